This design comes from an exercise in tuning for small area and a short achievable clock period on the open sky130 flow, not from production work.
Where RTL was checked, it was by simulation tests only, not by an equivalence proof against the original.
The runs stand in the order in which they began. Some may have run side by side, so a run need not build on the results above it, and the first need not be the original design.
The series may have gaps, and a smaller design here may also do less where the tests do not look.
No functional check of the RTL was part of runs 3 to 12, 18 and 20.
The clock cells of runs 10 and 12 to 24 come from the design's own scripts or RTL, not from TritonCTS.
The clock port is modelled as an ideal driver, which makes a skipped or thinned clock tree look cheaper than it is; a real chip needs a root buffer or a tree.

==> flow/design.v <==
module fifo #(
  parameter DATA_WIDTH = 32,
  parameter DEPTH      = 16
) (
  input  logic                  clk,
  input  logic                  rst_n,
  input  logic                  wr_en,
  input  logic [DATA_WIDTH-1:0] wr_data,
  input  logic                  rd_en,
  output logic [DATA_WIDTH-1:0] rd_data,
  output logic                  full,
  output logic                  empty
);
  localparam AW = $clog2(DEPTH);
  logic [DATA_WIDTH-1:0] mem [DEPTH];
  logic [AW:0] wr_ptr;
  logic [AW:0] rd_ptr;
  logic [AW:0] used;
  always_ff @(posedge clk or negedge rst_n) begin
    if (!rst_n) begin
      wr_ptr <= '0;
      rd_ptr <= '0;
    end else begin
      if (wr_en && !full) begin
        mem[wr_ptr[AW-1:0]] <= wr_data;
        wr_ptr      <= wr_ptr + 1;
      end
      if (rd_en && !empty) begin
        rd_ptr <= rd_ptr + 1;
      end
    end
  end
  assign used    = wr_ptr - rd_ptr;
  assign rd_data = mem[rd_ptr[AW-1:0]];
  assign full    = used == DEPTH;
  assign empty   = wr_ptr == rd_ptr;
endmodule
==> flow/run.sh <==
#!/bin/bash
# synth_recipe.tcl (not shown) runs the flow's synth.tcl, then flattens the netlist and writes it again
# the make line also repeats each setting of config.mk as NAME=value (left out here)
make -C /OpenROAD-flow-scripts/flow DESIGN_CONFIG=/design/flow/config.mk WORK_HOME=/design/flow/orfs CLKGATE_MAP_FILE= SYNTH_SCRIPT=/design/flow/synth_recipe.tcl finish
==> flow/config.mk <==
export PLATFORM = sky130hd
export DESIGN_NAME = fifo
export DESIGN_NICKNAME = fifo
export VERILOG_FILES = /design/flow/design.v
export SDC_FILE = /design/flow/constraint.sdc
export NUM_CORES = 4
export LEC_CHECK = 0
export CAP_MARGIN = 20
export CORE_MARGIN = 2
export CORE_UTILIZATION = 40
export PLACE_DENSITY = 0.6
export SLEW_MARGIN = 20
==> flow/constraint.sdc <==
create_clock -name core_clock -period 4.2 [get_ports {clk}]
set_input_delay 0.8400 -clock core_clock [delete_from_list [all_inputs] [get_ports {clk}]]
set_output_delay 0.8400 -clock core_clock [all_outputs]
set_load 0.01 [all_outputs]
==> reports/metrics.csv, run 1 <==
metric;value;unit
die-area;52300;um2
grt_pass1_wl;82.2;mm
numCtsBuffers;52;
final_cell_mix;512 x edfxtp_1, 68 x clkdlybuf4s50_1, 61 x buf_4;
cts.clk_slew.worst_paths;0.06;ns
async_flop_share;1.92;%
yosys_warnings;2;
vias;12181;
fp.dieW;229;um
critical_path_class;reg -> out;
setup_viol;0;
core_area;50000;um2
io_pins;70;
overflow;0;
arrival;3.24;ns
root_buffer;clkbuf_16;
holdCritPathClass;in -> async;
cap_violations;0;
critical_path_required;3.36;ns
clk_latency;0.61;ns
synth_cell_types;60;
synth_seq_cells;522;
fin_nets;1363;
synth_top_flop_cell;edfxtp_1;
syn_inst;1193;
max_slew_margin;53.3;%
place.gp.congestion;0.769;
ff2ff_path_depth;9;
cp-start-kind;register;
hold_viol_final;0;
endpoint_kind;output pin;
htree_levels;2;
synth_edf_count;512;
fp-row-count;82;
r2r_slack;0.82;ns
drc;0;
skew;0.0217;ns
finalWirelength;56.5;mm
grt_pass1_vias;12214;
min_period_over_period;97.2;%
min_period;4.08;ns
cts_sinks;522;
antenna_found_initial;1;
final_area;24100;um2
seq_area_frac_synth;77.3;%
initial_utilization;40.4;%
drive_above_1_share;16.3;%
first_iter_violations;1466;
hold_buffers;0;
run_status;complete, no violations;
drt-wirelength-per-cell;27.9;um
fp.dieH;229;um
syn_nets;1241;
cts_tree;yes;
max_freq;245;MHz
drt-vias-per-instance;6.01;
critPathMaxFanout;15;
n_antenna_cell;0;
area_growth;19.1;%
place_area;22200;um2
layout_commonest_cell;edfxtp_1;
gr-usage-all-layers;21.3;%
syn_area;20200;um2
hpwl;30.4;mm
firstDrtPassIters;5;
detail-route-antenna-nets;0;
synth_area_per_cell;16.9;um2
io_buffer_count;69;
grt_max_degree;50;
worstMarginPinSlew;0.701;ns
report.final.slew_viol_count;0;
nFillCells;4272;
cts_buffer_depth;3;
-- area by class of cell --
class	instances	area, um2	share of cell area [%]
clock buffer	70	1390	5.78
tap	672	841	3.49
multi-input combinational	574	4350	18.1
sequential	522	15600	65.0
clock inverter	23	218	0.905
timing repair buffer	155	1600	6.63
inverter	10	38.8	0.161
-- critical path, cell delays in order, from the launching register on --
cell and delay (ns):
dfrtp_4 0.59, buf_4 0.24, nor2_1 0.25, buf_4 0.26, nand2_1 0.07, o21ai_0 0.14
a22oi_1 0.15, a31oi_1 0.34, clkdlybuf4s50_1 0.61
-- sequential cells by signal, summed over array words and instances (netlist names) --
register,flops
wr_ptr,5
mem,512
rd_ptr,5
-- synthesized netlist by cell type (7+ instances only) --
library cell	n	area share, %
a21oi_1	48	1.2
edfxtp_1	512	76
buf_1	8	0.15
a221oi_1	55	2.4
nand2_1	54	1.0
buf_2	40	0.99
a31oi_1	17	0.53
a22oi_1	57	2.1
nor3_1	23	0.57
o21ai_0	38	0.94
ha_1	12	0.74
buf_4	8	0.30
inv_1	9	0.17
nor2_1	39	0.72
a222oi_1	34	1.7
nand3_1	25	0.62
a32oi_1	10	0.43
xnor2_1	7	0.30
nor2b_1	12	0.37
mux2i_1	20	0.99
mux2_2	18	1.0
dfrtp_1	10	1.2
clkbuf_1	30	0.56
a22o_1	29	1.3
-- worst paths after layout --
path,end,from
min in group core_clock,rd_ptr[4]$_DFFE_PN0P_,rd_ptr[4]$_DFFE_PN0P_
hold / removal,rd_ptr[0]$_DFFE_PN0P_,rst_n
setup / recovery,rd_data[0],rd_ptr[2]$_DFFE_PN0P_
max in group asynchronous,rd_ptr[3]$_DFFE_PN0P_,rst_n
hold reg to reg,rd_ptr[4]$_DFFE_PN0P_,rd_ptr[4]$_DFFE_PN0P_
setup reg to reg,mem[1][6]$_DFFE_PP_,rd_ptr[2]$_DFFE_PN0P_
-- per-stage QoR --
stage | TNS (ns) | cells | setup slack (ns) | utilization (%) | hold slack [ns]
2_1_floorplan | -278.96 | 1193 | -0.712 | - | 0.502
3_3_place_gp | 0 | 1918 | 0.413 | 44.5 | 0.528
3_5_place_dp | 0 | 1918 | 0.370 | 44.5 | 0.528
4_1_cts | 0 | 2015 | 0.00518 | 47.9 | 0.506
5_1_grt | -0.00469 | 2026 | -0.00444 | 48.2 | 0.521
6_report | 0 | 2026 | 0.117 | 48.2 | 0.518
-- cells by family (layout without fill, tap and decap cells) --
family          count (synthesis)  after routing  synth area share, %
xor+xnor                       10             10                0.564
simple gates                  174            174                 3.95
buf+inv                        97            258                 2.24
compound gates                336            336                 12.7
mux                            42             42                 2.44
flops                         522            522                 77.3
fa+ha+maj                      12             12                0.743
-- routing by layer --
layer / global-route usage [%] / routed length (um) / up-vias
met5: 0 / 13 / -
met4: 7.41 / 1870 / 2
met3: 3.42 / 4240 / 126
met2: 34.4 / 26900 / 581
met1: 29.5 / 23500 / 6282
li1: - / - / 5190
-- repair_timing --
item	in CTS	in global routing
pin swaps	1	3
hold endpoints to repair	0	0
gates cloned	0	0
endpoints found under the setup margin	30	22
setup buffers	4	11
gates resized for setup	16	9
Power of run 1 is not shown: the default activity estimate is doubtful for this run.
==> run 2, diff against run 1 <==
==> flow/design.v (replaced) <==
module fifo #(
  parameter DATA_WIDTH = 32,
  parameter DEPTH      = 16
) (
  input  logic                  clk,
  input  logic                  rst_n,
  input  logic                  wr_en,
  input  logic [DATA_WIDTH-1:0] wr_data,
  input  logic                  rd_en,
  output logic [DATA_WIDTH-1:0] rd_data,
  output logic                  full,
  output logic                  empty
);
  localparam RD  = DEPTH - 1;           
  localparam RAW = $clog2(RD);
  localparam CW  = $clog2(DEPTH) + 1;
  logic [DATA_WIDTH-1:0] head;
  logic [DATA_WIDTH-1:0] mem [RD];
  logic [RAW-1:0]        wptr;
  logic [RD-1:0]         rsel;           
  logic [CW-1:0]         cnt;
  logic                  full_r, empty_r, ram_empty;
  logic push, pop, winc, rinc;
  logic [DATA_WIDTH-1:0] ram_q;
  assign push = wr_en && !full_r;
  assign pop  = rd_en && !empty_r;
  assign winc = push && !(empty_r || (ram_empty && pop));
  assign rinc = pop && !ram_empty;
  always_ff @(posedge clk) begin
    for (int i = 0; i < RD; i++)
      if (push && wptr == i) mem[i] <= wr_data;
  end
  always_comb begin
    ram_q = '0;
    for (int i = 0; i < RD; i++)
      ram_q = ram_q | (mem[i] & {DATA_WIDTH{rsel[i]}});
  end
  always_ff @(posedge clk) begin
    if (rd_en || empty_r)
      head <= ram_empty ? wr_data : ram_q;
  end
  always_ff @(posedge clk or negedge rst_n) begin
    if (!rst_n) begin
      wptr    <= '0;
      rsel    <= {{(RD-1){1'b0}}, 1'b1};
      cnt     <= '0;
      full_r  <= 1'b0;
      empty_r <= 1'b1;
      ram_empty <= 1'b1;
    end else begin
      if (winc)
        wptr <= (wptr == RD-1) ? '0 : wptr + 1'b1;
      if (rinc)
        rsel <= {rsel[RD-2:0], rsel[RD-1]};
      if (push && !pop) begin
        cnt       <= cnt + 1'b1;
        full_r    <= cnt == DEPTH-1;
        empty_r   <= 1'b0;
        ram_empty <= cnt == 0;
      end else if (pop && !push) begin
        cnt       <= cnt - 1'b1;
        full_r    <= 1'b0;
        empty_r   <= cnt == 1;
        ram_empty <= cnt <= 2;
      end
    end
  end
  assign rd_data = head;
  assign full    = full_r;
  assign empty   = empty_r;
endmodule
==> reports/metrics.csv, run 2 <==
metric;value;unit
ctsResizeCount;0;
worstMarginPinSlew;0.956;ns
yosys_warnings;2;
cts_buffer_depth;3;
initial_utilization;40.5;%
n_antenna_cell;0;
syn_area;19800;um2
fp.dieW;226;um
finalWirelength;49.7;mm
place.gp.congestion;0.798;
min_period_over_period;65.2;%
grt_pass1_vias;10688;
io_pins;70;
reg2reg_from;full_r$_DFFE_PN0P_;
layout_commonest_cell;edfxtp_1;
run_status;complete, no violations;
cp-start-kind;input port;
numCtsBuffers;55;
seqCellArea;16100;um2
max_freq;365;MHz
drc;0;
grt_setup_unrepaired;no;
synth_area_leaders;edfxtp_1 78%, a22oi_1 3.6%, dfrtp_1 3.0%, a221oi_1 2.8%, a22o_1 2.8%;
syn_nets;1103;
multi_input_area;3330;um2
synth_top_area_share;77.7;%
cap_violations;0;
setup_tns;0;ns
synth_edf_count;512;
min_period;2.74;ns
fp-row-count;81;
synth_cell_types;41;
cts_tree;yes;
grt_max_degree;35;
critical_path_required;4.47;ns
gr-usage-all-layers;19.6;%
detail-route-antenna-nets;0;
endpoint_kind;register;
drive_above_1_share;13.6;%
first_iter_violations;1046;
firstDrtPassIters;5;
cts_setup_buffers;0;
vias;10687;
io_buffer_count;69;
htree_levels;2;
skew;0.0182;ns
hold_viol_final;0;
die-area;51300;um2
synth_area_per_cell;18.7;um2
critPathMaxFanout;17;
seq_area_frac_synth;81.2;%
yosys-top-cells-count;512 x edfxtp_1, 96 x a22oi_1, 64 x a221oi_1, 64 x a22o_1, 55 x buf_2;
setup_viol;0;
synth_seq_cells;539;
arrival;3.01;ns
max_slew_margin;36.2;%
hold_buffers;0;
synth_most_common_cell;edfxtp_1;
fp.dieH;226;um
root_buffer;clkbuf_16;
report.final.slew_viol_count;0;
core_area;48800;um2
syn_inst;1060;
largest_register_ffs;480;
final_cell_mix;512 x edfxtp_1, 96 x a22oi_1, 68 x clkdlybuf4s50_1;
critical_path_class;in -> reg;
async_flop_share;5.01;%
grt_pass1_wl;72.5;mm
drt-vias-per-instance;5.74;
nFillCells;4115;
clk_latency;0.60;ns
overflow;0;
cts.clk_slew.worst_paths;0.07;ns
cts_sinks;539;
hpwl;29.4;mm
synth_area_leader_cell;edfxtp_1;
synth_top_flop_cell;edfxtp_1;
area_growth;17.5;%
holdCritPathClass;in -> async;
drt-wirelength-per-cell;26.7;um
antenna_found_initial;1;
fin_nets;1199;
critPathLaunch;wr_en;
-- run 2: layout make-up --
| type | instances | area share [%] |
|---|---|---|
| clock buffer | 68 | 6.13 |
| tap | 664 | 3.58 |
| inverter | 38 | 0.614 |
| sequential | 539 | 69.1 |
| clock inverter | 32 | 1.62 |
| timing repair buffer | 113 | 4.64 |
| multi-input combinational | 409 | 14.3 |
-- run 2: worst paths after layout --
check	depth (start not counted)	end	slack (ns)
max	5	mem[7][4]$_DFFE_PP_	1.46
min	1	cnt[1]$_DFFE_PN0P_	0.22
max reg2reg	4	mem[7][4]$_DFFE_PP_	1.72
min reg2reg	2	full_r$_DFFE_PN0P_	0.50
max in group asynchronous	2	wptr[3]$_DFFE_PN0P_	3.49
min in group core_clock	2	full_r$_DFFE_PN0P_	0.50
-- run 2: cells by family (layout without fill, tap and decap cells) --
group / after synthesis / after routing / share of synthesized area, %
buf+inv: 112 / 251 / 2.56
simple gates: 75 / 75 / 2.54
mux: 17 / 17 / 0.961
xor+xnor: 4 / 4 / 0.177
flops: 539 / 539 / 81.2
fa+ha+maj: 7 / 7 / 0.443
compound gates: 306 / 306 / 12.2
-- run 2: critical path, cell delays in order --
cell	delay [ns]
clkdlybuf4s50_1	0.48
nand2b_1	0.20
or3_1	0.52
nor2_4	0.53
buf_4	0.41
-- run 2: metrics by stage --
step	cell area (um2)	worst slack (ns)	utilization, %	cells	hold slack [ns]
finish	23200	1.46	47.6	1863	0.216
global route	23200	1.39	47.6	1863	0.239
CTS	23200	1.47	47.6	1863	0.510
detailed placement	21400	0.835	43.9	1763	0.495
global placement	21400	0.856	43.9	1763	0.490
floorplan	19800	0.201	-	1060	0.469
-- run 2: layer usage --
layer,wire [um],track usage [%],vias to the layer above,part of all wire (%)
met3,3060,3.93,76,6.2
met5,13,0,-,0.026
met1,21900,27.4,5597,44
met4,1060,5.24,2,2.1
met2,23700,31.6,388,48
li1,-,-,4624,-
Power of run 2 is not shown: the default activity estimate is doubtful for this run.
==> run 3, diff against run 2 <==
==> flow/design.v (replaced) <==
module fifo #(
  parameter DATA_WIDTH = 32,
  parameter DEPTH      = 16
) (
  input  logic                  clk,
  input  logic                  rst_n,
  input  logic                  wr_en,
  input  logic [DATA_WIDTH-1:0] wr_data,
  input  logic                  rd_en,
  output logic [DATA_WIDTH-1:0] rd_data,
  output logic                  full,
  output logic                  empty
);
  localparam RD = DEPTH - 1;             
  localparam CW = $clog2(DEPTH) + 1;
  logic [DATA_WIDTH-1:0] head;
  logic [DATA_WIDTH-1:0] mem [RD];
  logic [RD-1:0]         wsel, src;
  logic                  src_w;          
  logic [CW-1:0]         cnt;
  logic                  full_r, empty_r;
  logic push, pop, winc, rinc;
  logic [RD-1:0] woh, rsel, woh_n, rsel_n;
  logic [CW-1:0] cnt_n;
  logic full_n, empty_n, ram_empty_n;
  logic [DATA_WIDTH-1:0] head_d;
  assign push = wr_en && !full_r;
  assign pop  = rd_en && !empty_r;
  assign winc = push && !(empty_r || (src_w && pop));
  assign rinc = pop && !src_w;
  assign woh  = full_r ? src  : wsel;
  assign rsel = src_w  ? wsel : src;
  always_ff @(posedge clk) begin
    for (int i = 0; i < RD; i++)
      if (wr_en && wsel[i]) mem[i] <= wr_data;
  end
  always_comb begin
    head_d = wr_data & {DATA_WIDTH{src_w}};
    for (int i = 0; i < RD; i++)
      head_d = head_d | (mem[i] & {DATA_WIDTH{src[i]}});
  end
  always_ff @(posedge clk) begin
    if (rd_en || empty_r)
      head <= head_d;
  end
  always_comb begin
    woh_n       = winc ? {woh[RD-2:0], woh[RD-1]}   : woh;
    rsel_n      = rinc ? {rsel[RD-2:0], rsel[RD-1]} : rsel;
    cnt_n       = cnt;
    full_n      = full_r;
    empty_n     = empty_r;
    ram_empty_n = src_w;
    if (push && !pop) begin
      cnt_n       = cnt + 1'b1;
      full_n      = cnt == DEPTH-1;
      empty_n     = 1'b0;
      ram_empty_n = cnt == 0;
    end else if (pop && !push) begin
      cnt_n       = cnt - 1'b1;
      full_n      = 1'b0;
      empty_n     = cnt == 1;
      ram_empty_n = cnt <= 2;
    end
  end
  always_ff @(posedge clk or negedge rst_n) begin
    if (!rst_n) begin
      wsel    <= {{(RD-1){1'b0}}, 1'b1};
      src     <= '0;
      src_w   <= 1'b1;
      cnt     <= '0;
      full_r  <= 1'b0;
      empty_r <= 1'b1;
    end else begin
      wsel    <= full_n ? '0 : woh_n;
      src     <= ram_empty_n ? '0 : rsel_n;
      src_w   <= ram_empty_n;
      cnt     <= cnt_n;
      full_r  <= full_n;
      empty_r <= empty_n;
    end
  end
  assign rd_data = head;
  assign full    = full_r;
  assign empty   = empty_r;
endmodule
--- a/flow/config.mk
+++ b/flow/config.mk
@@ -8,5 +8,8 @@
 export CAP_MARGIN = 20
 export CORE_MARGIN = 2
-export CORE_UTILIZATION = 40
-export PLACE_DENSITY = 0.6
+export CORE_UTILIZATION = 65
+export CTS_CLUSTER_DIAMETER = 80
+export CTS_CLUSTER_SIZE = 30
+export PLACE_DENSITY = 0.75
+export SETUP_SLACK_MARGIN = 2.6
 export SLEW_MARGIN = 20
==> reports/metrics.csv, run 3 <==
metric;value;unit
run_status;complete, no violations;
overflow;0;
drive_above_1_share;33.9;%
critPathMaxFanout;2;
largest_register_ffs;480;
crit_chain;buf_6;
detail-route-antenna-nets;0;
syn_nets;1129;
layout_commonest_cell;edfxtp_1;
max_freq;486;MHz
yosys-top-cells-count;512 x edfxtp_1, 128 x a22o_1, 127 x a221oi_1;
worstMarginPinSlew;0.914;ns
async_flop_share;6.91;%
synth_area_leaders;edfxtp_1 76%, a22o_1 5.5%, a221oi_1 5.5%, dfrtp_1 4.3%, nand4_1 1.0%;
grt_pass1_wl;84.7;mm
drt-wirelength-per-cell;39.0;um
fp.dieW;181;um
path_depth;1;
synth_seq_cells;550;
initial_utilization;66.2;%
hold_buffers;0;
max_slew_margin;39.0;%
critPathTopFamily;flip-flops;
cts.clk_slew.worst_paths;0.12;ns
first_iter_violations;2333;
report.final.slew_viol_count;0;
area_growth;21.5;%
hold_viol_final;0;
grt_max_degree;39;
cts_sinks;550;
grt_setup_unrepaired;yes;
synth_top_flop_cell;edfxtp_1;
vias;12806;
gr-usage-all-layers;36.9;%
synth_area_per_cell;18.7;um2
hpwl;22.0;mm
die-area;32700;um2
synth_cell_types;43;
arrival;1.22;ns
synth_edf_count;512;
multi_input_area;4700;um2
syn_area;20300;um2
yosys_warnings;2;
seq_area_frac_synth;80.4;%
endpoint;empty;
io_buffer_count;69;
synth_most_common_cell;edfxtp_1;
skew;0.0144;ns
seqCellArea;16400;um2
io_pins;70;
place.gp.congestion;0.766;
ff2ff_path_depth;5;
cap_violations;0;
syn_inst;1085;
grt_pass1_vias;11951;
antenna_found_initial;4;
r2r_slack;2.25;ns
finalWirelength;64.5;mm
path_buf_inv;1;
critical_path_class;reg -> out;
r2r-end;head[6]$_DFFE_PP_;
setup_viol;0;
min_period_over_period;49.0;%
fp.dieH;181;um
root_buffer;clkbuf_16;
numCtsBuffers;22;
core_area;30700;um2
fin_nets;1291;
synth_area_leader_cell;edfxtp_1;
final_cell_mix;512 x edfxtp_1, 128 x a22o_1, 107 x a221oi_2;
firstDrtPassIters;6;
holdCritPathClass;in -> async;
cts_buffer_depth;3;
htree_levels;1;
setup_tns;0;ns
clk_latency;0.57;ns
cp-start-kind;register;
nFillCells;1451;
drt-vias-per-instance;7.74;
fp-row-count;64;
critPathLaunch;empty_r$_DFFE_PN1P_;
critical-path-slowest-cell;dfstp_2;
cts_tree;yes;
synth_top_area_share;75.7;%
drc;0;
reg2reg_from;src[0]$_DFF_PN0_;
cpPeakStageDelay;0.56;ns
min_period;2.06;ns
endpoint_kind;output pin;
critical_path_required;3.36;ns
## run 3: cell types whose count changed after synthesis, moves of 26 or more
cell,previous run,this run
clkbuf_1,14,41
a22o_1,64,128
and4_1,32,0
a22oi_1,96,0
a32oi_1,32,0
inv_1,38,5
buf_2,55,29
nand4_1,1,33
a221oi_1,64,127
## run 3: stage by stage
step	utilization (%)	setup slack (ns)	std cells	hold slack, ns	area, um2
6_report	80.4	2.14	1654	0.396	24700
5_1_grt	80.4	2.12	1653	0.470	24700
4_1_cts	78.1	2.14	1620	0.404	24000
3_5_place_dp	69.9	1.06	1483	0.496	21500
3_3_place_gp	69.9	1.10	1483	0.485	21500
2_1_floorplan	-	2.04	1085	0.461	20600
## run 3: logic make-up after synthesis
kind of cell | after synthesis | share of synthesized area (%)
xor gates and xnor gates | 4 | 0.172
buffers and inverters | 84 | 1.97
AOI/OAI and AO/OA | 310 | 12.5
and+or+nand+nor | 98 | 2.69
muxes | 31 | 1.74
adders and majority gates | 8 | 0.493
DFF | 550 | 80.4
## run 3: per-layer routing
| layer | GRT usage [%] | up-vias | part of all wire [%] |
|---|---|---|---|
| li1 | - | 4900 | - |
| met1 | 50.5 | 6333 | 32 |
| met2 | 56.0 | 1262 | 45 |
| met3 | 9.82 | 305 | 16 |
| met4 | 18.1 | 6 | 6.9 |
| met5 | 0 | - | 0.068 |
## run 3: timing repair
action,4_1_cts,5_1_grt
hold endpoints to repair,0,0
buffers inserted,77,26
pin swaps,51,45
setup endpoints to repair,616,234
gates resized for setup,345,97
cloned,26,7
## run 3: cell type report
type	count	area share [%]
clock buffer	29	2.42
multi-input combinational	467	19.0
tap	396	2.01
timing repair buffer	199	9.74
clock inverter	5	0.218
sequential	550	66.4
antenna	1	0.0101
inverter	7	0.188
## run 3: worst register-to-register path, stage by stage, from the launching register on
cell	delay (ns)
dfrtp_4	0.58
buf_12	0.18
buf_12	0.14
a22o_1	0.22
a221oi_2	0.24
nand4_1	0.27
## run 3: how the worst min path moves through the flow
| stage | end | cells past startpoint | start | slack, ns |
|---|---|---|---|---|
| 3_5_place_dp | wsel[0]$_DFF_PN1_ | 2 | wsel[0]$_DFF_PN1_ | 0.50 |
| 2_1_floorplan | wsel[0]$_DFF_PN1_ | 2 | wsel[0]$_DFF_PN1_ | 0.46 |
| 3_3_place_gp | wsel[0]$_DFF_PN1_ | 2 | wsel[0]$_DFF_PN1_ | 0.48 |
| 6_report | src[3]$_DFF_PN0_ | 1 | rst_n | 0.40 |
| 5_1_grt | cnt[0]$_DFFE_PN0P_ | 1 | rst_n | 0.47 |
| 4_1_cts | cnt[2]$_DFFE_PN0P_ | 1 | rst_n | 0.40 |
Power of run 3 is not shown: the default activity estimate is doubtful for this run.
==> run 4, diff against run 3 <==
==> flow/config.mk (replaced) <==
export PLATFORM = sky130hd
export DESIGN_NAME = fifo
export DESIGN_NICKNAME = fifo
export VERILOG_FILES = /design/flow/design.v
export SDC_FILE = /design/flow/constraint.sdc
export NUM_CORES = 4
export LEC_CHECK = 0
export CAP_MARGIN = 20
export CORE_MARGIN = 2
export CORE_UTILIZATION = 40
export PLACE_DENSITY = 0.6
export SLEW_MARGIN = 20
==> reports/metrics.csv, run 4 <==
metric;value;unit
synth_cell_types;43;
cp-start-kind;register;
final_cell_mix;512 x edfxtp_1, 128 x a22o_1, 127 x a221oi_1;
finalWirelength;51.2;mm
nFillCells;4132;
synth_top_area_share;75.7;%
path_buf_inv;1;
synth_top_flop_cell;edfxtp_1;
first_iter_violations;963;
cap_violations;0;
layout_commonest_cell;edfxtp_1;
hold_viol_final;0;
syn_area;20300;um2
io_pins;70;
min_period;2.86;ns
synth_seq_cells;550;
cts_buffer_depth;3;
drt-vias-per-instance;5.87;
report.final.slew_viol_count;0;
synth_most_common_cell;edfxtp_1;
detail-route-antenna-nets;0;
critPathMaxFanout;18;
skew;0.0231;ns
n_antenna_cell;0;
worstMarginPinSlew;1.14;ns
place.gp.congestion;0.771;
fp.dieW;229;um
firstDrtPassIters;5;
antenna_found_initial;1;
cpPeakStageDelay;0.74;ns
grt_pass1_wl;75.1;mm
area_growth;15.5;%
synth_edf_count;512;
drc;0;
clk_latency;0.60;ns
io_buffer_count;69;
setup_tns;0;ns
numCtsBuffers;53;
synth_area_leaders;edfxtp_1 76%, a22o_1 5.5%, a221oi_1 5.5%, dfrtp_1 4.3%, nand4_1 1.0%;
setup_viol;0;
fp.dieH;229;um
hpwl;27.0;mm
grt_setup_unrepaired;no;
endpoint_kind;output pin;
cts_setup_buffers;0;
holdCritPathClass;in -> async;
grt_pass1_vias;10993;
max_freq;350;MHz
max_slew_margin;24.2;%
hold_slack;0.348;ns
async_flop_share;6.91;%
synth_area_per_cell;18.7;um2
run_status;complete, no violations;
critPathTopFamily;flip-flops;
fp-row-count;82;
gr-usage-all-layers;19.4;%
yosys-top-cells-count;512 x edfxtp_1, 128 x a22o_1, 127 x a221oi_1;
cts.clk_slew.worst_paths;0.07;ns
fin_nets;1203;
syn_nets;1129;
critical_path_required;3.36;ns
min_period_over_period;68.1;%
drive_above_1_share;13.6;%
synth_area_leader_cell;edfxtp_1;
critical-path-slowest-cell;dfrtp_1;
initial_utilization;40.5;%
seq_area_frac_synth;80.4;%
cts_tree;yes;
critical_path_class;reg -> out;
vias;11001;
drt-wirelength-per-cell;27.3;um
crit_chain;clkdlybuf4s50_1;
largest_register_ffs;480;
arrival;2.02;ns
syn_inst;1085;
cts_sinks;550;
hold_buffers;0;
die-area;52600;um2
core_area;50200;um2
ctsResizeCount;0;
grt_max_degree;39;
root_buffer;clkbuf_16;
overflow;0;
htree_levels;2;
yosys_warnings;2;
## run 4: path summary, 6_finish.rpt
| kind | start | end | slack, ns | cells past startpoint |
|---|---|---|---|---|
| min reg2reg | wsel[0]$_DFF_PN1_ | wsel[0]$_DFF_PN1_ | 0.51 | 2 |
| max in group asynchronous | rst_n | src[13]$_DFF_PN0_ | 3.23 | 1 |
| max reg2reg | full_r$_DFF_PN0_ | wsel[10]$_DFF_PN0_ | 1.64 | 8 |
| min in group core_clock | wsel[0]$_DFF_PN1_ | wsel[0]$_DFF_PN1_ | 0.51 | 2 |
| max | full_r$_DFF_PN0_ | full | 1.34 | 1 |
| min | rst_n | cnt[2]$_DFFE_PN0P_ | 0.35 | 1 |
## run 4: final cells by class
cell class | count | area, um2 | share of cell area [%]
multi-input combinational | 451 | 3610 | 15.4
clock buffer | 70 | 1480 | 6.32
clock inverter | 27 | 219 | 0.933
timing repair buffer | 96 | 938 | 4.00
sequential | 550 | 16300 | 69.7
inverter | 7 | 26.3 | 0.112
tap | 672 | 841 | 3.58
## run 4: metrics by stage
| step | std cells | util, % | cell area [um2] | setup slack [ns] |
|---|---|---|---|---|
| floorplan | 1085 | - | 20300 | 1.81 |
| global placement | 1776 | 43.4 | 21800 | 0.867 |
| detailed placement | 1776 | 43.4 | 21800 | 0.818 |
| CTS | 1873 | 46.8 | 23500 | 1.32 |
| global route | 1873 | 46.8 | 23500 | 1.19 |
| finish | 1873 | 46.8 | 23500 | 1.34 |
## run 4: layer usage
metal	routed length [um]	track usage [%]
met5	11	0
met4	801	4.97
met3	3310	3.56
met2	24500	31.3
met1	22500	27.3
## run 4: cells by family after synthesis
family	after synthesis	synth area share (%)
multiplexers	31	1.74
adder cells (fa/ha/maj)	8	0.493
AO/OA/AOI/OAI	310	12.5
buffers and inverters	84	1.97
XOR/XNOR	4	0.172
AND/OR/NAND/NOR	98	2.69
flip-flops	550	80.4
Power of run 4 is not shown: the default activity estimate is doubtful for this run.
==> run 5, diff against run 4 <==
--- a/flow/design.v
+++ b/flow/design.v
@@ -17,7 +17,8 @@
   logic [DATA_WIDTH-1:0] mem [RD];
   logic [RD-1:0]         wsel, src;
-  logic                  src_w;          
+  logic                  ram_ne;         
+  logic                  src_w;
   logic [CW-1:0]         cnt;
-  logic                  full_r, empty_r;
+  logic                  full_r, nempty_r, empty_r;
   logic push, pop, winc, rinc;
   logic [RD-1:0] woh, rsel, woh_n, rsel_n;
@@ -25,4 +26,6 @@
   logic full_n, empty_n, ram_empty_n;
   logic [DATA_WIDTH-1:0] head_d;
+  assign src_w   = !ram_ne;
+  assign empty_r = !nempty_r;
   assign push = wr_en && !full_r;
   assign pop  = rd_en && !empty_r;
@@ -67,15 +70,15 @@
       wsel    <= {{(RD-1){1'b0}}, 1'b1};
       src     <= '0;
-      src_w   <= 1'b1;
+      ram_ne  <= 1'b0;
       cnt     <= '0;
       full_r  <= 1'b0;
-      empty_r <= 1'b1;
+      nempty_r <= 1'b0;
     end else begin
       wsel    <= full_n ? '0 : woh_n;
       src     <= ram_empty_n ? '0 : rsel_n;
-      src_w   <= ram_empty_n;
+      ram_ne  <= !ram_empty_n;
       cnt     <= cnt_n;
       full_r  <= full_n;
-      empty_r <= empty_n;
+      nempty_r <= !empty_n;
     end
   end
--- a/flow/config.mk
+++ b/flow/config.mk
@@ -8,5 +8,6 @@
 export CAP_MARGIN = 20
 export CORE_MARGIN = 2
-export CORE_UTILIZATION = 40
-export PLACE_DENSITY = 0.6
+export CORE_UTILIZATION = 65
+export PLACE_DENSITY = 0.75
+export SETUP_SLACK_MARGIN = 2.4
 export SLEW_MARGIN = 20
==> reports/metrics.csv, run 5 <==
metric;value;unit
arrival;1.23;ns
area_growth;16.3;%
cp-start-kind;register;
grt_max_degree;39;
grt_pass1_vias;12021;
max_slew_margin;38.7;%
run_status;complete, no violations;
root_buffer;clkbuf_16;
critical_path_required;3.36;ns
drt-vias-per-instance;7.26;
worstMarginPinSlew;0.920;ns
min_period;2.07;ns
overflow;0;
final_cell_mix;512 x edfxtp_1, 128 x a22o_1, 119 x a221oi_1;
n_antenna_cell;0;
clk_latency;0.58;ns
syn_area;20700;um2
fin_nets;1266;
grt_pass1_wl;74.7;mm
holdCritPathClass;in -> async;
drc;0;
cts.clk_slew.worst_paths;0.06;ns
endpoint_kind;output pin;
setup_tns;0;ns
numCtsBuffers;51;
async_flop_share;6.91;%
cts_buffer_depth;3;
synth_edf_count;512;
cts_tree;yes;
synth_most_common_cell;edfxtp_1;
place_area;21700;um2
fin_util;76.5;%
skew;0.0170;ns
critPathMaxFanout;2;
synth_seq_cells;550;
synth_cell_types;45;
setup_viol;0;
die-area;33300;um2
final_area;24100;um2
hpwl;23.6;mm
min_period_over_period;49.4;%
grt_setup_unrepaired;yes;
place.gp.congestion;0.779;
antenna_found_initial;1;
yosys-top-cells-count;512 x edfxtp_1, 141 x a221oi_1, 128 x a22o_1;
critical_path_class;reg -> out;
synth_top_area_share;74.2;%
detail-route-antenna-nets;0;
firstDrtPassIters;5;
cap_violations;0;
fp-row-count;65;
nFillCells;1622;
htree_levels;2;
io_pins;70;
layout_commonest_cell;edfxtp_1;
initial_utilization;65.8;%
synth_area_leader_cell;edfxtp_1;
synth_area_per_cell;18.3;um2
drive_above_1_share;21.4;%
io_buffer_count;69;
gr-usage-all-layers;31.1;%
vias;12069;
report.final.slew_viol_count;0;
drt-wirelength-per-cell;31.9;um
cts_sinks;550;
first_iter_violations;1725;
hold_buffers;0;
finalWirelength;53.1;mm
core_area;31500;um2
fp.dieH;182;um
synth_area_leaders;edfxtp_1 74%, a221oi_1 6.0%, a22o_1 5.4%, dfrtp_1 4.5%, buf_2 1.1%;
syn_nets;1177;
seq_area_frac_synth;78.8;%
yosys_warnings;2;
synth_top_flop_cell;edfxtp_1;
fp.dieW;182;um
largest_register_ffs;480;
syn_inst;1133;
max_freq;482;MHz
hold_viol_final;0;
## run 5: changes by cell type after synthesis, sizes merged, moves of 15 or more
cell,previous run,this run
a21bo,0,15
o21ai,19,4
a21oi,33,3
mux2i,17,2
buf,36,59
nand2,19,2
a31o,0,16
## run 5: logic make-up after synthesis
family	Yosys count	share of synthesized area (%)
adder cells (fa/ha/maj)	8	0.483
AO/OA/AOI/OAI	352	14.9
buffers and inverters	116	2.68
AND/OR/NAND/NOR	100	2.73
XOR/XNOR	4	0.169
multiplexers	3	0.151
flip-flops	550	78.8
## run 5: timing repair
item,4_1_cts,5_1_grt
setup buffers,24,9
endpoints found under the setup margin,607,130
cloned,6,2
pin swaps,19,7
gates resized for setup,226,56
## run 5: layout make-up
type / count / area [um2] / share of cell area [%]
Sequential cell: 550 / 16400 / 68.0
Multi-Input combinational cell: 470 / 4210 / 17.5
Clock buffer: 63 / 1360 / 5.66
Timing Repair Buffer: 126 / 1330 / 5.51
Tap cell: 402 / 503 / 2.09
Clock inverter: 28 / 190 / 0.790
Inverter: 22 / 103 / 0.426
Timing Repair inverter: 1 / 16.3 / 0.0675
## run 5: critical path, cell delays in order, from the launching register on
cell and delay [ns]:
dfrtp_1 0.39, clkinvlp_4 0.14, buf_6 0.14
## run 5: final timing paths
path	startpoint	endpoint	slack [ns]	depth (start not counted)
min in group core_clock	wsel[0]$_DFF_PN1_	wsel[0]$_DFF_PN1_	0.52	2
max in group asynchronous	rst_n	src[10]$_DFF_PN0_	3.12	1
min	rst_n	cnt[3]$_DFFE_PN0P_	0.41	1
max reg2reg	nempty_r$_DFF_PN0_	src[14]$_DFF_PN0_	2.21	9
max	nempty_r$_DFF_PN0_	empty	2.13	2
min reg2reg	wsel[0]$_DFF_PN1_	wsel[0]$_DFF_PN1_	0.52	2
## run 5: layer usage
layer	routed length, um	track usage, %	vias up
li1	-	-	5003
met4	1580	11.6	2
met1	19600	42.4	6111
met5	13	0	-
met3	5580	5.51	131
met2	26300	51.1	822
## run 5: through the flow
| stage | setup WS (ns) | cells | hold WS (ns) |
|---|---|---|---|
| floorplan | 1.89 | 1133 | 0.487 |
| global placement | 1.07 | 1530 | 0.507 |
| detailed placement | 0.970 | 1530 | 0.511 |
| global route | 2.09 | 1662 | 0.471 |
| CTS | 2.13 | 1651 | 0.424 |
| finish | 2.13 | 1662 | 0.405 |
Power of run 5 is not shown: the default activity estimate is doubtful for this run.
==> run 6, diff against run 5 <==
==> flow/design.v (replaced) <==
module fifo #(
  parameter DATA_WIDTH = 32,
  parameter DEPTH      = 16
) (
  input  logic                  clk,
  input  logic                  rst_n,
  input  logic                  wr_en,
  input  logic [DATA_WIDTH-1:0] wr_data,
  input  logic                  rd_en,
  output logic [DATA_WIDTH-1:0] rd_data,
  output logic                  full,
  output logic                  empty
);
  localparam RD = DEPTH - 1;             
  logic [DATA_WIDTH-1:0] head;
  logic [DATA_WIDTH-1:0] mem [RD];
  logic [RD-1:0]         wsel, src;
  logic [DEPTH-1:0]      lvl;
  logic nempty, ram_ne, is_full;
  logic push, pop, up, down;
  logic [DATA_WIDTH-1:0] head_d;
  logic [DEPTH-1:0]      lvl_n;
  logic [RD-1:0]         wsel_n, src_n;
  assign nempty  = lvl[0];
  assign ram_ne  = lvl[1];
  assign is_full = lvl[DEPTH-1];
  assign push = wr_en && !is_full;
  assign pop  = rd_en && nempty;
  assign up   = push && !pop;
  assign down = pop && !push;
  always_ff @(posedge clk) begin
    for (int i = 0; i < RD; i++)
      if (wr_en && wsel[i]) mem[i] <= wr_data;
  end
  always_comb begin
    head_d = wr_data & {DATA_WIDTH{!ram_ne}};
    for (int i = 0; i < RD; i++)
      head_d = head_d | (mem[i] & {DATA_WIDTH{src[i]}});
  end
  always_ff @(posedge clk) begin
    if (rd_en || !nempty)
      head <= head_d;
  end
  always_comb begin
    for (int k = 0; k < DEPTH; k++) begin
      if (up)
        lvl_n[k] = (k == 0) ? 1'b1 : lvl[k-1];
      else if (down)
        lvl_n[k] = (k == DEPTH-1) ? 1'b0 : lvl[k+1];
      else
        lvl_n[k] = lvl[k];
    end
    if (is_full)
      wsel_n = rd_en ? src : '0;
    else if (push && nempty && !(pop && !ram_ne))
      wsel_n = (up && lvl[DEPTH-2]) ? '0 : {wsel[RD-2:0], wsel[RD-1]};
    else
      wsel_n = wsel;
    if (ram_ne) begin
      if (down && !lvl[2])
        src_n = '0;                          
      else if (rd_en)
        src_n = {src[RD-2:0], src[RD-1]};
      else
        src_n = src;
    end else begin
      src_n = (up && nempty) ? wsel : '0;
    end
  end
  always_ff @(posedge clk or negedge rst_n) begin
    if (!rst_n) begin
      wsel <= {{(RD-1){1'b0}}, 1'b1};
      src  <= '0;
      lvl  <= '0;
    end else begin
      wsel <= wsel_n;
      src  <= src_n;
      lvl  <= lvl_n;
    end
  end
  assign rd_data = head;
  assign full    = is_full;
  assign empty   = !nempty;
endmodule
--- a/flow/config.mk
+++ b/flow/config.mk
@@ -6,4 +6,5 @@
 export NUM_CORES = 4
 export LEC_CHECK = 0
+export ABC_AREA = 1
 export CAP_MARGIN = 20
 export CORE_MARGIN = 2
==> reports/metrics.csv, run 6 <==
metric;value;unit
drc;0;
multi_input_area;4700;um2
grt_pass1_wl;78.7;mm
cts.clk_slew.worst_paths;0.07;ns
fin_nets;2087;
cts_buffer_depth;3;
root_buffer;clkbuf_16;
vias;14144;
n_antenna_cell;0;
drt-vias-per-instance;5.57;
final_cell_mix;870 x nand2_1, 512 x edfxtp_1, 158 x inv_1;
cp-start-kind;register;
synth_seq_cells;558;
synth_area_leaders;edfxtp_1 69%, nand2_1 15%, dfrtp_1 5.1%, inv_1 3.0%, nand3_1 2.6%;
arrival;1.20;ns
drt-wirelength-per-cell;20.5;um
clk_latency;0.58;ns
syn_nets;1993;
finalWirelength;52.0;mm
seqCellArea;16600;um2
antenna_found_initial;0;
synth_area_per_cell;11.4;um2
synth_most_common_cell;nand2_1;
report.final.slew_viol_count;0;
max_slew_margin;30.7;%
run_status;complete, no violations;
hold_viol_final;0;
crit_chain;buf_6;
first_iter_violations;1465;
synth_top_area_share;69.3;%
critPathTopFamily;flip-flops;
drive_above_1_share;10.7;%
synth_top_flop_cell;edfxtp_1;
syn_inst;1955;
fp-row-count;67;
nFillCells;2069;
syn_area;22200;um2
min_period;2.04;ns
fp.dieW;189;um
place.gp.congestion;0.786;
hpwl;25.0;mm
cts_sinks;558;
synth_area_leader_cell;edfxtp_1;
cpPeakStageDelay;0.49;ns
path_buf_inv;1;
largest_register_ffs;480;
setup_tns;0;ns
core_area;33600;um2
r2r_slack;2.46;ns
critical-path-slowest-cell;dfrtp_4;
numCtsBuffers;54;
setup_viol;0;
fp.dieH;189;um
critical_path_required;3.36;ns
yosys-top-cells-count;884 x nand2_1, 512 x edfxtp_1, 177 x inv_1;
initial_utilization;66.0;%
holdCritPathClass;in -> async;
layout_commonest_cell;nand2_1;
synth_edf_count;512;
endpoint_kind;output pin;
seq_area_frac_synth;74.5;%
io_buffer_count;69;
min_period_over_period;48.6;%
grt_pass1_vias;13729;
yosys_warnings;2;
gr-usage-all-layers;29.9;%
cap_violations;0;
grt_setup_unrepaired;yes;
r2r-end;head[10]$_DFFE_PP_;
grt_max_degree;51;
cts_tree;yes;
worstMarginPinSlew;1.04;ns
critPathMaxFanout;2;
overflow;0;
skew;0.0197;ns
detail-route-antenna-nets;0;
async_flop_share;8.24;%
hold_slack;0.268;ns
io_pins;70;
ff2ff_path_depth;4;
max_freq;490;MHz
critical_path_class;reg -> out;
htree_levels;2;
firstDrtPassIters;6;
area_growth;14.1;%
die-area;35600;um2
reg2reg_from;src[9]$_DFFE_PN0P_;
synth_cell_types;21;
## run 6: cell types whose count changed in the layout (fill, tap and decap cells not counted), sizes merged, moves of 16 or more
| cell | before | now |
|---|---|---|
| nand2 | 2 | 885 |
| inv | 20 | 166 |
| a221oi | 142 | 0 |
| a22o | 128 | 0 |
| nand3 | 15 | 116 |
| nor2 | 19 | 73 |
| clkinvlp | 2 | 33 |
| clkdlybuf4s50 | 0 | 23 |
| a31o | 17 | 0 |
| and2 | 17 | 0 |
| buf | 88 | 72 |
## run 6: logic make-up after synthesis
family / Yosys count / synth area share (%)
AND/OR/NAND/NOR: 1098 / 19.6
flip-flops: 558 / 74.5
buffers and inverters: 265 / 5.00
AO/OA/AOI/OAI: 32 / 0.874
adder cells (fa/ha/maj): 2 / 0.113
## run 6: final cells by class
| cell class | count | share of cell area [%] |
|---|---|---|
| flip-flops and latches | 558 | 65.3 |
| multi-input cells | 1132 | 18.6 |
| clock buffers | 62 | 5.45 |
| repair buffers | 106 | 3.88 |
| inverters | 180 | 2.98 |
| well taps | 448 | 2.21 |
| clock inverters | 38 | 1.08 |
| repair inverters | 17 | 0.509 |
## run 6: worst max-delay path by stage
stage / from / depth (start not counted) / to
5_1_grt: lvl[15]$_DFFE_PN0P_ / 1 / full
6_report: lvl[15]$_DFFE_PN0P_ / 1 / full
3_5_place_dp: wr_en / 4 / mem[12][31]$_DFFE_PP_
2_1_floorplan: wr_en / 4 / mem[13][0]$_DFFE_PP_
3_3_place_gp: wr_en / 4 / mem[12][31]$_DFFE_PP_
4_1_cts: lvl[15]$_DFFE_PN0P_ / 1 / full
## run 6: per-stage QoR
stage / std cells / setup WS, ns / instance area (um2) / util, %
finish: 2541 / 2.16 / 25300 / 75.4
global route: 2541 / 2.15 / 25300 / 75.4
CTS: 2537 / 2.16 / 25200 / 75.0
detailed placement: 2395 / 0.655 / 23300 / 69.2
global placement: 2395 / 0.705 / 23300 / 69.2
floorplan: 1955 / 2.19 / 22500 / -
## run 6: metal layers
| layer | part of all wire (%) | vias to the layer above | track usage (%) |
|---|---|---|---|
| li1 | - | 6600 | - |
| met4 | 4.2 | 0 | 12.4 |
| met1 | 38 | 6666 | 40.2 |
| met3 | 9.4 | 163 | 4.86 |
| met5 | 0 | - | 0 |
| met2 | 48 | 715 | 49.4 |
## run 6: timing repair
action | 4_1_cts | 5_1_grt
buffers inserted | 26 | 3
gates cloned | 16 | 1
endpoints found under the setup margin | 602 | 178
hold buffers | 0 | 0
gates resized for setup | 173 | 24
pin swaps | 0 | 1
Power of run 6 is not shown: the default activity estimate is doubtful for this run.
==> run 7, diff against run 6 <==
--- a/flow/config.mk
+++ b/flow/config.mk
@@ -6,5 +6,4 @@
 export NUM_CORES = 4
 export LEC_CHECK = 0
-export ABC_AREA = 1
 export CAP_MARGIN = 20
 export CORE_MARGIN = 2
==> reports/metrics.csv, run 7 <==
metric;value;unit
run_status;complete, no violations;
clk_latency;0.57;ns
synth-compound-area-share;13.3;%
first_iter_violations;1340;
critPathMaxFanout;2;
synth-simple-area-share;2.12;%
synthMuxAreaShare;1.70;%
htree_levels;2;
layout_commonest_cell;edfxtp_1;
drive_above_1_share;20.1;%
antenna_found_initial;0;
place_area;21400;um2
synth_top_area_share;75.3;%
r2r_slack;2.36;ns
synth_xor_xnor_area_share;0;%
min_period;1.96;ns
worstMarginPinSlew;0.717;ns
hold_slack;0.274;ns
reg2reg_from;lvl[15]$_DFFE_PN0P_;
synth_edf_count;512;
syn_inst;1066;
fp.dieH;181;um
setup_viol;0;
seqCellArea;16600;um2
synth_seq_cells;558;
cp-start-kind;register;
max_freq;510;MHz
async_flop_share;8.24;%
final_cell_mix;512 x edfxtp_1, 157 x a22o_1, 121 x a221oi_1;
synth_area_per_cell;19.1;um2
max_slew_margin;52.2;%
grt_max_degree;47;
skew;0.0149;ns
cts_buffer_depth;3;
fp.dieW;181;um
critical_path_required;3.36;ns
setup_tns;0;ns
endpoint_kind;output pin;
multi_input_area;3680;um2
largest_register_ffs;480;
place_worst_setup_slack;1.31;ns
initial_utilization;66.4;%
synth_area_leaders;edfxtp_1 75%, a22o_1 6.7%, dfrtp_1 5.5%, a221oi_1 5.5%, clkbuf_1 1.2%;
ff2ff_path_depth;8;
n_antenna_cell;0;
endpoint;empty;
grt_pass1_wl;73.4;mm
place.gp.congestion;0.750;
synth_area_leader_cell;edfxtp_1;
numCtsBuffers;53;
cts_tree;yes;
root_buffer;clkbuf_16;
area_growth;17.0;%
synth_most_common_cell;edfxtp_1;
syn_nets;1104;
firstDrtPassIters;7;
holdCritPathClass;in -> async;
final_area;23900;um2
core_area;30700;um2
setup_slack;2.24;ns
drt-vias-per-instance;7.15;
critPathLaunch;lvl[0]$_DFFE_PN0P_;
hold_buffers;0;
detail-route-antenna-nets;0;
synth_cell_types;31;
seq_area_frac_synth;81.0;%
io_buffer_count;69;
report.final.slew_viol_count;0;
grt_pass1_vias;11451;
yosys-top-cells-count;512 x edfxtp_1, 157 x a22o_1, 128 x a221oi_1;
cap_violations;0;
synth_top_flop_cell;edfxtp_1;
nFillCells;1601;
hold_viol_final;0;
drt-wirelength-per-cell;31.6;um
hpwl;22.9;mm
cts.clk_slew.worst_paths;0.07;ns
fp-row-count;64;
synthAdderAreaFrac;0.123;%
gr-usage-all-layers;30.7;%
yosys_warnings;2;
drc;0;
vias;11516;
r2r-end;src[12]$_DFFE_PN0P_;
die-area;32800;um2
finalWirelength;50.9;mm
io_pins;70;
critical_path_class;reg -> out;
min_period_over_period;46.7;%
fin_nets;1210;
arrival;1.12;ns
syn_area;20400;um2
synth_top_family_by_area;compound AO/OA/AOI/OAI gates;
overflow;0;
grt_setup_unrepaired;yes;
cts_sinks;558;
-- run 7: changes by cell type in the layout (fill, tap and decap cells not counted), moves of 18 or more --
cell and delta:
nand2_1 -853, nor2_1 -72, a22o_1 +157, clkdlybuf4s50_1 -21, clkinvlp_4 -29, nand3_1 -115, inv_1 -157, dlygate4sd2_1 +18
a221oi_1 +121
-- run 7: cells by family after synthesis --
logic type | Yosys count
flops | 558
compound gates | 319
buf+inv | 83
simple gates | 75
mux | 29
fa+ha+maj | 2
-- run 7: what timing repair did --
action / CTS / global route
resized for setup: 196 / 29
hold endpoints to repair: 0 / 0
buffers inserted: 22 / 24
gates cloned: 4 / 1
pin swaps: 2 / 7
endpoints found under the setup margin: 622 / 79
-- run 7: critical path, cell delays in order (launching register included) --
cell and delay [ns]:
dfrtp_2 0.41, inv_2 0.06, buf_6 0.09
-- run 7: worst min-delay path by stage --
stage / from / end / cells after the start
global route: rst_n / src[14]$_DFFE_PN0P_ / 1
CTS: rst_n / wsel[2]$_DFFE_PN0P_ / 1
global placement: lvl[11]$_DFFE_PN0P_ / lvl[11]$_DFFE_PN0P_ / 2
detailed placement: lvl[6]$_DFFE_PN0P_ / lvl[6]$_DFFE_PN0P_ / 2
finish: rst_n / src[10]$_DFFE_PN0P_ / 1
floorplan: lvl[10]$_DFFE_PN0P_ / lvl[10]$_DFFE_PN0P_ / 2
-- run 7: routing by layer --
metal  GRT usage (%)  vias to the layer above  routed length, um
met2            48.5                      735              24500
met3            6.35                      112               5150
met1            43.5                     5918              19700
met4            10.5                        0               1640
li1                -                     4751                  -
met5               0                        -                  0
-- run 7: area by class of cell --
cell class / count / share of cell area [%]
clock buffer: 68 / 6.01
clock inverter: 29 / 1.45
inverter: 4 / 0.0786
multi-input combinational: 427 / 15.4
sequential: 558 / 69.5
tap: 396 / 2.08
timing repair buffer: 127 / 5.47
timing repair inverter: 1 / 0.0314
-- run 7: metrics by stage --
step / cells / util (%)
6_report: 1610 / 77.6
5_1_grt: 1610 / 77.6
4_1_cts: 1585 / 76.2
3_5_place_dp: 1462 / 69.6
3_3_place_gp: 1462 / 69.6
2_1_floorplan: 1066 / -
Power of run 7 is not shown: the default activity estimate is doubtful for this run.
==> run 8, diff against run 7 <==
--- a/flow/config.mk
+++ b/flow/config.mk
@@ -8,6 +8,8 @@
 export CAP_MARGIN = 20
 export CORE_MARGIN = 2
-export CORE_UTILIZATION = 65
-export PLACE_DENSITY = 0.75
-export SETUP_SLACK_MARGIN = 2.4
+export CORE_UTILIZATION = 70
+export CTS_CLUSTER_DIAMETER = 80
+export CTS_CLUSTER_SIZE = 30
+export PLACE_DENSITY = 0.8
+export SETUP_SLACK_MARGIN = 2.6
 export SLEW_MARGIN = 20
==> reports/metrics.csv, run 8 <==
metric;value;unit
cap_violations;0;
fp-row-count;62;
r2r_slack;2.37;ns
synth_top_flop_cell;edfxtp_1;
grt_setup_unrepaired;yes;
drc;0;
nFillCells;1279;
synth_edf_count;512;
fp.dieH;175;um
cts_buffer_depth;3;
finalWirelength;54.4;mm
area_growth;15.2;%
cp-start-kind;register;
layout_commonest_cell;edfxtp_1;
drt-vias-per-instance;7.56;
yosys-top-cells-count;512 x edfxtp_1, 157 x a22o_1, 128 x a221oi_1;
antenna_found_initial;3;
core_area;28700;um2
synth_area_per_cell;19.1;um2
path_buf_inv;1;
yosys_warnings;2;
initial_utilization;71.1;%
synth_most_common_cell;edfxtp_1;
synth_cell_types;31;
synth_top_area_share;75.3;%
critical_path_required;3.36;ns
critPathTopFamily;flip-flops;
grt_pass1_vias;11432;
io_buffer_count;69;
drt-wirelength-per-cell;34.9;um
setup_viol;0;
firstDrtPassIters;8;
fin_nets;1192;
grt_pass1_wl;73.0;mm
synth_seq_cells;558;
reg2reg_from;src[8]$_DFFE_PN0P_;
fp.dieW;175;um
hpwl;22.6;mm
endpoint_kind;output pin;
setup_tns;0;ns
htree_levels;1;
holdCritPathClass;in -> async;
gr-usage-all-layers;33.1;%
root_buffer;clkbuf_16;
hold_viol_final;0;
cts_tree;yes;
cts_sinks;558;
critical-path-slowest-cell;edfxtp_1;
numCtsBuffers;23;
critPathMaxFanout;1;
syn_area;20400;um2
io_pins;70;
overflow;0;
cts.clk_slew.worst_paths;0.12;ns
drive_above_1_share;24.1;%
crit_chain;buf_2;
max_freq;487;MHz
report.final.slew_viol_count;0;
detail-route-antenna-nets;0;
async_flop_share;8.24;%
r2r-end;head[16]$_DFFE_PP_;
clk_latency;0.58;ns
hold_buffers;0;
syn_inst;1066;
place.gp.congestion;0.748;
die-area;30500;um2
cpPeakStageDelay;0.45;ns
min_period_over_period;48.9;%
ff2ff_path_depth;4;
synth_area_leader_cell;edfxtp_1;
max_slew_margin;51.8;%
syn_nets;1104;
grt_max_degree;47;
run_status;complete, no violations;
skew;0.0263;ns
largest_register_ffs;480;
worstMarginPinSlew;0.722;ns
critical_path_class;reg -> out;
arrival;1.21;ns
seq_area_frac_synth;81.0;%
min_period;2.05;ns
vias;11785;
first_iter_violations;1872;
synth_area_leaders;edfxtp_1 75%, a22o_1 6.7%, dfrtp_1 5.5%, a221oi_1 5.5%, clkbuf_1 1.2%;
final_cell_mix;512 x edfxtp_1, 156 x a22o_1, 80 x a221oi_2;
## run 8: cell counts after synthesis
Identical to the previous run, type by type.
## run 8: final cells by class
type / count / area [um2] / share of cell area, %
repair inverters: 1 / 7.51 / 0.0319
well taps: 384 / 480 / 2.04
repair buffers: 134 / 1410 / 6.01
flip-flops and latches: 558 / 16500 / 70.4
clock inverters: 4 / 62.6 / 0.266
diodes: 3 / 7.51 / 0.0319
clock buffers: 38 / 642 / 2.73
multi-input cells: 432 / 4340 / 18.4
inverters: 4 / 18.8 / 0.0798
## run 8: cells by family after synthesis
logic type | Yosys count | synth area share [%]
buffers and inverters | 83 | 1.74
DFF | 558 | 81.0
AOI/OAI and AO/OA | 319 | 13.3
and+or+nand+nor | 75 | 2.12
muxes | 29 | 1.70
adders and majority gates | 2 | 0.123
## run 8: per-layer routing
layer  GRT usage, %  vias up  share of wire, %
met1           46.8     5910                35
met4           13.4        2               5.0
met5              0        -             0.017
met3           6.09      187                13
li1               -     4697                 -
met2           52.5      989                48
## run 8: through the flow
stage	instances	setup WS (ns)	hold WS [ns]	utilization [%]	area (um2)
after floorplan	1066	2.17	0.470	-	20500
after detailed placement	1458	1.22	0.504	74.7	21400
after global placement	1458	1.30	0.488	74.7	21400
final	1558	2.15	0.268	81.9	23500
after CTS	1542	2.20	0.469	79.9	22900
after global routing	1556	2.14	0.303	81.9	23500
## run 8: what timing repair did
action | 4_1_cts | 5_1_grt
endpoints found under the hold margin | 0 | 0
endpoints found under the setup margin | 624 | 182
gates cloned | 7 | 9
resized for setup | 285 | 92
pin swaps | 28 | 38
buffers inserted | 35 | 4
## run 8: worst max path at each step
stage	slack, ns	cells after the start	from	endpoint
3_3_place_gp	1.30	6	rd_en	wsel[6]$_DFFE_PN0P_
4_1_cts	2.20	2	lvl[0]$_DFFE_PN0P_	empty
2_1_floorplan	2.17	9	wr_en	src[10]$_DFFE_PN0P_
3_5_place_dp	1.22	6	rd_en	wsel[12]$_DFFE_PN0P_
6_report	2.15	1	head[18]$_DFFE_PP_	rd_data[18]
5_1_grt	2.14	1	head[18]$_DFFE_PP_	rd_data[18]
Power of run 8 is not shown: the default activity estimate is doubtful for this run.
==> run 9, diff against run 8 <==
==> flow/config.mk (replaced) <==
export PLATFORM = sky130hd
export DESIGN_NAME = fifo
export DESIGN_NICKNAME = fifo
export VERILOG_FILES = /design/flow/design.v
export SDC_FILE = /design/flow/constraint.sdc
export NUM_CORES = 4
export LEC_CHECK = 0
export CAP_MARGIN = 20
export CORE_MARGIN = 2
export CORE_UTILIZATION = 65
export CTS_CLUSTER_DIAMETER = 70
export CTS_CLUSTER_SIZE = 25
export PLACE_DENSITY = 0.75
export SETUP_SLACK_MARGIN = 2.4
export SLEW_MARGIN = 20
==> reports/metrics.csv, run 9 <==
metric;value;unit
run_status;complete, no violations;
firstDrtPassIters;5;
numCtsBuffers;28;
max_slew_margin;52.5;%
hpwl;22.9;mm
layout_commonest_cell;edfxtp_1;
critical_path_class;reg -> out;
syn_area;20400;um2
critPathLaunch;lvl[0]$_DFFE_PN0P_;
synth_seq_cells;558;
yosys_warnings;2;
synth_most_common_cell;edfxtp_1;
fp.dieW;181;um
cts_buffer_depth;3;
final_area;23000;um2
setup_viol;0;
synth_area_per_cell;19.1;um2
area_growth;12.8;%
first_iter_violations;1468;
critPathTopFamily;flip-flops;
worstMarginPinSlew;0.713;ns
cap_violations;0;
hold_viol_final;0;
die-area;32800;um2
clk_latency;0.61;ns
synth_area_leader_cell;edfxtp_1;
final_cell_mix;512 x edfxtp_1, 157 x a22o_1, 115 x a221oi_1;
hold_buffers;0;
min_period_over_period;48.0;%
vias;11407;
place_area;21400;um2
cts.clk_slew.worst_paths;0.10;ns
syn_inst;1066;
drt-wirelength-per-cell;32.6;um
cts_tree;yes;
syn_nets;1104;
cpPeakStageDelay;0.42;ns
skew;0.0336;ns
yosys-top-cells-count;512 x edfxtp_1, 157 x a22o_1, 128 x a221oi_1;
fin_nets;1191;
cts_sinks;558;
report.final.slew_viol_count;0;
drive_above_1_share;18.3;%
core_area;30700;um2
synth_cell_types;31;
place.gp.congestion;0.750;
grt_pass1_wl;72.3;mm
drt-vias-per-instance;7.30;
crit_chain;inv_2 > buf_6;
grt_max_degree;47;
critical_path_required;3.36;ns
synth_area_leaders;edfxtp_1 75%, a22o_1 6.7%, dfrtp_1 5.5%, a221oi_1 5.5%, clkbuf_1 1.2%;
synth_top_flop_cell;edfxtp_1;
overflow;0;
io_pins;70;
htree_levels;1;
max_freq;496;MHz
min_period;2.02;ns
antenna_found_initial;0;
gr-usage-all-layers;30.3;%
detail-route-antenna-nets;0;
drc;0;
async_flop_share;8.24;%
synth_edf_count;512;
grt_setup_unrepaired;yes;
cp-start-kind;register;
setup_tns;0;ns
fp.dieH;181;um
seq_area_frac_synth;81.0;%
critPathMaxFanout;2;
arrival;1.18;ns
n_antenna_cell;0;
reg2reg_from;src[11]$_DFFE_PN0P_;
largest_register_ffs;480;
finalWirelength;51.0;mm
hold_slack;0.225;ns
nFillCells;1743;
grt_pass1_vias;11066;
initial_utilization;66.4;%
critical-path-slowest-cell;dfrtp_2;
path_buf_inv;2;
holdCritPathClass;in -> async;
io_buffer_count;69;
fp-row-count;64;
endpoint_kind;output pin;
root_buffer;clkbuf_16;
synth_top_area_share;75.3;%
## run 9: cell counts after synthesis
No cell type changed its count.
## run 9: path summary, 6_finish.rpt
check	slack [ns]	depth (start not counted)	end
worst max-delay path	2.18	2	empty
worst min-delay path	0.22	1	lvl[2]$_DFFE_PN0P_
worst max register to register	2.36	4	head[30]$_DFFE_PP_
worst min register to register	0.52	2	lvl[6]$_DFFE_PN0P_
max in group asynchronous	3.47	1	src[12]$_DFFE_PN0P_
min in group core_clock	0.52	2	lvl[6]$_DFFE_PN0P_
## run 9: per-layer routing
| layer | GRT usage, % | routed length (um) |
|---|---|---|
| met5 | 0 | 0 |
| met1 | 44.5 | 19500 |
| met4 | 10.4 | 1680 |
| met3 | 4.84 | 5530 |
| met2 | 47.3 | 24300 |
## run 9: metrics by stage
step           worst slack (ns)  util (%)  std cells
3_3_place_gp               1.34      69.6       1462
4_1_cts                    2.18      73.6       1545
6_report                   2.18      74.8       1563
2_1_floorplan              2.17         -       1066
3_5_place_dp               1.31      69.6       1462
5_1_grt                    2.16      74.8       1563
## run 9: timing repair
action	CTS	global route
pin swaps	1	4
gates resized for setup	186	38
buffers inserted	35	18
setup endpoints to repair	617	100
gates cloned	4	0
## run 9: layout make-up
| cell class | instances | area, um2 | area share (%) |
|---|---|---|---|
| Multi-Input combinational cell | 427 | 3720 | 16.1 |
| Timing Repair inverter | 1 | 7.51 | 0.0326 |
| Clock buffer | 34 | 723 | 3.14 |
| Inverter | 4 | 18.8 | 0.0815 |
| Clock inverter | 10 | 97.6 | 0.424 |
| Tap cell | 396 | 495 | 2.15 |
| Sequential cell | 558 | 16600 | 72.1 |
| Timing Repair Buffer | 133 | 1370 | 5.95 |
## run 9: cells by family after synthesis
kind of cell    after synthesis  synth area share [%]
flops                       558                  81.0
compound gates              319                  13.3
buf+inv                      83                  1.74
simple gates                 75                  2.12
mux                          29                  1.70
fa+ha+maj                     2                 0.123
Power of run 9 is not shown: the default activity estimate is doubtful for this run.
==> run 10, diff against run 9 <==
==> flow/flow/run.sh (new file) <==
#!/bin/bash
# Standard layout, except that the clock tree CTS builds is replaced (in the
# POST_CTS hook) by a balanced two-level tree: four root buffers fed by the
# clock port, each feeding leaf buffers that drive ~28 registers each.
set -euo pipefail
export POST_CTS_TCL="$PWD/flow/mycts.tcl"
export MYCTS_CLK=clk
bash standard.sh > standard_flow.log 2>&1 || { tail -50 standard_flow.log; exit 1; }
tail -5 standard_flow.log
==> flow/flow/mycts.tcl (new file) <==
# Replace the clock tree that CTS built (run from the POST_CTS hook) with a
# balanced two-level tree: a few root buffers on the clock port, each feeding
# leaf buffers that each drive a cluster of nearby registers.
proc mycts_kmeans {pts k iters} {
  set n [llength $pts]
  set cents {}
  set sorted [lsort -real -index 0 $pts]
  for {set i 0} {$i < $k} {incr i} {
    lappend cents [lindex $sorted [expr {int(($i + 0.5) * $n / $k)}]]
  }
  set cap [expr {int(ceil($n / double($k)))}]
  for {set iter 0} {$iter < $iters} {incr iter} {
    set pairs {}
    for {set s 0} {$s < $n} {incr s} {
      lassign [lindex $pts $s] x y
      for {set c 0} {$c < $k} {incr c} {
        lassign [lindex $cents $c] cx cy
        lappend pairs [list [expr {abs($x-$cx)+abs($y-$cy)}] $s $c]
      }
    }
    set pairs [lsort -real -index 0 $pairs]
    set asg [lrepeat $n -1]
    set cnt [lrepeat $k 0]
    foreach pr $pairs {
      lassign $pr d s c
      if {[lindex $asg $s] >= 0 || [lindex $cnt $c] >= $cap} continue
      lset asg $s $c; lset cnt $c [expr {[lindex $cnt $c]+1}]
    }
    set sx [lrepeat $k 0.0]; set sy [lrepeat $k 0.0]
    for {set s 0} {$s < $n} {incr s} {
      set c [lindex $asg $s]; lassign [lindex $pts $s] x y
      lset sx $c [expr {[lindex $sx $c]+$x}]; lset sy $c [expr {[lindex $sy $c]+$y}]
    }
    set nc {}
    for {set c 0} {$c < $k} {incr c} {
      set m [lindex $cnt $c]
      if {$m == 0} { lappend nc [lindex $cents $c] } else { lappend nc [list [expr {[lindex $sx $c]/$m}] [expr {[lindex $sy $c]/$m}]] }
    }
    set cents $nc
  }
  return [list $asg $cents]
}

proc mycts_run {} {
  set block [ord::get_db_block]
  set clk [$block findNet $::env(MYCTS_CLK)]
  set bufm [[ord::get_db] findMaster sky130_fd_sc_hd__clkbuf_16]
  set per [expr {[info exists ::env(MYCTS_PER)] ? $::env(MYCTS_PER) : 28}]

  # walk the existing tree: collect buffers and sinks
  set sinks {}
  set tree {}
  set todo [list [list $clk 0]]
  while {[llength $todo]} {
    lassign [lindex $todo 0] net par; set todo [lrange $todo 1 end]
    foreach it [$net getITerms] {
      if {![$it isInputSignal] && [$it getIoType] ne "INPUT"} continue
      set inst [$it getInst]
      set mname [[$inst getMaster] getName]
      set inv [expr {[string match "sky130_fd_sc_hd__clkinv*" $mname] || [string match "sky130_fd_sc_hd__inv_*" $mname]}]
      if {[string match "clkload*" [$inst getName]]} { lappend tree $inst; continue }
      if {$inv || [string match "sky130_fd_sc_hd__clkbuf*" $mname] || [string match "sky130_fd_sc_hd__buf_*" $mname]} {
        lappend tree $inst
        foreach o [$inst getITerms] {
          if {[$o isOutputSignal]} { set on [$o getNet]; if {$on ne "NULL"} { lappend todo [list $on [expr {$par ^ $inv}]] } }
        }
      } else {
        if {$par} { error "mycts: sink [[$it getInst] getName] sees an inverted clock" }
        lappend sinks $it
      }
    }
  }
  foreach it $sinks { set mn [[[$it getInst] getMaster] getName]; if {![string match "*df*" $mn]} { puts "mycts: odd sink [[$it getInst] getName] $mn [[$it getMTerm] getName]" } }
  puts "mycts: [llength $sinks] sinks, removing [llength $tree] tree buffers"
  # disconnect sinks, remove tree
  foreach it $sinks { $it disconnect }
  foreach inst $tree {
    foreach o [$inst getITerms] {
      set n [$o getNet]
      if {$n ne "NULL" && [$o isOutputSignal]} { $o disconnect; if {[llength [$n getITerms]] == 0 && [llength [$n getBTerms]] == 0} { odb::dbNet_destroy $n } }
    }
    odb::dbInst_destroy $inst
  }
  # sink locations
  set pts {}
  foreach it $sinks {
    set b [[$it getInst] getBBox]
    lappend pts [list [expr {([$b xMin]+[$b xMax])/2.0}] [expr {([$b yMin]+[$b yMax])/2.0}]]
  }
  set n [llength $sinks]
  set k [expr {int(ceil($n / double($per)))}]
  lassign [mycts_kmeans $pts $k 30] asg cents
  set nroot [expr {[info exists ::env(MYCTS_ROOTS)] ? $::env(MYCTS_ROOTS) : 4}]
  lassign [mycts_kmeans $cents $nroot 30] rasg rcents
  set rnets {}
  for {set r 0} {$r < $nroot} {incr r} {
    lassign [lindex $rcents $r] rx ry
    set root [odb::dbInst_create $block $bufm "mycts_root_$r"]
    $root setLocation [expr {int($rx)}] [expr {int($ry)}]; $root setPlacementStatus PLACED
    [$root findITerm A] connect $clk
    set rnet [odb::dbNet_create $block "mycts_root_net_$r"]
    $rnet setSigType CLOCK
    [$root findITerm X] connect $rnet
    lappend rnets $rnet
  }
  for {set c 0} {$c < $k} {incr c} {
    set leaf [odb::dbInst_create $block $bufm "mycts_leaf_$c"]
    lassign [lindex $cents $c] cx cy
    $leaf setLocation [expr {int($cx)}] [expr {int($cy)}]; $leaf setPlacementStatus PLACED
    [$leaf findITerm A] connect [lindex $rnets [lindex $rasg $c]]
    set ln [odb::dbNet_create $block "mycts_leaf_net_$c"]
    $ln setSigType CLOCK
    [$leaf findITerm X] connect $ln
    for {set s 0} {$s < $n} {incr s} {
      if {[lindex $asg $s] == $c} { [lindex $sinks $s] connect $ln }
    }
  }
  puts "mycts: built $nroot roots + $k leaves"
}
mycts_run
global_connect
detailed_placement
estimate_parasitics -placement
==> flow/standard.sh (new file) <==
#!/bin/bash
# synth_recipe.tcl (not shown) runs the flow's synth.tcl, then flattens the netlist and writes it again
# the make line also repeats each setting of config.mk as NAME=value (left out here)
make -C /OpenROAD-flow-scripts/flow DESIGN_CONFIG=/design/flow/config.mk WORK_HOME=/design/flow/orfs CLKGATE_MAP_FILE= SYNTH_SCRIPT=/design/flow/synth_recipe.tcl "${@:-finish}"
--- a/flow/config.mk
+++ b/flow/config.mk
@@ -9,6 +9,4 @@
 export CORE_MARGIN = 2
 export CORE_UTILIZATION = 65
-export CTS_CLUSTER_DIAMETER = 70
-export CTS_CLUSTER_SIZE = 25
 export PLACE_DENSITY = 0.75
 export SETUP_SLACK_MARGIN = 2.4
removed: flow/run.sh
==> reports/metrics.csv, run 10 <==
metric;value;unit
run_status;complete, no violations;
max_slew_margin;52.2;%
initial_utilization;66.4;%
setup_viol;0;
synth_seq_cells;558;
synth_cell_types;31;
fp.dieW;181;um
place_worst_setup_slack;1.31;ns
die-area;32800;um2
fin_nets;1237;
synth_edf_count;512;
grt_pass1_wl;72.4;mm
synth_most_common_cell;edfxtp_1;
drt-wirelength-per-cell;32.9;um
vias;11371;
hold_viol_final;0;
largest_register_ffs;480;
io_pins;70;
critPathMaxFanout;8;
cts.clk_slew.worst_paths;0.11;ns
syn_nets;1104;
cpPeakStageDelay;0.31;ns
yosys-top-cells-count;512 x edfxtp_1, 157 x a22o_1, 128 x a221oi_1;
n_antenna_cell;0;
final_cell_mix;512 x edfxtp_1, 157 x a22o_1, 105 x a221oi_1;
drt-vias-per-instance;7.35;
endpoint_kind;register;
multi_input_area;3780;um2
clk_latency;0.37;ns
min_period_over_period;44.5;%
drive_above_1_share;19.3;%
synth_area_leaders;edfxtp_1 75%, a22o_1 6.7%, dfrtp_1 5.5%, a221oi_1 5.5%, clkbuf_1 1.2%;
place.gp.congestion;0.750;
io_buffer_count;69;
max_freq;535;MHz
cap_violations;0;
synth_top_area_share;75.3;%
area_growth;11.9;%
seqCellArea;16600;um2
synth_area_leader_cell;edfxtp_1;
grt_max_degree;47;
firstDrtPassIters;5;
grt_pass1_vias;11133;
fp-row-count;64;
fp.dieH;181;um
place_area;21400;um2
crit_chain;buf_8 > buf_8 > nand2b_4 > inv_2 > ha_4 > and3b_2 > a22o_1 > a21o_1;
arrival;2.13;ns
drc;0;
setup_slack;2.33;ns
syn_area;20400;um2
core_area;30700;um2
path_common_cell;buf_8;
report.final.slew_viol_count;0;
layout_commonest_cell;edfxtp_1;
hpwl;22.9;mm
finalWirelength;50.9;mm
detail-route-antenna-nets;0;
async_flop_share;8.24;%
skew;0.0316;ns
seq_area_frac_synth;81.0;%
cp-start-kind;input port;
syn_inst;1066;
synth_area_per_cell;19.1;um2
critical_path_class;in -> reg;
final_area;22800;um2
cts_sinks;558;
synth_top_flop_cell;edfxtp_1;
antenna_found_initial;0;
yosys_warnings;2;
gr-usage-all-layers;30.4;%
first_iter_violations;1311;
overflow;0;
worstMarginPinSlew;0.716;ns
critical_path_required;4.46;ns
min_period;1.87;ns
grt_setup_unrepaired;yes;
holdCritPathClass;in -> async;
setup_tns;0;ns
nFillCells;1742;
critical-path-slowest-cell;and3b_2;
[run 10: cell counts after synthesis]
Identical to the previous run, type by type.
[run 10: cell type report]
class	count	share of cell area [%]
Timing Repair inverter	1	0.0329
Inverter	4	0.0822
Buffer	24	2.63
Multi-Input combinational cell	427	16.6
Sequential cell	558	72.7
Tap cell	396	2.17
Timing Repair Buffer	137	5.88
[run 10: worst max-delay path, delay by kind of cell]
family | cells | cell delay (ns)
AND/OR/NAND/NOR | 2 | 0.38
adder cells (fa/ha/maj) | 1 | 0.20
AO/OA/AOI/OAI | 2 | 0.42
buffers and inverters | 3 | 0.27
[run 10: kinds of logic after synthesis]
family                     synth area share, %
DFF                                       81.0
AOI/OAI and AO/OA                         13.3
muxes                                     1.70
buffers and inverters                     1.74
adders and majority gates                0.123
and+or+nand+nor                           2.12
[run 10: final timing paths]
path,cells past startpoint,to,from,slack [ns]
min reg2reg,2,lvl[6]$_DFFE_PN0P_,lvl[6]$_DFFE_PN0P_,0.52
max reg2reg,8,src[12]$_DFFE_PN0P_,lvl[15]$_DFFE_PN0P_,2.39
max,8,src[12]$_DFFE_PN0P_,wr_en,2.33
max in group asynchronous,2,wsel[0]$_DFFE_PN1P_,rst_n,3.27
min,1,lvl[3]$_DFFE_PN0P_,rst_n,0.36
min in group core_clock,2,lvl[6]$_DFFE_PN0P_,lvl[6]$_DFFE_PN0P_,0.52
[run 10: metal layers]
metal  part of all wire, %  GRT usage (%)  vias to the layer above
met5                     0              0                        -
met4                   2.9           8.59                        0
met3                    11           5.93                      109
met2                    48           48.5                      723
met1                    38           43.6                     5871
li1                      -              -                     4668
[run 10: stage by stage]
step	instances	utilization, %	hold slack [ns]
floorplan	1066	-	0.470
global placement	1462	69.6	0.494
detailed placement	1462	69.6	0.501
global route	1547	74.2	0.369
finish	1547	74.2	0.364
Power of run 10 is not shown: the default activity estimate is doubtful for this run.
==> run 11, diff against run 10 <==
--- a/flow/design.v
+++ b/flow/design.v
@@ -18,5 +18,4 @@
   logic [DEPTH-1:0]      lvl;
   logic nempty, ram_ne, is_full;
-  logic push, pop, up, down;
   logic [DATA_WIDTH-1:0] head_d;
   logic [DEPTH-1:0]      lvl_n;
@@ -25,8 +24,4 @@
   assign ram_ne  = lvl[1];
   assign is_full = lvl[DEPTH-1];
-  assign push = wr_en && !is_full;
-  assign pop  = rd_en && nempty;
-  assign up   = push && !pop;
-  assign down = pop && !push;
   always_ff @(posedge clk) begin
     for (int i = 0; i < RD; i++)
@@ -42,29 +37,33 @@
       head <= head_d;
   end
+  logic [DEPTH-1:0] lvl_up, lvl_dn;
+  logic [RD-1:0]    wsel_adv, src_rot;
+  assign lvl_up   = {lvl[DEPTH-2:0], 1'b1};
+  assign lvl_dn   = {1'b0, lvl[DEPTH-1:1]};
+  assign wsel_adv = {wsel[RD-2:0], wsel[RD-1]};
+  assign src_rot  = {src[RD-2:0], src[RD-1]};
   always_comb begin
-    for (int k = 0; k < DEPTH; k++) begin
-      if (up)
-        lvl_n[k] = (k == 0) ? 1'b1 : lvl[k-1];
-      else if (down)
-        lvl_n[k] = (k == DEPTH-1) ? 1'b0 : lvl[k+1];
-      else
-        lvl_n[k] = lvl[k];
-    end
-    if (is_full)
-      wsel_n = rd_en ? src : '0;
-    else if (push && nempty && !(pop && !ram_ne))
-      wsel_n = (up && lvl[DEPTH-2]) ? '0 : {wsel[RD-2:0], wsel[RD-1]};
-    else
-      wsel_n = wsel;
-    if (ram_ne) begin
-      if (down && !lvl[2])
-        src_n = '0;                          
-      else if (rd_en)
-        src_n = {src[RD-2:0], src[RD-1]};
-      else
-        src_n = src;
-    end else begin
-      src_n = (up && nempty) ? wsel : '0;
-    end
+    case ({wr_en, rd_en})
+      2'b10: begin    
+        lvl_n  = is_full ? lvl : lvl_up;
+        wsel_n = (!is_full && nempty) ? (lvl[DEPTH-2] ? '0 : wsel_adv) : wsel;
+        src_n  = ram_ne ? src : (nempty ? wsel : '0);
+      end
+      2'b01: begin    
+        lvl_n  = nempty ? lvl_dn : lvl;
+        wsel_n = is_full ? src : wsel;
+        src_n  = (ram_ne && lvl[2]) ? src_rot : '0;
+      end
+      2'b11: begin    
+        lvl_n  = !nempty ? lvl_up : (is_full ? lvl_dn : lvl);
+        wsel_n = is_full ? src : (ram_ne ? wsel_adv : wsel);
+        src_n  = ram_ne ? src_rot : '0;
+      end
+      default: begin  
+        lvl_n  = lvl;
+        wsel_n = wsel;
+        src_n  = src;
+      end
+    endcase
   end
   always_ff @(posedge clk or negedge rst_n) begin
==> flow/run.sh (new file) <==
#!/bin/bash
# synth_recipe.tcl (not shown) runs the flow's synth.tcl, then flattens the netlist and writes it again
# the make line also repeats each setting of config.mk as NAME=value (left out here)
make -C /OpenROAD-flow-scripts/flow DESIGN_CONFIG=/design/flow/config.mk WORK_HOME=/design/flow/orfs CLKGATE_MAP_FILE= SYNTH_SCRIPT=/design/flow/synth_recipe.tcl finish
--- a/flow/config.mk
+++ b/flow/config.mk
@@ -9,4 +9,6 @@
 export CORE_MARGIN = 2
 export CORE_UTILIZATION = 65
+export CTS_CLUSTER_DIAMETER = 70
+export CTS_CLUSTER_SIZE = 25
 export PLACE_DENSITY = 0.75
 export SETUP_SLACK_MARGIN = 2.4
removed: flow/flow/run.sh
removed: flow/flow/mycts.tcl
removed: flow/standard.sh
==> reports/metrics.csv, run 11 <==
metric;value;unit
endpoint_kind;output pin;
grt_use_met1;46.0;%
numCtsBuffers;28;
setup_viol;0;
path_depth;1;
grt_util_met3;5.72;%
dp_cells;1539;
antenna_found_initial;4;
drive_above_1_share;16.1;%
cap_violations;0;
cp-start-kind;register;
finalWirelength;54.9;mm
crit_chain;buf_2;
htree_levels;1;
place.gp.congestion;0.779;
setup_tns;0;ns
syn_nets;1175;
critPathMaxFanout;1;
fp-row-count;65;
synth_edf_count;512;
syn_area;20800;um2
overflow;0;
run_status;complete, no violations;
synth_most_common_cell;edfxtp_1;
fp.dieW;183;um
report.final.slew_viol_count;0;
cpPeakStageDelay;0.46;ns
critPathTopFamily;flip-flops;
met2_usage;49.2;%
nFillCells;1867;
first_iter_violations;1978;
seq_area_frac_synth;79.5;%
path_buf_inv;1;
arrival;1.24;ns
cts_buffer_depth;3;
root_buffer;clkbuf_16;
critical-path-slowest-cell;edfxtp_1;
yosys_warnings;2;
clk_latency;0.60;ns
grt_pass1_vias;11484;
hold_slack;0.260;ns
drt-vias-per-instance;7.54;
synth_cell_types;39;
max_freq;481;MHz
synth_seq_cells;558;
synth_top_area_share;74.0;%
hpwl;24.0;mm
critical_path_required;3.36;ns
grt_pass1_wl;75.6;mm
stdcell_count;1624;
core_area;31600;um2
layout_commonest_cell;edfxtp_1;
synth_top_flop_cell;edfxtp_1;
critical_path_class;reg -> out;
drt-wirelength-per-cell;33.8;um
initial_utilization;65.9;%
min_period;2.08;ns
skew;0.0235;ns
cts.clk_slew.worst_paths;0.10;ns
largest_register_ffs;480;
io_buffer_count;69;
cts_tree;yes;
max_slew_margin;50.1;%
vias;12253;
async_flop_share;8.24;%
area_growth;11.2;%
holdCritPathClass;in -> async;
hold_viol_final;0;
synth_area_leaders;edfxtp_1 74%, a22o_1 5.5%, dfrtp_1 5.4%, a221oi_1 5.4%, a41oi_2 1.2%;
grt_setup_unrepaired;yes;
cts_sinks;558;
worstMarginPinSlew;0.748;ns
synth_area_per_cell;18.3;um2
fp.dieH;183;um
firstDrtPassIters;7;
top_usage_layer;met2;
drc;0;
final_cell_mix;512 x edfxtp_1, 130 x a22o_1, 124 x a221oi_1;
grt_max_degree;47;
min_period_over_period;49.5;%
yosys-top-cells-count;512 x edfxtp_1, 130 x a22o_1, 128 x a221oi_1;
gr-usage-all-layers;31.3;%
synth_area_leader_cell;edfxtp_1;
syn_inst;1139;
die-area;33400;um2
ff2ff_path_depth;4;
io_pins;70;
fin_nets;1242;
detail-route-antenna-nets;0;
-- run 11: changes by cell type after synthesis, moves of 17 or more --
cell	previous run	this run
nor2_1	0	17
clkbuf_1	65	36
a22o_1	157	130
nand3_1	0	17
nand2_1	18	45
buf_2	8	41
-- run 11: timing repair --
action	CTS	global route
pin swaps	3	2
hold endpoints to repair	0	0
gates resized for setup	177	39
cloned	1	4
hold buffers	0	0
buffers inserted	13	21
setup endpoints to repair	623	196
-- run 11: cell families after synthesis --
group                  after synthesis  synth area share [%]
AOI/OAI and AO/OA                  338                  14.6
DFF                                558                  79.5
and+or+nand+nor                    138                  3.51
buffers and inverters              105                  2.43
-- run 11: area by class of cell --
cell class / instances / area [um2] / area share, %
Inverter: 18 / 101 / 0.439
Tap cell: 402 / 503 / 2.18
Clock inverter: 10 / 125 / 0.541
Clock buffer: 34 / 723 / 3.13
Timing Repair inverter: 1 / 8.76 / 0.0379
Antenna cell: 2 / 5.00 / 0.0217
Multi-Input combinational cell: 480 / 3870 / 16.8
Timing Repair Buffer: 119 / 1190 / 5.17
Sequential cell: 558 / 16600 / 71.7
-- run 11: path summary, 6_finish.rpt --
path                               startpoint                  end  slack [ns]
max                        head[15]$_DFFE_PP_          rd_data[15]        2.12
min                                     rst_n   lvl[4]$_DFFE_PN0P_        0.26
max reg2reg                src[6]$_DFFE_PN0P_    head[7]$_DFFE_PP_        2.37
min reg2reg                lvl[3]$_DFFE_PN0P_   lvl[3]$_DFFE_PN0P_        0.55
max in group asynchronous               rst_n  src[14]$_DFFE_PN0P_        3.46
min in group core_clock    lvl[3]$_DFFE_PN0P_   lvl[3]$_DFFE_PN0P_        0.55
-- run 11: per-stage QoR --
step	util [%]	worst slack, ns	cell area, um2
4_1_cts	71.9	2.13	22700
5_1_grt	73.2	2.09	23100
2_1_floorplan	-	2.27	20900
3_5_place_dp	68.9	0.861	21700
3_3_place_gp	68.9	0.959	21700
6_report	73.2	2.12	23100
-- run 11: per-layer routing --
metal	part of all wire [%]	routed length (um)
met1	37	20100
met2	47	25800
met3	13	7060
met4	3.5	1940
met5	0.044	24
Power of run 11 is not shown: the default activity estimate is doubtful for this run.
==> run 12, diff against run 11 <==
==> flow/flow/run.sh (new file) <==
#!/bin/bash
# Standard layout, except that the clock tree CTS builds is replaced (in the
# POST_CTS hook) by a balanced two-level tree: four root buffers fed by the
# clock port, each feeding leaf buffers that drive ~28 registers each.
set -euo pipefail
export POST_CTS_TCL="$PWD/flow/mycts.tcl"
export MYCTS_CLK=clk
bash standard.sh > standard_flow.log 2>&1 || { tail -50 standard_flow.log; exit 1; }
tail -5 standard_flow.log
==> flow/flow/mycts.tcl: back to that of run 10 <==
==> flow/standard.sh (new file) <==
#!/bin/bash
# synth_recipe.tcl (not shown) runs the flow's synth.tcl, then flattens the netlist and writes it again
# the make line also repeats each setting of config.mk as NAME=value (left out here)
make -C /OpenROAD-flow-scripts/flow DESIGN_CONFIG=/design/flow/config.mk WORK_HOME=/design/flow/orfs CLKGATE_MAP_FILE= SYNTH_SCRIPT=/design/flow/synth_recipe.tcl "${@:-finish}"
--- a/flow/config.mk
+++ b/flow/config.mk
@@ -9,6 +9,4 @@
 export CORE_MARGIN = 2
 export CORE_UTILIZATION = 65
-export CTS_CLUSTER_DIAMETER = 70
-export CTS_CLUSTER_SIZE = 25
 export PLACE_DENSITY = 0.75
 export SETUP_SLACK_MARGIN = 2.4
removed: flow/run.sh
==> reports/metrics.csv, run 12 <==
metric;value;unit
io_buffer_count;69;
die-area;33400;um2
drt-wirelength-per-cell;34.6;um
critPathTopFamily;compound AO/OA/AOI/OAI gates;
min_period_over_period;43.9;%
finalWirelength;55.9;mm
path_depth;4;
synth_area_leaders;edfxtp_1 74%, a22o_1 5.5%, dfrtp_1 5.4%, a221oi_1 5.4%, a41oi_2 1.2%;
setup_viol;0;
core_area;31600;um2
cpPeakStageDelay;0.50;ns
place.gp.congestion;0.779;
overflow;0;
skew;0.0247;ns
yosys_warnings;2;
largest_register_ffs;480;
synth_cell_types;39;
r2r_slack;2.36;ns
cp-start-kind;register;
endpoint_kind;register;
endpoint;head[18]$_DFFE_PP_;
crit_chain;buf_6 > a22o_1 > a221oi_1 > nand4_1;
wl_met1;19.7;mm
synth_edf_count;512;
holdCritPathClass;in -> async;
critPathMaxFanout;20;
r2r-end;head[18]$_DFFE_PP_;
yosys-top-cells-count;512 x edfxtp_1, 130 x a22o_1, 128 x a221oi_1;
synth_area_per_cell;18.3;um2
grt_setup_unrepaired;yes;
synth_most_common_cell;edfxtp_1;
cts_sinks;558;
wl_met2;26.0;mm
synth_area_leader_cell;edfxtp_1;
fp-row-count;65;
critPathLaunch;src[8]$_DFFE_PN0P_;
drc;0;
report.final.slew_viol_count;0;
arrival;1.88;ns
clk_latency;0.36;ns
cap_violations;0;
grt_pass1_wl;76.2;mm
max_slew_margin;51.7;%
syn_nets;1175;
critical_path_class;reg -> reg;
top_layer;met5;
synth_top_area_share;74.0;%
min_period;1.84;ns
fp.dieH;183;um
grt_max_degree;47;
hold_viol_final;0;
syn_area;20800;um2
drive_above_1_share;16.9;%
critical_path_required;4.24;ns
layout_commonest_cell;edfxtp_1;
synth_top_flop_cell;edfxtp_1;
run_status;complete, no violations;
cts.clk_slew.worst_paths;0.11;ns
nFillCells;1862;
critical-path-slowest-cell;dfrtp_4;
area_growth;11.1;%
async_flop_share;8.24;%
initial_utilization;65.9;%
hpwl;24.0;mm
first_iter_violations;2328;
reg2reg_from;src[8]$_DFFE_PN0P_;
ff2ff_path_depth;4;
firstDrtPassIters;13;
detail-route-antenna-nets;0;
synth_seq_cells;558;
fin_nets;1300;
io_pins;70;
grt_pass1_vias;11662;
gr-usage-all-layers;31.6;%
worstMarginPinSlew;0.724;ns
drt-vias-per-instance;7.65;
final_cell_mix;512 x edfxtp_1, 130 x a22o_1, 120 x a221oi_1;
vias;12367;
seq_area_frac_synth;79.5;%
dr_wl_met3;7.85;mm
path_buf_inv;1;
antenna_found_initial;2;
syn_inst;1139;
n_antenna_cell;0;
max_freq;542;MHz
fp.dieW;183;um
setup_tns;0;ns
run 12: cell count changes in the layout (fill, tap and decap cells not counted), moves of 3 or more:
cell / change
clkbuf_1: -6
buf_6: +5
dlygate4sd2_1: +3
dlymetal6s2s_1: +3
a221oi_1: -4
buf_4: +6
clkdlybuf4s50_1: -8
a221oi_2: +4
run 12: final cells by class:
type,instances,area [um2],share of cell area [%]
repair inverters,1,8.76,0.0379
plain buffers,24,601,2.60
inverters,18,104,0.450
flip-flops and latches,558,16600,71.8
well taps,402,503,2.18
repair buffers,132,1370,5.91
multi-input cells,482,3930,17.0
run 12: how the worst min path moves through the flow:
stage          slack, ns  depth (start not counted)                  end
6_report            0.48                          1   lvl[5]$_DFFE_PN0P_
3_3_place_gp        0.52                          2   lvl[3]$_DFFE_PN0P_
3_5_place_dp        0.53                          2   lvl[3]$_DFFE_PN0P_
2_1_floorplan       0.49                          2  lvl[13]$_DFFE_PN0P_
5_1_grt             0.52                          1   lvl[5]$_DFFE_PN0P_
run 12: layer usage:
metal / GRT usage [%] / vias to the layer above
li1: - / 4938
met1: 45.8 / 6242
met2: 49.3 / 1009
met3: 6.27 / 174
met4: 11.0 / 4
met5: 0 / -
run 12: kinds of logic after synthesis:
| logic type | synth area share [%] |
|---|---|
| DFF | 79.5 |
| AOI/OAI and AO/OA | 14.6 |
| and+or+nand+nor | 3.51 |
| buffers and inverters | 2.43 |
run 12: per-stage QoR:
| stage | util [%] | worst slack, ns | cells | instance area, um2 | hold slack [ns] |
|---|---|---|---|---|---|
| 6_report | 73.2 | 2.36 | 1617 | 23100 | 0.476 |
| 5_1_grt | 73.2 | 2.36 | 1617 | 23100 | 0.522 |
| 3_5_place_dp | 68.9 | 0.861 | 1539 | 21700 | 0.526 |
| 3_3_place_gp | 68.9 | 0.959 | 1539 | 21700 | 0.525 |
| 2_1_floorplan | - | 2.27 | 1139 | 20900 | 0.493 |
Power of run 12 is not shown: the default activity estimate is doubtful for this run.
==> run 13, diff against run 12 <==
--- a/flow/design.v
+++ b/flow/design.v
@@ -33,8 +33,8 @@
       head_d = head_d | (mem[i] & {DATA_WIDTH{src[i]}});
   end
-  always_ff @(posedge clk) begin
-    if (rd_en || !nempty)
-      head <= head_d;
-  end
+  logic hold;
+  assign hold = nempty && !rd_en;
+  always_ff @(posedge clk)
+    head <= (head & {DATA_WIDTH{hold}}) | (head_d & {DATA_WIDTH{!hold}});
   logic [DEPTH-1:0] lvl_up, lvl_dn;
   logic [RD-1:0]    wsel_adv, src_rot;
==> reports/metrics.csv, run 13 <==
metric;value;unit
arrival;1.89;ns
synth_cell_types;43;
worstMarginPinSlew;0.740;ns
place.gp.congestion;0.747;
grt_max_degree;47;
dp_cells;1531;
grt_pass1_wl;73.7;mm
hpwl;22.0;mm
synth_area_leaders;edfxtp_1 75%, a22o_1 5.5%, dfrtp_1 5.5%, a221oi_1 5.4%, a22oi_1 0.98%;
synth_top_area_share;74.6;%
drt-wirelength-per-cell;33.1;um
area_growth;11.0;%
nFillCells;1811;
first_iter_violations;1655;
holdCritPathClass;in -> async;
max_slew_margin;50.7;%
critical_path_class;reg -> reg;
drc;0;
firstDrtPassIters;6;
synth_most_common_cell;edfxtp_1;
io_buffer_count;69;
r2r_slack;2.40;ns
layout_commonest_cell;edfxtp_1;
setup_viol;0;
synth_edf_count;512;
synth_top_flop_cell;edfxtp_1;
seq_area_frac_synth;80.2;%
synth_area_leader_cell;edfxtp_1;
gr-usage-all-layers;31.0;%
fp-row-count;65;
min_period;1.80;ns
drive_above_1_share;14.3;%
core_area;31400;um2
drt-vias-per-instance;7.41;
critPathMaxFanout;19;
cts_sinks;558;
hold_viol_final;0;
io_pins;70;
clk_latency;0.36;ns
cap_violations;0;
grt_pass1_vias;11288;
endpoint_kind;register;
ff2ff_path_depth;3;
fp.dieH;182;um
skew;0.0212;ns
async_flop_share;8.24;%
largest_register_ffs;480;
syn_area;20600;um2
critical_path_required;4.29;ns
reg2reg_from;src[10]$_DFFE_PN0P_;
die-area;33100;um2
stdcell_count;1602;
cp-start-kind;register;
overflow;0;
grt_setup_unrepaired;yes;
setup_tns;0;ns
synth_seq_cells;558;
detail-route-antenna-nets;0;
initial_utilization;65.6;%
cts.clk_slew.worst_paths;0.12;ns
yosys_warnings;2;
syn_nets;1176;
yosys-top-cells-count;512 x edfxtp_1, 129 x a22o_1, 128 x a221oi_1;
syn_inst;1140;
finalWirelength;53.0;mm
fp.dieW;182;um
critPathLaunch;src[10]$_DFFE_PN0P_;
max_freq;555;MHz
run_status;complete, no violations;
report.final.slew_viol_count;0;
min_period_over_period;42.9;%
synth_area_per_cell;18.1;um2
antenna_found_initial;2;
fin_nets;1282;
final_cell_mix;512 x edfxtp_1, 129 x a22o_1, 122 x a221oi_1;
vias;11875;
==> run 13: changes by cell type after synthesis, sizes merged, moves of 2 or more <==
| cell | previous run | this run |
|---|---|---|
| o21ai | 16 | 32 |
| a41oi | 15 | 0 |
| a22oi | 14 | 27 |
| a32o | 12 | 0 |
| nor2 | 20 | 8 |
| a31oi | 0 | 11 |
| a21o | 0 | 10 |
| inv | 18 | 8 |
| a222oi | 13 | 4 |
| buf | 51 | 45 |
| clkbuf | 36 | 42 |
| nor2b | 1 | 4 |
| and2 | 15 | 17 |
| o211ai | 2 | 0 |
==> run 13: worst max-delay path: stages, from the launching register on <==
cell	delay, ns
dfrtp_4	0.68
buf_12	0.24
a221oi_1	0.43
nand4_1	0.15
==> run 13: logic make-up (layout without fill, tap and decap cells) <==
| group | Yosys count | count (layout) | synth area share [%] |
|---|---|---|---|
| AOI/OAI and AO/OA | 354 | 354 | 14.1 |
| DFF | 558 | 558 | 80.2 |
| buffers and inverters | 95 | 153 | 2.20 |
| muxes | 1 | 1 | 0.109 |
| other | 0 | 1 | 0 |
| and+or+nand+nor | 132 | 133 | 3.38 |
==> run 13: through the flow <==
stage                     util (%)  area [um2]  hold slack, ns  worst slack (ns)
after floorplan                  -       20700           0.460              2.15
after global placement        68.4       21500           0.483             0.994
after detailed placement      68.4       21500           0.505             0.925
after global routing          72.8       22900           0.517              2.38
final                         72.8       22900           0.482              2.40
==> run 13: worst max path at each step <==
stage | end | slack [ns] | cells past startpoint
after floorplan | register | 2.15 | 4
after global placement | src[14]$_DFFE_PN0P_ | 0.99 | 6
after detailed placement | wsel[13]$_DFFE_PN0P_ | 0.93 | 6
after global routing | empty | 2.38 | 2
final | register | 2.40 | 3
==> run 13: per-layer routing <==
metal / vias up / share of wire, % / global-route usage, %
met5: - / 0.028 / 0
met4: 2 / 3.9 / 11.8
met3: 152 / 12 / 5.07
met2: 808 / 47 / 48.2
met1: 6040 / 38 / 45.3
li1: 4873 / - / -
==> run 13: area by class of cell <==
cell class | count | area (um2) | share of cell area, %
diodes | 1 | 2.50 | 0.0109
plain buffers | 24 | 601 | 2.63
inverters | 8 | 41.3 | 0.181
multi-input cells | 488 | 3760 | 16.4
flip-flops and latches | 558 | 16600 | 72.5
well taps | 402 | 503 | 2.20
repair buffers | 121 | 1370 | 6.00
Power of run 13 is not shown: the default activity estimate is doubtful for this run.
==> run 14, diff against run 13 <==
--- a/flow/flow/run.sh
+++ b/flow/flow/run.sh
@@ -6,4 +6,5 @@
 export POST_CTS_TCL="$PWD/flow/mycts.tcl"
 export MYCTS_CLK=clk
+export MYCTS_PER=22
 bash standard.sh > standard_flow.log 2>&1 || { tail -50 standard_flow.log; exit 1; }
 tail -5 standard_flow.log
==> reports/metrics.csv, run 14 <==
metric;value;unit
initial_utilization;65.6;%
worstMarginPinSlew;0.741;ns
setup_tns;0;ns
drc;0;
grt_util_met3;5.60;%
grt_use_met1;45.8;%
cp-start-kind;register;
stdcell_count;1608;
synth_top_area_share;74.6;%
grt_setup_unrepaired;yes;
hpwl;22.0;mm
synth_area_leader_cell;edfxtp_1;
final_cell_mix;512 x edfxtp_1, 129 x a22o_1, 124 x a221oi_1;
synth_top_flop_cell;edfxtp_1;
critPathMaxFanout;1;
fp-row-count;65;
nFillCells;1796;
core_area;31400;um2
min_period_over_period;43.2;%
synth_most_common_cell;edfxtp_1;
io_pins;70;
synth_seq_cells;558;
vias;12010;
dp_cells;1531;
yosys_warnings;2;
critPathTopFamily;flip-flops;
drt-wirelength-per-cell;33.2;um
setup_viol;0;
drt-vias-per-instance;7.47;
firstDrtPassIters;7;
detail-route-antenna-nets;0;
cpPeakStageDelay;0.43;ns
die-area;33100;um2
largest_register_ffs;480;
run_status;complete, no violations;
gr-usage-all-layers;31.3;%
crit_chain;buf_2;
met2_usage;48.5;%
layout_commonest_cell;edfxtp_1;
critical_path_required;3.36;ns
async_flop_share;8.24;%
skew;0.0647;ns
hold_slack;0.484;ns
cap_violations;0;
report.final.slew_viol_count;0;
syn_nets;1176;
synth_area_leaders;edfxtp_1 75%, a22o_1 5.5%, dfrtp_1 5.5%, a221oi_1 5.4%, a22oi_1 0.98%;
critical_path_class;reg -> out;
fin_nets;1288;
holdCritPathClass;in -> async;
drive_above_1_share;14.9;%
place.gp.congestion;0.747;
io_buffer_count;69;
min_period;1.81;ns
top_usage_layer;met2;
critical-path-slowest-cell;edfxtp_1;
max_freq;552;MHz
synth_cell_types;43;
area_growth;11.6;%
synth_area_per_cell;18.1;um2
antenna_found_initial;2;
fp.dieW;182;um
cts_sinks;558;
path_buf_inv;1;
syn_area;20600;um2
arrival;0.97;ns
cts.clk_slew.worst_paths;0.09;ns
finalWirelength;53.5;mm
synth_edf_count;512;
yosys-top-cells-count;512 x edfxtp_1, 129 x a22o_1, 128 x a221oi_1;
overflow;0;
max_slew_margin;50.6;%
fp.dieH;182;um
grt_pass1_wl;74.3;mm
clk_latency;0.39;ns
hold_viol_final;0;
first_iter_violations;1711;
endpoint_kind;output pin;
grt_pass1_vias;11352;
syn_inst;1140;
seq_area_frac_synth;80.2;%
grt_max_degree;47;
run 14: kinds of logic after synthesis:
family | Yosys count | synth area share [%]
flops | 558 | 80.2
compound gates | 354 | 14.1
simple gates | 132 | 3.38
buf+inv | 95 | 2.20
mux | 1 | 0.109
run 14: worst reg2reg max path, stage by stage, from the launching register on:
cell      delay (ns)
dfrtp_4         0.75
a22o_1          0.34
a221oi_1        0.25
nand4_1         0.21
run 14: per-layer routing:
layer  share of wire, %  wire (um)
met1                 38      20300
met2                 47      25000
met3                 12       6270
met4                3.5       1860
met5              0.030         16
run 14: area by class of cell:
cell class	count	area [um2]	area share, %
Multi-Input combinational cell	490	3810	16.6
Sequential cell	558	16600	72.1
Tap cell	402	503	2.19
Antenna cell	1	2.50	0.0109
Timing Repair Buffer	119	1280	5.58
Inverter	8	60.1	0.261
Buffer	30	751	3.26
run 14: final timing paths:
kind                                          start             endpoint  slack (ns)  cells after the start
min in group core_clock         lvl[10]$_DFFE_PN0P_  lvl[10]$_DFFE_PN0P_        0.54                      1
max in group asynchronous                     rst_n  src[13]$_DFFE_PN0P_        3.22                      1
worst min register to register  lvl[10]$_DFFE_PN0P_  lvl[10]$_DFFE_PN0P_        0.54                      1
worst max-delay path                       register          rd_data[23]        2.39                      1
worst min-delay path                          rst_n   src[4]$_DFFE_PN0P_        0.48                      1
worst max register to register   src[8]$_DFFE_PN0P_             register        2.39                      3
run 14: through the flow:
stage               worst slack (ns)  cell area, um2  util (%)
global placement               0.994           21500      68.4
floorplan                       2.15           20700         -
finish                          2.39           23000      73.3
global route                    2.36           23000      73.3
detailed placement             0.925           21500      68.4
Power of run 14 is not shown: the default activity estimate is doubtful for this run.
==> run 15, diff against run 14 <==
--- a/flow/config.mk
+++ b/flow/config.mk
@@ -10,4 +10,5 @@
 export CORE_UTILIZATION = 65
 export PLACE_DENSITY = 0.75
-export SETUP_SLACK_MARGIN = 2.4
+export SETUP_SLACK_MARGIN = 2.55
 export SLEW_MARGIN = 20
+export TNS_END_PERCENT = 10
==> reports/metrics.csv, run 15 <==
metric;value;unit
clk_latency;0.37;ns
fp-row-count;65;
run_status;complete, no violations;
setup_viol;0;
yosys_warnings;2;
synth_area_leaders;edfxtp_1 75%, a22o_1 5.5%, dfrtp_1 5.5%, a221oi_1 5.4%, a22oi_1 0.98%;
largest_register_ffs;480;
detail-route-antenna-nets;0;
cp-start-kind;register;
area_growth;23.8;%
cts_sinks;558;
syn_inst;1140;
cts.clk_slew.worst_paths;0.09;ns
grt_max_degree;47;
critical-path-slowest-cell;dfrtp_4;
hold_slack;0.490;ns
min_period;1.88;ns
place.gp.congestion;0.741;
cpPeakStageDelay;0.65;ns
grt_pass1_wl;77.0;mm
final_cell_mix;512 x edfxtp_1, 129 x a22o_1, 88 x buf_12;
ff2ff_path_depth;3;
arrival;1.91;ns
drt-wirelength-per-cell;38.4;um
critical_path_required;4.24;ns
synth_top_flop_cell;edfxtp_1;
final_area;25500;um2
endpoint_kind;register;
hpwl;21.9;mm
fp.dieH;182;um
layout_commonest_cell;edfxtp_1;
firstDrtPassIters;6;
synth_seq_cells;558;
synth_area_per_cell;18.1;um2
hold_viol_final;0;
min_period_over_period;44.7;%
worstMarginPinSlew;0.675;ns
synth_area_leader_cell;edfxtp_1;
grt_setup_unrepaired;yes;
drt-vias-per-instance;7.77;
syn_area;20600;um2
die-area;33100;um2
overflow;0;
seq_area_frac_synth;80.2;%
setup_tns;0;ns
max_freq;533;MHz
fin_nets;1446;
gr-usage-all-layers;32.8;%
async_flop_share;8.24;%
critPathMaxFanout;18;
critical_path_class;reg -> reg;
max_slew_margin;54.9;%
nFillCells;1423;
io_buffer_count;69;
drive_above_1_share;27.5;%
first_iter_violations;2247;
vias;13698;
synth_most_common_cell;edfxtp_1;
place_area;21500;um2
r2r_slack;2.32;ns
cap_violations;0;
synth_edf_count;512;
drc;0;
initial_utilization;65.6;%
fp.dieW;182;um
syn_nets;1176;
report.final.slew_viol_count;0;
reg2reg_from;src[5]$_DFFE_PN0P_;
grt_pass1_vias;11571;
synth_top_area_share;74.6;%
antenna_found_initial;1;
yosys-top-cells-count;512 x edfxtp_1, 129 x a22o_1, 128 x a221oi_1;
skew;0.0300;ns
crit_chain;buf_16 > a221oi_1 > nand4_1;
finalWirelength;67.7;mm
io_pins;70;
holdCritPathClass;in -> async;
core_area;31400;um2
synth_cell_types;43;
==> run 15: through the flow <==
step	instances	util, %	worst slack [ns]
2_1_floorplan	1140	-	2.15
3_3_place_gp	1535	68.5	1.23
3_5_place_dp	1535	68.5	1.14
5_1_grt	1761	81.2	2.23
6_report	1764	81.3	2.32
==> run 15: how the worst max path moves through the flow <==
stage	from	to	depth (start not counted)
5_1_grt	lvl[1]$_DFFE_PN0P_	register	5
2_1_floorplan	rd_en	register	4
3_3_place_gp	rd_en	register	5
3_5_place_dp	rd_en	register	5
6_report	src[5]$_DFFE_PN0P_	register	3
==> run 15: final cells by class <==
class                           instances  area, um2  area share (%)
Multi-Input combinational cell        502       4170            16.3
Buffer                                 30        751            2.94
Timing Repair Buffer                  261       3460            13.6
Inverter                                8       36.3           0.142
Antenna cell                            3       7.51          0.0294
Tap cell                              402        503            1.97
Sequential cell                       558      16600            65.0
==> run 15: routing by layer <==
layer | GRT usage, % | routed length [um] | up-vias | share of wire [%]
met4 | 12.3 | 4210 | 0 | 6.2
met3 | 7.60 | 10500 | 320 | 15
li1 | - | - | 5216 | -
met1 | 45.0 | 21900 | 6801 | 32
met2 | 52.4 | 31200 | 1361 | 46
met5 | 0 | 0 | - | 0
==> run 15: cells by family (layout without fill, tap and decap cells) <==
family / Yosys count / after routing / synth area share [%]
AOI/OAI and AO/OA: 354 / 354 / 14.1
buffers and inverters: 95 / 299 / 2.20
DFF: 558 / 558 / 80.2
muxes: 1 / 1 / 0.109
other: 0 / 3 / 0
and+or+nand+nor: 132 / 147 / 3.38
==> run 15: worst max-delay path: cells and delay by family, from the launching register on <==
family                 cells  cell delay (ns)
AO/OA/AOI/OAI              1             0.37
buffers and inverters      1             0.24
flip-flops                 1             0.65
AND/OR/NAND/NOR            1             0.28
Power of run 15 is not shown: the default activity estimate is doubtful for this run.
==> run 16, diff against run 15 <==
--- a/flow/config.mk
+++ b/flow/config.mk
@@ -10,5 +10,4 @@
 export CORE_UTILIZATION = 65
 export PLACE_DENSITY = 0.75
-export SETUP_SLACK_MARGIN = 2.55
+export SETUP_SLACK_MARGIN = 2.0
 export SLEW_MARGIN = 20
-export TNS_END_PERCENT = 10
==> reports/metrics.csv, run 16 <==
metric;value;unit
fp.dieW;182;um
min_period_over_period;51.3;%
n_antenna_cell;0;
syn_inst;1140;
endpoint_kind;register;
clk_latency;0.36;ns
area_growth;9.39;%
dp_cells;1561;
grt_max_degree;47;
synth_cell_types;43;
skew;0.0337;ns
critical_path_class;reg -> reg;
synth_xor_xnor_area_share;0;%
seqCellArea;16600;um2
fin_util;71.8;%
synth-simple-area-share;3.38;%
final_cell_mix;512 x edfxtp_1, 129 x a22o_1, 128 x a221oi_1;
min_period;2.15;ns
syn_area;20600;um2
grt_pass1_vias;11409;
yosys-top-cells-count;512 x edfxtp_1, 129 x a22o_1, 128 x a221oi_1;
fp.dieH;182;um
layout_commonest_cell;edfxtp_1;
largest_register_ffs;480;
arrival;2.20;ns
io_pins;70;
first_iter_violations;1593;
grt_setup_unrepaired;no;
firstDrtPassIters;7;
place_worst_setup_slack;0.993;ns
grt_pass1_wl;73.4;mm
yosys_warnings;2;
drive_above_1_share;9.97;%
worstMarginPinSlew;1.14;ns
vias;11730;
synth_seq_cells;558;
stdcell_count;1595;
seq_area_frac_synth;80.2;%
synthMuxAreaShare;0.109;%
holdCritPathClass;in -> async;
critical_path_required;4.24;ns
synthAdderAreaFrac;0;%
finalWirelength;49.7;mm
critPathTopFamily;compound AO/OA/AOI/OAI gates;
synth_area_leader_cell;edfxtp_1;
io_buffer_count;69;
synth_most_common_cell;edfxtp_1;
setup_viol;0;
cap_violations;0;
drc;0;
die-area;33100;um2
hold_viol_final;0;
cpPeakStageDelay;0.59;ns
synth_edf_count;512;
hpwl;26.1;mm
setup_tns;0;ns
synth_area_leaders;edfxtp_1 75%, a22o_1 5.5%, dfrtp_1 5.5%, a221oi_1 5.4%, a22oi_1 0.98%;
synth_top_area_share;74.6;%
synth_top_flop_cell;edfxtp_1;
path_buf_inv;1;
place.gp.congestion;0.805;
multi_input_area;3660;um2
syn_nets;1176;
max_slew_margin;23.7;%
report.final.slew_viol_count;0;
drt-wirelength-per-cell;31.1;um
critPathMaxFanout;14;
crit_chain;buf_4 > a22o_1 > a221oi_1 > nand4_1;
gr-usage-all-layers;30.4;%
run_status;complete, no violations;
cts_sinks;558;
detail-route-antenna-nets;0;
synth_top_family_by_area;compound AO/OA/AOI/OAI gates;
nFillCells;1831;
setup_slack;2.05;ns
fin_nets;1277;
core_area;31400;um2
async_flop_share;8.24;%
cts.clk_slew.worst_paths;0.09;ns
synth-compound-area-share;14.1;%
antenna_found_initial;1;
cp-start-kind;register;
synth_area_per_cell;18.1;um2
max_freq;464;MHz
overflow;0;
fp-row-count;65;
critical-path-slowest-cell;dfrtp_2;
drt-vias-per-instance;7.35;
initial_utilization;65.6;%
run 16: cell counts after synthesis:
No cell type changed its count.
run 16: layout make-up:
type | count | area share (%)
plain buffers | 30 | 3.33
inverters | 8 | 0.150
multi-input cells | 487 | 16.3
flip-flops and latches | 558 | 73.4
well taps | 402 | 2.23
repair buffers | 110 | 4.58
run 16: worst paths after layout:
kind | from | end | slack, ns | cells after the start
worst max register to register | src[3]$_DFFE_PN0P_ | register | 2.05 | 4
max in group asynchronous | rst_n | src[9]$_DFFE_PN0P_ | 3.27 | 1
min in group core_clock | wsel[0]$_DFFE_PN1P_ | wsel[0]$_DFFE_PN1P_ | 0.49 | 2
worst min register to register | wsel[0]$_DFFE_PN1P_ | wsel[0]$_DFFE_PN1P_ | 0.49 | 2
worst min-delay path | rst_n | src[0]$_DFFE_PN0P_ | 0.48 | 1
worst max-delay path | src[3]$_DFFE_PN0P_ | register | 2.05 | 4
run 16: metrics by stage:
stage | hold slack (ns) | cell area (um2)
after floorplan | 0.457 | 20600
after global placement | 0.471 | 21700
after detailed placement | 0.480 | 21700
after global routing | 0.504 | 22500
final | 0.478 | 22500
run 16: per-layer routing:
metal	track usage (%)	share of wire, %	vias to the layer above
met5	0	0	-
met4	9.48	2.7	0
met3	6.04	11	100
met2	47.4	48	782
met1	44.3	39	5997
li1	-	-	4851
run 16: cell families after synthesis:
| logic type | Yosys count |
|---|---|
| buf+inv | 95 |
| simple gates | 132 |
| compound gates | 354 |
| mux | 1 |
| flops | 558 |
Power of run 16 is not shown: the default activity estimate is doubtful for this run.
==> run 17, diff against run 16 <==
--- a/flow/config.mk
+++ b/flow/config.mk
@@ -10,4 +10,4 @@
 export CORE_UTILIZATION = 65
 export PLACE_DENSITY = 0.75
-export SETUP_SLACK_MARGIN = 2.0
+export SETUP_SLACK_MARGIN = 2.3
 export SLEW_MARGIN = 20
==> reports/metrics.csv, run 17 <==
metric;value;unit
ff2ff_path_depth;3;
critical_path_required;4.28;ns
cts_sinks;558;
max_slew_margin;53.6;%
antenna_found_initial;2;
synth-compound-area-share;14.1;%
firstDrtPassIters;6;
grt_pass1_wl;76.1;mm
cts.clk_slew.worst_paths;0.09;ns
cp-start-kind;register;
layout_commonest_cell;edfxtp_1;
overflow;0;
cap_violations;0;
syn_area;20600;um2
synth_edf_count;512;
detail-route-antenna-nets;0;
critPathLaunch;src[10]$_DFFE_PN0P_;
min_period;1.89;ns
synth_area_leader_cell;edfxtp_1;
syn_nets;1176;
synth_area_per_cell;18.1;um2
drt-wirelength-per-cell;34.5;um
synth_cell_types;43;
synth_top_flop_cell;edfxtp_1;
grt_pass1_vias;11321;
skew;0.0366;ns
fin_util;72.8;%
drive_above_1_share;13.5;%
clk_latency;0.38;ns
grt_setup_unrepaired;yes;
syn_inst;1140;
vias;12114;
hold_viol_final;0;
setup_tns;0;ns
drc;0;
place_worst_setup_slack;1.10;ns
reg2reg_from;src[10]$_DFFE_PN0P_;
fin_nets;1281;
holdCritPathClass;in -> async;
report.final.slew_viol_count;0;
seq_area_frac_synth;80.2;%
synth-simple-area-share;3.38;%
synthAdderAreaFrac;0;%
largest_register_ffs;480;
critPathMaxFanout;19;
synth_xor_xnor_area_share;0;%
initial_utilization;65.6;%
gr-usage-all-layers;32.4;%
synthMuxAreaShare;0.109;%
run_status;complete, no violations;
r2r_slack;2.31;ns
synth_most_common_cell;edfxtp_1;
grt_max_degree;47;
place.gp.congestion;0.764;
synth_top_family_by_area;compound AO/OA/AOI/OAI gates;
hold_slack;0.480;ns
hpwl;21.6;mm
synth_area_leaders;edfxtp_1 75%, a22o_1 5.5%, dfrtp_1 5.5%, a221oi_1 5.4%, a22oi_1 0.98%;
async_flop_share;8.24;%
endpoint_kind;register;
arrival;1.97;ns
area_growth;10.9;%
critical_path_class;reg -> reg;
first_iter_violations;1754;
core_area;31400;um2
max_freq;529;MHz
worstMarginPinSlew;0.696;ns
fp-row-count;65;
die-area;33100;um2
final_cell_mix;512 x edfxtp_1, 129 x a22o_1, 128 x a221oi_1;
io_pins;70;
yosys-top-cells-count;512 x edfxtp_1, 129 x a22o_1, 128 x a221oi_1;
setup_slack;2.31;ns
synth_seq_cells;558;
yosys_warnings;2;
finalWirelength;55.3;mm
io_buffer_count;69;
fp.dieW;182;um
min_period_over_period;45.0;%
fp.dieH;182;um
drt-vias-per-instance;7.56;
setup_viol;0;
synth_top_area_share;74.6;%
[run 17: cell counts after synthesis]
No cell type changed its count.
[run 17: how the worst max path moves through the flow]
stage / to / cells past startpoint
finish: register / 3
global route: register / 3
detailed placement: register / 5
global placement: register / 5
floorplan: register / 4
[run 17: cell type report]
type	count	area (um2)
flip-flops and latches	558	16600
fillers	1847	8550
multi-input cells	504	3880
repair buffers	99	1090
plain buffers	30	751
well taps	402	503
inverters	8	33.8
diodes	1	2.50
[run 17: critical path, cell delays in order (launching register included)]
cell      delay [ns]
dfrtp_4         0.68
a22o_1          0.31
a221oi_1        0.41
nand4_1         0.21
[run 17: cells by family (layout without fill, tap and decap cells)]
| family | count (synthesis) | count (layout) |
|---|---|---|
| flops | 558 | 558 |
| other cells | 0 | 1 |
| simple gates | 132 | 148 |
| mux | 1 | 1 |
| buf+inv | 95 | 137 |
| compound gates | 354 | 355 |
[run 17: metal layers]
layer	up-vias	track usage (%)	routed length [um]
met2	966	49.6	25500
met5	-	0	12
met3	152	5.68	7840
li1	4899	-	-
met1	6095	47.5	19900
met4	2	12.6	2150
[run 17: metrics by stage]
step	cells	area [um2]
finish	1602	22800
detailed placement	1534	21500
floorplan	1140	20700
global placement	1534	21500
global route	1602	22800
Power of run 17 is not shown: the default activity estimate is doubtful for this run.
==> run 18, diff against run 17 <==
--- a/flow/design.v
+++ b/flow/design.v
@@ -12,7 +12,9 @@
   output logic                  empty
 );
-  localparam RD = DEPTH - 1;             
+  localparam RD  = DEPTH - 1;            
+  localparam RAW = $clog2(RD);
   logic [DATA_WIDTH-1:0] head;
   logic [DATA_WIDTH-1:0] mem [RD];
+  logic [RAW-1:0]        wptr;
   logic [RD-1:0]         wsel, src;
   logic [DEPTH-1:0]      lvl;
@@ -20,8 +22,12 @@
   logic [DATA_WIDTH-1:0] head_d;
   logic [DEPTH-1:0]      lvl_n;
-  logic [RD-1:0]         wsel_n, src_n;
+  logic [RAW-1:0]        wptr_n;
+  logic [RD-1:0]         src_n;
   assign nempty  = lvl[0];
   assign ram_ne  = lvl[1];
   assign is_full = lvl[DEPTH-1];
+  always_comb
+    for (int i = 0; i < RD; i++)
+      wsel[i] = !is_full && wptr == i;
   always_ff @(posedge clk) begin
     for (int i = 0; i < RD; i++)
@@ -38,8 +44,9 @@
     head <= (head & {DATA_WIDTH{hold}}) | (head_d & {DATA_WIDTH{!hold}});
   logic [DEPTH-1:0] lvl_up, lvl_dn;
-  logic [RD-1:0]    wsel_adv, src_rot;
+  logic [RAW-1:0]   wptr_adv;
+  logic [RD-1:0]    src_rot;
   assign lvl_up   = {lvl[DEPTH-2:0], 1'b1};
   assign lvl_dn   = {1'b0, lvl[DEPTH-1:1]};
-  assign wsel_adv = {wsel[RD-2:0], wsel[RD-1]};
+  assign wptr_adv = (wptr == RD-1) ? '0 : wptr + 1'b1;
   assign src_rot  = {src[RD-2:0], src[RD-1]};
   always_comb begin
@@ -47,20 +54,20 @@
       2'b10: begin    
         lvl_n  = is_full ? lvl : lvl_up;
-        wsel_n = (!is_full && nempty) ? (lvl[DEPTH-2] ? '0 : wsel_adv) : wsel;
+        wptr_n = (!is_full && nempty) ? wptr_adv : wptr;
         src_n  = ram_ne ? src : (nempty ? wsel : '0);
       end
       2'b01: begin    
         lvl_n  = nempty ? lvl_dn : lvl;
-        wsel_n = is_full ? src : wsel;
+        wptr_n = wptr;
         src_n  = (ram_ne && lvl[2]) ? src_rot : '0;
       end
       2'b11: begin    
         lvl_n  = !nempty ? lvl_up : (is_full ? lvl_dn : lvl);
-        wsel_n = is_full ? src : (ram_ne ? wsel_adv : wsel);
+        wptr_n = (!is_full && ram_ne) ? wptr_adv : wptr;
         src_n  = ram_ne ? src_rot : '0;
       end
       default: begin  
         lvl_n  = lvl;
-        wsel_n = wsel;
+        wptr_n = wptr;
         src_n  = src;
       end
@@ -69,9 +76,9 @@
   always_ff @(posedge clk or negedge rst_n) begin
     if (!rst_n) begin
-      wsel <= {{(RD-1){1'b0}}, 1'b1};
+      wptr <= '0;
       src  <= '0;
       lvl  <= '0;
     end else begin
-      wsel <= wsel_n;
+      wptr <= wptr_n;
       src  <= src_n;
       lvl  <= lvl_n;
--- a/flow/config.mk
+++ b/flow/config.mk
@@ -10,4 +10,4 @@
 export CORE_UTILIZATION = 65
 export PLACE_DENSITY = 0.75
-export SETUP_SLACK_MARGIN = 2.3
+export SETUP_SLACK_MARGIN = 2.4
 export SLEW_MARGIN = 20
==> reports/metrics.csv, run 18 <==
metric;value;unit
run_status;complete, no violations;
syn_inst;1167;
critical_path_required;4.27;ns
clk_latency;0.39;ns
r2r_slack;2.13;ns
arrival;2.19;ns
synth_area_leaders;edfxtp_1 76%, a221oi_1 5.6%, dfrtp_1 4.3%, a22o_1 4.2%, clkbuf_1 1.3%;
holdCritPathClass;reg -> reg;
skew;0.0545;ns
finalWirelength;64.4;mm
min_period;2.12;ns
setup_tns;0;ns
hpwl;24.8;mm
setup_viol;0;
worstMarginPinSlew;0.675;ns
fp.dieW;180;um
detail-route-antenna-nets;0;
yosys_warnings;2;
nFillCells;1294;
final_cell_mix;512 x edfxtp_1, 98 x a22o_1, 98 x a221oi_1;
grt_pass1_vias;12058;
die-area;32500;um2
endpoint_kind;register;
synth_most_common_cell;edfxtp_1;
critical_path_class;in -> reg;
drc;0;
largest_register_ffs;480;
core_area;30600;um2
gr-usage-all-layers;34.1;%
area_growth;24.6;%
drive_above_1_share;27.5;%
synth_seq_cells;547;
io_pins;70;
cts.clk_slew.worst_paths;0.09;ns
report.final.slew_viol_count;0;
fp-row-count;64;
cts_sinks;547;
fp.dieH;180;um
synth_edf_count;512;
fin_nets;1442;
drt-vias-per-instance;7.67;
grt_setup_unrepaired;yes;
max_slew_margin;55.0;%
syn_nets;1203;
synth_top_flop_cell;edfxtp_1;
firstDrtPassIters;8;
first_iter_violations;2573;
io_buffer_count;69;
hold_viol_final;0;
cp-start-kind;input port;
vias;13498;
max_freq;472;MHz
seq_area_frac_synth;80.5;%
min_period_over_period;50.5;%
critPathMaxFanout;6;
place.gp.congestion;0.786;
antenna_found_initial;0;
grt_max_degree;36;
synth_top_area_share;76.1;%
synth_cell_types;40;
synth_area_per_cell;17.3;um2
synth_area_leader_cell;edfxtp_1;
cap_violations;0;
async_flop_share;6.40;%
yosys-top-cells-count;512 x edfxtp_1, 128 x a221oi_1, 98 x a22o_1;
grt_pass1_wl;80.6;mm
syn_area;20200;um2
overflow;0;
layout_commonest_cell;edfxtp_1;
initial_utilization;66.0;%
drt-wirelength-per-cell;36.6;um
-- run 18: cell count changes after synthesis, moves of 10 or more --
| cell | change |
|---|---|
| o21ai_0 | +35 |
| o21ai_1 | -26 |
| a21oi_1 | +13 |
| dfrtp_1 | -10 |
| nor2_1 | +24 |
| a22o_1 | -31 |
| inv_1 | +30 |
| and2_1 | -16 |
| clkbuf_1 | +26 |
| buf_2 | -22 |
| a22oi_1 | -18 |
-- run 18: layout make-up --
cell class | instances | area [um2] | area share (%)
Multi-Input combinational cell | 503 | 4090 | 16.3
Sequential cell | 547 | 16300 | 64.7
Antenna cell | 1 | 2.50 | 0.00994
Tap cell | 396 | 495 | 1.97
Inverter | 36 | 135 | 0.537
Buffer | 29 | 726 | 2.88
Timing Repair Buffer | 248 | 3430 | 13.6
-- run 18: worst paths after layout --
kind | cells past startpoint | from | end
max in group asynchronous | 2 | rst_n | lvl[1]$_DFFE_PN0P_
setup / recovery | 8 | wr_en | mem[3][22]$_DFFE_PP_
hold / removal | 1 | lvl[9]$_DFFE_PN0P_ | lvl[9]$_DFFE_PN0P_
setup reg to reg | 7 | lvl[15]$_DFFE_PN0P_ | mem[3][22]$_DFFE_PP_
hold reg to reg | 1 | lvl[9]$_DFFE_PN0P_ | lvl[9]$_DFFE_PN0P_
min in group asynchronous | 2 | rst_n | lvl[14]$_DFFE_PN0P_
-- run 18: cell families (layout without fill, tap and decap cells) --
family / Yosys count / in the layout / share of synthesized area, %
multiplexers: 1 / 1 / 0.0557
AO/OA/AOI/OAI: 330 / 332 / 13.0
XOR/XNOR: 1 / 1 / 0.0434
other: 0 / 1 / 0
AND/OR/NAND/NOR: 168 / 169 / 4.14
buffers and inverters: 120 / 313 / 2.33
flip-flops: 547 / 547 / 80.5
-- run 18: per-stage QoR --
stage / hold slack [ns] / std cells / util [%] / worst slack, ns / cell area (um2)
global route: 0.577 / 1759 / 82.3 / 2.07 / 25200
global placement: 0.511 / 1587 / 70.7 / 1.10 / 21600
detailed placement: 0.522 / 1587 / 70.7 / 1.03 / 21600
finish: 0.564 / 1760 / 82.3 / 2.08 / 25200
floorplan: 0.487 / 1167 / - / 1.54 / 20400
-- run 18: worst max-delay path, cell delays in order --
cell	delay, ns
buf_8	0.08
buf_6	0.10
nand2b_4	0.06
or3_4	0.44
nor2_4	0.25
buf_12	0.17
buf_12	0.10
buf_16	0.12
-- run 18: routing by layer --
layer | track usage, % | share of wire (%)
met1 | 47.8 | 33
met2 | 53.8 | 47
met3 | 7.60 | 15
met4 | 12.3 | 5.3
met5 | 0 | 0
Power of run 18 is not shown: the default activity estimate is doubtful for this run.
==> run 19, diff against run 18 <==
--- a/flow/design.v
+++ b/flow/design.v
@@ -12,9 +12,7 @@
   output logic                  empty
 );
-  localparam RD  = DEPTH - 1;            
-  localparam RAW = $clog2(RD);
+  localparam RD = DEPTH - 1;             
   logic [DATA_WIDTH-1:0] head;
   logic [DATA_WIDTH-1:0] mem [RD];
-  logic [RAW-1:0]        wptr;
   logic [RD-1:0]         wsel, src;
   logic [DEPTH-1:0]      lvl;
@@ -22,12 +20,8 @@
   logic [DATA_WIDTH-1:0] head_d;
   logic [DEPTH-1:0]      lvl_n;
-  logic [RAW-1:0]        wptr_n;
-  logic [RD-1:0]         src_n;
+  logic [RD-1:0]         wsel_n, src_n;
   assign nempty  = lvl[0];
   assign ram_ne  = lvl[1];
   assign is_full = lvl[DEPTH-1];
-  always_comb
-    for (int i = 0; i < RD; i++)
-      wsel[i] = !is_full && wptr == i;
   always_ff @(posedge clk) begin
     for (int i = 0; i < RD; i++)
@@ -44,9 +38,8 @@
     head <= (head & {DATA_WIDTH{hold}}) | (head_d & {DATA_WIDTH{!hold}});
   logic [DEPTH-1:0] lvl_up, lvl_dn;
-  logic [RAW-1:0]   wptr_adv;
-  logic [RD-1:0]    src_rot;
+  logic [RD-1:0]    wsel_adv, src_rot;
   assign lvl_up   = {lvl[DEPTH-2:0], 1'b1};
   assign lvl_dn   = {1'b0, lvl[DEPTH-1:1]};
-  assign wptr_adv = (wptr == RD-1) ? '0 : wptr + 1'b1;
+  assign wsel_adv = {wsel[RD-2:0], wsel[RD-1]};
   assign src_rot  = {src[RD-2:0], src[RD-1]};
   always_comb begin
@@ -54,20 +47,20 @@
       2'b10: begin    
         lvl_n  = is_full ? lvl : lvl_up;
-        wptr_n = (!is_full && nempty) ? wptr_adv : wptr;
+        wsel_n = (!is_full && nempty) ? (lvl[DEPTH-2] ? '0 : wsel_adv) : wsel;
         src_n  = ram_ne ? src : (nempty ? wsel : '0);
       end
       2'b01: begin    
         lvl_n  = nempty ? lvl_dn : lvl;
-        wptr_n = wptr;
+        wsel_n = is_full ? src : wsel;
         src_n  = (ram_ne && lvl[2]) ? src_rot : '0;
       end
       2'b11: begin    
         lvl_n  = !nempty ? lvl_up : (is_full ? lvl_dn : lvl);
-        wptr_n = (!is_full && ram_ne) ? wptr_adv : wptr;
+        wsel_n = is_full ? src : (ram_ne ? wsel_adv : wsel);
         src_n  = ram_ne ? src_rot : '0;
       end
       default: begin  
         lvl_n  = lvl;
-        wptr_n = wptr;
+        wsel_n = wsel;
         src_n  = src;
       end
@@ -76,9 +69,9 @@
   always_ff @(posedge clk or negedge rst_n) begin
     if (!rst_n) begin
-      wptr <= '0;
+      wsel <= {{(RD-1){1'b0}}, 1'b1};
       src  <= '0;
       lvl  <= '0;
     end else begin
-      wptr <= wptr_n;
+      wsel <= wsel_n;
       src  <= src_n;
       lvl  <= lvl_n;
--- a/flow/config.mk
+++ b/flow/config.mk
@@ -8,6 +8,6 @@
 export CAP_MARGIN = 20
 export CORE_MARGIN = 2
-export CORE_UTILIZATION = 65
-export PLACE_DENSITY = 0.75
+export CORE_UTILIZATION = 75
+export PLACE_DENSITY = 0.85
 export SETUP_SLACK_MARGIN = 2.4
 export SLEW_MARGIN = 20
==> reports/metrics.csv, run 19 <==
metric;value;unit
cts_sinks;558;
critical_path_class;reg -> reg;
firstDrtPassIters;9;
drt-wirelength-per-cell;37.1;um
finalWirelength;57.8;mm
place.gp.congestion;0.783;
syn_inst;1140;
endpoint_kind;register;
grt_max_degree;47;
setup_tns;0;ns
multi_input_area;3960;um2
layout_commonest_cell;edfxtp_1;
synth_area_leaders;edfxtp_1 75%, a22o_1 5.5%, dfrtp_1 5.5%, a221oi_1 5.4%, a22oi_1 0.98%;
gr-usage-all-layers;39.8;%
clk_latency;0.38;ns
vias;12817;
async_flop_share;8.24;%
final_cell_mix;512 x edfxtp_1, 128 x a22o_1, 92 x a221oi_1;
fin_nets;1293;
fp.dieW;170;um
largest_register_ffs;480;
run_status;complete, no violations;
grt_pass1_wl;81.0;mm
grt_setup_unrepaired;yes;
critical_path_required;4.23;ns
grt_util_met3;10.4;%
io_buffer_count;69;
area_growth;11.2;%
nFillCells;1044;
top_usage_layer;met2;
detail-route-antenna-nets;0;
grt_pass1_vias;12618;
cap_violations;0;
io_pins;70;
fp-row-count;60;
yosys_warnings;2;
syn_area;20600;um2
skew;0.0479;ns
hpwl;24.9;mm
drc;0;
yosys-top-cells-count;512 x edfxtp_1, 129 x a22o_1, 128 x a221oi_1;
min_period;1.92;ns
max_freq;520;MHz
max_slew_margin;51.6;%
synth_area_leader_cell;edfxtp_1;
drt-vias-per-instance;8.24;
antenna_found_initial;3;
worstMarginPinSlew;0.725;ns
cp-start-kind;register;
core_area;27000;um2
fp.dieH;170;um
min_period_over_period;45.8;%
arrival;1.95;ns
cts.clk_slew.worst_paths;0.09;ns
hold_viol_final;0;
syn_nets;1176;
synth_top_flop_cell;edfxtp_1;
met2_usage;61.7;%
drive_above_1_share;18.0;%
synth_top_area_share;74.6;%
synth_area_per_cell;18.1;um2
synth_most_common_cell;edfxtp_1;
holdCritPathClass;in -> async;
place_area;21500;um2
initial_utilization;76.4;%
die-area;28800;um2
report.final.slew_viol_count;0;
hold_slack;0.466;ns
grt_use_met1;53.0;%
seq_area_frac_synth;80.2;%
setup_viol;0;
first_iter_violations;2527;
seqCellArea;16600;um2
synth_seq_cells;558;
critPathMaxFanout;18;
synth_edf_count;512;
synth_cell_types;43;
overflow;0;
final_area;22900;um2
[run 19: changes by cell type after synthesis, sizes merged, moves of 9 or more]
cell	before	now
buf	16	45
a22o	98	129
dfrtp	35	45
o21ai	41	32
clkbuf	68	42
inv	36	8
and2	1	17
nor2	32	8
a21oi	18	4
a22oi	9	27
[run 19: layout make-up]
class	instances	area share [%]
diodes	3	0.0328
plain buffers	30	3.28
inverters	8	0.191
multi-input cells	489	17.3
flip-flops and latches	558	72.3
well taps	341	1.86
repair buffers	126	5.04
repair inverters	1	0.0328
[run 19: metal layers]
layer / vias to the layer above / part of all wire (%)
met4: 2 / 5.9
li1: 4897 / -
met2: 1345 / 47
met3: 290 / 15
met5: - / 0.026
met1: 6283 / 32
[run 19: worst paths after layout]
check                               startpoint                  end  slack, ns  cells past startpoint
hold / removal                           rst_n  wsel[9]$_DFFE_PN0P_       0.47                      1
setup reg to reg            src[3]$_DFFE_PN0P_             register       2.28                      4
hold reg to reg            wsel[0]$_DFFE_PN1P_  wsel[0]$_DFFE_PN1P_       0.52                      2
min in group core_clock    wsel[0]$_DFFE_PN1P_  wsel[0]$_DFFE_PN1P_       0.52                      2
setup / recovery            src[3]$_DFFE_PN0P_             register       2.28                      4
max in group asynchronous                rst_n   src[6]$_DFFE_PN0P_       3.28                      1
[run 19: stage by stage]
stage               instances  util, %  setup WS (ns)
global route             1555     85.0           2.30
detailed placement       1487     79.9           1.00
global placement         1487     79.9           1.06
finish                   1556     85.0           2.28
floorplan                1140        -           2.15
[run 19: kinds of logic (layout without fill, tap and decap cells)]
family	count (synthesis)	after routing	share of synthesized area, %
compound gates	354	354	14.1
simple gates	132	134	3.38
buf+inv	95	165	2.20
mux	1	1	0.109
flops	558	558	80.2
other cells	0	3	0
[run 19: critical path, cell delays in order, from the launching register on]
cell and delay (ns):
dfrtp_4 0.54, buf_8 0.20, a22o_1 0.26, a221oi_2 0.29, nand4_1 0.26
Power of run 19 is not shown: the default activity estimate is doubtful for this run.
==> run 20, diff against run 19 <==
--- a/flow/design.v
+++ b/flow/design.v
@@ -16,9 +16,10 @@
   logic [DATA_WIDTH-1:0] mem [RD];
   logic [RD-1:0]         wsel, src;
+  logic [RD-1:0]         src2;           
   logic [DEPTH-1:0]      lvl;
   logic nempty, ram_ne, is_full;
   logic [DATA_WIDTH-1:0] head_d;
   logic [DEPTH-1:0]      lvl_n;
-  logic [RD-1:0]         wsel_n, src_n;
+  logic [RD-1:0]         wsel_n, src_n, src2_n;
   assign nempty  = lvl[0];
   assign ram_ne  = lvl[1];
@@ -31,5 +32,5 @@
     head_d = wr_data & {DATA_WIDTH{!ram_ne}};
     for (int i = 0; i < RD; i++)
-      head_d = head_d | (mem[i] & {DATA_WIDTH{src[i]}});
+      head_d = head_d | (mem[i] & {{(DATA_WIDTH/2){src2[i]}}, {(DATA_WIDTH/2){src[i]}}});
   end
   logic hold;
@@ -38,9 +39,10 @@
     head <= (head & {DATA_WIDTH{hold}}) | (head_d & {DATA_WIDTH{!hold}});
   logic [DEPTH-1:0] lvl_up, lvl_dn;
-  logic [RD-1:0]    wsel_adv, src_rot;
+  logic [RD-1:0]    wsel_adv, src_rot, src2_rot;
   assign lvl_up   = {lvl[DEPTH-2:0], 1'b1};
   assign lvl_dn   = {1'b0, lvl[DEPTH-1:1]};
   assign wsel_adv = {wsel[RD-2:0], wsel[RD-1]};
   assign src_rot  = {src[RD-2:0], src[RD-1]};
+  assign src2_rot = {src2[RD-2:0], src2[RD-1]};
   always_comb begin
     case ({wr_en, rd_en})
@@ -49,4 +51,5 @@
         wsel_n = (!is_full && nempty) ? (lvl[DEPTH-2] ? '0 : wsel_adv) : wsel;
         src_n  = ram_ne ? src : (nempty ? wsel : '0);
+        src2_n = ram_ne ? src2 : (nempty ? wsel : '0);
       end
       2'b01: begin    
@@ -54,4 +57,5 @@
         wsel_n = is_full ? src : wsel;
         src_n  = (ram_ne && lvl[2]) ? src_rot : '0;
+        src2_n = (ram_ne && lvl[2]) ? src2_rot : '0;
       end
       2'b11: begin    
@@ -59,4 +63,5 @@
         wsel_n = is_full ? src : (ram_ne ? wsel_adv : wsel);
         src_n  = ram_ne ? src_rot : '0;
+        src2_n = ram_ne ? src2_rot : '0;
       end
       default: begin  
@@ -64,4 +69,5 @@
         wsel_n = wsel;
         src_n  = src;
+        src2_n = src2;
       end
     endcase
@@ -71,8 +77,10 @@
       wsel <= {{(RD-1){1'b0}}, 1'b1};
       src  <= '0;
+      src2 <= '0;
       lvl  <= '0;
     end else begin
       wsel <= wsel_n;
       src  <= src_n;
+      src2 <= src2_n;
       lvl  <= lvl_n;
     end
--- a/flow/config.mk
+++ b/flow/config.mk
@@ -8,6 +8,6 @@
 export CAP_MARGIN = 20
 export CORE_MARGIN = 2
-export CORE_UTILIZATION = 75
-export PLACE_DENSITY = 0.85
+export CORE_UTILIZATION = 65
+export PLACE_DENSITY = 0.75
 export SETUP_SLACK_MARGIN = 2.4
 export SLEW_MARGIN = 20
==> reports/metrics.csv, run 20 <==
metric;value;unit
hold_slack;0.562;ns
endpoint_kind;output pin;
final_area;24000;um2
syn_nets;1218;
io_pins;70;
run_status;complete, no violations;
overflow;0;
place_area;22300;um2
grt_max_degree;50;
syn_inst;1182;
finalWirelength;56.5;mm
skew;0.0281;ns
min_period_over_period;42.7;%
grt_pass1_wl;81.3;mm
die-area;34600;um2
worstMarginPinSlew;0.916;ns
drt-wirelength-per-cell;33.3;um
drive_above_1_share;18.9;%
gr-usage-all-layers;33.2;%
critical_path_class;reg -> out;
yosys_warnings;2;
grt_setup_unrepaired;yes;
max_slew_margin;38.9;%
vias;12583;
drc;0;
seq_area_frac_synth;78.6;%
clk_latency;0.35;ns
fp-row-count;66;
syn_area;21500;um2
core_area;32500;um2
cap_violations;0;
grt_pass1_vias;12479;
cp-start-kind;register;
hpwl;25.0;mm
synth_top_flop_cell;edfxtp_1;
firstDrtPassIters;5;
drt-vias-per-instance;7.41;
min_period;1.79;ns
fp.dieH;186;um
async_flop_share;10.6;%
cts.clk_slew.worst_paths;0.09;ns
setup_tns;0;ns
critPathMaxFanout;2;
setup_viol;0;
r2r_slack;2.44;ns
critPathLaunch;lvl[0]$_DFFE_PN0P_;
cts_sinks;573;
synth_seq_cells;573;
n_antenna_cell;0;
fin_nets;1341;
fp.dieW;186;um
yosys-top-cells-count;512 x edfxtp_1, 157 x a22o_1, 129 x a221oi_1;
largest_register_ffs;480;
first_iter_violations;1870;
reg2reg_from;src[5]$_DFFE_PN0P_;
holdCritPathClass;reg -> reg;
layout_commonest_cell;edfxtp_1;
critical_path_required;3.36;ns
final_cell_mix;512 x edfxtp_1, 157 x a22o_1, 126 x a221oi_1;
max_freq;557;MHz
area_growth;11.5;%
synth_top_area_share;71.5;%
synth_cell_types;42;
antenna_found_initial;1;
synth_edf_count;512;
arrival;0.95;ns
synth_area_per_cell;18.2;um2
synth_area_leaders;edfxtp_1 71%, dfrtp_1 7.0%, a22o_1 6.4%, a221oi_1 5.3%, mux2_2 1.5%;
synth_area_leader_cell;edfxtp_1;
detail-route-antenna-nets;0;
place.gp.congestion;0.798;
initial_utilization;66.1;%
hp-start;lvl[9]$_DFFE_PN0P_;
report.final.slew_viol_count;0;
io_buffer_count;69;
hold_viol_final;0;
synth_most_common_cell;edfxtp_1;
==> run 20: cell count changes in the layout (fill, tap and decap cells not counted), sizes merged, moves of 27 or more <==
cell	previous run	this run
a22o	129	157
a22oi	27	0
mux2	0	29
nand2	46	4
o211ai	0	29
o21ai	32	2
==> run 20: cell families after synthesis <==
kind of cell	share of synthesized area, %
AO/OA/AOI/OAI	14.3
buffers and inverters	2.73
multiplexers	1.52
AND/OR/NAND/NOR	2.85
flip-flops	78.6
==> run 20: metal layers <==
| layer | global-route usage [%] | wire length, um |
|---|---|---|
| met1 | 45.9 | 20400 |
| met2 | 51.3 | 26500 |
| met3 | 8.61 | 7170 |
| met4 | 13.2 | 2480 |
| met5 | 0 | 13 |
==> run 20: area by class of cell <==
class | count | area, um2
buffer | 31 | 776
fill | 1837 | 8550
inverter | 19 | 85.1
multi-input combinational | 511 | 4260
sequential | 573 | 16900
tap | 442 | 553
timing repair buffer | 122 | 1370
==> run 20: final timing paths <==
path / to / cells past startpoint
max in group asynchronous: wsel[0]$_DFFE_PN1P_ / 2
min in group asynchronous: lvl[15]$_DFFE_PN0P_ / 1
hold / removal: lvl[10]$_DFFE_PN0P_ / 2
setup reg to reg: register / 3
setup / recovery: empty / 2
hold reg to reg: lvl[10]$_DFFE_PN0P_ / 2
==> run 20: critical path: stages (launching register included) <==
cell	delay (ns)
dfrtp_2	0.44
inv_4	0.07
buf_6	0.09
==> run 20: metrics by stage <==
step	util [%]	worst slack, ns	instances
global placement	68.6	1.34	1604
floorplan	-	2.25	1182
global route	73.7	2.38	1698
finish	73.7	2.41	1698
detailed placement	68.6	1.26	1604
Power of run 20 is not shown: the default activity estimate is doubtful for this run.
==> run 21, diff against run 20 <==
--- a/flow/design.v
+++ b/flow/design.v
@@ -16,10 +16,9 @@
   logic [DATA_WIDTH-1:0] mem [RD];
   logic [RD-1:0]         wsel, src;
-  logic [RD-1:0]         src2;           
   logic [DEPTH-1:0]      lvl;
   logic nempty, ram_ne, is_full;
   logic [DATA_WIDTH-1:0] head_d;
   logic [DEPTH-1:0]      lvl_n;
-  logic [RD-1:0]         wsel_n, src_n, src2_n;
+  logic [RD-1:0]         wsel_n, src_n;
   assign nempty  = lvl[0];
   assign ram_ne  = lvl[1];
@@ -32,5 +31,5 @@
     head_d = wr_data & {DATA_WIDTH{!ram_ne}};
     for (int i = 0; i < RD; i++)
-      head_d = head_d | (mem[i] & {{(DATA_WIDTH/2){src2[i]}}, {(DATA_WIDTH/2){src[i]}}});
+      head_d = head_d | (mem[i] & {DATA_WIDTH{src[i]}});
   end
   logic hold;
@@ -39,10 +38,9 @@
     head <= (head & {DATA_WIDTH{hold}}) | (head_d & {DATA_WIDTH{!hold}});
   logic [DEPTH-1:0] lvl_up, lvl_dn;
-  logic [RD-1:0]    wsel_adv, src_rot, src2_rot;
+  logic [RD-1:0]    wsel_adv, src_rot;
   assign lvl_up   = {lvl[DEPTH-2:0], 1'b1};
   assign lvl_dn   = {1'b0, lvl[DEPTH-1:1]};
   assign wsel_adv = {wsel[RD-2:0], wsel[RD-1]};
   assign src_rot  = {src[RD-2:0], src[RD-1]};
-  assign src2_rot = {src2[RD-2:0], src2[RD-1]};
   always_comb begin
     case ({wr_en, rd_en})
@@ -51,5 +49,4 @@
         wsel_n = (!is_full && nempty) ? (lvl[DEPTH-2] ? '0 : wsel_adv) : wsel;
         src_n  = ram_ne ? src : (nempty ? wsel : '0);
-        src2_n = ram_ne ? src2 : (nempty ? wsel : '0);
       end
       2'b01: begin    
@@ -57,5 +54,4 @@
         wsel_n = is_full ? src : wsel;
         src_n  = (ram_ne && lvl[2]) ? src_rot : '0;
-        src2_n = (ram_ne && lvl[2]) ? src2_rot : '0;
       end
       2'b11: begin    
@@ -63,5 +59,4 @@
         wsel_n = is_full ? src : (ram_ne ? wsel_adv : wsel);
         src_n  = ram_ne ? src_rot : '0;
-        src2_n = ram_ne ? src2_rot : '0;
       end
       default: begin  
@@ -69,5 +64,4 @@
         wsel_n = wsel;
         src_n  = src;
-        src2_n = src2;
       end
     endcase
@@ -77,10 +71,8 @@
       wsel <= {{(RD-1){1'b0}}, 1'b1};
       src  <= '0;
-      src2 <= '0;
       lvl  <= '0;
     end else begin
       wsel <= wsel_n;
       src  <= src_n;
-      src2 <= src2_n;
       lvl  <= lvl_n;
     end
--- a/flow/flow/run.sh
+++ b/flow/flow/run.sh
@@ -6,5 +6,5 @@
 export POST_CTS_TCL="$PWD/flow/mycts.tcl"
 export MYCTS_CLK=clk
-export MYCTS_PER=22
+export MYCTS_PER=28
 bash standard.sh > standard_flow.log 2>&1 || { tail -50 standard_flow.log; exit 1; }
 tail -5 standard_flow.log
--- a/flow/config.mk
+++ b/flow/config.mk
@@ -10,4 +10,4 @@
 export CORE_UTILIZATION = 65
 export PLACE_DENSITY = 0.75
-export SETUP_SLACK_MARGIN = 2.4
+export SETUP_SLACK_MARGIN = 2.45
 export SLEW_MARGIN = 20
==> reports/metrics.csv, run 21 <==
metric;value;unit
io_pins;70;
synth_area_leaders;edfxtp_1 75%, a22o_1 5.5%, dfrtp_1 5.5%, a221oi_1 5.4%, a22oi_1 0.98%;
synth_seq_cells;558;
firstDrtPassIters;8;
hpwl;23.5;mm
async_flop_share;8.24;%
first_iter_violations;2018;
overflow;0;
synth_edf_count;512;
fin_nets;1333;
stdcell_count;1648;
worstMarginPinSlew;0.617;ns
layout_commonest_cell;edfxtp_1;
critPathTopFamily;flip-flops;
grt_pass1_wl;78.3;mm
drt-vias-per-instance;7.50;
seqCellArea;16600;um2
report.final.slew_viol_count;0;
clk_latency;0.37;ns
io_buffer_count;69;
min_period_over_period;42.9;%
seq_area_frac_synth;80.2;%
yosys_warnings;2;
yosys-top-cells-count;512 x edfxtp_1, 129 x a22o_1, 128 x a221oi_1;
cp-start-kind;register;
final_cell_mix;512 x edfxtp_1, 129 x a22o_1, 87 x a221oi_1;
n_antenna_cell;0;
die-area;33100;um2
holdCritPathClass;in -> async;
nFillCells;1717;
fp.dieW;182;um
finalWirelength;56.6;mm
dp_cells;1540;
synth_area_leader_cell;edfxtp_1;
synth_top_flop_cell;edfxtp_1;
multi_input_area;4160;um2
largest_register_ffs;480;
cap_violations;0;
cts_sinks;558;
arrival;0.96;ns
setup_viol;0;
min_period;1.80;ns
syn_nets;1176;
critPathMaxFanout;2;
detail-route-antenna-nets;0;
setup_tns;0;ns
max_slew_margin;58.8;%
critical_path_required;3.36;ns
path_buf_inv;2;
hold_slack;0.476;ns
cts.clk_slew.worst_paths;0.12;ns
drc;0;
grt_max_degree;47;
syn_area;20600;um2
cpPeakStageDelay;0.44;ns
final_area;23400;um2
synth_top_area_share;74.6;%
crit_chain;inv_2 > buf_6;
fp.dieH;182;um
skew;0.0326;ns
run_status;complete, no violations;
place.gp.congestion;0.770;
drive_above_1_share;21.1;%
max_freq;556;MHz
critical_path_class;reg -> out;
grt_pass1_vias;11839;
vias;12354;
synth_cell_types;43;
synth_most_common_cell;edfxtp_1;
area_growth;13.8;%
gr-usage-all-layers;33.3;%
hold_viol_final;0;
fp-row-count;65;
drt-wirelength-per-cell;34.4;um
endpoint_kind;output pin;
grt_setup_unrepaired;yes;
synth_area_per_cell;18.1;um2
core_area;31400;um2
syn_inst;1140;
antenna_found_initial;0;
initial_utilization;65.6;%
critical-path-slowest-cell;dfrtp_2;
place_area;21600;um2
## run 21: cell count changes after synthesis, moves of 22 or more
cell and change:
nand2_1 +42, a22oi_1 +27, o21ai_1 +26, o211ai_1 -29, nand3_1 -22, mux2_2 -29, a22o_1 -28
## run 21: kinds of logic after synthesis
logic type / after synthesis / share of synthesized area [%]
mux: 1 / 0.109
compound gates: 354 / 14.1
simple gates: 132 / 3.38
buf+inv: 95 / 2.20
flops: 558 / 80.2
## run 21: final cells by class
class                      count  share of cell area, %
sequential                   558                   70.7
inverter                       8                  0.165
multi-input combinational    504                   17.7
timing repair buffer         152                   6.66
tap                          402                   2.15
buffer                        24                   2.56
## run 21: metal layers
metal	track usage (%)	vias up	wire, um
li1	-	4988	-
met1	45.4	6221	19800
met2	53.2	964	27000
met3	7.86	181	7190
met4	12.9	0	2630
met5	0	-	0
## run 21: through the flow
stage | utilization [%] | setup slack, ns
final | 74.7 | 2.40
after global routing | 74.7 | 2.35
after detailed placement | 68.7 | 1.02
after global placement | 68.7 | 1.09
after floorplan | - | 2.15
## run 21: final timing paths
kind                                      from  cells after the start             endpoint  slack, ns
max                         lvl[0]$_DFFE_PN0P_                      2                empty       2.40
min                                      rst_n                      1  wsel[3]$_DFFE_PN0P_       0.48
max reg2reg                src[14]$_DFFE_PN0P_                      4             register       2.43
min reg2reg                wsel[0]$_DFFE_PN1P_                      2  wsel[0]$_DFFE_PN1P_       0.54
max in group asynchronous                rst_n                      1  src[12]$_DFFE_PN0P_       3.28
min in group core_clock    wsel[0]$_DFFE_PN1P_                      2  wsel[0]$_DFFE_PN1P_       0.54
Power of run 21 is not shown: the default activity estimate is doubtful for this run.
==> run 22, diff against run 21 <==
--- a/flow/config.mk
+++ b/flow/config.mk
@@ -8,6 +8,6 @@
 export CAP_MARGIN = 20
 export CORE_MARGIN = 2
-export CORE_UTILIZATION = 65
-export PLACE_DENSITY = 0.75
-export SETUP_SLACK_MARGIN = 2.45
+export CORE_UTILIZATION = 55
+export PLACE_DENSITY = 0.7
+export SETUP_SLACK_MARGIN = 2.4
 export SLEW_MARGIN = 20
==> reports/metrics.csv, run 22 <==
metric;value;unit
yosys_warnings;2;
synth_top_area_share;74.6;%
area_growth;12.3;%
setup_tns;0;ns
synth_most_common_cell;edfxtp_1;
io_pins;70;
core_area;36800;um2
fp.dieW;198;um
synth_seq_cells;558;
hpwl;24.6;mm
syn_inst;1140;
fp.dieH;198;um
fin_util;62.9;%
synth_area_leaders;edfxtp_1 75%, a22o_1 5.5%, dfrtp_1 5.5%, a221oi_1 5.4%, a22oi_1 0.98%;
setup_slack;2.37;ns
detail-route-antenna-nets;0;
place_worst_setup_slack;1.13;ns
gr-usage-all-layers;27.8;%
min_period;1.83;ns
grt_max_degree;47;
max_freq;548;MHz
grt_pass1_vias;11482;
syn_area;20600;um2
finalWirelength;55.4;mm
report.final.slew_viol_count;0;
overflow;0;
drive_above_1_share;18.4;%
multi_input_area;4060;um2
endpoint_kind;register;
worstMarginPinSlew;0.655;ns
initial_utilization;56.0;%
drt-wirelength-per-cell;32.7;um
clk_latency;0.36;ns
synth_edf_count;512;
grt_pass1_wl;77.8;mm
yosys-top-cells-count;512 x edfxtp_1, 129 x a22o_1, 128 x a221oi_1;
drt-vias-per-instance;7.13;
nFillCells;2520;
run_status;complete, no violations;
skew;0.0259;ns
syn_nets;1176;
fin_nets;1310;
cts.clk_slew.worst_paths;0.12;ns
antenna_found_initial;0;
max_slew_margin;56.2;%
critical_path_required;4.42;ns
async_flop_share;8.24;%
cts_sinks;558;
final_cell_mix;512 x edfxtp_1, 129 x a22o_1, 101 x a221oi_1;
firstDrtPassIters;6;
arrival;2.05;ns
seqCellArea;16600;um2
io_buffer_count;69;
largest_register_ffs;480;
place.gp.congestion;0.778;
final_area;23100;um2
n_antenna_cell;0;
hold_viol_final;0;
cap_violations;0;
fp-row-count;70;
die-area;39000;um2
synth_cell_types;43;
place_area;21600;um2
layout_commonest_cell;edfxtp_1;
synth_top_flop_cell;edfxtp_1;
cp-start-kind;register;
critical_path_class;reg -> reg;
setup_viol;0;
drc;0;
vias;12081;
synth_area_leader_cell;edfxtp_1;
critPathMaxFanout;37;
seq_area_frac_synth;80.2;%
ff2ff_path_depth;5;
first_iter_violations;1867;
synth_area_per_cell;18.1;um2
grt_setup_unrepaired;yes;
holdCritPathClass;in -> async;
min_period_over_period;43.5;%
-- run 22: cell counts after synthesis --
No cell type changed its count.
-- run 22: per-stage QoR --
| stage | std cells | hold WS [ns] |
|---|---|---|
| floorplan | 1140 | 0.460 |
| detailed placement | 1607 | 0.493 |
| global route | 1695 | 0.508 |
| finish | 1695 | 0.465 |
| global placement | 1607 | 0.493 |
-- run 22: cell type report --
type / count / area share [%]
Sequential cell: 558 / 71.6
Buffer: 24 / 2.60
Timing Repair Buffer: 133 / 5.56
Multi-Input combinational cell: 504 / 17.6
Inverter: 8 / 0.168
Tap cell: 468 / 2.53
-- run 22: worst paths after layout --
kind / from / end / slack (ns)
worst min-delay path: rst_n / lvl[15]$_DFFE_PN0P_ / 0.47
worst max register to register: lvl[1]$_DFFE_PN0P_ / src[4]$_DFFE_PN0P_ / 2.37
worst min register to register: lvl[4]$_DFFE_PN0P_ / lvl[4]$_DFFE_PN0P_ / 0.55
worst max-delay path: lvl[1]$_DFFE_PN0P_ / src[4]$_DFFE_PN0P_ / 2.37
min in group core_clock: lvl[4]$_DFFE_PN0P_ / lvl[4]$_DFFE_PN0P_ / 0.55
max in group asynchronous: rst_n / src[7]$_DFFE_PN0P_ / 3.28
-- run 22: cell families after synthesis --
| family | synth area share [%] |
|---|---|
| mux | 0.109 |
| simple gates | 3.38 |
| buf+inv | 2.20 |
| compound gates | 14.1 |
| flops | 80.2 |
-- run 22: per-layer routing --
layer  track usage, %  vias to the layer above  wire [um]
met1             39.9                     6264      21800
met5                0                        -          0
met3             4.61                      118       5610
met2             44.6                      753      26300
li1                 -                     4946          -
met4             8.27                        0       1660
-- run 22: critical path: stages, from the launching register on --
cell     delay, ns
dfrtp_1       0.49
inv_6         0.41
nor3_4        0.11
buf_12        0.17
a22oi_1       0.35
o21ai_1       0.13
Power of run 22 is not shown: the default activity estimate is doubtful for this run.
==> run 23, diff against run 22 <==
==> flow/flow/run.sh (replaced) <==
#!/bin/bash
# Standard layout, except that the clock tree CTS builds is replaced (in the
# POST_CTS hook) by a balanced two-level tree: four root buffers fed by the
# clock port, each feeding leaf buffers that drive ~22 registers each.
set -euo pipefail
export POST_CTS_TCL="$PWD/flow/mycts.tcl"
export MYCTS_CLK=clk
export MYCTS_PER=22
bash standard.sh > standard_flow.log 2>&1 || { tail -50 standard_flow.log; exit 1; }
tail -5 standard_flow.log
--- a/flow/config.mk
+++ b/flow/config.mk
@@ -8,6 +8,6 @@
 export CAP_MARGIN = 20
 export CORE_MARGIN = 2
-export CORE_UTILIZATION = 55
-export PLACE_DENSITY = 0.7
+export CORE_UTILIZATION = 65
+export PLACE_DENSITY = 0.75
 export SETUP_SLACK_MARGIN = 2.4
 export SLEW_MARGIN = 20
==> reports/metrics.csv, run 23 <==
metric;value;unit
vias;12010;
final_cell_mix;512 x edfxtp_1, 129 x a22o_1, 124 x a221oi_1;
run_status;complete, no violations;
gr-usage-all-layers;31.3;%
cp-start-kind;register;
setup_viol;0;
cts_sinks;558;
dr_wl_met3;6.27;mm
synth_most_common_cell;edfxtp_1;
synth_edf_count;512;
yosys-top-cells-count;512 x edfxtp_1, 129 x a22o_1, 128 x a221oi_1;
critical_path_class;reg -> out;
drive_above_1_share;14.9;%
cap_violations;0;
top_layer;met5;
largest_register_ffs;480;
fp.dieW;182;um
layout_commonest_cell;edfxtp_1;
path_buf_inv;1;
grt_max_degree;47;
detail-route-antenna-nets;0;
cpPeakStageDelay;0.43;ns
firstDrtPassIters;7;
hpwl;22.0;mm
worstMarginPinSlew;0.741;ns
synth_area_leader_cell;edfxtp_1;
async_flop_share;8.24;%
hold_viol_final;0;
syn_inst;1140;
wl_met2;25.0;mm
critical_path_required;3.36;ns
critPathTopFamily;flip-flops;
seq_area_frac_synth;80.2;%
fin_nets;1288;
syn_area;20600;um2
grt_pass1_wl;74.3;mm
synth_area_leaders;edfxtp_1 75%, a22o_1 5.5%, dfrtp_1 5.5%, a221oi_1 5.4%, a22oi_1 0.98%;
overflow;0;
endpoint_kind;output pin;
fp-row-count;65;
die-area;33100;um2
first_iter_violations;1711;
report.final.slew_viol_count;0;
arrival;0.97;ns
drt-vias-per-instance;7.47;
initial_utilization;65.6;%
nFillCells;1796;
crit_chain;buf_2;
drc;0;
antenna_found_initial;2;
finalWirelength;53.5;mm
max_freq;552;MHz
fp.dieH;182;um
yosys_warnings;2;
drt-wirelength-per-cell;33.2;um
cts.clk_slew.worst_paths;0.09;ns
core_area;31400;um2
io_pins;70;
synth_top_flop_cell;edfxtp_1;
synth_seq_cells;558;
syn_nets;1176;
io_buffer_count;69;
area_growth;11.6;%
synth_area_per_cell;18.1;um2
holdCritPathClass;in -> async;
max_slew_margin;50.6;%
synth_top_area_share;74.6;%
grt_setup_unrepaired;yes;
place.gp.congestion;0.747;
critical-path-slowest-cell;edfxtp_1;
critPathMaxFanout;1;
synth_cell_types;43;
min_period;1.81;ns
setup_tns;0;ns
skew;0.0647;ns
wl_met1;20.3;mm
grt_pass1_vias;11352;
clk_latency;0.39;ns
min_period_over_period;43.2;%
[run 23: final timing paths]
| check | startpoint | to | slack [ns] | depth (start not counted) |
|---|---|---|---|---|
| max | register | rd_data[23] | 2.39 | 1 |
| min | rst_n | src[4]$_DFFE_PN0P_ | 0.48 | 1 |
| max reg2reg | src[8]$_DFFE_PN0P_ | register | 2.39 | 3 |
| min reg2reg | lvl[10]$_DFFE_PN0P_ | lvl[10]$_DFFE_PN0P_ | 0.54 | 1 |
| max in group asynchronous | rst_n | src[13]$_DFFE_PN0P_ | 3.22 | 1 |
| min in group core_clock | lvl[10]$_DFFE_PN0P_ | lvl[10]$_DFFE_PN0P_ | 0.54 | 1 |
[run 23: area by class of cell]
cell class | count | area (um2) | share of cell area (%)
Inverter | 8 | 60.1 | 0.261
Buffer | 30 | 751 | 3.26
Multi-Input combinational cell | 490 | 3810 | 16.6
Antenna cell | 1 | 2.50 | 0.0109
Tap cell | 402 | 503 | 2.19
Timing Repair Buffer | 119 | 1280 | 5.58
Sequential cell | 558 | 16600 | 72.1
[run 23: kinds of logic after synthesis]
| kind of cell | Yosys count | synth area share (%) |
|---|---|---|
| compound gates | 354 | 14.1 |
| flops | 558 | 80.2 |
| simple gates | 132 | 3.38 |
| buf+inv | 95 | 2.20 |
| mux | 1 | 0.109 |
[run 23: stage by stage]
step | util [%] | instance area, um2 | hold WS, ns | std cells | setup slack [ns]
2_1_floorplan | - | 20700 | 0.460 | 1140 | 2.15
3_3_place_gp | 68.4 | 21500 | 0.483 | 1531 | 0.994
3_5_place_dp | 68.4 | 21500 | 0.505 | 1531 | 0.925
5_1_grt | 73.3 | 23000 | 0.529 | 1608 | 2.36
6_report | 73.3 | 23000 | 0.484 | 1608 | 2.39
[run 23: metal layers]
metal / GRT usage, % / vias up
li1: - / 4892
met4: 11.2 / 2
met2: 48.5 / 805
met3: 5.60 / 128
met5: 0 / -
met1: 45.8 / 6183
Power of run 23 is not shown: the default activity estimate is doubtful for this run.
==> run 24, diff against run 23 <==
--- a/flow/config.mk
+++ b/flow/config.mk
@@ -9,4 +9,5 @@
 export CORE_MARGIN = 2
 export CORE_UTILIZATION = 65
+export GPL_TIMING_DRIVEN = 0
 export PLACE_DENSITY = 0.75
 export SETUP_SLACK_MARGIN = 2.4
==> reports/metrics.csv, run 24 <==
metric;value;unit
cp-start-kind;input port;
endpoint_kind;register;
worstMarginPinSlew;0.739;ns
synth_top_area_share;74.6;%
initial_utilization;65.6;%
place_area;21900;um2
yosys_warnings;2;
clk_latency;0.37;ns
max_freq;514;MHz
overflow;0;
cap_violations;0;
fp-row-count;65;
place.gp.congestion;0.888;
grt_pass1_vias;11808;
gr-usage-all-layers;34.7;%
grt_setup_unrepaired;yes;
place_worst_setup_slack;1.54;ns
layout_commonest_cell;edfxtp_1;
seq_area_frac_synth;80.2;%
run_status;complete, no violations;
core_area;31400;um2
n_antenna_cell;0;
io_pins;70;
critical_path_required;4.17;ns
arrival;1.91;ns
grt_pass1_wl;80.6;mm
final_area;23200;um2
reg2reg_from;src[0]$_DFFE_PN0P_;
detail-route-antenna-nets;0;
firstDrtPassIters;8;
yosys-top-cells-count;512 x edfxtp_1, 129 x a22o_1, 128 x a221oi_1;
die-area;33100;um2
synth_edf_count;512;
min_period_over_period;46.3;%
max_slew_margin;50.7;%
fp.dieW;182;um
critPathMaxFanout;32;
grt_max_degree;33;
largest_register_ffs;480;
fin_nets;1336;
drt-wirelength-per-cell;35.3;um
synth_cell_types;43;
min_period;1.94;ns
io_buffer_count;67;
drt-vias-per-instance;7.61;
synth_area_leader_cell;edfxtp_1;
vias;12579;
fin_util;73.9;%
synth_seq_cells;558;
syn_inst;1140;
synth_area_per_cell;18.1;um2
report.final.slew_viol_count;0;
setup_tns;0;ns
drc;0;
holdCritPathClass;in -> async;
drive_above_1_share;18.4;%
setup_slack;2.26;ns
finalWirelength;58.4;mm
syn_area;20600;um2
hpwl;30.4;mm
first_iter_violations;2274;
syn_nets;1176;
synth_area_leaders;edfxtp_1 75%, a22o_1 5.5%, dfrtp_1 5.5%, a221oi_1 5.4%, a22oi_1 0.98%;
nFillCells;1808;
final_cell_mix;512 x edfxtp_1, 129 x a22o_1, 99 x a221oi_1;
cts.clk_slew.worst_paths;0.08;ns
cts_sinks;558;
setup_viol;0;
hold_viol_final;0;
fp.dieH;182;um
skew;0.0473;ns
synth_top_flop_cell;edfxtp_1;
critical_path_class;in -> reg;
critPathLaunch;wr_en;
synth_most_common_cell;edfxtp_1;
antenna_found_initial;0;
async_flop_share;8.24;%
area_growth;12.6;%
## run 24: cell counts after synthesis
No cell type changed its count.
## run 24: path summary, 6_finish.rpt
check | end | slack (ns) | cells after the start
max reg2reg | register | 2.35 | 5
max | mem[8][25]$_DFFE_PP_ | 2.26 | 4
max in group asynchronous | lvl[10]$_DFFE_PN0P_ | 3.24 | 2
min reg2reg | wsel[0]$_DFFE_PN1P_ | 0.50 | 2
min in group core_clock | wsel[0]$_DFFE_PN1P_ | 0.50 | 2
min | wsel[6]$_DFFE_PN0P_ | 0.44 | 1
## run 24: cell type report
type	instances	area (um2)	share of cell area [%]
repair inverters	1	7.51	0.0324
flip-flops and latches	558	16500	71.3
inverters	8	36.3	0.156
well taps	402	503	2.17
multi-input cells	493	3910	16.9
repair buffers	75	616	2.65
plain buffers	117	1590	6.86
## run 24: cell families (layout without fill, tap and decap cells)
family          Yosys count  count (layout)  share of synthesized area [%]
flops                   558             558                           80.2
compound gates          354             354                           14.1
simple gates            132             138                           3.38
buf+inv                  95             201                           2.20
mux                       1               1                          0.109
## run 24: per-stage QoR
stage	hold slack (ns)	instances
after global placement	0.484	1609
after floorplan	0.460	1140
final	0.444	1654
after detailed placement	0.499	1610
after global routing	0.467	1654
## run 24: metal layers
layer / track usage [%] / wire [um] / vias to the layer above
li1: - / - / 4981
met4: 14.0 / 2920 / 0
met3: 8.76 / 8250 / 197
met5: 0 / 0 / -
met2: 52.6 / 26400 / 1132
met1: 49.4 / 20900 / 6269
## run 24: critical path: stages
cell,delay (ns)
buf_12,0.10
buf_8,0.13
clkbuf_8,0.17
and2_4,0.62
Power of run 24 is not shown: the default activity estimate is doubtful for this run.

[separate check: timing with driven ports]
The flow's constraints put no driver on any port. The routed layouts listed below were extracted and timed again, unchanged, in two steps. Step 1 (the two cells are an assumption about what drives the block):
set clk [get_ports {clk}]
set_driving_cell -lib_cell sky130_fd_sc_hd__clkbuf_16 $clk
set_driving_cell -lib_cell sky130_fd_sc_hd__buf_2 [delete_from_list [all_inputs] $clk]
Step 2 also shifts input and output timing later by t, the mid clock arrival at the registers, as if the neighbouring blocks saw the same clock. Slacks: ideal ports / drivers / drivers and shift; pairs: ideal ports / drivers.
run	t, ns	setup WS [ns]	worst hold slack (ns)	worst data-port slew with drivers (ns)	pins driven straight from the clock port
run 1	0.650	0.117 / 0.062 / 0.712	0.518 / 0.510 / 0.550	0.05	1
run 2	0.645	1.462 / 1.490 / 0.844	0.216 / 0.204 / 0.504	0.05	1
run 3	0.617	2.142 / 2.088 / 1.757	0.396 / 0.367 / 0.556	0.06	1
run 4	0.644	1.339 / 1.286 / 0.797	0.348 / 0.318 / 0.509	0.08	1
run 5	0.619	2.127 / 2.075 / 1.715	0.405 / 0.376 / 0.520	0.06	1
run 6	0.631	2.161 / 2.105 / 1.847	0.268 / 0.237 / 0.546	0.03	1
run 7	0.623	2.239 / 2.182 / 1.889	0.274 / 0.246 / 0.514	0.06	1
run 8	0.627	2.147 / 2.090 / 1.848	0.268 / 0.249 / 0.554	0.12	1
run 9	0.643	2.183 / 2.129 / 1.797	0.225 / 0.197 / 0.517	0.05	1
run 10	0.454	2.330 / 2.312 / 1.934	0.364 / 0.285 / 0.523	0.06	4
run 11	0.638	2.120 / 2.068 / 1.776	0.260 / 0.233 / 0.551	0.08	1
run 12	0.455	2.355 / 2.275 / 2.028	0.476 / 0.391 / 0.550	0.07	4
run 13	0.454	2.398 / 2.297 / 2.047	0.482 / 0.402 / 0.525	0.07	4
run 14	0.464	2.387 / 2.276 / 2.045	0.484 / 0.402 / 0.541	0.08	4
run 15	0.467	2.323 / 2.312 / 2.037	0.490 / 0.407 / 0.539	0.07	4
run 16	0.453	2.046 / 2.046 / 1.700	0.478 / 0.397 / 0.490	0.04	4
run 17	0.461	2.308 / 2.308 / 1.955	0.480 / 0.404 / 0.552	0.08	4
run 18	0.470	2.080 / 2.131 / 1.670	0.564 / 0.564 / 0.564	0.06	4
run 19	0.468	2.275 / 2.276 / 1.955	0.466 / 0.386 / 0.520	0.09	4
run 20	0.454	2.405 / 2.293 / 2.035	0.562 / 0.532 / 0.562	0.06	4
run 21	0.463	2.400 / 2.292 / 2.055	0.476 / 0.397 / 0.535	0.06	4
run 22	0.458	2.374 / 2.302 / 2.039	0.465 / 0.394 / 0.553	0.04	4
run 23	0.464	2.387 / 2.276 / 2.045	0.484 / 0.402 / 0.541	0.08	4
run 24	0.457	2.256 / 2.252 / 1.846	0.444 / 0.353 / 0.504	0.06	4
After both steps setup and hold are still met in every run listed. The setup slack of run 2, which loses most, moves by +0.028 ns with the drivers and by -0.618 ns with both steps.
